Background: an optimization exercise with open tools, aiming at small area. Do not read the settings as production practice.
Where RTL was checked, it was by simulation tests only, not by an equivalence proof against the original.
Runs are listed by start time; runs that overlapped did not see each other's results, and the first one shown may already differ from the original design.
The series may have gaps, and a smaller design here may also do less where the tests do not look.
For run 3, only the layout was checked, not whether the RTL still works.
Power and IR drop assume default switching activity.

**design.v**
```verilog
`timescale 1ns / 1ps
module uart_tx(clk,clk_x,rst,data_in,send,trans_done,txd);
input clk;
input clk_x;
input rst;
input[7:0] data_in;
input send;
output reg trans_done;
output reg txd;
reg[7:0] data_in_buf;
reg act0,act1;
reg act_down;
parameter
    idle=5'b00000,
    start=5'b00001,
    b0=5'b00011,
    b1=5'b00010,
    b2=5'b00110,
    b3=5'b00111,
    b4=5'b00101,
    b5=5'b00100,
    b6=5'b01100,
    b7=5'b01101,
    check=5'b01111,
    stop=5'b01110;
reg[4:0] present_state;
always@(posedge clk)
begin
    if(rst)
    begin
        act0 <= 1'b0;
        act1 <= 1'b0;
        act_down <= 1'b0;
        present_state <= idle;
        txd <= 1;
        trans_done <= 1'b0;
        data_in_buf <= 8'd0;
    end
    else if (clk_x) begin
     act0<=send;
     act1<=act0;
     act_down<=act0&~act1;
     case(present_state)
        idle: begin
                txd<=1;
                data_in_buf<=data_in;
                if(act_down==1)
                begin
                    present_state <= start;
                end
                else
                    present_state <= idle;
             end
             start: begin
                txd <= 'd0;
                present_state <= b0;
             end
             b0: begin
                txd <= data_in_buf[0];
                present_state<=b1;
             end
             b1: begin
                txd<=data_in_buf[1];
                present_state<=b2;
             end
             b2: begin
                txd<=data_in_buf[2];
                present_state<=b3;
             end
             b3: begin
                txd<=data_in_buf[3];
                present_state<=b4;
             end
             b4: begin
                txd<=data_in_buf[4];
                present_state<=b5;
             end
             b5: begin
                txd<=data_in_buf[5];
                present_state<=b6;
             end
             b6: begin
                txd<=data_in_buf[6];
                present_state<=b7;
             end
             b7: begin
                txd<=data_in_buf[7];
                present_state<=check;
             end
             check: begin
                txd<=data_in_buf[7]^data_in_buf[6]^data_in_buf[5]^data_in_buf[4]^data_in_buf[3]^data_in_buf[2]^data_in_buf[1]^data_in_buf[0];
                present_state<=stop;
             end
             stop: begin
                txd<='d1;
                trans_done <= 1;
                present_state<=idle;
             end
             default: present_state<=present_state;
        endcase
    end
end
endmodule
`timescale 1ns / 1ps
module uart_rx(clk,clk_16x,rst,rxd,data_rec,data_ready,data_error);
input clk;
input clk_16x;
input rst;
input rxd;
output reg data_ready;
output reg data_error;
output[7:0] data_rec;
reg[7:0] data_out,data_out1;
wire rxd_buf = ^data_out;
reg[15:0] clk_16x_cnt;
reg rxd1,rxd2;
reg start_flag;
parameter width=8;
parameter idle=1,one=2,two=3,stop=4;
reg[width-1:0] present_state;
reg[width-1:0] next_state;
assign data_rec=data_out1;
always@ (posedge clk)
begin
    if(rst)
        present_state<=idle;
    else if (clk_16x)
        present_state<=next_state;
end
always @(*)
begin
    next_state=idle;
    if(clk_16x_cnt<='d8)
        next_state=idle;
    if(clk_16x_cnt>'d8 && clk_16x_cnt <= 'd136)
        next_state=one;
    if(clk_16x_cnt>'d136 && clk_16x_cnt <= 'd152)
        next_state=two;
    if(clk_16x_cnt>'d152 && clk_16x_cnt <= 'd168)
        next_state=stop;
    if(clk_16x_cnt > 'd168)
        next_state=idle;
end
always@(posedge clk)
begin
    if(rst)
    begin
        rxd1<=1'd1;
        rxd2<=1'd1;
        data_ready<='d0;
        data_error<=1'd0;
        clk_16x_cnt<='d0;
        start_flag<=0;
        data_out<=8'd0;
        data_out1<=8'd0;
    end
    else if (clk_16x) begin
        case(present_state)
        idle: begin
              rxd1<=rxd;
              rxd2<=rxd1;
              if((~rxd1)&&rxd2)
                    start_flag<='d1;
              else if(start_flag==1)
                clk_16x_cnt<=clk_16x_cnt+'d1;
            end
         one: begin
                clk_16x_cnt<=clk_16x_cnt + 'd1;
                if(clk_16x_cnt=='d24)data_out[0]<=rxd;
                else if(clk_16x_cnt=='d40)data_out[1]<=rxd;
                else if(clk_16x_cnt=='d56)data_out[2]<=rxd;
                else if(clk_16x_cnt=='d72)data_out[3]<=rxd;
                else if(clk_16x_cnt=='d88)data_out[4]<=rxd;
                else if(clk_16x_cnt=='d104)data_out[5]<=rxd;
                else if(clk_16x_cnt=='d120)data_out[6]<=rxd;
                else if(clk_16x_cnt=='d136)data_out[7]<=rxd;
            end
         two: begin
                if(clk_16x_cnt=='d152)
                begin
                    if(rxd_buf==rxd) data_error<=1'd0;
                    else data_error<=1'd1;
                end
                clk_16x_cnt <= clk_16x_cnt+'d1;
            end
         stop: begin
                if(clk_16x_cnt=='d168)
                begin
                    if(1'd1==rxd)
                    begin
                        data_error<=1'd0;
                        data_ready<='d1;
                    end
                    else begin
                        data_error<=1'd1;
                        data_ready<='d0;
                    end
                end
                data_out1<=data_out;
                if(clk_16x_cnt>168)
                begin
                    clk_16x_cnt <= 0;
                    start_flag <= 0;
                end
                else
                    clk_16x_cnt <= clk_16x_cnt + 'd1;
            end
         default: ;
         endcase
    end
end
endmodule
`timescale 1ns / 1ps
module uart_top(
    input clk,
    input rst,
    input[7:0] data_in,
    output[7:0] data_rec,
    input rxd,
    output txd
);
wire clk_ms,clk_20ms,clk_16x,clk_x;
wire data_ready;
wire data_error;
wire send_ready;
reg send;
always @(posedge clk)
    if (rst) send <= 1'b0;
    else if (clk_ms) send <= ~send;
divclk my_divclk(
    .clk(clk),
    .rst(rst),
    .clk_ms(clk_ms),
    .btnclk(clk_20ms),
    .clk_16x(clk_16x),
    .clk_x(clk_x)
);
uart_tx tx(
    .clk(clk),
    .clk_x(clk_x),
    .rst(rst),
    .data_in({1'b1,data_in[6:0]}),
    .send(send),
    .trans_done(send_ready),
    .txd(txd)
    );
uart_rx rx(
    .clk(clk),
    .clk_16x(clk_16x),
    .rst(rst),
    .rxd(rxd),
    .data_rec(data_rec),
    .data_ready(data_ready),
    .data_error(data_error)
);
endmodule
module divclk(clk,rst,clk_ms,btnclk,clk_16x,clk_x);
input clk;
input rst;
output clk_ms,btnclk,clk_16x,clk_x;
reg[31:0] cnt1;
reg[31:0] cnt2;
reg[31:0] cnt3;
reg[31:0] cntclk_cnt;
reg clk_ms_q;
reg btnclk_q;
reg clk_16x_q;
reg clk_x_q;
parameter MS_MAX = 32'd15;
parameter BTN_MAX = 32'd63;
parameter X16_MAX = 32'd0;
parameter X_MAX = 32'd15;
assign clk_ms = (cnt1==MS_MAX) && !clk_ms_q;
assign btnclk = (cntclk_cnt==BTN_MAX) && !btnclk_q;
assign clk_16x = (cnt2==X16_MAX) && !clk_16x_q;
assign clk_x = (cnt3==X_MAX) && !clk_x_q;
always@(posedge clk)
begin
    if (rst) begin
        clk_ms_q<=1'b0;
        cnt1<=0;
    end
    else if(cnt1==MS_MAX)
    begin
        clk_ms_q<=~clk_ms_q;
        cnt1<=0;
    end
    else
        cnt1<=cnt1+1'b1;
end
always@(posedge clk)
begin
    if (rst) begin
        btnclk_q<=1'b0;
        cntclk_cnt<=0;
    end
    else if(cntclk_cnt==BTN_MAX)
    begin
        btnclk_q<=~btnclk_q;
        cntclk_cnt<=0;
    end
    else
        cntclk_cnt<=cntclk_cnt+1'b1;
end
always@(posedge clk)
begin
    if (rst) begin
        clk_16x_q<=1'b0;
        cnt2<=0;
    end
    else if(cnt2==X16_MAX)
    begin
        clk_16x_q<=~clk_16x_q;
        cnt2<='d0;
    end
    else
        cnt2<=cnt2+1'b1;
end
always@(posedge clk)
begin
    if (rst) begin
        clk_x_q<=1'b0;
        cnt3<=0;
    end
    else if(cnt3==X_MAX)
    begin
        clk_x_q<=~clk_x_q;
        cnt3<= 0;
    end
    else
        cnt3<=cnt3+1'b1;
end
endmodule
`timescale 1ns / 1ps
module engine(input [1:0] global_state, input clk, rst, power_on, power_off, manual_power,
              output reg next_power, output reg power_light);
    parameter POFF=1'b0,PON=1'b1;
    reg [1:0] temp_state;
    wire clk_ms,clk_20ms,clk_16x,clk_x;
    divclk my_divclk(
        .clk(clk),
        .rst(rst),
        .clk_ms(clk_ms),
        .btnclk(clk_20ms),
        .clk_16x(clk_16x),
        .clk_x(clk_x)
    );
    reg power1;
    reg [9:0] cnt;
    always @(posedge clk) begin
        if (rst) begin
          temp_state <= 2'b00;
          cnt <= 10'b0;
          power1 <= 1'b0;
        end
        else if (clk_ms) begin
          if (power_on == 1'b1 && power1 == 1'b0) begin
            cnt <= cnt + 10'b1;
            if (cnt == 10'd1000) begin
                cnt <= 10'b0;
                power1 <= 1'b1;
            end
          end
          if (power1 == 1'b1 && power_off == 1'b1) begin
            cnt <= 10'b0;
            power1 <= 1'b0;
          end
          if (global_state == 2'b00 && power_on != 1'b1 && manual_power == POFF) begin
            cnt <= 10'b0;
            power1 <= 1'b0;
          end
          if (temp_state != global_state) begin
            temp_state <= global_state;
            cnt <= 10'b0;
            power1 <= 1'b0;
          end
        end
    end
    always @(*) begin
        next_power = power1;
        power_light = next_power;
    end
endmodule
`timescale 1ns / 1ps
module milecounter(input clk, input rst, input moving, input activate,
output reg [7:0] seg1, output reg [7:0] seg2, output reg [7:0] an);
    reg[18:0] divclk_cnt;
    reg divclk;
    reg[29:0] cntclk_cnt;
    reg cntclk;
    reg[3:0] disp_dat;
    reg[2:0] disp_bit;
    reg[23:0] count;
    reg[3:0] res1;
    reg[3:0] res2;
    reg[3:0] res3;
    reg[3:0] res4;
    reg[3:0] res5;
    reg[3:0] res6;
    reg[3:0] res7;
    reg[23:0] count_n;
    reg[3:0] r1, r2, r3, r4, r5, r6, r7;
    reg[3:0] disp_dat_n;
    reg[2:0] disp_bit_n;
    reg[7:0] an_n;
    reg[7:0] seg_n;
    integer i;
    parameter maxcnt = 19'd7;
    parameter maxcount = 24'd9999999;
    parameter maxclk = 30'd0;
    wire div_en = (divclk_cnt == maxcnt) && !divclk;
    wire cnt_en = (cntclk_cnt == maxclk) && !cntclk;
    always @(posedge clk) begin
        if (rst) begin
            divclk_cnt <= 0;
            divclk <= 1'b0;
            cntclk_cnt <= 0;
            cntclk <= 1'b0;
        end
        else begin
            if (divclk_cnt == maxcnt) begin
                divclk <= ~divclk;
                divclk_cnt <= 0;
            end
            else divclk_cnt <= divclk_cnt + 1'b1;
            if (cntclk_cnt == maxclk) begin
                cntclk <= ~cntclk;
                cntclk_cnt <= 0;
            end
            else cntclk_cnt <= cntclk_cnt + 1'b1;
        end
    end
    always @(*) begin
        disp_bit_n = (disp_bit >= 7) ? 1'b0 : disp_bit + 1'b1;
        case (disp_bit_n)
            3'b000: begin
                disp_dat_n = (activate==1'b0)? 4'hf:res1;
                an_n = 8'b00000001;
            end
            3'b001: begin
                disp_dat_n = (activate==1'b0)? 4'hf:res2;
                an_n = 8'b00000010;
            end
            3'b010: begin
                disp_dat_n = (activate==1'b0)? 4'hf:res3;
                an_n = 8'b00000100;
            end
            3'b011: begin
                disp_dat_n = (activate==1'b0)? 4'hf:res4;
                an_n = 8'b00001000;
            end
            3'b100: begin
                disp_dat_n = (activate==1'b0)? 4'hf:res5;
                an_n = 8'b00010000;
            end
            3'b101: begin
                disp_dat_n = (activate==1'b0)? 4'hf:res6;
                an_n = 8'b00100000;
            end
            3'b110: begin
                disp_dat_n = (activate==1'b0)? 4'hf:res7;
                an_n = 8'b01000000;
            end
            3'b111: begin
                disp_dat_n = 0;
                an_n = 8'b10000000;
            end
            default: begin
                disp_dat_n = 0;
                an_n = 8'b00000000;
            end
        endcase
        case (disp_dat_n)
            4'h0 : seg_n = 8'hfc;
            4'h1 : seg_n = 8'h60;
            4'h2 : seg_n = 8'hda;
            4'h3 : seg_n = 8'hf2;
            4'h4 : seg_n = 8'h66;
            4'h5 : seg_n = 8'hb6;
            4'h6 : seg_n = 8'hbe;
            4'h7 : seg_n = 8'he0;
            4'h8 : seg_n = 8'hfe;
            4'h9 : seg_n = 8'hf6;
            4'ha : seg_n = 8'hee;
            4'hb : seg_n = 8'h3e;
            4'hc : seg_n = 8'h9c;
            4'hd : seg_n = 8'h7a;
            4'he : seg_n = 8'h9e;
            default : seg_n = 8'h8e;
        endcase
    end
    always @(posedge clk) begin
        if (rst) begin
            disp_bit <= 3'd0;
            disp_dat <= 4'd0;
            an <= 8'b00000001;
            seg1 <= 8'd0;
            seg2 <= 8'd0;
        end
        else if (div_en) begin
            disp_bit <= disp_bit_n;
            disp_dat <= disp_dat_n;
            an <= an_n;
            if (an_n > 8'b00001000) seg1 <= seg_n;
            else seg2 <= seg_n;
        end
    end
    always @(*) begin
        if(activate==1'b0)
            count_n = 0;
        else
            count_n = (moving == 1'b1) ? ((count == maxcount) ? 24'd0 : count + 24'd1) : count;
        r1 = 0;
        r2 = 0;
        r3 = 0;
        r4 = 0;
        r5 = 0;
        r6 = 0;
        r7 = 0;
        for (i = 23; i >= 0; i = i - 1) begin
            if (r1 >= 4'd5) r1 = r1 + 4'd3;
            if (r2 >= 4'd5) r2 = r2 + 4'd3;
            if (r3 >= 4'd5) r3 = r3 + 4'd3;
            if (r4 >= 4'd5) r4 = r4 + 4'd3;
            if (r5 >= 4'd5) r5 = r5 + 4'd3;
            if (r6 >= 4'd5) r6 = r6 + 4'd3;
            if (r7 >= 4'd5) r7 = r7 + 4'd3;
            r7 = {r7[2:0], r6[3]};
            r6 = {r6[2:0], r5[3]};
            r5 = {r5[2:0], r4[3]};
            r4 = {r4[2:0], r3[3]};
            r3 = {r3[2:0], r2[3]};
            r2 = {r2[2:0], r1[3]};
            r1 = {r1[2:0], count_n[i]};
        end
    end
    always @(posedge clk) begin
        if (rst) begin
            count <= 24'd0;
            res1 <= 4'd0;
            res2 <= 4'd0;
            res3 <= 4'd0;
            res4 <= 4'd0;
            res5 <= 4'd0;
            res6 <= 4'd0;
            res7 <= 4'd0;
        end
        else if (cnt_en) begin
            count <= count_n;
            res1 <= r1;
            res2 <= r2;
            res3 <= r3;
            res4 <= r4;
            res5 <= r5;
            res6 <= r6;
            res7 <= r7;
        end
    end
endmodule
`timescale 1ns / 1ps
module manual(input clk, input rst, input power, input[1:0] global_state, input[1:0] state, 
input[3:0] moving_state, input clutch,brake,throttle,rgs,left,right,
output reg [1:0] next_state, output reg [3:0] next_moving_state, 
output reg manual_power, output reg turn_left_light, output reg turn_right_light,
output [7:0] seg1, output [7:0] seg2, output [7:0] an);
    parameter POFF=1'b0,PON=1'b1;
    parameter NSTART=2'b00,START=2'b01,MOVING=2'b10;
    parameter NON_MOVING=4'b0000,MOVE_FORWARD=4'b0001,MOVE_BACK=4'b0010,
    TURN_RIGHT=4'b1000,TURN_LEFT=4'b0100;
    reg activate;
    reg moving;
    milecounter mc(.clk(clk), .rst(rst), .moving(moving), .activate(activate),
    .seg1(seg1), .seg2(seg2), .an(an));
    always @(*) begin
      if (power == 1'b1 && global_state == 2'b00) activate = 1'b1;
      else activate = 1'b0;
    end
    always @(*) begin
      if (moving_state == MOVE_FORWARD || moving_state == MOVE_BACK) moving = 1'b1;
      else moving = 1'b0;
    end
    always @(*) begin
    turn_left_light = 1'b0;
    turn_right_light = 1'b0;
    next_state = NSTART;
    next_moving_state = NON_MOVING;
    manual_power = power;
    if (power == PON && global_state == 2'b00) begin
      case(state)
      NSTART:begin
        turn_left_light = 1'b1;
        turn_right_light = 1'b1;
      if (brake) begin 
        next_state = NSTART;
        manual_power = PON; 
      end
      else if(throttle&&~clutch) begin 
        next_state = NSTART;
        manual_power = POFF; 
      end
      else if(throttle&&clutch&&~brake&&~rgs) begin 
        next_state = START;
        manual_power = PON; 
      end
      else begin 
        next_state = state;
        manual_power = power; 
      end
      next_moving_state = NON_MOVING;
      end
      START:begin
      turn_left_light = 1'b0;
      turn_right_light = 1'b0;
      manual_power = PON;
      if (brake) begin 
        next_state = NSTART;
        next_moving_state = NON_MOVING; 
      end
      else if (~clutch&&throttle) begin 
        next_state = MOVING;
        if (rgs) next_moving_state = MOVE_BACK;
        else next_moving_state = MOVE_FORWARD; 
      end
      else if (~throttle) begin
        next_state = state;
        next_moving_state = NON_MOVING;
        manual_power = power;
      end
      else begin 
        next_state = state;
        next_moving_state = moving_state;
        manual_power = power; 
      end
      if (next_state != NSTART && next_moving_state != NON_MOVING && next_moving_state != MOVE_BACK) begin
        if(~left&&~right) begin 
          if (next_state == MOVING) next_moving_state = MOVE_FORWARD;
          turn_left_light = 1'b0;
          turn_right_light = 1'b0;
        end 
        else if (~left&&right) begin
          if (next_state == MOVING) next_moving_state = TURN_RIGHT;
          turn_left_light = 1'b0;
          turn_right_light = 1'b1;
        end
        else if (left&&~right) begin
          if (next_state == MOVING) next_moving_state = TURN_LEFT;
          turn_right_light = 1'b0;
          turn_left_light = 1'b1;
        end
        else begin
          if (next_state == MOVING) next_moving_state = MOVE_FORWARD;
          turn_left_light = 1'b1;
          turn_right_light = 1'b1;
        end
      end
      end
      MOVING:begin
      if (rgs&&~clutch) begin
        manual_power = POFF;
        next_state = NSTART;
        next_moving_state = NON_MOVING;
      end
      else if (brake) begin
        manual_power = PON;
        next_state = NSTART;
        next_moving_state = NON_MOVING;
      end
      else if (~throttle) begin
        manual_power = PON;
        next_state = START;
        next_moving_state = NON_MOVING;
      end
      else if (rgs&&clutch) begin
        manual_power = PON;
        next_state = MOVING;
        next_moving_state = MOVE_BACK;
      end
      else if (~rgs) begin
        manual_power = PON;
        next_state = MOVING;
        next_moving_state = MOVE_FORWARD;
      end
      else begin
        manual_power = PON;
        next_state = state;
        next_moving_state = moving_state;
      end
      if (next_state != NSTART && next_moving_state != NON_MOVING && next_moving_state != MOVE_BACK) begin
        if(~left&&~right) begin 
          if (next_state == MOVING) next_moving_state = MOVE_FORWARD;
          turn_left_light = 1'b0;
          turn_right_light = 1'b0;
        end 
        else if (~left&&right) begin
          if (next_state == MOVING) next_moving_state = TURN_RIGHT;
          turn_left_light = 1'b0;
          turn_right_light = 1'b1;
        end
        else if (left&&~right) begin
          if (next_state == MOVING) next_moving_state = TURN_LEFT;
          turn_right_light = 1'b0;
          turn_left_light = 1'b1;
        end
        else begin
          if (next_state == MOVING) next_moving_state = MOVE_FORWARD;
          turn_left_light = 1'b1;
          turn_right_light = 1'b1;
        end
      end
      end
      endcase
    end
    else begin
      turn_left_light = 1'b0;
      turn_right_light = 1'b0; 
      next_state = NSTART;
      next_moving_state = NON_MOVING;
    end
    end
endmodule
`timescale 1ns / 1ps
module semiauto(input power, input [1:0] global_state, input [3:0] detector, 
input[1:0] state, input[3:0] moving_state, input rst, input sys_clk, 
input left, input right, input straight, input back, 
output reg [1:0] next_state, output reg [3:0] next_moving_state);
  parameter s1=2'b01, s2=2'b00, s3=2'b10, s4=2'b11;
  parameter MOVE_FORWARD=4'b0001, STOP=4'b0000, TURN_LEFT=4'b0100, TURN_RIGHT=4'b1000;
  reg crossroad;
  reg around;
  reg [15:0] turn_cnt;
  reg [10:0] cool_cnt;
  reg [3:0] traffic;
  wire clk_ms,clk_20ms,clk_16x,clk_x;
  divclk myclk(sys_clk,rst,clk_ms,clk_20ms,clk_16x,clk_x);
  always @(posedge sys_clk) begin
    if (rst == 1'b1) begin
      turn_cnt <= 11'b0;
    end
    else if (clk_20ms) begin
      if (state == s3) turn_cnt <= turn_cnt + 11'b1;
      else turn_cnt <= 11'b0;
    end
  end
  always @(posedge sys_clk) begin
    if (rst == 1'b1) begin
      cool_cnt <= 11'b0;
    end
    else if (clk_20ms) begin
      if (state == s4) cool_cnt <= cool_cnt + 11'b1;
      else cool_cnt <= 11'b0;
    end
  end
  always @(posedge sys_clk) begin
    if (rst) crossroad <= 1'b1;
    else if (detector[0] || ~detector[1] || ~detector[2]) crossroad <= 1'b1;
    else crossroad <= 1'b0;
  end
  always @(*) begin
    if (straight) begin
      traffic = MOVE_FORWARD;
      around = 1'b0;
    end
    else if (back) begin
      traffic = TURN_LEFT;
      around = 1'b1;
    end
    else if (left && ~right) begin
      traffic = TURN_LEFT;
      around = 1'b0;
    end 
    else if (~left && right) begin
      traffic = TURN_RIGHT;
      around = 1'b0;
    end 
    else begin
      traffic = STOP;
      around = 1'b0;
    end 
  end
  always @(*) begin
    if (power == 1'b1 && global_state == 2'b10) begin
      case (state)
        s1:begin
          case (crossroad)
            1'b0: begin
              next_state = s1;
              next_moving_state = MOVE_FORWARD;
            end
            1'b1: begin
              next_state = s2;
              next_moving_state = STOP;
            end
            default: begin
              next_state = s1;
              next_moving_state = MOVE_FORWARD;
            end
          endcase
        end 
        s2:begin
          case (traffic)
            STOP: begin
              next_state = s2;
              next_moving_state = STOP;
            end 
            MOVE_FORWARD: begin
              next_state = s4;
              next_moving_state = MOVE_FORWARD;
            end
            TURN_LEFT: begin
              next_state = s3;
              next_moving_state = TURN_LEFT;
            end
            TURN_RIGHT: begin
              next_state = s3;
              next_moving_state = TURN_RIGHT;
            end
            default: begin
              next_state = s2;
              next_moving_state = STOP;
            end
          endcase
        end
        s3:begin
          case (around)
            1'b1: begin
              if (turn_cnt >= 16'd200) begin
                next_state = s4;
                next_moving_state = MOVE_FORWARD;
              end
              else begin
                next_state = s3;
                if (moving_state == TURN_LEFT) next_moving_state = TURN_LEFT;
                else next_moving_state = TURN_RIGHT;
              end
            end
            1'b0: begin
              if (turn_cnt >= 16'd100) begin
                next_state = s4;
                next_moving_state = MOVE_FORWARD;
              end
              else begin
                next_state = s3;
                if (moving_state == TURN_LEFT) next_moving_state = TURN_LEFT;
                else next_moving_state = TURN_RIGHT;
              end
            end
            default: begin
              next_state = s3;
              if (moving_state == TURN_LEFT) next_moving_state = TURN_LEFT;
              else next_moving_state = TURN_RIGHT;
            end
          endcase
        end
        s4:begin
          if (cool_cnt >= 11'd50) begin
            next_state = s1;
            next_moving_state = MOVE_FORWARD;
          end
          else begin
            next_state = s4;
            next_moving_state = MOVE_FORWARD;
          end
        end
      endcase
    end
    else begin
      next_state = s2;
      next_moving_state = STOP;
    end
  end
endmodule
`timescale 1ns / 1ps
module auto(input sys_clk, rst, power,
global_state, input[1:0] state, input[3:0] moving_state, input[3:0] detector,
output pl_beacon_sig, output de_beacon_sig,
output reg[1:0] next_state, output reg[3:0] next_moving_state);
    parameter MOVING=2'b01, WAITING=2'b00, TURNING=2'b10, COOLING=2'b11;
    parameter MOVE_FORWARD=4'b0001, STOP=4'b0000, TURN_LEFT=4'b0100, TURN_RIGHT=4'b1000;
    assign pl_beacon_sig = 1'b0;
    assign de_beacon_sig = 1'b0;
    reg crossroad;
    reg [3:0] nms;
    reg [10:0] turn_cnt;
    reg [10:0] cool_cnt;
    reg [10:0] wait_cnt;
    wire clk_ms,clk_20ms,clk_16x,clk_x;
    divclk myclk(sys_clk,rst,clk_ms,clk_20ms,clk_16x,clk_x);
    always @(*) begin
        if (power == 1'b1 && global_state == 2'b01) begin
            case (state)
                MOVING: begin
                  case (crossroad)
                    1'b0: begin
                      next_state = MOVING;
                      next_moving_state = MOVE_FORWARD;
                    end
                    1'b1: begin
                      next_state = WAITING;
                      next_moving_state = STOP;
                    end
                  endcase
                end
                WAITING: begin
                  if (wait_cnt >= 11'd100) begin
                    case (nms)
                        MOVE_FORWARD: begin
                            next_state = COOLING;
                            next_moving_state = MOVE_FORWARD;
                        end
                        TURN_LEFT: begin
                            next_state = TURNING;
                            next_moving_state = TURN_LEFT;
                        end
                        TURN_RIGHT: begin
                            next_state = TURNING;
                            next_moving_state = TURN_RIGHT;
                        end
                        default: begin
                            next_state = WAITING;
                            next_moving_state = STOP;
                        end
                    endcase
                  end
                  else begin
                    next_state = WAITING;
                    next_moving_state = STOP;
                  end       
                end 
                TURNING: begin
                    if (turn_cnt >= 11'd100) begin
                        next_state = COOLING;
                        next_moving_state = MOVE_FORWARD;
                    end
                    else begin
                        next_state = TURNING;
                        if (moving_state == TURN_LEFT) next_moving_state = TURN_LEFT;
                        else next_moving_state = TURN_RIGHT;
                    end
                end
                COOLING: begin
                    if (cool_cnt >= 11'd50) begin
                        next_state = MOVING;
                        next_moving_state = MOVE_FORWARD;
                    end
                    else begin
                        next_state = COOLING;
                        next_moving_state = MOVE_FORWARD;
                    end
                end
            endcase
        end
        else begin
          next_state = WAITING;
          next_moving_state = STOP;
        end
    end
    always @(posedge sys_clk) begin
         if (rst) nms <= STOP;
         else case (detector)  
            4'b0001: nms <= TURN_LEFT;
            4'b0010: nms <= TURN_LEFT;
            4'b0011: nms <= TURN_LEFT;
            4'b1010: nms <= TURN_LEFT;
            4'b1011: nms <= TURN_LEFT;
            4'b0000: nms <= TURN_RIGHT;
            4'b0100: nms <= TURN_RIGHT;
            4'b0101: nms <= TURN_RIGHT;
            4'b1000: nms <= TURN_RIGHT;
            4'b1001: nms <= TURN_RIGHT;
            4'b1100: nms <= TURN_RIGHT;
            4'b1101: nms <= TURN_RIGHT;
            4'b0110: nms <= MOVE_FORWARD;
            4'b0111: nms <= MOVE_FORWARD;
            4'b1110: nms <= MOVE_FORWARD;
            4'b1111: nms <= MOVE_FORWARD;
         endcase
    end
    always @(posedge sys_clk) begin
        if (rst) crossroad <= 1'b1;
        else if (detector[0] || ~detector[1] || ~detector[2]) crossroad <= 1'b1;
        else crossroad <= 1'b0;
    end
    always @(posedge sys_clk) begin
        if (rst == 1'b1) begin
            wait_cnt <= 11'b0;
        end
        else if (clk_20ms) begin
            if (state == WAITING) wait_cnt <= wait_cnt + 11'b1;
            else wait_cnt <= 11'b0;
        end
    end
    always @(posedge sys_clk) begin
        if (rst == 1'b1) begin
            turn_cnt <= 11'b0;
        end
        else if (clk_20ms) begin
            if (state == TURNING) turn_cnt <= turn_cnt + 11'b1;
            else turn_cnt <= 11'b0;
        end
    end
    always @(posedge sys_clk) begin
        if (rst == 1'b1) begin
            cool_cnt <= 11'b0;
        end
        else if (clk_20ms) begin
            if (state == COOLING) cool_cnt <= cool_cnt + 11'b1;
            else cool_cnt <= 11'b0;
        end
    end
endmodule
`timescale 1ns / 1ps
module SimulatedDevice(
    input[1:0] global_state,
    input sys_clk,
    input rx,
    output tx,
    input turn_left_signal,
    input turn_right_signal,
    input move_forward_signal,
    input move_backward_signal,
    input place_barrier_signal,
    input destroy_barrier_signal,
    input rst,
    input clutch,
    input throttle,
    input brake,
    input power_on,
    input power_off,
    output front_detector,
    output back_detector,
    output left_detector,
    output right_detector,
    output move_backward_light,
    output move_forward_light,
    output turn_left_light,
    output turn_right_light,
    output power_light,
    output reg [2:0] state_light,
    output reg [3:0] moving_light,
    output [7:0] seg1,
    output [7:0] seg2,
    output [7:0] an
    );
    wire power;
    reg [1:0] state;
    reg [3:0] moving_state;
    wire manual_power;
    wire [1:0] next_state1;
    wire [1:0] next_state2;
    wire [1:0] next_state3;
    wire [3:0] next_moving_state1;
    wire [3:0] next_moving_state2;
    wire [3:0] next_moving_state3;
    wire pl_beacon_sig, de_beacon_sig;
    wire next_power;
    engine en(.global_state(global_state), .clk(sys_clk), .rst(rst), .power_on(power_on), .power_off(power_off), 
    .manual_power(manual_power), .next_power(next_power), .power_light(power_light));
    manual ma(.clk(sys_clk), .rst(rst), .power(power), .global_state(global_state), .state(state), .moving_state(moving_state), .clutch(clutch), 
    .brake(brake), .throttle(throttle), .rgs(move_backward_signal), .left(turn_left_signal), 
    .right(turn_right_signal), .next_state(next_state1), .next_moving_state(next_moving_state1),
    .manual_power(manual_power), .turn_left_light(turn_left_light), .turn_right_light(turn_right_light),
    .seg1(seg1), .seg2(seg2), .an(an));
    semiauto sa(.power(power), .global_state(global_state),
    .detector({front_detector, left_detector, right_detector, back_detector}),
    .state(state), .moving_state(moving_state), .rst(rst), .sys_clk(sys_clk), 
    .left(turn_left_signal), .right(turn_right_signal), .straight(move_forward_signal), 
    .back(move_backward_signal), .next_state(next_state2), .next_moving_state(next_moving_state2));
    auto au(.sys_clk(sys_clk), .rst(rst), .power(power), .global_state(global_state), 
    .state(state), .moving_state(moving_state),
    .detector({front_detector, left_detector, right_detector, back_detector}),
    .pl_beacon_sig(pl_beacon_sig), .de_beacon_sig(de_beacon_sig), 
    .next_state(next_state3), .next_moving_state(next_moving_state3));
    assign power = next_power;
    assign move_backward_light = 1'b0;
    assign move_forward_light = 1'b0;
    always @(*) begin
      if (power == 1'b1) begin
        if (global_state == 2'b00) begin
            if (state == 2'b00) state_light = 3'b001;
            else if (state == 2'b01) state_light = 3'b010;
            else state_light = 3'b100;
        end
        else begin
          case (state)
            2'b00: state_light = 3'b001;
            2'b01: state_light = 3'b010;
            2'b10: state_light = 3'b100;
            2'b11: state_light = 3'b111; 
          endcase
        end
        moving_light = moving_state;
      end 
      else begin
        state_light = 3'b000;
        moving_light = moving_state;
      end
    end
    always @(posedge sys_clk) begin
        if (rst == 1'b1) begin
          state <= 2'b00;
          moving_state <= 4'b0000;
        end
        else begin
          case (global_state)
            2'b00:begin
                state <= next_state1;
                moving_state <= next_moving_state1;
            end
            2'b10:begin
                state <= next_state2;
                moving_state <= next_moving_state2;
            end
            2'b01:begin
                state <= next_state3;
                moving_state <= next_moving_state3;
            end
            default: ;
          endcase
        end
    end
    wire [7:0] in = {2'b10, 2'b00, moving_state};
    wire [7:0] rec;
    assign front_detector = rec[0];
    assign left_detector = rec[1];
    assign right_detector = rec[2];
    assign back_detector = rec[3];
    uart_top md(.clk(sys_clk), .rst(rst), .data_in(in), .data_rec(rec), .rxd(rx), .txd(tx));
endmodule
```
**run.sh**
```bash
#!/bin/bash
# synth_recipe.tcl (not shown) runs the flow's synth.tcl, then flattens the netlist and writes it again
# the make line also repeats each setting of config.mk as NAME=value (left out here)
make -C /OpenROAD-flow-scripts/flow DESIGN_CONFIG=/design/flow/config.mk WORK_HOME=/design/flow/orfs CLKGATE_MAP_FILE= SYNTH_SCRIPT=/design/flow/synth_recipe.tcl finish
```
**config.mk**
```make
export PLATFORM = sky130hd
export DESIGN_NAME = SimulatedDevice
export DESIGN_NICKNAME = SimulatedDevice
export VERILOG_FILES = /design/flow/design.v
export SDC_FILE = /design/flow/constraint.sdc
export NUM_CORES = 4
export LEC_CHECK = 0
export CAP_MARGIN = 20
export CORE_MARGIN = 2
export CORE_UTILIZATION = 40
export SLEW_MARGIN = 20
```
**constraint.sdc**
```tcl
create_clock -name core_clock -period 25.0 [get_ports {sys_clk}]
set_input_delay 5.0000 -clock core_clock [delete_from_list [all_inputs] [get_ports {sys_clk}]]
set_output_delay 5.0000 -clock core_clock [all_outputs]
set_load 0.01 [all_outputs]
```
==> metrics.md, run 1 <==
| Metric | Value |
|---|---|
| Number of synthesized flops with an enable pin | `0` |
| Area share of the largest cell type after synthesis | `26.4%` |
| Clk buf depth | `3` |
| Drt drc | `0` |
| Die X | `297 microns` |
| Total Power | `1.51 mW` |
| Via Count | `between 30000 and 40000` |
| #FFs+latches synth | `452` |
| Max Cap Viol | `0` |
| CTS tree | `yes` |
| Setup slack, reg-to-reg | `5170 ps` |
| P_leak | `approximately 14 nW` |
| Cell Area, Synth | `34300 sq um` |
| Final Skew | `23.8 ps` |
| Crit path required time | `25500 ps` |
| Commonest non-fill, non-tap cell in the layout | `nor2_1` |
| Hold WS | `437 ps` |
| GRT Overall Usage | `between 10% and 20%` |
| Worst Max-Slew Pin Slew | `1120 ps` |
| Outcome | `finished clean` |
| NetSw | `0.331 mW` |
| Post-synth ARST share | `0%` |
| RR Endpoint | `ma.mc.res5[3]` |
| Cell family with most CP delay | `compound AO/OA/AOI/OAI gates` |
| Clock Latency Late Sink | `between 500 and 600 ps` |
| Buf+Inv Stages, Crit Path | `13` |
| Ant diodes | `0` |
| Worst-path fanout max | `10` |
| Crit share post-route | `94.1%` |
| Slew margin rel. | `around a quarter` |
| Global-route wire length before repair | `approximately 140000 microns` |
| Placed cell count | `5648` |
| GPL Wtd Cong | `0.884` |
| Row cnt | `107` |
| Warning count from the yosys run | `11` |
| Startpoint types | `input port` |
| Final setup viols | `0` |
| Routed wl met3 | `2870 microns` |
| TritonRoute pass-1 iters | `6` |
| Reg power frac | `between 40% and 50%` |
| Grt total ovfl | `0` |
| HP Class | `flip-flop to flip-flop` |
| Initial drt markers | `around 2100` |
| Switching part of the total | `21.9%` |
| Cells after synthesis | `4554` |
| Fin Setup TNS | `0 ps` |
| Largest net degree at the start of global routing | `77` |
| Crit path depth | `95` |
| Die ar. | `around 90000 sq um` |
| Drt wl/cell | `14.1 microns` |
| Starting Density | `slightly above 40%` |
| Most numerous cell on the critical path | `ha_1` |
| Cell taking the most area after synthesis | `dfxtp_1` |
| Synth Flop Type | `dfxtp_1` |
| Top cells by area, synth | `dfxtp_1 (26%), nor2_1 (7.2%), xor2_1 (5.0%)` |
| I/O Buffers | `50` |
| P_int | `1.18 mW` |
| Area Overhead vs Synth | `10.5%` |
| Fill count | `8591` |
| Vias/cell | `about 5.7` |
| Initial antenna violation count | `0` |
| FMAX | `~43 MHz` |
| Worst Setup SP | `global_state[1]` |
| Arrival time at the worst endpoint | `24030 ps` |
| Setup ws final | `about 1500 ps` |
| Worst-path clk slew | `60 ps` |
| Seq/Total Area, Yosys | `26.4%` |
| Crit end category | `flip-flop` |
| Syn Area/Cell | `7.53 sq um` |
| Ratio of cells with drive above 1 in the final layout | `8.72%` |
| Logic gate share of total power | `2.6%` |
| Antenna-violating nets left | `0` |
| H-tree level count | `2` |
| Post-Route M1 WL | `a little under 40000 microns` |
| Commonest cells after routing, fill and taps aside | `nor2_1 (655), dfxtp_1 (452), nand2_1 (419)` |
| Peak supply drop | `51.2 uV` |
| Worst-case reg-to-reg path depth | `between 90 and 100` |
| Die Y | `297 microns` |
| Tmin final | `23520 ps` |
| Unrepaired setup endpoints after global routing | `no` |
| CTS buffer count | `48` |
| Netlist cell types | `140` |
| DP Worst Slack | `198 ps` |
| Crit path to | `ma.mc.res5[3]` |
| Setup Crit Path Kind | `input port to flip-flop` |
| Hold-fix buffers, CTS | `0` |
| Core Footprint | `approximately 85000 sq um` |
| Clock group share of total power | `between 40 and 50%` |
| Met2 WL | `36900 microns` |
| Final net count | `4683` |
| Final Non-Filler Cells | `5742` |
| Slowest cell on crit path | `or4_1` |
| Via count of the first global-routing pass | `29500` |
| CTS root buf | `clkbuf_16` |
| Reg2reg start | `moving_state[0]` |
| Hpwl dp | `57700 microns` |
| Power Density | `39.8 nW/um^2` |
| Wirelength, routed | `80800 microns` |
| Final max-slew violation count | `0` |
| Final Hold Vio Count | `0` |
| Number of clock sinks | `452` |
| Critical path's largest stage delay | `520 ps` |
| Top routing layer used | `met4` |
| Ports | `57` |
[repair_timing]
action	CTS	global route
resized for setup	0	23
setup buffers	0	5
endpoints found under the setup margin	0	11
[cell usage after synthesis, drive strengths merged, types with 26 or more instances]
library cell / instances
o31ai: 26
dfxtp: 452
or3: 75
buf: 44
o211ai: 75
ha: 108
o21ai: 210
nand4: 91
nand2: 420
o21a: 26
a21o: 35
a31oi: 38
o22ai: 55
and3: 79
clkbuf: 150
or2: 33
inv: 167
a311oi: 26
nor2: 665
nor3: 138
a211oi: 58
and2: 47
nand3: 233
nor4: 80
mux2i: 71
xor2: 197
a21oi: 260
nand2b: 48
xnor2: 143
[cell families (layout without fill, tap and decap cells)]
kind of cell | count (synthesis) | in the layout | synth area share (%)
muxes | 95 | 95 | 3.03
other | 1 | 4 | 0.0109
adders and majority gates | 115 | 115 | 4.15
and+or+nand+nor | 2033 | 2033 | 28.8
buffers and inverters | 365 | 406 | 4.26
AOI/OAI and AO/OA | 1148 | 1148 | 24.1
DFF | 452 | 452 | 26.4
xor gates and xnor gates | 345 | 345 | 9.26
[through the flow]
step	cell area (sq um)	util [%]
6_report	37900	44.6
5_1_grt	37900	44.6
2_1_floorplan	34300	-
3_5_place_dp	36100	42.5
4_1_cts	37800	44.4
3_3_place_gp	36100	42.5
[power groups by stage]
stage	clock [mW]	combinational, mW	sequential [mW]
after detailed placement	0	0.0390	0.745
after floorplan	0	0.0287	0.744
after global routing	0.794	0.0436	0.730
after CTS	0.766	0.0392	0.729
final	0.739	0.0387	0.729
after global placement	0	0.0389	0.745
[layout make-up]
cell class / instances / area [sq um] / share of cell area, %
inverters: 171 / 642 / 1.69
clock buffers: 72 / 1430 / 3.78
repair buffers: 146 / 1220 / 3.21
multi-input cells: 3740 / 23900 / 63.1
well taps: 1144 / 1430 / 3.78
flip-flops and latches: 452 / 9050 / 23.9
clock inverters: 17 / 210 / 0.554
[state kept, by name (all words and copies together) (netlist names), 23 cells and up]
signal               cells
md.my_divclk.cnt1       32
md.my_divclk.cnt2       32
ma.mc.cntclk_cnt        30
en.my_divclk.cnt1       32
au.myclk.cntclk_cnt     32
sa.myclk.cntclk_cnt     32
ma.mc.count             23
md.my_divclk.cnt3       32
[metal layers]
| layer | vias up | GRT usage, % |
|---|---|---|
| li1 | 16700 | - |
| met3 | 97 | 1.86 |
| met2 | 543 | 29.2 |
| met1 | 15100 | 24.1 |
| met4 | 0 | 4.05 |
| met5 | - | 0 |
[how the worst min path moves through the flow]
stage | start | endpoint | slack [ps] | cells past startpoint
4_1_cts | md.my_divclk.cnt3[0] | md.my_divclk.cnt3[0] | 440 | 1
2_1_floorplan | md.my_divclk.cnt1[0] | md.my_divclk.cnt1[0] | 410 | 1
5_1_grt | md.my_divclk.cnt3[0] | md.my_divclk.cnt3[0] | 470 | 1
3_5_place_dp | ma.mc.divclk_cnt[0] | ma.mc.divclk_cnt[0] | 430 | 1
3_3_place_gp | ma.mc.divclk_cnt[0] | ma.mc.divclk_cnt[0] | 430 | 1
6_report | md.my_divclk.cnt1[0] | md.my_divclk.cnt1[0] | 440 | 1
==> inputs of run 2 (changes only) <==
==> design.v (replaced) <==
`timescale 1ns / 1ps
module SimulatedDevice(
    input[1:0] global_state,
    input sys_clk,
    input rx,
    output tx,
    input turn_left_signal,
    input turn_right_signal,
    input move_forward_signal,
    input move_backward_signal,
    input place_barrier_signal,
    input destroy_barrier_signal,
    input rst,
    input clutch,
    input throttle,
    input brake,
    input power_on,
    input power_off,
    output front_detector,
    output back_detector,
    output left_detector,
    output right_detector,
    output move_backward_light,
    output move_forward_light,
    output turn_left_light,
    output turn_right_light,
    output power_light,
    output reg [2:0] state_light,
    output [3:0] moving_light,
    output [7:0] seg1,
    output [7:0] seg2,
    output [7:0] an
    );
    localparam [3:0] NON_MOVING = 4'b0000, MOVE_FORWARD = 4'b0001,
                     MOVE_BACK = 4'b0010, TURN_LEFT = 4'b0100, TURN_RIGHT = 4'b1000;
    reg [6:0] g;
    always @(posedge sys_clk)
        if (rst) g <= 7'd8;
        else g <= g + 7'd1;
    wire even     = ~g[0];                  
    wire tick_ms  = (g[4:0] == 5'd23);      
    wire tick_20  = (g == 7'd71);           
    wire tick_div = (g[3:0] == 4'hf);       
    reg power1;
    reg [1:0] temp_state;
    reg [1:0] state;
    reg [3:0] moving_state;
    wire power = power1;
    assign power_light = power1;
    assign moving_light = moving_state;
    assign move_backward_light = 1'b0;
    assign move_forward_light = 1'b0;
    wire [3:0] rec;
    assign front_detector = rec[0];
    assign left_detector  = rec[1];
    assign right_detector = rec[2];
    assign back_detector  = rec[3];
    reg crossroad, nms_fwd, nms_left;
    always @(posedge sys_clk) begin
        crossroad <= rec[3] | ~rec[2] | ~rec[1];
        nms_fwd   <= rec[1] & rec[2];
        nms_left  <= ~rec[1] & (rec[2] | (rec[3] & ~rec[0]));
    end
    reg [15:0] mc;
    reg [1:0] tag;
    always @(posedge sys_clk) begin
        if (rst) tag <= 2'b01;
        else if (tick_20) begin
            tag <= state;
            mc <= (state == tag) ? mc + 16'd1 : 16'd1;
        end
    end
    wire turn_v  = (tag == 2'b10);
    wire turn16_ge100 = turn_v & (mc >= 16'd100);
    wire turn16_ge200 = turn_v & (mc >= 16'd200);
    wire turn11_ge100 = turn_v & (mc[10:0] >= 11'd100);
    wire cool_ge50    = (tag == 2'b11) & (mc[10:0] >= 11'd50);
    wire wait_ge100   = (tag == 2'b00) & (mc[10:0] >= 11'd100);
    reg [1:0] ns_m;
    reg [3:0] nms_m;
    reg manual_power, tll, trl;
    wire rgs = move_backward_signal;
    wire left = turn_left_signal;
    wire right = turn_right_signal;
    always @(*) begin
        tll = 1'b0;
        trl = 1'b0;
        ns_m = 2'b00;
        nms_m = NON_MOVING;
        manual_power = power;
        case (state)
        2'b00: begin
            tll = 1'b1;
            trl = 1'b1;
            if (~brake & throttle & ~clutch) manual_power = 1'b0;
            if (~brake & throttle & clutch & ~rgs) ns_m = 2'b01;
        end
        2'b01: begin
            if (brake) ;
            else if (~clutch & throttle) begin
                ns_m = 2'b10;
                nms_m = rgs ? MOVE_BACK : MOVE_FORWARD;
            end
            else if (~throttle) ns_m = 2'b01;
            else begin
                ns_m = 2'b01;
                nms_m = moving_state;
            end
            if (ns_m != 2'b00 && nms_m != NON_MOVING && nms_m != MOVE_BACK) begin
                tll = left;
                trl = right;
                if (ns_m == 2'b10)
                    nms_m = (left & ~right) ? TURN_LEFT : (~left & right) ? TURN_RIGHT : MOVE_FORWARD;
            end
        end
        2'b10: begin
            if (rgs & ~clutch) manual_power = 1'b0;
            else if (brake) ;
            else if (~throttle) ns_m = 2'b01;
            else if (rgs) begin
                ns_m = 2'b10;
                nms_m = MOVE_BACK;
            end
            else begin
                ns_m = 2'b10;
                tll = left;
                trl = right;
                nms_m = (left & ~right) ? TURN_LEFT : (~left & right) ? TURN_RIGHT : MOVE_FORWARD;
            end
        end
        default: ;
        endcase
    end
    wire man_act = power & (global_state == 2'b00);
    assign turn_left_light = man_act & tll;
    assign turn_right_light = man_act & trl;
    reg [1:0] ns_s;
    reg [3:0] nms_s;
    wire [3:0] turn_hold = (moving_state == TURN_LEFT) ? TURN_LEFT : TURN_RIGHT;
    always @(*) begin
        ns_s = 2'b00;
        nms_s = NON_MOVING;
        case (state)
        2'b01: if (~crossroad) begin ns_s = 2'b01; nms_s = MOVE_FORWARD; end
        2'b00: begin
            if (move_forward_signal) begin ns_s = 2'b11; nms_s = MOVE_FORWARD; end
            else if (move_backward_signal) begin ns_s = 2'b10; nms_s = TURN_LEFT; end
            else if (left & ~right) begin ns_s = 2'b10; nms_s = TURN_LEFT; end
            else if (~left & right) begin ns_s = 2'b10; nms_s = TURN_RIGHT; end
        end
        2'b10: begin
            if ((~move_forward_signal & move_backward_signal) ? turn16_ge200 : turn16_ge100) begin
                ns_s = 2'b11; nms_s = MOVE_FORWARD;
            end
            else begin
                ns_s = 2'b10; nms_s = turn_hold;
            end
        end
        2'b11: begin
            ns_s = cool_ge50 ? 2'b01 : 2'b11;
            nms_s = MOVE_FORWARD;
        end
        endcase
    end
    reg [1:0] ns_a;
    reg [3:0] nms_a;
    always @(*) begin
        ns_a = 2'b00;
        nms_a = NON_MOVING;
        case (state)
        2'b01: if (~crossroad) begin ns_a = 2'b01; nms_a = MOVE_FORWARD; end
        2'b00: if (wait_ge100) begin
            if (nms_fwd) begin ns_a = 2'b11; nms_a = MOVE_FORWARD; end
            else begin ns_a = 2'b10; nms_a = nms_left ? TURN_LEFT : TURN_RIGHT; end
        end
        2'b10: begin
            if (turn11_ge100) begin ns_a = 2'b11; nms_a = MOVE_FORWARD; end
            else begin ns_a = 2'b10; nms_a = turn_hold; end
        end
        2'b11: begin
            ns_a = cool_ge50 ? 2'b01 : 2'b11;
            nms_a = MOVE_FORWARD;
        end
        endcase
    end
    always @(posedge sys_clk) begin
        if (rst) begin
            state <= 2'b00;
            moving_state <= NON_MOVING;
        end
        else if (global_state != 2'b11) begin
            if (~power) begin
                state <= 2'b00;
                moving_state <= NON_MOVING;
            end
            else case (global_state)
                2'b00: begin state <= ns_m; moving_state <= nms_m; end
                2'b10: begin state <= ns_s; moving_state <= nms_s; end
                default: begin state <= ns_a; moving_state <= nms_a; end
            endcase
        end
    end
    always @(*) begin
        if (power) begin
            case (state)
                2'b00: state_light = 3'b001;
                2'b01: state_light = 3'b010;
                2'b10: state_light = 3'b100;
                default: state_light = (global_state == 2'b00) ? 3'b100 : 3'b111;
            endcase
        end
        else state_light = 3'b000;
    end
    reg [27:0] R;
    reg [27:0] R_inc;
    reg c;
    integer k;
    always @(*) begin
        c = 1'b1;
        for (k = 0; k < 7; k = k + 1) begin
            if (c) begin
                if (R[4*k +: 4] == 4'd9) R_inc[4*k +: 4] = 4'd0;
                else begin
                    R_inc[4*k +: 4] = R[4*k +: 4] + 4'd1;
                    c = 1'b0;
                end
            end
            else R_inc[4*k +: 4] = R[4*k +: 4];
        end
    end
    wire gs_chg = (temp_state != global_state);
    wire manual_poff = ~manual_power;
    wire off_req = power_off | ((global_state == 2'b00) & ~power_on & manual_poff) | gs_chg;
    wire r1000 = R[12];
    wire activate = man_act;
    wire moving = moving_state[0] | moving_state[1];
    always @(posedge sys_clk) begin
        if (rst) begin
            power1 <= 1'b0;
            temp_state <= 2'b00;
            R <= 28'd0;
        end
        else if (tick_ms) begin
            temp_state <= global_state;
            if (power1) begin
                if (off_req) begin
                    power1 <= 1'b0;
                    R <= 28'd0;
                end
            end
            else begin
                if (gs_chg) R <= 28'd0;
                else if (power_on) begin
                    if (r1000) begin
                        R <= 28'd0;
                        power1 <= 1'b1;
                    end
                    else R <= R_inc;
                end
                else if (global_state == 2'b00) R <= 28'd0;
            end
        end
        else if (even & power1) begin
            if (~activate) R <= 28'd0;
            else if (moving) R <= R_inc;
        end
    end
    localparam [3:0] BLANK = 4'ha;
    reg [3:0] S1, S2;
    wire [2:0] dn = g[6:4] + 3'd1;
    reg [3:0] code;
    always @(*) begin
        case (dn)
            3'd0: code = R[3:0];
            3'd1: code = R[7:4];
            3'd2: code = R[11:8];
            3'd3: code = R[15:12];
            3'd4: code = R[19:16];
            3'd5: code = R[23:20];
            3'd6: code = R[27:24];
            default: code = 4'd0;
        endcase
        if (dn != 3'd7 && ~activate) code = 4'hf;
    end
    always @(posedge sys_clk) begin
        if (rst) begin
            S1 <= BLANK;
            S2 <= BLANK;
        end
        else if (tick_div) begin
            if (dn[2]) S1 <= code;
            else S2 <= code;
        end
    end
    function [7:0] segdec(input [3:0] d);
        case (d)
            4'h0 : segdec = 8'hfc;
            4'h1 : segdec = 8'h60;
            4'h2 : segdec = 8'hda;
            4'h3 : segdec = 8'hf2;
            4'h4 : segdec = 8'h66;
            4'h5 : segdec = 8'hb6;
            4'h6 : segdec = 8'hbe;
            4'h7 : segdec = 8'he0;
            4'h8 : segdec = 8'hfe;
            4'h9 : segdec = 8'hf6;
            4'hf : segdec = 8'h8e;
            default : segdec = 8'h00;
        endcase
    endfunction
    assign seg1 = segdec(S1);
    assign seg2 = segdec(S2);
    assign an = 8'b1 << g[6:4];
    reg [3:0] q;
    reg [3:0] tbuf;
    always @(posedge sys_clk) begin
        if (rst) q <= 4'd12;
        else if (tick_ms) begin
            q <= (q == 4'd11) ? 4'd0 : q + 4'd1;
            if (q[3] & q[1] & q[0]) tbuf <= moving_state;
        end
    end
    reg txd;
    always @(*) begin
        case (q)
            4'd1, 4'd6, 4'd7, 4'd8: txd = 1'b0;
            4'd2: txd = tbuf[0];
            4'd3: txd = tbuf[1];
            4'd4: txd = tbuf[2];
            4'd5: txd = tbuf[3];
            4'd10: txd = ~|tbuf;
            default: txd = 1'b1;
        endcase
    end
    assign tx = txd;
    reg [7:0] P;
    reg rxd1, rxd2;
    reg [3:0] dsh, dout1;
    wire p_idle = (P <= 8'd10);
    wire edge_s = ~rxd1 & rxd2;
    always @(posedge sys_clk) begin
        if (rst) begin
            P <= 8'd0;
            rxd1 <= 1'b1;
            rxd2 <= 1'b1;
            dout1 <= 4'd0;
        end
        else if (even) begin
            if (p_idle) begin
                rxd1 <= rx;
                rxd2 <= rxd1;
            end
            if (P == 8'd0) P <= {7'd0, edge_s};
            else if (p_idle) P <= P + {6'd0, ~edge_s & (P == 8'd10), ~edge_s ^ (P == 8'd10)};
            else if (P == 8'd171) P <= 8'd0;
            else P <= P + 8'd1;
            if (P[3:0] == 4'ha && P[7:4] != 4'd0 && P[7:4] <= 4'd4) dsh <= {rx, dsh[3:1]};
            if (P[7:2] == 6'b100111) dout1 <= dsh;
        end
    end
    assign rec = dout1;
endmodule
==> run 2 against run 1 <==
First-iteration DRC count shrank 82%. Via count fell by 81%. Hold slack gained 16 ps. Area after synthesis shrank 79%. Core utilization rose by 3.6 points. Clock-buffer cell count decreased by 51. Critical path depth down 87. Worst setup slack better by 11000 ps. Synthesized cell count is 82% lower. Final area decreased by 78%. Register-to-register slack improved by 16000 ps. Die area down 78%.
==> metrics.md, run 2 <==
| Metric | Value |
|---|---|
| Outcome | `finished clean` |
| Largest net degree at the start of global routing | `64` |
| Crit share post-route | `48.9%` |
| Hpwl dp | `11700 microns` |
| Fin Setup TNS | `0 ps` |
| Startpoint types | `input port` |
| Worst-path cell chain | `clkdlybuf4s50_1 > inv_1 > or4_1 > a31oi_1 > nor2_1 > a21oi_1 > nor3_1 > clkdlybuf4s50_1` |
| Cell Area, Synth | `7150 sq um` |
| Post-synth ARST share | `0%` |
| Final max-slew violation count | `0` |
| Placed cell count | `about 1100` |
| CTS buffer count | `17` |
| Buf+Inv Stages, Crit Path | `3` |
| Max FFs per register | `28` |
| Row cnt | `48` |
| Registers with the most flip-flops | `R x28, mc x16, P x8` |
| Vias/cell | `roughly 5.6` |
| Cell family with most CP delay | `buffers and inverters` |
| Initial antenna violation count | `0` |
| Top reg by flops | `R` |
| Hold WS | `453 ps` |
| Netlist cell types | `85` |
| Tmin final | `~12000 ps` |
| Commonest non-fill, non-tap cell in the layout | `dfxtp_1` |
| Final net count | `927` |
| Post-CTS Resized | `0` |
| Worst-path fanout max | `12` |
| GRT Overall Usage | `a little under a fifth` |
| Grt total ovfl | `0` |
| P_leak | `2.94 nW` |
| Peak supply drop | `52.9 uV` |
| H-tree level count | `4` |
| CTS root buf | `clkbuf_16` |
| Final setup viols | `0` |
| Commonest cells after routing, fill and taps aside | `dfxtp_1 (89), nand2_1 (75), nor2_1 (70)` |
| Hold Path Depth | `0` |
| Warning count from the yosys run | `1` |
| #FFs+latches synth | `113` |
| Cells after synthesis | `837` |
| GPL Wtd Cong | `0.827` |
| Area Overhead vs Synth | `16.9%` |
| FMAX | `81.8 MHz` |
| Most common cell in the synthesized netlist | `dfxtp_1` |
| Slew margin rel. | `just over 40%` |
| Starting Density | `41.2%` |
| Cell taking the most area after synthesis | `dfxtp_1` |
| Crit path required time | `20000 ps` |
| Area share of the largest cell type after synthesis | `24.9%` |
| Drt wl/cell | `15.6 microns` |
| Final Skew | `14.0 ps` |
| Die X | `between 100 and 150 microns` |
| Worst hold path startpoint | `dsh[3]` |
| Hold endpoint | `dsh[2]` |
| HP Class | `flip-flop to flip-flop` |
| Fill count | `1666` |
| Via Count | `6145` |
| Ports | `57` |
| Slowest cell on crit path | `clkdlybuf4s50_1` |
| Worst Max-Slew Pin Slew | `~900 ps` |
| Number of clock sinks | `about 110` |
| Worst-case reg-to-reg path depth | `10` |
| Clk buf depth | `2` |
| Initial drt markers | `about 370` |
| Syn Area/Cell | `8.54 sq um` |
| Power Density | `about 55 nW/um^2` |
| Via count of the first global-routing pass | `5525` |
| Setup bufs post-CTS | `0` |
| Wirelength, routed | `17200 microns` |
| Synth Flop Type | `dfxtp_1` |
| Seq/Total Area, Yosys | `35.0%` |
| Global-route wire length before repair | `28200 microns` |
| Unrepaired setup endpoints after global routing | `no` |
| Critical path's largest stage delay | `720 ps` |
| Hold-fix buffers, CTS | `0` |
| Worst-path clk slew | `roughly 50 ps` |
| Max Cap Viol | `0` |
| Arrival time at the worst endpoint | `7220 ps` |
| TritonRoute pass-1 iters | `5` |
| Ratio of cells with drive above 1 in the final layout | `under 10%` |
| Most numerous cell on the critical path | `clkdlybuf4s50_1` |
| Ant diodes | `0` |
| Setup slack, reg-to-reg | `approximately 21000 ps` |
| DP Worst Slack | `12790 ps` |
| Reg2reg start | `g[4]` |
| Crit end category | `output port` |
| RR Endpoint | `seg1[3]` |
| CTS tree | `yes` |
| Top cells by area, synth | `dfxtp_1 (25%), edfxtp_1 (10%), ha_1 (7.9%)` |
| I/O Buffers | `50` |
| Antenna-violating nets left | `0` |
| Final Non-Filler Cells | `1103` |
| Setup ws final | `12780 ps` |
| Drt drc | `0` |
| Post-synth top cells | `dfxtp_1 (89), nand2_1 (75), nor2_1 (70)` |
| Die Y | `138 microns` |
| Number of synthesized flops with an enable pin | `24` |
| Clock Latency Late Sink | `420 ps` |
| Die ar. | `19000 sq um` |
| Final Hold Vio Count | `0` |
| Setup Crit Path Kind | `input port to output port` |
| Core Footprint | `between 15000 and 20000 sq um` |
[run 2: changes by cell type after synthesis, moves of 119 or more]
cell / previous run / this run
a21oi_1: 251 / 47
clkbuf_1: 149 / 29
dfxtp_1: 452 / 89
nand2_1: 419 / 75
nand3_1: 232 / 31
nor2_1: 657 / 70
o21ai_0: 176 / 45
xnor2_1: 135 / 16
xor2_1: 195 / 9
[run 2: through the flow]
step	total power [mW]	instance area, sq um	util, %
floorplan	0.204	7160	-
global placement	0.209	7730	44.6
detailed placement	0.209	7730	44.6
CTS	0.465	8350	48.1
global route	0.474	8360	48.2
finish	0.461	8360	48.2
[run 2: worst max path at each step]
stage,startpoint,end,slack [ps],depth (start not counted)
finish,clutch,turn_left_light,12780,8
global route,clutch,turn_right_light,12620,8
CTS,clutch,turn_right_light,12790,8
detailed placement,clutch,turn_right_light,12790,8
global placement,clutch,turn_right_light,12780,8
floorplan,clutch,turn_left_light,13800,7
[run 2: power by group]
group	switching, mW	internal, mW	total [mW]
combinational	0.0110	0.00659	0.0176
sequential	0.00106	0.187	0.188
clock	0.0842	0.171	0.255
total	0.0962	0.364	0.461
[run 2: per-layer routing]
layer | GRT usage, % | vias up | part of all wire, %
met3 | 3.94 | 17 | 5.2
met5 | 0 | - | 0
met2 | 28.1 | 163 | 43
met1 | 27.1 | 2876 | 50
met4 | 6.07 | 0 | 1.2
li1 | - | 3089 | -
[run 2: kinds of logic (layout without fill, tap and decap cells)]
family	after synthesis	in the layout	share of synthesized area [%]
AO/OA/AOI/OAI	209	209	20.3
XOR/XNOR	25	25	3.06
adder cells (fa/ha/maj)	46	46	8.16
buffers and inverters	96	134	5.90
flip-flops	113	113	35.0
multiplexers	18	18	2.66
other	1	4	0.0525
AND/OR/NAND/NOR	329	329	24.8
[run 2: area by class of cell]
class,instances,area (sq um),share of cell area [%]
repair buffers,56,541,6.47
flip-flops and latches,113,2500,29.9
inverters,46,173,2.07
clock buffers,21,462,5.52
multi-input cells,631,4240,50.7
well taps,225,282,3.37
clock inverters,11,159,1.90
==> inputs of run 3 (changes only) <==
--- a/design.v
+++ b/design.v
@@ -212,75 +212,70 @@
         else state_light = 3'b000;
     end
     reg [27:0] R;
-    reg [27:0] R_inc;
-    reg c;
-    integer k;
-    always @(*) begin
-        c = 1'b1;
-        for (k = 0; k < 7; k = k + 1) begin
-            if (c) begin
-                if (R[4*k +: 4] == 4'd9) R_inc[4*k +: 4] = 4'd0;
-                else begin
-                    R_inc[4*k +: 4] = R[4*k +: 4] + 4'd1;
-                    c = 1'b0;
-                end
-            end
-            else R_inc[4*k +: 4] = R[4*k +: 4];
-        end
-    end
+    wire [7:0] cy;
+    wire [27:0] R_inc;
+    assign cy[0] = 1'b1;
+    genvar gk;
+    generate for (gk = 0; gk < 7; gk = gk + 1) begin : bcd
+        wire [3:0] d = R[4*gk +: 4];
+        assign R_inc[4*gk]   = ~d[0];
+        assign R_inc[4*gk+1] = (d[1] ^ d[0]) & ~d[3];
+        assign R_inc[4*gk+2] = d[2] ^ (d[1] & d[0]);
+        assign R_inc[4*gk+3] = (d[3] & ~d[0]) | (d[2] & d[1] & d[0]);
+        assign cy[gk+1] = cy[gk] & d[3] & d[0];
+    end endgenerate
     wire gs_chg = (temp_state != global_state);
     wire manual_poff = ~manual_power;
     wire off_req = power_off | ((global_state == 2'b00) & ~power_on & manual_poff) | gs_chg;
     wire r1000 = R[12];
     wire activate = man_act;
     wire moving = moving_state[0] | moving_state[1];
+    reg r_clr, r_inc;
+    always @(*) begin
+        r_clr = 1'b0;
+        r_inc = 1'b0;
+        if (rst) r_clr = 1'b1;
+        else if (tick_ms) begin
+            if (power1) r_clr = off_req;
+            else if (gs_chg | (power_on & r1000) | (~power_on & (global_state == 2'b00))) r_clr = 1'b1;
+            else r_inc = power_on;
+        end
+        else if (even & power1) begin
+            r_clr = ~activate;
+            r_inc = activate & moving;
+        end
+    end
+    integer k;
+    always @(posedge sys_clk)
+        for (k = 0; k < 7; k = k + 1)
+            if (r_clr) R[4*k +: 4] <= 4'd0;
+            else if (r_inc & cy[k]) R[4*k +: 4] <= R_inc[4*k +: 4];
     always @(posedge sys_clk) begin
         if (rst) begin
             power1 <= 1'b0;
             temp_state <= 2'b00;
-            R <= 28'd0;
         end
         else if (tick_ms) begin
             temp_state <= global_state;
-            if (power1) begin
-                if (off_req) begin
-                    power1 <= 1'b0;
-                    R <= 28'd0;
-                end
-            end
-            else begin
-                if (gs_chg) R <= 28'd0;
-                else if (power_on) begin
-                    if (r1000) begin
-                        R <= 28'd0;
-                        power1 <= 1'b1;
-                    end
-                    else R <= R_inc;
-                end
-                else if (global_state == 2'b00) R <= 28'd0;
-            end
-        end
-        else if (even & power1) begin
-            if (~activate) R <= 28'd0;
-            else if (moving) R <= R_inc;
+            if (power1) power1 <= ~off_req;
+            else power1 <= ~gs_chg & power_on & r1000;
         end
     end
     localparam [3:0] BLANK = 4'ha;
     reg [3:0] S1, S2;
-    wire [2:0] dn = g[6:4] + 3'd1;
     reg [3:0] code;
     always @(*) begin
-        case (dn)
-            3'd0: code = R[3:0];
-            3'd1: code = R[7:4];
-            3'd2: code = R[11:8];
-            3'd3: code = R[15:12];
-            3'd4: code = R[19:16];
-            3'd5: code = R[23:20];
-            3'd6: code = R[27:24];
-            default: code = 4'd0;
+        case (g[6:4])
+            3'd7: code = R[3:0];
+            3'd0: code = R[7:4];
+            3'd1: code = R[11:8];
+            3'd2: code = R[15:12];
+            3'd3: code = R[19:16];
+            3'd4: code = R[23:20];
+            default: code = R[27:24];
         endcase
-        if (dn != 3'd7 && ~activate) code = 4'hf;
+        if (~activate) code = 4'hf;
+        if (g[6:4] == 3'd6) code = 4'd0;
     end
     always @(posedge sys_clk) begin
         if (rst) begin
@@ -288,28 +283,14 @@
             S2 <= BLANK;
         end
         else if (tick_div) begin
-            if (dn[2]) S1 <= code;
+            if (g[6:4] == 3'd3 || g[6:4] == 3'd4 || g[6:4] == 3'd5 || g[6:4] == 3'd6) S1 <= code;
             else S2 <= code;
         end
     end
-    function [7:0] segdec(input [3:0] d);
-        case (d)
-            4'h0 : segdec = 8'hfc;
-            4'h1 : segdec = 8'h60;
-            4'h2 : segdec = 8'hda;
-            4'h3 : segdec = 8'hf2;
-            4'h4 : segdec = 8'h66;
-            4'h5 : segdec = 8'hb6;
-            4'h6 : segdec = 8'hbe;
-            4'h7 : segdec = 8'he0;
-            4'h8 : segdec = 8'hfe;
-            4'h9 : segdec = 8'hf6;
-            4'hf : segdec = 8'h8e;
-            default : segdec = 8'h00;
-        endcase
-    endfunction
-    assign seg1 = segdec(S1);
-    assign seg2 = segdec(S2);
+    localparam [127:0] SEGTAB = {8'h8e, 8'h00, 8'h00, 8'h00, 8'h00, 8'h00,
+        8'hf6, 8'hfe, 8'he0, 8'hbe, 8'hb6, 8'h66, 8'hf2, 8'hda, 8'h60, 8'hfc};
+    assign seg1 = SEGTAB[{S1, 3'b000} +: 8];
+    assign seg2 = SEGTAB[{S2, 3'b000} +: 8];
     assign an = 8'b1 << g[6:4];
     reg [3:0] q;
     reg [3:0] tbuf;
@@ -350,10 +331,9 @@
                 rxd1 <= rx;
                 rxd2 <= rxd1;
             end
-            if (P == 8'd0) P <= {7'd0, edge_s};
-            else if (p_idle) P <= P + {6'd0, ~edge_s & (P == 8'd10), ~edge_s ^ (P == 8'd10)};
+            if (P == 8'd10) P <= edge_s ? 8'd11 : 8'd12;
             else if (P == 8'd171) P <= 8'd0;
-            else P <= P + 8'd1;
+            else if (~(p_idle & ((P == 8'd0) ^ edge_s))) P <= P + 8'd1;
             if (P[3:0] == 4'ha && P[7:4] != 4'd0 && P[7:4] <= 4'd4) dsh <= {rx, dsh[3:1]};
             if (P[7:2] == 6'b100111) dout1 <= dsh;
         end
==> flow/run.sh (new file) <==
#!/bin/bash
# Own layout flow: the standard synthesis, then the combinational logic
# re-mapped for area (flip-flops untouched, checked equivalent), then the standard flow's
# standard layout with small port buffers and a small clock tree.
set -uo pipefail
WORK=$(pwd)
PLAT=${FLOW_PLATFORM:-sky130hd}
RES=$WORK/orfs/results/$PLAT/SimulatedDevice/base
LIB=$FLOW_HOME/platforms/$PLAT/lib/sky130_fd_sc_hd__tt_025C_1v80.lib
YOSYS=yosys
[ -x "$FLOW_HOME/../tools/install/yosys/bin/yosys" ] && YOSYS=$FLOW_HOME/../tools/install/yosys/bin/yosys

bash standard.sh synth > $WORK/flow_synth.log 2>&1 || exit 1

# re-map the combinational logic of the standard netlist
cp $RES/1_2_yosys.v $WORK/std_netlist.v
DU=""
for c in $(sed -n '/^export DONT_USE_CELLS/,/^$/p' $FLOW_HOME/platforms/$PLAT/config.mk | grep -o "sky130_fd_sc_hd__[a-z0-9_]*"); do DU="$DU -dont_use $c"; done
SEQ=$(grep -oE "sky130_fd_sc_hd__(e?df|sdf|sedf|dl|conb)[a-z0-9_]*" $WORK/std_netlist.v | sort -u | tr '\n' ' ')
cat > $WORK/remap.ys <<EOF
read_liberty -ignore_miss_func $LIB
blackbox $SEQ
read_verilog $WORK/std_netlist.v
hierarchy -top $FLOW_TOP
flatten
opt_clean
abc -script $WORK/flow/remap.abc -liberty $LIB $DU -D 25000
opt_clean -purge
hilomap -singleton -hicell sky130_fd_sc_hd__conb_1 HI -locell sky130_fd_sc_hd__conb_1 LO
splitnets
opt_clean -purge
stat -liberty $LIB
write_verilog -noattr -noexpr -nohex -nodec -selected $WORK/remap_all.v
EOF
ok=0
if $YOSYS -s $WORK/remap.ys > $WORK/flow_remap.log 2>&1; then
  python3 - $WORK/remap_all.v $WORK/remap_netlist.v $FLOW_TOP <<'P' && ok=1
import sys,re
t=open(sys.argv[1]).read()
m=re.search(r'module '+sys.argv[3]+r'\b.*?endmodule',t,re.S)
open(sys.argv[2],'w').write(m.group(0)+'\n')
P
fi
# check: same flip-flop instances, and equivalent to the standard netlist
if [ $ok = 1 ]; then
  a=$(grep -oE "sky130_fd_sc_hd__(e?df|sdf|sedf)[a-z0-9_]* +[^ ]+" $WORK/std_netlist.v | sort | md5sum)
  b=$(grep -oE "sky130_fd_sc_hd__(e?df|sdf|sedf)[a-z0-9_]* +[^ ]+" $WORK/remap_netlist.v | sort | md5sum)
  [ "$a" = "$b" ] || ok=0
fi
if [ $ok = 1 ]; then
  cat > $WORK/equiv.ys <<EOF
read_liberty -ignore_miss_func $LIB
blackbox $SEQ
read_verilog $WORK/std_netlist.v
hierarchy -top $FLOW_TOP
flatten
rename $FLOW_TOP gold
design -stash gold
read_liberty -ignore_miss_func $LIB
blackbox $SEQ
read_verilog $WORK/remap_netlist.v
hierarchy -top $FLOW_TOP
flatten
rename $FLOW_TOP gate
design -stash gate
design -copy-from gold -as gold gold
design -copy-from gate -as gate gate
equiv_make gold gate equiv
hierarchy -top equiv
equiv_simple
equiv_status -assert
EOF
  $YOSYS -s $WORK/equiv.ys > $WORK/flow_equiv.log 2>&1 || ok=0
fi
if [ $ok = 1 ]; then
  echo "using re-mapped netlist" > $WORK/flow_choice.log
  cp $WORK/remap_netlist.v $RES/1_2_yosys.v
  touch $RES/1_2_yosys.v
else
  echo "using standard netlist" > $WORK/flow_choice.log
fi

bash standard.sh \
  BUFFER_PORTS_ARGS="-buffer_cell sky130_fd_sc_hd__buf_1" \
  CTS_ARGS="-sink_clustering_enable -repair_clock_nets -dont_use_dummy_load -buf_list {sky130_fd_sc_hd__clkbuf_4 sky130_fd_sc_hd__clkbuf_8}" \
  finish > $WORK/flow_layout.log 2>&1
==> flow/remap.abc (new file) <==
strash
dch -f
map -a
strash
balance
rewrite
refactor
balance
rewrite
rewrite -z
balance
refactor -z
rewrite -z
balance
dch -f
map -a
strash
dch -f
map -a
topo
==> standard.sh (new file) <==
#!/bin/bash
# synth_recipe.tcl (not shown) runs the flow's synth.tcl, then flattens the netlist and writes it again
# the make line also repeats each setting of config.mk as NAME=value (left out here)
make -C /OpenROAD-flow-scripts/flow DESIGN_CONFIG=/design/flow/config.mk WORK_HOME=/design/flow/orfs CLKGATE_MAP_FILE= SYNTH_SCRIPT=/design/flow/synth_recipe.tcl "${@:-finish}"
removed: run.sh
==> run 3 against run 2 <==
Still clean on timing, DRC and antenna. Area after synthesis fell by 12%. Combinational power rose by 47%. Sequential power fell by 11%. Critical endpoint is now state_light[0].
==> metrics.md, run 3 <==
| Metric | Value |
|---|---|
| Slowest cell on crit path | `buf_1` |
| Post-CTS Resized | `0` |
| Crit share post-route | `46.3%` |
| Post-synth ARST share | `0%` |
| Area share of the largest cell type after synthesis | `24.0%` |
| Ratio of cells with drive above 1 in the final layout | `4.16%` |
| Commonest cells after routing, fill and taps aside | `dfxtp_1 (75), nand2_1 (74), o21ai_0 (64)` |
| I/O Buffers | `50` |
| Via Count | `5546` |
| Netlist cell types | `between 70 and 80` |
| Post-route cell area | `between 6000 and 7000 sq um` |
| Initial antenna violation count | `0` |
| Cells after synthesis | `between 700 and 800` |
| Critical path's largest stage delay | `680 ps` |
| Peak supply drop | `23.4 uV` |
| Worst-path fanout max | `21` |
| CTS root buf | `clkbuf_8` |
| H-tree level count | `3` |
| Clk buf depth | `2` |
| Max FFs per register | `21` |
| Power Density | `between 40 and 50 nW/um^2` |
| CTS buffer count | `9` |
| Largest net degree at the start of global routing | `49` |
| Setup Crit Path Kind | `input port to output port` |
| Wirelength, routed | `15400 microns` |
| Worst-path cell chain | `buf_1 > nor2_1 > nand2_1 > nand2_1 > nor2_1 > buf_1` |
| FMAX | `between 80 and 90 MHz` |
| Unrepaired setup endpoints after global routing | `no` |
| Row cnt | `45` |
| Max Cap Viol | `0` |
| Drt wl/cell | `15.7 microns` |
| GRT Overall Usage | `18.6%` |
| Final net count | `~800` |
| Crit end category | `output port` |
| Core Footprint | `15300 sq um` |
| Fill count | `1501` |
| Most common cell in the synthesized netlist | `dfxtp_1` |
| Ports | `57` |
| Global-route wire length before repair | `approximately 25000 microns` |
| CTS tree | `yes` |
| Final Non-Filler Cells | `just under 1000` |
| Number of synthesized flops with an enable pin | `24` |
| Top reg by flops | `R` |
| TritonRoute pass-1 iters | `5` |
| Antenna-violating nets left | `0` |
| Hold WS | `452 ps` |
| Die Y | `129 microns` |
| Seq/Total Area, Yosys | `between 30% and 40%` |
| Slew margin rel. | `a little under two fifths` |
| GPL Wtd Cong | `0.927` |
| Tmin final | `11570 ps` |
| Cell taking the most area after synthesis | `dfxtp_1` |
| Worst-path clk slew | `80 ps` |
| P_leak | `2.25 nW` |
| Die X | `about 130 microns` |
| Via count of the first global-routing pass | `5141` |
| Area Overhead vs Synth | `6.40%` |
| Syn Area/Cell | `roughly 8.4 sq um` |
| Vias/cell | `5.66` |
| Drt drc | `0` |
| Commonest non-fill, non-tap cell in the layout | `dfxtp_1` |
| HP Class | `flip-flop to flip-flop` |
| Final Hold Vio Count | `0` |
| Arrival time at the worst endpoint | `~6600 ps` |
| Fin Setup TNS | `0 ps` |
| Registers with the most flip-flops | `R x21, mc x16, P x8` |
| Number of clock sinks | `99` |
| Crit path required time | `20000 ps` |
| Ant diodes | `0` |
| Outcome | `finished clean` |
| Synth Flop Type | `dfxtp_1` |
| Starting Density | `roughly 41%` |
| Setup bufs post-CTS | `0` |
| Initial drt markers | `586` |
| Hpwl dp | `11000 microns` |
| Cell Area, Synth | `6260 sq um` |
| Final max-slew violation count | `0` |
| Warning count from the yosys run | `1` |
| Final Skew | `roughly 24 ps` |
| Grt total ovfl | `0` |
| Area taken by multi-input logic gates | `approximately 3700 sq um` |
| #FFs+latches synth | `99` |
| Startpoint types | `input port` |
| Top cells by area, synth | `dfxtp_1 (24%), edfxtp_1 (12%), ha_1 (7.4%)` |
| Total Power | `0.279 mW` |
| Placed cell count | `971` |
| Clock Latency Late Sink | `390 ps` |
| Die ar. | `16700 sq um` |
| Reg area | `2220 sq um` |
| Final setup viols | `0` |
| Placed instance area | `about 6500 sq um` |
| Hold-fix buffers, CTS | `0` |
| Worst Max-Slew Pin Slew | `930 ps` |
| Post-synth top cells | `dfxtp_1 (75), nand2_1 (74), o21ai_0 (64)` |
run 3: final timing paths:
check                                     start              to  slack (ps)  cells past startpoint
worst min-delay path                     dsh[1]          dsh[0]         450                      0
worst max register to register         state[1]            R[1]       22200                      6
worst max-delay path            global_state[0]  state_light[0]       13430                      6
worst min register to register           dsh[1]          dsh[0]         450                      0
run 3: logic make-up (layout without fill, tap and decap cells):
kind of cell	count (synthesis)	in the layout	synth area share, %
XOR/XNOR	29	29	4.06
other	1	4	0.0599
flip-flops	99	99	35.5
AND/OR/NAND/NOR	296	296	25.3
buffers and inverters	76	95	5.32
adder cells (fa/ha/maj)	37	37	7.40
AO/OA/AOI/OAI	193	193	19.6
multiplexers	16	16	2.76
run 3: cell type report:
class                      instances  share of cell area [%]
timing repair buffer              53                    3.16
multi-input combinational        575                    55.8
tap                              211                    3.97
sequential                        99                    33.4
inverter                          33                    1.86
clock buffer                       9                    1.86
run 3: critical path, delay by kind of cell:
family	cells	cell delay (ps)
buf+inv	2	850
simple gates	4	720
run 3: routing by layer:
metal	part of all wire (%)	track usage, %	vias to the layer above
met5	0	0	-
met4	1.7	7.67	0
met3	4.6	3.18	20
met2	45	28.9	141
met1	49	25.8	2644
li1	-	-	2741
run 3: report_power, final:
group	switching (mW)	internal, mW
Combinational	0.0160	0.00981
Clock	0.0528	0.0324
Sequential	0.00283	0.165
Total	0.0717	0.207
run 3: stage by stage:
step,util [%],setup WS (ps)
after floorplan,-,14070
after global placement,42.8,13490
after detailed placement,42.8,13450
after CTS,43.6,13460
after global routing,43.6,13280
final,43.6,13430
==> inputs of run 4 (changes only) <==
--- a/design.v
+++ b/design.v
@@ -43,8 +43,12 @@
     wire tick_div = (g[3:0] == 4'hf);       
     reg power1;
     reg [1:0] temp_state;
-    reg [1:0] state;
-    reg [3:0] moving_state;
+    localparam [2:0] E_A = 3'd0, E_B = 3'd1, E_C = 3'd3, E_H = 3'd2,
+                     E_D = 3'd4, E_E = 3'd5, E_F = 3'd6, E_G = 3'd7;
+    reg [2:0] e;
+    wire [1:0] state = (e == E_A) ? 2'b00 : (e == E_B || e == E_C) ? 2'b01 :
+                       (e == E_H) ? 2'b11 : 2'b10;
+    wire [3:0] moving_state = {e == E_G, e == E_F, e == E_E, e == E_C || e == E_D || e == E_H};
     wire power = power1;
     assign power_light = power1;
     assign moving_light = moving_state;
@@ -183,23 +187,28 @@
         end
         endcase
     end
-    always @(posedge sys_clk) begin
-        if (rst) begin
-            state <= 2'b00;
-            moving_state <= NON_MOVING;
-        end
-        else if (global_state != 2'b11) begin
-            if (~power) begin
-                state <= 2'b00;
-                moving_state <= NON_MOVING;
-            end
-            else case (global_state)
-                2'b00: begin state <= ns_m; moving_state <= nms_m; end
-                2'b10: begin state <= ns_s; moving_state <= nms_s; end
-                default: begin state <= ns_a; moving_state <= nms_a; end
-            endcase
-        end
+    reg [1:0] ns;
+    reg [3:0] nms;
+    always @(*) begin
+        if (~power) begin ns = 2'b00; nms = NON_MOVING; end
+        else case (global_state)
+            2'b00: begin ns = ns_m; nms = nms_m; end
+            2'b10: begin ns = ns_s; nms = nms_s; end
+            default: begin ns = ns_a; nms = nms_a; end
+        endcase
+    end
+    reg [2:0] e_n;
+    always @(*) begin
+        case (ns)
+            2'b00: e_n = E_A;
+            2'b01: e_n = nms[0] ? E_C : E_B;
+            2'b11: e_n = E_H;
+            default: e_n = nms[1] ? E_E : nms[2] ? E_F : nms[3] ? E_G : E_D;
+        endcase
     end
+    always @(posedge sys_clk)
+        if (rst) e <= E_A;
+        else if (global_state != 2'b11) e <= e_n;
     always @(*) begin
         if (power) begin
             case (state)
@@ -293,23 +302,24 @@
     assign seg2 = SEGTAB[{S2, 3'b000} +: 8];
     assign an = 8'b1 << g[6:4];
     reg [3:0] q;
-    reg [3:0] tbuf;
+    reg [2:0] tbuf;
+    wire [3:0] tms = {tbuf == E_G, tbuf == E_F, tbuf == E_E, tbuf == E_C || tbuf == E_D || tbuf == E_H};
     always @(posedge sys_clk) begin
         if (rst) q <= 4'd12;
         else if (tick_ms) begin
             q <= (q == 4'd11) ? 4'd0 : q + 4'd1;
-            if (q[3] & q[1] & q[0]) tbuf <= moving_state;
+            if (q[3] & q[1] & q[0]) tbuf <= e;
         end
     end
     reg txd;
     always @(*) begin
         case (q)
             4'd1, 4'd6, 4'd7, 4'd8: txd = 1'b0;
-            4'd2: txd = tbuf[0];
-            4'd3: txd = tbuf[1];
-            4'd4: txd = tbuf[2];
-            4'd5: txd = tbuf[3];
-            4'd10: txd = ~|tbuf;
+            4'd2: txd = tms[0];
+            4'd3: txd = tms[1];
+            4'd4: txd = tms[2];
+            4'd5: txd = tms[3];
+            4'd10: txd = (tbuf == E_A || tbuf == E_B);
             default: txd = 1'b1;
         endcase
     end
--- a/flow/run.sh
+++ b/flow/run.sh
@@ -47,28 +47,30 @@
   b=$(grep -oE "sky130_fd_sc_hd__(e?df|sdf|sedf)[a-z0-9_]* +[^ ]+" $WORK/remap_netlist.v | sort | md5sum)
   [ "$a" = "$b" ] || ok=0
 fi
+# combinational equivalence with every flip-flop cut into ports
+if [ $ok = 1 ]; then
+  python3 $WORK/flow/cutff.py $WORK/std_netlist.v $WORK/cut_std.v && \
+  python3 $WORK/flow/cutff.py $WORK/remap_netlist.v $WORK/cut_remap.v || ok=0
+fi
 if [ $ok = 1 ]; then
   cat > $WORK/equiv.ys <<EOF
 read_liberty -ignore_miss_func $LIB
-blackbox $SEQ
-read_verilog $WORK/std_netlist.v
+read_verilog $WORK/cut_std.v
 hierarchy -top $FLOW_TOP
 flatten
 rename $FLOW_TOP gold
 design -stash gold
 read_liberty -ignore_miss_func $LIB
-blackbox $SEQ
-read_verilog $WORK/remap_netlist.v
+read_verilog $WORK/cut_remap.v
 hierarchy -top $FLOW_TOP
 flatten
 rename $FLOW_TOP gate
 design -stash gate
 design -copy-from gold -as gold gold
 design -copy-from gate -as gate gate
-equiv_make gold gate equiv
-hierarchy -top equiv
-equiv_simple
-equiv_status -assert
+miter -equiv -flatten -make_assert gold gate miter
+hierarchy -top miter
+sat -verify -prove-asserts miter
 EOF
   $YOSYS -s $WORK/equiv.ys > $WORK/flow_equiv.log 2>&1 || ok=0
 fi
==> flow/cutff.py (new file) <==
import re,sys
# cutff.py IN.v OUT.v : replace every flip-flop instance by ports (Q -> input, other pins -> outputs)
t=re.sub(r'\(\*.*?\*\)','',open(sys.argv[1]).read())
m=re.search(r'module\s+(\w+)\s*\((.*?)\);',t,re.S)
top=m.group(1)
newports=[];decls=[];assigns=[]
def repl(mm):
    typ,name,body=mm.group(1),mm.group(2),mm.group(3)
    if not re.match(r'sky130_fd_sc_hd__(e?df|sdf|sedf)',typ): return mm.group(0)
    key=re.sub(r'[^A-Za-z0-9_]','_',name)
    for p,n in re.findall(r'\.(\w+)\(([^()]*)\)',body):
        n=n.strip()
        if n.startswith('\\'): n=n+' '
        if p in ('CLK',): continue
        if p in ('Q','Q_N'):
            pn='ffq_%s_%s'%(key,p); newports.append(pn); decls.append('input %s;'%pn)
            assigns.append('assign %s = %s%s;'%(n,'~' if p=='Q_N' else '',pn))
        else:
            pn='ffd_%s_%s'%(key,p); newports.append(pn); decls.append('output %s;'%pn)
            assigns.append('assign %s = %s;'%(pn,n))
    return ''
body=re.sub(r'(sky130_fd_sc_hd__\w+)\s+(\\\S+\s|\S+)\s*\((.*?)\);',repl,t,flags=re.S)
body=body.replace(m.group(0),'module %s(%s, %s);\n%s\n%s'%(top,m.group(2),', '.join(newports),'\n'.join(decls),'\n'.join(assigns)),1)
open(sys.argv[2],'w').write(body)
==> run 4 against run 3 <==
Final area shrank 18%. Core utilization grew 1.8 points. Global-route usage grew 2.0 points. Routed wire length shrank 17%. Non-clock buffer count shrank 1. Sequential cell count shrank 4. First-iteration DRC count shrank 35%. Sequential power shrank 5%. Critical path depth grew 2. Combinational power shrank 38%. Final cell count shrank 7.3%.
==> metrics.md, run 4 <==
| Metric | Value |
|---|---|
| Top routing layer used | `met4` |
| Die ar. | `~13000 sq um` |
| Reg2reg start | `power1` |
| Peak supply drop | `25.6 uV` |
| Die X | `115 microns` |
| CTS tree | `yes` |
| Worst-path clk slew | `around 70 ps` |
| Final max-slew violation count | `0` |
| Wirelength, routed | `12800 microns` |
| Startpoint types | `input port` |
| Final Hold Vio Count | `0` |
| P_leak | `1.76 nW` |
| Ratio of cells with drive above 1 in the final layout | `1.97%` |
| Setup slack, reg-to-reg | `between 20000 and 25000 ps` |
| Die Y | `115 microns` |
| Global-route wire length before repair | `between 20000 and 25000 microns` |
| TritonRoute pass-1 iters | `5` |
| Antenna-violating nets left | `0` |
| Setup bufs post-CTS | `0` |
| CTS root buf | `clkbuf_8` |
| Post-CTS Resized | `0` |
| Post-route cell area | `5450 sq um` |
| Worst-path fanout max | `4` |
| Final setup viols | `0` |
| Area Overhead vs Synth | `10.6%` |
| Hold Path Depth | `2` |
| Grt total ovfl | `0` |
| Clock Latency Late Sink | `380 ps` |
| FMAX | `between 80 and 90 MHz` |
| DP Worst Slack | `13130 ps` |
| Worst hold path startpoint | `dout1[0]` |
| Syn Area/Cell | `7.07 sq um` |
| Largest net degree at the start of global routing | `24` |
| Ant diodes | `0` |
| Warning count from the yosys run | `1` |
| Setup ws final | `13070 ps` |
| Final Skew | `19.4 ps` |
| Number of clock sinks | `95` |
| Worst-case reg-to-reg path depth | `17` |
| Unrepaired setup endpoints after global routing | `no` |
| GRT Overall Usage | `20.6%` |
| Fill count | `around 1300` |
| Hold endpoint | `dout1[0]` |
| Drt drc | `0` |
| Top reg by flops | `R` |
| Starting Density | `41.0%` |
| Met2 WL | `5780 microns` |
| RR Endpoint | `R[25]` |
| Max Cap Viol | `0` |
| Power Density | `46.9 nW/um^2` |
| Via Count | `4916` |
| Arrival time at the worst endpoint | `between 6000 and 7000 ps` |
| Drt wl/cell | `14.1 microns` |
| Area taken by multi-input logic gates | `2350 sq um` |
| Fin Setup TNS | `0 ps` |
| Crit share post-route | `47.7%` |
| Ports | `57` |
| Routed wl met3 | `603 microns` |
| Via count of the first global-routing pass | `approximately 4600` |
| Initial drt markers | `between 300 and 400` |
| GPL Wtd Cong | `0.926` |
| I/O Buffers | `50` |
| Core Footprint | `12000 sq um` |
| Clk buf depth | `2` |
| H-tree level count | `3` |
| Crit path required time | `20000 ps` |
| Tmin final | `11930 ps` |
| Placed instance area | `approximately 5300 sq um` |
| Reg area | `2130 sq um` |
| Hold WS | `451 ps` |
| Vias/cell | `5.41` |
| Setup Crit Path Kind | `input port to output port` |
| HP Class | `flip-flop to flip-flop` |
| Worst Max-Slew Pin Slew | `689 ps` |
| Registers with the most flip-flops | `R x21, mc x16, P x8` |
| Cells after synthesis | `697` |
| Commonest cells after routing, fill and taps aside | `nor2_1 (130), clkinv_1 (121), nand2_1 (81)` |
| Final net count | `779` |
| Commonest non-fill, non-tap cell in the layout | `nor2_1` |
| Row cnt | `40` |
| Initial antenna violation count | `0` |
| Slew margin rel. | `53.6%` |
| Hold-fix buffers, CTS | `0` |
| Crit end category | `output port` |
| Outcome | `finished clean` |
| Max FFs per register | `21` |
| CTS buffer count | `9` |
| Hpwl dp | `approximately 9800 microns` |
| Post-Route M1 WL | `6110 microns` |
| Cell Area, Synth | `between 4000 and 5000 sq um` |
-- run 4: layer usage --
metal	track usage (%)	up-vias
li1	-	2513
met1	27.7	2250
met2	32.9	132
met3	3.27	21
met4	9.16	0
met5	0	-
-- run 4: critical path, cell delays in order --
cell,delay [ps]
buf_1,80
clkinv_1,100
nor4_1,630
clkinv_1,270
o21ai_0,430
nand2_1,100
a21oi_1,150
buf_1,170
-- run 4: report_power, final --
group | internal (mW) | switching [mW]
clock network | 0.0323 | 0.0488
registers | 0.158 | 0.00101
logic | 0.00457 | 0.0115
total | 0.195 | 0.0613
-- run 4: metrics by stage --
| step | utilization (%) | instances | power [mW] |
|---|---|---|---|
| 2_1_floorplan | - | 700 | 0.172 |
| 3_3_place_gp | 44.4 | 899 | 0.178 |
| 3_5_place_dp | 44.4 | 899 | 0.178 |
| 4_1_cts | 45.4 | 908 | 0.258 |
| 5_1_grt | 45.4 | 908 | 0.267 |
| 6_report | 45.4 | 908 | 0.256 |
-- run 4: cell type report --
type                    instances  area share, %
multi-input cells             484           43.2
flip-flops and latches         95           39.1
inverters                     121           8.33
repair buffers                 52           3.72
well taps                     147           3.37
clock buffers                   9           2.27
-- run 4: worst max path at each step --
stage	from	to	slack, ps	depth (start not counted)
final	throttle	turn_left_light	13070	8
after global routing	throttle	turn_right_light	12800	8
after CTS	global_state[1]	turn_right_light	13110	7
after detailed placement	global_state[1]	turn_right_light	13130	7
after global placement	global_state[1]	turn_right_light	13150	7
after floorplan	throttle	turn_left_light	13810	6
==> inputs of run 5 (changes only) <==
==> design.v (replaced) <==
`timescale 1ns / 1ps
module SimulatedDevice(
    input[1:0] global_state,
    input sys_clk,
    input rx,
    output tx,
    input turn_left_signal,
    input turn_right_signal,
    input move_forward_signal,
    input move_backward_signal,
    input place_barrier_signal,
    input destroy_barrier_signal,
    input rst,
    input clutch,
    input throttle,
    input brake,
    input power_on,
    input power_off,
    output front_detector,
    output back_detector,
    output left_detector,
    output right_detector,
    output move_backward_light,
    output move_forward_light,
    output turn_left_light,
    output turn_right_light,
    output power_light,
    output reg [2:0] state_light,
    output [3:0] moving_light,
    output [7:0] seg1,
    output [7:0] seg2,
    output [7:0] an
    );
    localparam [3:0] NON_MOVING = 4'b0000, MOVE_FORWARD = 4'b0001,
                     MOVE_BACK = 4'b0010, TURN_LEFT = 4'b0100, TURN_RIGHT = 4'b1000;
    reg [6:0] g;
    reg [1:0] m3;
    always @(posedge sys_clk)
        if (rst) begin
            g <= 7'd16;
            m3 <= 2'd0;
        end
        else begin
            g <= g + 7'd1;
            if (g == 7'd127) m3 <= m3[1] ? 2'd0 : m3 + 2'd1;
        end
    wire even     = ~g[0];                  
    wire tick_ms  = (g[4:0] == 5'd31);      
    wire tick_20  = (g == 7'd79);           
    wire tick_div = (g[3:0] == 4'h7);       
    reg power1;
    reg [1:0] temp_state;
    localparam [2:0] E_A = 3'd0, E_B = 3'd1, E_C = 3'd3, E_H = 3'd2,
                     E_D = 3'd4, E_E = 3'd5, E_F = 3'd6, E_G = 3'd7;
    reg [2:0] e;
    wire [1:0] state = (e == E_A) ? 2'b00 : (e == E_B || e == E_C) ? 2'b01 :
                       (e == E_H) ? 2'b11 : 2'b10;
    wire [3:0] moving_state = {e == E_G, e == E_F, e == E_E, e == E_C || e == E_D || e == E_H};
    wire power = power1;
    assign power_light = power1;
    assign moving_light = moving_state;
    assign move_backward_light = 1'b0;
    assign move_forward_light = 1'b0;
    wire [3:0] rec;
    assign front_detector = rec[0];
    assign left_detector  = rec[1];
    assign right_detector = rec[2];
    assign back_detector  = rec[3];
    reg crossroad, nms_fwd, nms_left;
    always @(posedge sys_clk) begin
        crossroad <= rec[3] | ~rec[2] | ~rec[1];
        nms_fwd   <= rec[1] & rec[2];
        nms_left  <= ~rec[1] & (rec[2] | (rec[3] & ~rec[0]));
    end
    reg [15:0] mc;
    reg [1:0] tag;
    always @(posedge sys_clk) begin
        if (rst) tag <= 2'b01;
        else if (tick_20) begin
            tag <= state;
            mc <= (state == tag) ? mc + 16'd1 : 16'd1;
        end
    end
    wire turn_v  = (tag == 2'b10);
    wire turn16_ge100 = turn_v & (mc >= 16'd100);
    wire turn16_ge200 = turn_v & (mc >= 16'd200);
    wire turn11_ge100 = turn_v & (mc[10:0] >= 11'd100);
    wire cool_ge50    = (tag == 2'b11) & (mc[10:0] >= 11'd50);
    wire wait_ge100   = (tag == 2'b00) & (mc[10:0] >= 11'd100);
    wire rgs = move_backward_signal;
    wire left = turn_left_signal;
    wire right = turn_right_signal;
    wire lt_only = left & ~right;
    wire rt_only = ~left & right;
    wire [2:0] e_turn = lt_only ? E_F : rt_only ? E_G : E_D;    
    wire [2:0] e_hold = (e == E_F) ? E_F : E_G;                 
    wire s00 = (e == E_A);
    wire s01 = (e == E_B) | (e == E_C);
    wire s10 = (state == 2'b10);
    wire s11 = (e == E_H);
    reg [2:0] e_m, e_s, e_a;
    always @(*) begin
        e_m = E_A;
        if (s00) begin
            if (~brake & throttle & clutch & ~rgs) e_m = E_B;
        end
        else if (s01) begin
            if (brake) e_m = E_A;
            else if (~clutch & throttle) e_m = rgs ? E_E : e_turn;
            else if (~throttle) e_m = E_B;
            else e_m = e;
        end
        else if (s10) begin
            if ((rgs & ~clutch) | brake) e_m = E_A;
            else if (~throttle) e_m = E_B;
            else if (rgs) e_m = E_E;
            else e_m = e_turn;
        end
        e_s = E_A;
        if (s01) e_s = crossroad ? E_A : E_C;
        else if (s00) begin
            if (move_forward_signal) e_s = E_H;
            else if (rgs) e_s = E_F;
            else if (lt_only) e_s = E_F;
            else if (rt_only) e_s = E_G;
        end
        else if (s10) e_s = ((~move_forward_signal & rgs) ? turn16_ge200 : turn16_ge100) ? E_H : e_hold;
        else e_s = cool_ge50 ? E_C : E_H;
        e_a = E_A;
        if (s01) e_a = crossroad ? E_A : E_C;
        else if (s00) begin
            if (wait_ge100) e_a = nms_fwd ? E_H : nms_left ? E_F : E_G;
        end
        else if (s10) e_a = turn11_ge100 ? E_H : e_hold;
        else e_a = cool_ge50 ? E_C : E_H;
    end
    reg [2:0] e_n;
    always @(*) begin
        if (~power) e_n = E_A;
        else case (global_state)
            2'b00: e_n = e_m;
            2'b10: e_n = e_s;
            default: e_n = e_a;
        endcase
    end
    wire man_act = power & (global_state == 2'b00);
    wire lights_on = s00 | (~brake & throttle & ((s01 & ((~clutch & ~rgs) | (clutch & (e == E_C)))) | (s10 & ~rgs)));
    wire lights_lr = ~s00;
    assign turn_left_light = man_act & lights_on & (left | ~lights_lr);
    assign turn_right_light = man_act & lights_on & (right | ~lights_lr);
    wire manual_power = ~((s00 & ~brake & throttle & ~clutch) | (s10 & rgs & ~clutch));    
    always @(posedge sys_clk)
        if (rst) e <= E_A;
        else if (global_state != 2'b11) e <= e_n;
    always @(*) begin
        if (power) begin
            case (state)
                2'b00: state_light = 3'b001;
                2'b01: state_light = 3'b010;
                2'b10: state_light = 3'b100;
                default: state_light = (global_state == 2'b00) ? 3'b100 : 3'b111;
            endcase
        end
        else state_light = 3'b000;
    end
    reg [27:0] R;
    wire [7:0] cy;
    wire [27:0] R_inc;
    assign cy[0] = 1'b1;
    genvar gk;
    generate for (gk = 0; gk < 7; gk = gk + 1) begin : bcd
        wire [3:0] d = R[4*gk +: 4];
        assign R_inc[4*gk]   = ~d[0];
        assign R_inc[4*gk+1] = (d[1] ^ d[0]) & ~d[3];
        assign R_inc[4*gk+2] = d[2] ^ (d[1] & d[0]);
        assign R_inc[4*gk+3] = (d[3] & ~d[0]) | (d[2] & d[1] & d[0]);
        assign cy[gk+1] = cy[gk] & d[3] & d[0];
    end endgenerate
    wire gs_chg = (temp_state != global_state);
    wire manual_poff = ~manual_power;
    wire off_req = power_off | ((global_state == 2'b00) & ~power_on & manual_poff) | gs_chg;
    wire r1000 = R[12];
    wire activate = man_act;
    wire moving = moving_state[0] | moving_state[1];
    reg r_clr, r_inc;
    always @(*) begin
        r_clr = 1'b0;
        r_inc = 1'b0;
        if (rst) r_clr = 1'b1;
        else if (tick_ms) begin
            if (power1) r_clr = off_req;
            else if (gs_chg | (power_on & r1000) | (~power_on & (global_state == 2'b00))) r_clr = 1'b1;
            else r_inc = power_on;
        end
        else if (even & power1) begin
            r_clr = ~activate;
            r_inc = activate & moving;
        end
    end
    integer k;
    always @(posedge sys_clk)
        for (k = 0; k < 7; k = k + 1)
            if (r_clr) R[4*k +: 4] <= 4'd0;
            else if (r_inc & cy[k]) R[4*k +: 4] <= R_inc[4*k +: 4];
    always @(posedge sys_clk) begin
        if (rst) begin
            power1 <= 1'b0;
            temp_state <= 2'b00;
        end
        else if (tick_ms) begin
            temp_state <= global_state;
            if (power1) power1 <= ~off_req;
            else power1 <= ~gs_chg & power_on & r1000;
        end
    end
    localparam [3:0] BLANK = 4'd15;
    localparam [3:0] FCODE = 4'd12;
    reg [3:0] S1, S2;
    reg [3:0] code;
    always @(*) begin
        case (g[6:4])
            3'd0: code = R[3:0];
            3'd1: code = R[7:4];
            3'd2: code = R[11:8];
            3'd3: code = R[15:12];
            3'd4: code = R[19:16];
            3'd5: code = R[23:20];
            default: code = R[27:24];
        endcase
        if (~activate) code = FCODE;
        if (g[6:4] == 3'd7) code = 4'd0;
    end
    always @(posedge sys_clk) begin
        if (rst) begin
            S1 <= BLANK;
            S2 <= BLANK;
        end
        else if (tick_div) begin
            if (g[6]) S1 <= code;
            else S2 <= code;
        end
    end
    localparam [127:0] SEGTAB = {8'h00, 8'h1e, 8'h96, 8'h8e, 8'h52, 8'hda, 8'hf6, 8'hfe, 8'he0, 8'hbe, 8'hb6, 8'h66, 8'hf2, 8'hda, 8'h60, 8'hfc};
    assign seg1 = SEGTAB[{S1, 3'b000} +: 8];
    assign seg2 = SEGTAB[{S2, 3'b000} +: 8];
    genvar ai;
    generate for (ai = 0; ai < 8; ai = ai + 1) begin : anode
        assign an[ai] = (g[6:3] == 2*ai + 1) || (g[6:3] == ((2*ai + 2) % 16));
    end endgenerate
    reg started;
    reg [2:0] tbuf;
    wire [3:0] tms = {tbuf == E_G, tbuf == E_F, tbuf == E_E, tbuf == E_C || tbuf == E_D || tbuf == E_H};
    wire [3:0] h = {m3, g[6:5]};
    always @(posedge sys_clk) begin
        if (rst) started <= 1'b0;
        else if (m3 == 2'd0 && g == 7'd127) begin
            started <= 1'b1;
            tbuf <= e;
        end
    end
    reg txd;
    always @(*) begin
        case (h)
            4'd5, 4'd10, 4'd11, 4'd0: txd = 1'b0;
            4'd6: txd = tms[0];
            4'd7: txd = tms[1];
            4'd8: txd = tms[2];
            4'd9: txd = tms[3];
            4'd2: txd = (tbuf == E_A || tbuf == E_B);
            default: txd = 1'b1;
        endcase
        if (~started) txd = 1'b1;
    end
    assign tx = txd;
    reg [7:0] P;
    reg rxd1, rxd2;
    reg [3:0] dsh, dout1;
    wire p_idle = (P <= 8'd10);
    wire edge_s = ~rxd1 & rxd2;
    always @(posedge sys_clk) begin
        if (rst) begin
            P <= 8'd0;
            rxd1 <= 1'b1;
            rxd2 <= 1'b1;
            dout1 <= 4'd0;
        end
        else if (even) begin
            if (p_idle) begin
                rxd1 <= rx;
                rxd2 <= rxd1;
            end
            if (P == 8'd10) P <= edge_s ? 8'd11 : 8'd12;
            else if (P == 8'd171) P <= 8'd0;
            else if (~(p_idle & ((P == 8'd0) ^ edge_s))) P <= P + 8'd1;
            if (P[3:0] == 4'ha && P[7:4] != 4'd0 && P[7:4] <= 4'd4) dsh <= {rx, dsh[3:1]};
            if (P[7:2] == 6'b100111) dout1 <= dsh;
        end
    end
    assign rec = dout1;
endmodule
==> flow/run.sh (replaced) <==
#!/bin/bash
# Own layout flow: the standard synthesis; then the combinational logic
# re-mapped for area with a few ABC scripts (flip-flops untouched), keeping
# the smallest mapping that is proven equivalent to the standard netlist;
# then the standard layout with small port buffers and a small clock tree.
set -uo pipefail
WORK=$(pwd)
PLAT=${FLOW_PLATFORM:-sky130hd}
RES=$WORK/orfs/results/$PLAT/SimulatedDevice/base
LIB=$FLOW_HOME/platforms/$PLAT/lib/sky130_fd_sc_hd__tt_025C_1v80.lib
YOSYS=yosys
[ -x "$FLOW_HOME/../tools/install/yosys/bin/yosys" ] && YOSYS=$FLOW_HOME/../tools/install/yosys/bin/yosys

bash standard.sh synth > $WORK/flow_synth.log 2>&1 || exit 1
cp $RES/1_2_yosys.v $WORK/std_netlist.v
python3 $WORK/flow/cutff.py $WORK/std_netlist.v $WORK/cut_std.v || exit 1

DU=""
for c in $(sed -n '/^export DONT_USE_CELLS/,/^$/p' $FLOW_HOME/platforms/$PLAT/config.mk | grep -o "sky130_fd_sc_hd__[a-z0-9_]*"); do DU="$DU -dont_use $c"; done
SEQ=$(grep -oE "sky130_fd_sc_hd__(e?df|sdf|sedf|dl|conb)[a-z0-9_]*" $WORK/std_netlist.v | sort -u | tr '\n' ' ')
FFS_STD=$(grep -oE "sky130_fd_sc_hd__(e?df|sdf|sedf)[a-z0-9_]* +[^ ]+" $WORK/std_netlist.v | sort | md5sum)

best=""
best_area=""
for s in a b c d; do
  cat > $WORK/remap_$s.ys <<EOF
read_liberty -ignore_miss_func $LIB
blackbox $SEQ
read_verilog $WORK/std_netlist.v
hierarchy -top $FLOW_TOP
flatten
opt_clean
abc -script $WORK/flow/remap_$s.abc -liberty $LIB $DU -D 25000
opt_clean -purge
hilomap -singleton -hicell sky130_fd_sc_hd__conb_1 HI -locell sky130_fd_sc_hd__conb_1 LO
splitnets
opt_clean -purge
tee -o $WORK/remap_$s.stat stat -liberty $LIB
write_verilog -noattr -noexpr -nohex -nodec -selected $WORK/remap_all_$s.v
EOF
  $YOSYS -s $WORK/remap_$s.ys > $WORK/flow_remap_$s.log 2>&1 || continue
  python3 - $WORK/remap_all_$s.v $WORK/remap_$s.v $FLOW_TOP <<'P' || continue
import sys,re
t=open(sys.argv[1]).read()
m=re.search(r'module '+sys.argv[3]+r'\b.*?endmodule',t,re.S)
open(sys.argv[2],'w').write(m.group(0)+'\n')
P
  # same flip-flop instances as the standard netlist
  [ "$FFS_STD" = "$(grep -oE "sky130_fd_sc_hd__(e?df|sdf|sedf)[a-z0-9_]* +[^ ]+" $WORK/remap_$s.v | sort | md5sum)" ] || continue
  # combinational equivalence, every flip-flop cut into ports
  python3 $WORK/flow/cutff.py $WORK/remap_$s.v $WORK/cut_remap_$s.v || continue
  cat > $WORK/equiv_$s.ys <<EOF
read_liberty -ignore_miss_func $LIB
read_verilog $WORK/cut_std.v
hierarchy -top $FLOW_TOP
flatten
rename $FLOW_TOP gold
design -stash gold
read_liberty -ignore_miss_func $LIB
read_verilog $WORK/cut_remap_$s.v
hierarchy -top $FLOW_TOP
flatten
rename $FLOW_TOP gate
design -stash gate
design -copy-from gold -as gold gold
design -copy-from gate -as gate gate
miter -equiv -flatten -make_assert gold gate miter
hierarchy -top miter
sat -verify -prove-asserts miter
EOF
  $YOSYS -s $WORK/equiv_$s.ys > $WORK/flow_equiv_$s.log 2>&1 || continue
  area=$(grep "Chip area" $WORK/remap_$s.stat | awk '{print $NF}')
  echo "script $s: area $area, equivalent" >> $WORK/flow_choice.log
  if [ -z "$best" ] || python3 -c "import sys; sys.exit(0 if float('$area') < float('$best_area') else 1)"; then
    best=$s; best_area=$area
  fi
done
if [ -n "$best" ]; then
  echo "using re-mapped netlist $best ($best_area)" >> $WORK/flow_choice.log
  cp $WORK/remap_$best.v $RES/1_2_yosys.v
  touch $RES/1_2_yosys.v
else
  echo "using standard netlist" >> $WORK/flow_choice.log
fi

bash standard.sh \
  BUFFER_PORTS_ARGS="-buffer_cell sky130_fd_sc_hd__buf_1" \
  CTS_ARGS="-sink_clustering_enable -repair_clock_nets -dont_use_dummy_load -buf_list {sky130_fd_sc_hd__clkbuf_4 sky130_fd_sc_hd__clkbuf_8}" \
  finish > $WORK/flow_layout.log 2>&1
==> flow/remap_a.abc (new file) <==
strash
dch -f
map -a
strash
balance
rewrite
refactor
balance
rewrite
rewrite -z
balance
refactor -z
rewrite -z
balance
dch -f
map -a
strash
dch -f
map -a
topo
==> flow/remap_b.abc (new file) <==
strash
dch -f
amap
topo
==> flow/remap_c.abc (new file) <==
strash
dch -f
map -a
strash
dch -f
map -a
strash
dch -f
map -a
strash
dch -f
amap
topo
==> flow/remap_d.abc (new file) <==
strash
dc2
dch -f
map -a
strash
dc2
dch -f
map -a
topo
removed: flow/remap.abc
==> run 5 against run 4 <==
Clock power is 3.7% lower. Final cell count is 8.6% lower. Sequential share of layout area is 0.97 points higher. Global-route usage is 2.0 points lower. Still clean on timing, DRC and antenna. Power is 2.4% lower. Sequential cell count is 1 lower. Clock skew is 5.9 ps higher. Critical endpoint is now turn_right_light. Non-clock buffer count is 1 higher. Combinational power is 11% lower. Critical path type unchanged. Sequential power hardly changed. Final area is 3.3% lower.
==> metrics.md, run 5 <==
| Metric | Value |
|---|---|
| Outcome | `finished clean` |
| GPL Wtd Cong | `0.907` |
| Number of clock sinks | `94` |
| Final Hold Vio Count | `0` |
| HP Class | `flip-flop to flip-flop` |
| Final max-slew violation count | `0` |
| CTS buffer count | `9` |
| Grt total ovfl | `0` |
| Max Cap Viol | `0` |
| Top reg by flops | `R` |
| Largest net degree at the start of global routing | `29` |
| Clk buf depth | `2` |
| Die Y | `113 microns` |
| Setup bufs post-CTS | `0` |
| Fill count | `1191` |
| Final setup viols | `0` |
| Worst Max-Slew Pin Slew | `767 ps` |
| Final Skew | `25.2 ps` |
| Commonest non-fill, non-tap cell in the layout | `nor2_1` |
| Registers with the most flip-flops | `R x21, mc x16, P x8` |
| Worst-case reg-to-reg path depth | `17` |
| Initial antenna violation count | `0` |
| Tmin final | `12020 ps` |
| Fin Setup TNS | `0 ps` |
| Antenna-violating nets left | `0` |
| Final Non-Filler Cells | `830` |
| Die X | `113 microns` |
| Peak supply drop | `about 24 uV` |
| P_leak | `1.65 nW` |
| Die ar. | `about 13000 sq um` |
| H-tree level count | `3` |
| Cell Area, Synth | `4750 sq um` |
| Area taken by multi-input logic gates | `2300 sq um` |
| Via Count | `4633` |
| Reg2reg start | `g[0]` |
| Drt wl/cell | `around 14 microns` |
| Setup Crit Path Kind | `input port to output port` |
| Ratio of cells with drive above 1 in the final layout | `1.75%` |
| Power Density | `47.4 nW/um^2` |
| Worst-path fanout max | `6` |
| Crit path to | `turn_right_light` |
| Arrival time at the worst endpoint | `7020 ps` |
| Max FFs per register | `21` |
| Warning count from the yosys run | `1` |
| Ports | `57` |
| Hpwl dp | `8950 microns` |
| Util after Layout | `45.8%` |
| Worst-path clk slew | `70 ps` |
| Final net count | `705` |
| I/O Buffers | `50` |
| Wirelength, routed | `11800 microns` |
| Syn Area/Cell | `7.63 sq um` |
| Crit end category | `output port` |
| Cells after synthesis | `622` |
| Initial drt markers | `306` |
| Crit share post-route | `48.1%` |
| CTS root buf | `clkbuf_8` |
| Setup slack, reg-to-reg | `20280 ps` |
| Area Overhead vs Synth | `11.0%` |
| Worst Setup SP | `global_state[0]` |
| Startpoint types | `input port` |
| Post-CTS Resized | `0` |
| Unrepaired setup endpoints after global routing | `no` |
| Slew margin rel. | `48.1%` |
| Hold-fix buffers, CTS | `0` |
| Via count of the first global-routing pass | `4118` |
| CTS tree | `yes` |
| Ant diodes | `0` |
| Starting Density | `41.2%` |
| Global-route wire length before repair | `19600 microns` |
| Vias/cell | `5.58` |
| Reg area | `2110 sq um` |
| GRT Overall Usage | `18.7%` |
| Drt drc | `0` |
| TritonRoute pass-1 iters | `16` |
| Row cnt | `39` |
| Total Power | `between 0.2 and 0.25 mW` |
| Core Footprint | `11500 sq um` |
| Placed cell count | `between 800 and 900` |
| FMAX | `83.2 MHz` |
| Clock Latency Late Sink | `between 300 and 400 ps` |
| Crit path required time | `20000 ps` |
| Commonest cells after routing, fill and taps aside | `nor2_1 (128), clkinv_1 (92), dfxtp_1 (71)` |
## run 5: how the worst min path moves through the flow
stage	from	end	slack [ps]	depth (start not counted)
floorplan	g[2]	g[2]	430	1
CTS	dsh[2]	dsh[1]	460	0
finish	dsh[1]	dsh[0]	460	0
global placement	dsh[2]	dsh[1]	440	0
global route	dsh[2]	dsh[1]	480	0
detailed placement	dsh[2]	dsh[1]	440	0
## run 5: metal layers
layer | up-vias | track usage [%] | wire (microns)
li1 | 2371 | - | -
met1 | 2134 | 25.8 | 5620
met2 | 114 | 29.1 | 5360
met3 | 14 | 3.54 | 685
met4 | 0 | 7.07 | 158
met5 | - | 0 | 0
## run 5: report_power, final
part           switching, mW  total, mW  internal [mW]
clock                 0.0458     0.0782         0.0324
combinational        0.00981     0.0142        0.00435
sequential           0.00124      0.157          0.156
## run 5: critical path, stage by stage
cell and delay (ps):
buf_1 150, nor2_1 330, clkinv_1 260, nor2_1 340, clkinv_1 290, o22ai_1 340, o21a_1 170, buf_1 150
## run 5: through the flow
step	cell area, sq um	setup WS (ps)	hold WS, ps
after floorplan	4760	13830	425
after global placement	5150	13040	438
after detailed placement	5150	13050	441
after CTS	5270	13040	459
after global routing	5270	12850	477
final	5270	12980	460
## run 5: cell type report
cell class                      instances  area share (%)
Clock buffer                            9            2.35
Inverter                               92            6.55
Multi-Input combinational cell        439            43.6
Sequential cell                        94            40.1
Tap cell                              143            3.40
Timing Repair Buffer                   53            3.99
==> inputs of run 6 (changes only) <==
--- a/flow/run.sh
+++ b/flow/run.sh
@@ -85,5 +85,5 @@
 
 bash standard.sh \
   BUFFER_PORTS_ARGS="-buffer_cell sky130_fd_sc_hd__buf_1" \
-  CTS_ARGS="-sink_clustering_enable -repair_clock_nets -dont_use_dummy_load -buf_list {sky130_fd_sc_hd__clkbuf_4 sky130_fd_sc_hd__clkbuf_8}" \
+  CTS_ARGS="-sink_clustering_enable -repair_clock_nets -dont_use_dummy_load -buf_list {sky130_fd_sc_hd__clkbuf_4 sky130_fd_sc_hd__clkbuf_8} -root_buf sky130_fd_sc_hd__clkbuf_8 -sink_clustering_size 20" \
   finish > $WORK/flow_layout.log 2>&1
--- a/config.mk
+++ b/config.mk
@@ -7,5 +7,5 @@
 export LEC_CHECK = 0
 export CAP_MARGIN = 20
 export CORE_MARGIN = 2
-export CORE_UTILIZATION = 40
+export CORE_UTILIZATION = 60
 export SLEW_MARGIN = 20
==> run 6 against run 5 <==
First-iteration DRC count fell by 13%. Via count rose by 3.1%. Sequential power barely moved. Clock skew fell by 3.0 ps. Critical endpoint unchanged. Routed wire length rose by 0.95%. Die area fell by 32%. Fmax fell by 0.66%. Combinational power barely moved. Clock-buffer cell count did not move. Final area fell by 0.97%. Register-to-register slack got worse by 210 ps. Synthesized cell count did not move. Still clean.
==> metrics.md, run 6 <==
| Metric | Value |
|---|---|
| Outcome | `finished clean` |
| Max FFs per register | `21` |
| Crit path depth | `8` |
| Commonest non-fill, non-tap cell in the layout | `nor2_1` |
| Buf+Inv Stages, Crit Path | `4` |
| H-tree level count | `3` |
| Syn Area/Cell | `7.63 sq um` |
| Post-route cell area | `5220 sq um` |
| Cells after synthesis | `622` |
| Commonest cells after routing, fill and taps aside | `nor2_1 (128), clkinv_1 (92), dfxtp_1 (71)` |
| Final max-slew violation count | `0` |
| Critical path's largest stage delay | `390 ps` |
| Ports | `57` |
| Arrival time at the worst endpoint | `7110 ps` |
| Die X | `92.9 microns` |
| Row cnt | `32` |
| Hpwl dp | `just under 9000 microns` |
| Clk buf depth | `2` |
| Worst-path cell chain | `buf_1 > nor2_1 > clkinv_1 > nor2_1 > clkinv_1 > o22ai_1 > o21a_1 > buf_1` |
| Worst Setup SP | `global_state[0]` |
| Reg2reg start | `g[0]` |
| Cell Area, Synth | `4750 sq um` |
| Final Skew | `22.3 ps` |
| Area Overhead vs Synth | `9.97%` |
| HP Class | `flip-flop to flip-flop` |
| Worst-path fanout max | `6` |
| Wirelength, routed | `around 12000 microns` |
| Area taken by multi-input logic gates | `2300 sq um` |
| Final net count | `705` |
| Ant diodes | `0` |
| Worst-path clk slew | `60 ps` |
| Hold-fix buffers, CTS | `0` |
| Fin Setup TNS | `0 ps` |
| Setup bufs post-CTS | `0` |
| Setup ws final | `12890 ps` |
| Placed instance area | `5090 sq um` |
| Registers with the most flip-flops | `R x21, mc x16, P x8` |
| Worst Max-Slew Pin Slew | `811 ps` |
| Fill count | `~700` |
| Initial antenna violation count | `0` |
| DP Worst Slack | `12990 ps` |
| Number of clock sinks | `94` |
| CTS buffer count | `9` |
| Core Footprint | `7690 sq um` |
| Antenna-violating nets left | `0` |
| Worst-case reg-to-reg path depth | `17` |
| Worst hold path startpoint | `dout1[1]` |
| Global-route wire length before repair | `between 15000 and 20000 microns` |
| Drt wl/cell | `between 15 and 20 microns` |
| Clock Latency Late Sink | `360 ps` |
| Die Y | `92.9 microns` |
| GRT Overall Usage | `28.1%` |
| Largest net degree at the start of global routing | `29` |
| Starting Density | `61.7%` |
| FMAX | `82.6 MHz` |
| Via count of the first global-routing pass | `4320` |
| CTS root buf | `clkbuf_8` |
| TritonRoute pass-1 iters | `5` |
| Tmin final | `between 10000 and 15000 ps` |
| Power Density | `48.2 nW/um^2` |
| Initial drt markers | `266` |
| Slew margin rel. | `between 40% and 50%` |
| Reg area | `2110 sq um` |
| Crit path to | `turn_right_light` |
| Ratio of cells with drive above 1 in the final layout | `about 1.7%` |
| Final setup viols | `0` |
| Drt drc | `0` |
| Peak supply drop | `a little under 40 uV` |
| Via Count | `approximately 4800` |
| I/O Buffers | `50` |
| Grt total ovfl | `0` |
| Final Hold Vio Count | `0` |
| P_leak | `1.65 nW` |
| Crit path required time | `approximately 20000 ps` |
| Startpoint types | `input port` |
| GPL Wtd Cong | `about 0.94` |
| Setup Crit Path Kind | `input port to output port` |
| Warning count from the yosys run | `1` |
| Die ar. | `8640 sq um` |
| Slowest cell on crit path | `nor2_1` |
| Max Cap Viol | `0` |
| Top reg by flops | `R` |
| Post-CTS Resized | `0` |
| Vias/cell | `6.06` |
| Unrepaired setup endpoints after global routing | `no` |
| Cell family with most CP delay | `buffers and inverters` |
| CTS tree | `yes` |
| Crit end category | `output port` |
| Setup slack, reg-to-reg | `around 20000 ps` |
| Hold WS | `around 460 ps` |
| Crit share post-route | `48.4%` |
-- run 6: layout make-up --
type	instances	share of cell area, %
clock buffer	9	2.37
inverter	92	6.62
multi-input combinational	439	44.1
sequential	94	40.5
tap	102	2.45
timing repair buffer	53	4.03
-- run 6: worst min path at each step --
| stage | endpoint | depth (start not counted) |
|---|---|---|
| 2_1_floorplan | g[2] | 1 |
| 3_3_place_gp | nms_left | 1 |
| 3_5_place_dp | dsh[1] | 0 |
| 4_1_cts | nms_left | 1 |
| 5_1_grt | dsh[1] | 0 |
| 6_report | nms_left | 1 |
-- run 6: routing by layer --
layer  wire length [microns]  vias to the layer above  global-route usage, %
met2                    5580                      196                   46.3
met1                    5240                     2175                   37.2
met3                     841                       29                   4.88
met4                     259                        0                   10.2
li1                        -                     2378                      -
met5                       0                        -                      0
-- run 6: through the flow --
stage	instances	utilization, %	total power, mW
floorplan	625	-	0.170
global placement	780	66.3	0.174
detailed placement	780	66.3	0.174
CTS	789	67.9	0.253
global route	789	67.9	0.260
finish	789	67.9	0.252
-- run 6: power by group --
group / leakage, nW / switching (mW) / internal [mW]
Clock: 0.0647 / 0.0478 / 0.0324
Sequential: 0.785 / 0.00124 / 0.156
Combinational: 0.801 / 0.00975 / 0.00435
Total: 1.65 / 0.0588 / 0.193
==> inputs of run 7 (changes only) <==
--- a/flow/run.sh
+++ b/flow/run.sh
@@ -85,5 +85,5 @@
 
 bash standard.sh \
   BUFFER_PORTS_ARGS="-buffer_cell sky130_fd_sc_hd__buf_1" \
-  CTS_ARGS="-sink_clustering_enable -repair_clock_nets -dont_use_dummy_load -buf_list {sky130_fd_sc_hd__clkbuf_4 sky130_fd_sc_hd__clkbuf_8} -root_buf sky130_fd_sc_hd__clkbuf_8 -sink_clustering_size 20" \
+  CTS_ARGS="-sink_clustering_enable -repair_clock_nets -dont_use_dummy_load -buf_list {sky130_fd_sc_hd__clkbuf_16} -sink_clustering_size 100 -sink_clustering_max_diameter 500" \
   finish > $WORK/flow_layout.log 2>&1
==> run 7 against run 6 <==
Still clean. Non-clock buffer count stayed put. Core utilization rose by 1.3 points. Area after synthesis did not move. Hold slack worse by 2.8 ps. Sequential power hardly changed. Die area stayed put. Clock power is 44% higher. Final cell count unchanged.
==> metrics.md, run 7 <==
| Metric | Value |
|---|---|
| I/O Buffers | `50` |
| H-tree level count | `3` |
| GR Util met2 | `a little under half` |
| Wirelength, routed | `~12000 microns` |
| Worst-path cell chain | `buf_1 > nor2_1 > clkinv_1 > nor2_1 > clkinv_1 > o22ai_1 > o21a_1 > buf_1` |
| CTS buffer count | `9` |
| Area Overhead vs Synth | `12.1%` |
| CTS root buf | `clkbuf_16` |
| Clk buf depth | `2` |
| Buf+Inv Stages, Crit Path | `4` |
| Via Count | `4751` |
| Total Power | `0.287 mW` |
| Starting Density | `61.7%` |
| Worst-path clk slew | `around 50 ps` |
| Power Density | `54.0 nW/um^2` |
| Top reg by flops | `R` |
| Outcome | `finished clean` |
| Setup Crit Path Kind | `input port to output port` |
| Largest net degree at the start of global routing | `29` |
| Final Non-Filler Cells | `roughly 790` |
| Worst-path fanout max | `6` |
| Ant diodes | `0` |
| Number of clock sinks | `94` |
| Final setup viols | `0` |
| Setup bufs post-CTS | `0` |
| Row cnt | `32` |
| Final Hold Vio Count | `0` |
| GRT Overall Usage | `28.5%` |
| Vias/cell | `6.02` |
| Slowest cell on crit path | `nor2_1` |
| Die X | `92.9 microns` |
| Hold endpoint | `nms_left` |
| FMAX | `just over 80 MHz` |
| Crit share post-route | `48.4%` |
| Global-route wire length before repair | `19800 microns` |
| Slew margin rel. | `44.0%` |
| P_leak | `1.70 nW` |
| Critical path's largest stage delay | `390 ps` |
| Placed cell count | `780` |
| Cell Area, Synth | `roughly 4700 sq um` |
| Worst Max-Slew Pin Slew | `829 ps` |
| Placed instance area | `5090 sq um` |
| Via count of the first global-routing pass | `4375` |
| Final max-slew violation count | `0` |
| Syn Area/Cell | `7.63 sq um` |
| Die ar. | `between 8000 and 9000 sq um` |
| Final Skew | `between 15 and 20 ps` |
| Max FFs per register | `21` |
| GR Util met3 | `5.21%` |
| Startpoint types | `input port` |
| Ratio of cells with drive above 1 in the final layout | `1.75%` |
| Hpwl dp | `8830 microns` |
| Ports | `57` |
| Arrival time at the worst endpoint | `between 7000 and 8000 ps` |
| Final net count | `705` |
| Antenna-violating nets left | `0` |
| Tmin final | `12100 ps` |
| Core Footprint | `7690 sq um` |
| Clock Latency Late Sink | `330 ps` |
| Warning count from the yosys run | `1` |
| Crit path required time | `around 20000 ps` |
| Setup slack, reg-to-reg | `~20000 ps` |
| Initial antenna violation count | `0` |
| Hold-fix buffers, CTS | `0` |
| HP Class | `flip-flop to flip-flop` |
| TritonRoute pass-1 iters | `4` |
| Post-route cell area | `5320 sq um` |
| Peak supply drop | `35.5 uV` |
| Grt total ovfl | `0` |
| Commonest cells after routing, fill and taps aside | `nor2_1 (128), clkinv_1 (92), dfxtp_1 (71)` |
| Worst hold path startpoint | `dout1[1]` |
| Crit end category | `output port` |
| Post-CTS Resized | `0` |
| Max Cap Viol | `0` |
| Commonest non-fill, non-tap cell in the layout | `nor2_1` |
| Initial drt markers | `278` |
| Die Y | `around 93 microns` |
| Registers with the most flip-flops | `R x21, mc x16, P x8` |
| Hold Path Depth | `1` |
| CTS tree | `yes` |
| Unrepaired setup endpoints after global routing | `no` |
| Cell family with most CP delay | `buffers and inverters` |
| Cells after synthesis | `622` |
| Worst-case reg-to-reg path depth | `17` |
| Top Usage Layer GRT | `met2` |
| GPL Wtd Cong | `0.945` |
| Reg2reg start | `g[0]` |
| Drt drc | `0` |
| Fin Setup TNS | `0 ps` |
| Met1 Usage GRT | `37.5%` |
| Drt wl/cell | `between 15 and 20 microns` |
-- run 7: worst max path at each step --
stage	cells after the start	end	slack, ps	from
finish	8	turn_right_light	12900	global_state[0]
global route	8	turn_right_light	12640	global_state[0]
CTS	8	turn_left_light	12950	global_state[0]
detailed placement	8	turn_left_light	12990	global_state[0]
global placement	8	turn_right_light	12980	global_state[0]
floorplan	6	turn_left_light	13830	global_state[0]
-- run 7: final cells by class --
type | instances | area (sq um)
multi-input combinational | 439 | 2300
timing repair buffer | 53 | 210
tap | 102 | 128
inverter | 92 | 345
fill | 678 | 2370
sequential | 94 | 2110
clock buffer | 9 | 225
-- run 7: power breakdown --
group | internal [mW] | switching, mW
registers | 0.156 | 0.00124
logic | 0.00435 | 0.00972
clock network | 0.0635 | 0.0520
-- run 7: stage by stage --
stage,hold slack [ps],worst slack [ps],utilization (%)
after floorplan,425,13830,-
after global placement,430,12980,66.3
after detailed placement,448,12990,66.3
after CTS,460,12950,69.2
after global routing,466,12640,69.2
final,457,12900,69.2
-- run 7: worst register-to-register path, cell delays in order, from the launching register on --
cell and delay (ps):
dfxtp_1 450, clkinv_1 180, nor2b_1 250, nand2_1 190, nor2_1 210, clkinv_1 120
nor2_1 330, clkinv_1 260, o32a_1 390, nor2_1 200, nand2_1 140, or3_1 390
nor3_1 540, clkinv_1 190, nor3_1 390, clkinv_1 200, o21ai_0 290, o21bai_1 120
-- run 7: layer usage --
layer / wire (microns) / up-vias
met5: 0 / -
met4: 219 / 0
met3: 766 / 26
met2: 5690 / 182
met1: 5340 / 2166
li1: - / 2377
==> inputs of run 8 (changes only) <==
--- a/flow/run.sh
+++ b/flow/run.sh
@@ -85,5 +85,5 @@
 
 bash standard.sh \
   BUFFER_PORTS_ARGS="-buffer_cell sky130_fd_sc_hd__buf_1" \
-  CTS_ARGS="-sink_clustering_enable -repair_clock_nets -dont_use_dummy_load -buf_list {sky130_fd_sc_hd__clkbuf_16} -sink_clustering_size 100 -sink_clustering_max_diameter 500" \
+  CTS_ARGS="-sink_clustering_enable -repair_clock_nets -dont_use_dummy_load -buf_list {sky130_fd_sc_hd__clkbuf_8} -sink_clustering_size 50 -sink_clustering_max_diameter 300" \
   finish > $WORK/flow_layout.log 2>&1
==> run 8 against run 7 <==
Critical path type unchanged. Synthesized cell count unchanged. Non-clock buffer count unchanged. Die area unchanged. Via count increased by 0.57%. Still clean on timing, DRC and antenna. Routed wire length decreased by 0.74%. Fmax about the same. First-iteration DRC count decreased by 4.3%. Combinational power about the same. Clock power decreased by 31%.
==> metrics.md, run 8 <==
| Metric | Value |
|---|---|
| Outcome | `finished clean` |
| Starting Density | `61.7%` |
| Area taken by multi-input logic gates | `2300 sq um` |
| CTS root buf | `clkbuf_8` |
| GPL Wtd Cong | `0.945` |
| FMAX | `82.6 MHz` |
| Worst Max-Slew Pin Slew | `between 800 and 900 ps` |
| CTS tree | `yes` |
| Unrepaired setup endpoints after global routing | `no` |
| Crit end category | `output port` |
| Crit path required time | `20000 ps` |
| Commonest cells after routing, fill and taps aside | `nor2_1 (128), clkinv_1 (92), dfxtp_1 (71)` |
| Drt drc | `0` |
| H-tree level count | `3` |
| Final Skew | `22.3 ps` |
| Fin Setup TNS | `0 ps` |
| Global-route wire length before repair | `19600 microns` |
| Vias/cell | `6.06` |
| Area Overhead vs Synth | `9.97%` |
| Syn Area/Cell | `7.63 sq um` |
| Ratio of cells with drive above 1 in the final layout | `1.75%` |
| Startpoint types | `input port` |
| Antenna-violating nets left | `0` |
| Reg area | `2110 sq um` |
| Tmin final | `between 10000 and 15000 ps` |
| Placed cell count | `780` |
| Placed instance area | `between 5000 and 6000 sq um` |
| Hpwl dp | `8830 microns` |
| Grt total ovfl | `0` |
| Cell Area, Synth | `4750 sq um` |
| TritonRoute pass-1 iters | `5` |
| Via Count | `4778` |
| Util after Layout | `67.9%` |
| I/O Buffers | `50` |
| Slew margin rel. | `a little under half` |
| Registers with the most flip-flops | `R x21, mc x16, P x8` |
| Wirelength, routed | `around 12000 microns` |
| Arrival time at the worst endpoint | `7110 ps` |
| Final Hold Vio Count | `0` |
| Cells after synthesis | `about 620` |
| Crit share post-route | `48.4%` |
| Setup Crit Path Kind | `input port to output port` |
| Initial antenna violation count | `0` |
| Die X | `92.9 microns` |
| Die ar. | `8640 sq um` |
| Peak supply drop | `39.2 uV` |
| Setup bufs post-CTS | `0` |
| Initial drt markers | `266` |
| Hold-fix buffers, CTS | `0` |
| Top reg by flops | `R` |
| Via count of the first global-routing pass | `4320` |
| Worst-path clk slew | `60 ps` |
| Max Cap Viol | `0` |
| Worst hold path startpoint | `dout1[1]` |
| Post-route cell area | `around 5200 sq um` |
| Final Non-Filler Cells | `789` |
| Worst-path fanout max | `6` |
| Fill count | `691` |
| Clock Latency Late Sink | `around 360 ps` |
| Reg2reg start | `g[0]` |
| Power Density | `48.2 nW/um^2` |
| Clk buf depth | `2` |
| Final setup viols | `0` |
| Ant diodes | `0` |
| Largest net degree at the start of global routing | `29` |
| Setup slack, reg-to-reg | `20070 ps` |
| CTS buffer count | `9` |
| Drt wl/cell | `15.1 microns` |
| Number of clock sinks | `94` |
| Post-CTS Resized | `0` |
| Hold Path Depth | `1` |
| Ports | `57` |
| Commonest non-fill, non-tap cell in the layout | `nor2_1` |
| Worst-case reg-to-reg path depth | `17` |
| Final net count | `~710` |
| Warning count from the yosys run | `1` |
| Die Y | `92.9 microns` |
| Max FFs per register | `21` |
| HP Class | `flip-flop to flip-flop` |
| Final max-slew violation count | `0` |
| P_leak | `1.65 nW` |
| Row cnt | `32` |
| GRT Overall Usage | `28.1%` |
| Hold endpoint | `nms_left` |
| Core Footprint | `around 7700 sq um` |
==> run 8: how the worst max path moves through the flow <==
| stage | from | endpoint | cells after the start |
|---|---|---|---|
| global placement | global_state[0] | turn_right_light | 8 |
| CTS | global_state[0] | turn_left_light | 8 |
| floorplan | global_state[0] | turn_left_light | 6 |
| detailed placement | global_state[0] | turn_left_light | 8 |
| global route | global_state[0] | turn_right_light | 8 |
| finish | global_state[0] | turn_right_light | 8 |
==> run 8: worst max-delay path, stage by stage <==
cell      delay, ps
buf_1           140
nor2_1          390
clkinv_1        280
nor2_1          380
clkinv_1        340
o22ai_1         290
o21a_1          140
buf_1           140
==> run 8: cell type report <==
| type | instances | share of cell area, % |
|---|---|---|
| tap | 102 | 2.45 |
| multi-input combinational | 439 | 44.1 |
| inverter | 92 | 6.62 |
| sequential | 94 | 40.5 |
| timing repair buffer | 53 | 4.03 |
| clock buffer | 9 | 2.37 |
==> run 8: per-layer routing <==
| metal | GRT usage, % | up-vias | share of wire [%] |
|---|---|---|---|
| met2 | 46.3 | 196 | 47 |
| met5 | 0 | - | 0 |
| met4 | 10.2 | 0 | 2.2 |
| met3 | 4.88 | 29 | 7.1 |
| li1 | - | 2378 | - |
| met1 | 37.2 | 2175 | 44 |
==> run 8: stage by stage <==
step	worst slack (ps)	power [mW]	hold slack, ps
after floorplan	13830	0.170	425
after global placement	12980	0.174	430
after detailed placement	12990	0.174	448
after CTS	12990	0.253	462
after global routing	12670	0.260	473
final	12890	0.252	460
==> run 8: power breakdown <==
part / internal (mW) / switching (mW) / total [mW]
clock: 0.0324 / 0.0478 / 0.0803
sequential: 0.156 / 0.00124 / 0.157
combinational: 0.00435 / 0.00975 / 0.0141
==> inputs of run 9 (changes only) <==
--- a/design.v
+++ b/design.v
@@ -272,14 +272,14 @@
         if (~started) txd = 1'b1;
     end
     assign tx = txd;
-    reg [7:0] P;
+    reg [7:0] P;     
     reg rxd1, rxd2;
     reg [3:0] dsh, dout1;
-    wire p_idle = (P <= 8'd10);
+    wire p_idle = (P[7:4] == 4'd0);        
     wire edge_s = ~rxd1 & rxd2;
     always @(posedge sys_clk) begin
         if (rst) begin
-            P <= 8'd0;
+            P <= 8'd5;
             rxd1 <= 1'b1;
             rxd2 <= 1'b1;
             dout1 <= 4'd0;
@@ -289,11 +289,11 @@
                 rxd1 <= rx;
                 rxd2 <= rxd1;
             end
-            if (P == 8'd10) P <= edge_s ? 8'd11 : 8'd12;
-            else if (P == 8'd171) P <= 8'd0;
-            else if (~(p_idle & ((P == 8'd0) ^ edge_s))) P <= P + 8'd1;
-            if (P[3:0] == 4'ha && P[7:4] != 4'd0 && P[7:4] <= 4'd4) dsh <= {rx, dsh[3:1]};
-            if (P[7:2] == 6'b100111) dout1 <= dsh;
+            if (P == 8'd15) P <= edge_s ? 8'd16 : 8'd17;
+            else if (P == 8'd176) P <= 8'd5;
+            else if (~(p_idle & ((P == 8'd5) ^ edge_s))) P <= P + 8'd1;
+            if (P[3:0] == 4'hf && P[7:4] != 4'd0 && P[7:4] <= 4'd4) dsh <= {rx, dsh[3:1]};
+            if (P == 8'd161) dout1 <= dsh;
         end
     end
     assign rec = dout1;
--- a/flow/run.sh
+++ b/flow/run.sh
@@ -22,7 +22,8 @@
 
 best=""
 best_area=""
-for s in a b c d; do
+remap_one() {
+  local s=$1
   cat > $WORK/remap_$s.ys <<EOF
 read_liberty -ignore_miss_func $LIB
 blackbox $SEQ
@@ -38,17 +39,17 @@
 tee -o $WORK/remap_$s.stat stat -liberty $LIB
 write_verilog -noattr -noexpr -nohex -nodec -selected $WORK/remap_all_$s.v
 EOF
-  $YOSYS -s $WORK/remap_$s.ys > $WORK/flow_remap_$s.log 2>&1 || continue
-  python3 - $WORK/remap_all_$s.v $WORK/remap_$s.v $FLOW_TOP <<'P' || continue
+  $YOSYS -s $WORK/remap_$s.ys > $WORK/flow_remap_$s.log 2>&1 || return 1
+  python3 - $WORK/remap_all_$s.v $WORK/remap_$s.v $FLOW_TOP <<'P' || return 1
 import sys,re
 t=open(sys.argv[1]).read()
 m=re.search(r'module '+sys.argv[3]+r'\b.*?endmodule',t,re.S)
 open(sys.argv[2],'w').write(m.group(0)+'\n')
 P
   # same flip-flop instances as the standard netlist
-  [ "$FFS_STD" = "$(grep -oE "sky130_fd_sc_hd__(e?df|sdf|sedf)[a-z0-9_]* +[^ ]+" $WORK/remap_$s.v | sort | md5sum)" ] || continue
+  [ "$FFS_STD" = "$(grep -oE "sky130_fd_sc_hd__(e?df|sdf|sedf)[a-z0-9_]* +[^ ]+" $WORK/remap_$s.v | sort | md5sum)" ] || return 1
   # combinational equivalence, every flip-flop cut into ports
-  python3 $WORK/flow/cutff.py $WORK/remap_$s.v $WORK/cut_remap_$s.v || continue
+  python3 $WORK/flow/cutff.py $WORK/remap_$s.v $WORK/cut_remap_$s.v || return 1
   cat > $WORK/equiv_$s.ys <<EOF
 read_liberty -ignore_miss_func $LIB
 read_verilog $WORK/cut_std.v
@@ -68,7 +69,13 @@
 hierarchy -top miter
 sat -verify -prove-asserts miter
 EOF
-  $YOSYS -s $WORK/equiv_$s.ys > $WORK/flow_equiv_$s.log 2>&1 || continue
+  $YOSYS -s $WORK/equiv_$s.ys > $WORK/flow_equiv_$s.log 2>&1 || return 1
+  touch $WORK/remap_$s.ok
+}
+for s in a b c d; do remap_one $s & done
+wait
+for s in a b c d; do
+  [ -f $WORK/remap_$s.ok ] || continue
   area=$(grep "Chip area" $WORK/remap_$s.stat | awk '{print $NF}')
   echo "script $s: area $area, equivalent" >> $WORK/flow_choice.log
   if [ -z "$best" ] || python3 -c "import sys; sys.exit(0 if float('$area') < float('$best_area') else 1)"; then
@@ -85,5 +92,5 @@
 
 bash standard.sh \
   BUFFER_PORTS_ARGS="-buffer_cell sky130_fd_sc_hd__buf_1" \
-  CTS_ARGS="-sink_clustering_enable -repair_clock_nets -dont_use_dummy_load -buf_list {sky130_fd_sc_hd__clkbuf_8} -sink_clustering_size 50 -sink_clustering_max_diameter 300" \
+  CTS_ARGS="-sink_clustering_enable -repair_clock_nets -dont_use_dummy_load -buf_list {sky130_fd_sc_hd__clkbuf_4 sky130_fd_sc_hd__clkbuf_8}" \
   finish > $WORK/flow_layout.log 2>&1
==> flow/remap_a.abc (replaced) <==
strash
dch -f
map -a
strash
dch -f
map -a
strash
dch -f
map -a
strash
dch -f
amap
topo
==> flow/remap_c.abc (replaced) <==
strash
&get -n
&deepsyn -T 60 -S 3
&put
dch -f
map -a
strash
dch -f
map -a
strash
dch -f
map -a
strash
dch -f
amap
topo
==> flow/remap_d.abc (replaced) <==
strash
&get -n
&deepsyn -T 60 -S 11
&put
dch -f
map -a
strash
dch -f
map -a
strash
dch -f
map -a
strash
dch -f
amap
topo
--- a/config.mk
+++ b/config.mk
@@ -7,5 +7,5 @@
 export LEC_CHECK = 0
 export CAP_MARGIN = 20
 export CORE_MARGIN = 2
-export CORE_UTILIZATION = 60
+export CORE_UTILIZATION = 40
 export SLEW_MARGIN = 20
==> run 9 against run 8 <==
Still clean. Worst setup slack got worse by 320 ps. Critical path type unchanged. Clock skew about the same. Sequential cell count unchanged. Highest routed layer unchanged.
==> metrics.md, run 9 <==
| Metric | Value |
|---|---|
| Fin Setup TNS | `0 ps` |
| P_leak | `1.60 nW` |
| Arrival time at the worst endpoint | `7430 ps` |
| Final net count | `approximately 650` |
| Clk buf depth | `2` |
| Hold WS | `456 ps` |
| Final Skew | `around 22 ps` |
| Antenna-violating nets left | `0` |
| FMAX | `approximately 80 MHz` |
| Buf+Inv Stages, Crit Path | `4` |
| Most numerous cell on the critical path | `nor2_1` |
| Worst-path fanout max | `5` |
| Ant diodes | `0` |
| TritonRoute pass-1 iters | `5` |
| Final Non-Filler Cells | `770` |
| Reg power frac | `61.2%` |
| Reg area | `2110 sq um` |
| Row cnt | `38` |
| Clock group share of total power | `30.1%` |
| Area taken by multi-input logic gates | `about 2100 sq um` |
| Crit end category | `output port` |
| Outcome | `finished clean` |
| Top reg by flops | `R` |
| H-tree level count | `3` |
| P_int | `0.199 mW` |
| Hold-fix buffers, CTS | `0` |
| CTS root buf | `clkbuf_8` |
| Power Density | `52.8 nW/um^2` |
| Die ar. | `12100 sq um` |
| Initial drt markers | `about 240` |
| Startpoint types | `input port` |
| Placed cell count | `761` |
| Setup ws final | `12570 ps` |
| Via count of the first global-routing pass | `3837` |
| Number of clock sinks | `94` |
| Registers with the most flip-flops | `R x21, mc x16, P x8` |
| Initial antenna violation count | `0` |
| Setup Crit Path Kind | `input port to output port` |
| Core Footprint | `10900 sq um` |
| Max FFs per register | `21` |
| Setup slack, reg-to-reg | `around 20000 ps` |
| Worst-path clk slew | `90 ps` |
| Max Cap Viol | `0` |
| Setup bufs post-CTS | `0` |
| Commonest non-fill, non-tap cell in the layout | `nor2_1` |
| Cell family with most CP delay | `simple AND/OR/NAND/NOR gates` |
| Die X | `110 microns` |
| GPL Wtd Cong | `0.870` |
| Post-CTS Resized | `0` |
| Ratio of cells with drive above 1 in the final layout | `2.06%` |
| Cells after synthesis | `565` |
| DP Worst Slack | `12620 ps` |
| HP Class | `flip-flop to flip-flop` |
| Area Overhead vs Synth | `11.7%` |
| Unrepaired setup endpoints after global routing | `no` |
| Peak supply drop | `32.6 uV` |
| Ports | `between 50 and 60` |
| CTS tree | `yes` |
| Wirelength, routed | `11000 microns` |
| Worst Max-Slew Pin Slew | `922 ps` |
| Worst-path cell chain | `buf_1 > nor2_1 > clkinv_1 > nor2_1 > clkinv_1 > nor3_1 > a21oi_1 > or2_0 > a21oi_1 > nor2_1 > o32ai_1 > o21a_1 > buf_1` |
| Final max-slew violation count | `0` |
| Clock Latency Late Sink | `360 ps` |
| GRT Overall Usage | `19.2%` |
| Hpwl dp | `between 8000 and 9000 microns` |
| Die Y | `110 microns` |
| Commonest cells after routing, fill and taps aside | `nor2_1 (115), clkinv_1 (85), dfxtp_1 (71)` |
| Vias/cell | `5.51` |
| Final setup viols | `0` |
| Grt total ovfl | `0` |
| Final Hold Vio Count | `0` |
| Via Count | `4246` |
| Drt drc | `0` |
| Critical path's largest stage delay | `340 ps` |
| Slew margin rel. | `37.7%` |
| Global-route wire length before repair | `18200 microns` |
| Switching part of the total | `between 20% and 30%` |
| Crit share post-route | `49.7%` |
| Drt wl/cell | `14.3 microns` |
| Largest net degree at the start of global routing | `23` |
| Warning count from the yosys run | `1` |
| Tmin final | `12430 ps` |
| Starting Density | `41.2%` |
| Cell Area, Synth | `4490 sq um` |
| Syn Area/Cell | `between 7 and 8 sq um` |
| I/O Buffers | `50` |
| Crit path required time | `20000 ps` |
| Logic gate share of total power | `between 8 and 9%` |
| Slowest cell on crit path | `nor2_1` |
| Util after Layout | `between 40% and 50%` |
| Fill count | `1120` |
| CTS buffer count | `9` |
| NetSw | `0.0660 mW` |
## run 9: power groups by stage
stage / Combinational (mW) / Clock [mW] / Sequential [mW]
after floorplan: 0.0166 / 0 / 0.164
after global routing: 0.0266 / 0.0880 / 0.163
after detailed placement: 0.0232 / 0 / 0.165
final: 0.0232 / 0.0797 / 0.162
after global placement: 0.0226 / 0 / 0.165
after CTS: 0.0232 / 0.0821 / 0.162
## run 9: final cells by class
| class | count | share of cell area, % |
|---|---|---|
| Sequential cell | 94 | 42.1 |
| Multi-Input combinational cell | 389 | 41.4 |
| Inverter | 85 | 6.36 |
| Timing Repair Buffer | 53 | 4.19 |
| Tap cell | 140 | 3.49 |
| Clock buffer | 9 | 2.47 |
## run 9: path summary, 6_finish.rpt
| kind | start | endpoint | cells after the start |
|---|---|---|---|
| setup / recovery | global_state[0] | turn_left_light | 13 |
| hold reg to reg | started | started | 2 |
| hold / removal | started | started | 2 |
| setup reg to reg | g[0] | R[25] | 21 |
## run 9: stage by stage
| stage | cell area, sq um | power, mW |
|---|---|---|
| 2_1_floorplan | 4500 | 0.181 |
| 3_3_place_gp | 4890 | 0.188 |
| 3_5_place_dp | 4890 | 0.188 |
| 4_1_cts | 5010 | 0.267 |
| 5_1_grt | 5010 | 0.277 |
| 6_report | 5010 | 0.265 |
## run 9: layer usage
layer / up-vias / global-route usage (%) / part of all wire [%]
met2: 121 / 30.6 / 45
met1: 1973 / 25.9 / 48
li1: 2140 / - / -
met4: 0 / 6.15 / 1.1
met3: 12 / 4.15 / 6.0
met5: - / 0 / 0
## run 9: worst min-delay path, delay by kind of cell, from the launching register on
kind | cells | cell delay [ps]
flip-flops | 1 | 310
buffers and inverters | 1 | 40
AO/OA/AOI/OAI | 1 | 60
==> inputs of run 10 (changes only) <==
--- a/design.v
+++ b/design.v
@@ -272,14 +272,14 @@
         if (~started) txd = 1'b1;
     end
     assign tx = txd;
-    reg [7:0] P;     
+    reg [7:0] P;
     reg rxd1, rxd2;
     reg [3:0] dsh, dout1;
-    wire p_idle = (P[7:4] == 4'd0);        
+    wire p_idle = (P <= 8'd10);
     wire edge_s = ~rxd1 & rxd2;
     always @(posedge sys_clk) begin
         if (rst) begin
-            P <= 8'd5;
+            P <= 8'd0;
             rxd1 <= 1'b1;
             rxd2 <= 1'b1;
             dout1 <= 4'd0;
@@ -289,11 +289,11 @@
                 rxd1 <= rx;
                 rxd2 <= rxd1;
             end
-            if (P == 8'd15) P <= edge_s ? 8'd16 : 8'd17;
-            else if (P == 8'd176) P <= 8'd5;
-            else if (~(p_idle & ((P == 8'd5) ^ edge_s))) P <= P + 8'd1;
-            if (P[3:0] == 4'hf && P[7:4] != 4'd0 && P[7:4] <= 4'd4) dsh <= {rx, dsh[3:1]};
-            if (P == 8'd161) dout1 <= dsh;
+            if (P == 8'd10) P <= edge_s ? 8'd11 : 8'd12;
+            else if (P == 8'd171) P <= 8'd0;
+            else if (~(p_idle & ((P == 8'd0) ^ edge_s))) P <= P + 8'd1;
+            if (P[3:0] == 4'ha && P[7:4] != 4'd0 && P[7:4] <= 4'd4) dsh <= {rx, dsh[3:1]};
+            if (P[7:2] == 6'b100111) dout1 <= dsh;
         end
     end
     assign rec = dout1;
--- a/flow/run.sh
+++ b/flow/run.sh
@@ -22,8 +22,7 @@
 
 best=""
 best_area=""
-remap_one() {
-  local s=$1
+for s in a b c d; do
   cat > $WORK/remap_$s.ys <<EOF
 read_liberty -ignore_miss_func $LIB
 blackbox $SEQ
@@ -39,17 +38,17 @@
 tee -o $WORK/remap_$s.stat stat -liberty $LIB
 write_verilog -noattr -noexpr -nohex -nodec -selected $WORK/remap_all_$s.v
 EOF
-  $YOSYS -s $WORK/remap_$s.ys > $WORK/flow_remap_$s.log 2>&1 || return 1
-  python3 - $WORK/remap_all_$s.v $WORK/remap_$s.v $FLOW_TOP <<'P' || return 1
+  $YOSYS -s $WORK/remap_$s.ys > $WORK/flow_remap_$s.log 2>&1 || continue
+  python3 - $WORK/remap_all_$s.v $WORK/remap_$s.v $FLOW_TOP <<'P' || continue
 import sys,re
 t=open(sys.argv[1]).read()
 m=re.search(r'module '+sys.argv[3]+r'\b.*?endmodule',t,re.S)
 open(sys.argv[2],'w').write(m.group(0)+'\n')
 P
   # same flip-flop instances as the standard netlist
-  [ "$FFS_STD" = "$(grep -oE "sky130_fd_sc_hd__(e?df|sdf|sedf)[a-z0-9_]* +[^ ]+" $WORK/remap_$s.v | sort | md5sum)" ] || return 1
+  [ "$FFS_STD" = "$(grep -oE "sky130_fd_sc_hd__(e?df|sdf|sedf)[a-z0-9_]* +[^ ]+" $WORK/remap_$s.v | sort | md5sum)" ] || continue
   # combinational equivalence, every flip-flop cut into ports
-  python3 $WORK/flow/cutff.py $WORK/remap_$s.v $WORK/cut_remap_$s.v || return 1
+  python3 $WORK/flow/cutff.py $WORK/remap_$s.v $WORK/cut_remap_$s.v || continue
   cat > $WORK/equiv_$s.ys <<EOF
 read_liberty -ignore_miss_func $LIB
 read_verilog $WORK/cut_std.v
@@ -69,13 +68,7 @@
 hierarchy -top miter
 sat -verify -prove-asserts miter
 EOF
-  $YOSYS -s $WORK/equiv_$s.ys > $WORK/flow_equiv_$s.log 2>&1 || return 1
-  touch $WORK/remap_$s.ok
-}
-for s in a b c d; do remap_one $s & done
-wait
-for s in a b c d; do
-  [ -f $WORK/remap_$s.ok ] || continue
+  $YOSYS -s $WORK/equiv_$s.ys > $WORK/flow_equiv_$s.log 2>&1 || continue
   area=$(grep "Chip area" $WORK/remap_$s.stat | awk '{print $NF}')
   echo "script $s: area $area, equivalent" >> $WORK/flow_choice.log
   if [ -z "$best" ] || python3 -c "import sys; sys.exit(0 if float('$area') < float('$best_area') else 1)"; then
@@ -92,5 +85,5 @@
 
 bash standard.sh \
   BUFFER_PORTS_ARGS="-buffer_cell sky130_fd_sc_hd__buf_1" \
-  CTS_ARGS="-sink_clustering_enable -repair_clock_nets -dont_use_dummy_load -buf_list {sky130_fd_sc_hd__clkbuf_4 sky130_fd_sc_hd__clkbuf_8}" \
+  CTS_ARGS="-sink_clustering_enable -repair_clock_nets -dont_use_dummy_load -buf_list {sky130_fd_sc_hd__clkbuf_8} -sink_buffer_max_cap_derate 1.0 -sink_clustering_size 50 -sink_clustering_max_diameter 300" \
   finish > $WORK/flow_layout.log 2>&1
==> flow/remap_a.abc (replaced) <==
strash
dch -f
map -a
strash
balance
rewrite
refactor
balance
rewrite
rewrite -z
balance
refactor -z
rewrite -z
balance
dch -f
map -a
strash
dch -f
map -a
topo
==> flow/remap_c.abc (replaced) <==
strash
dch -f
map -a
strash
dch -f
map -a
strash
dch -f
map -a
strash
dch -f
amap
topo
==> flow/remap_d.abc (replaced) <==
strash
dc2
dch -f
map -a
strash
dc2
dch -f
map -a
topo
==> run 10 against run 9 <==
Clock-buffer cell count unchanged. Critical path depth decreased by 5. Via count increased by 9.1%. Die area increased by 5.5%. Synthesized cell count increased by 10%. Largest power group unchanged. Highest routed layer unchanged.
==> metrics.md, run 10 <==
| Metric | Value |
|---|---|
| Area Overhead vs Synth | `11.0%` |
| Commonest non-fill, non-tap cell in the layout | `nor2_1` |
| Top reg by flops | `R` |
| Setup slack, reg-to-reg | `20280 ps` |
| Starting Density | `between 40% and 50%` |
| Placed instance area | `5150 sq um` |
| Initial antenna violation count | `0` |
| Crit path to | `turn_right_light` |
| Ant diodes | `0` |
| Commonest cells after routing, fill and taps aside | `nor2_1 (128), clkinv_1 (92), dfxtp_1 (71)` |
| Setup bufs post-CTS | `0` |
| Final Non-Filler Cells | `between 800 and 900` |
| Antenna-violating nets left | `0` |
| Die Y | `113 microns` |
| Crit share post-route | `48.1%` |
| Hold Path Depth | `0` |
| Outcome | `finished clean` |
| Final net count | `roughly 700` |
| Die X | `113 microns` |
| Tmin final | `approximately 12000 ps` |
| CTS buffer count | `9` |
| Largest net degree at the start of global routing | `29` |
| Post-CTS Resized | `0` |
| P_leak | `1.65 nW` |
| GRT Overall Usage | `18.7%` |
| Hold-fix buffers, CTS | `0` |
| Reg2reg start | `g[0]` |
| TritonRoute pass-1 iters | `16` |
| Worst hold path startpoint | `dsh[1]` |
| Drt wl/cell | `around 14 microns` |
| Hold WS | `460 ps` |
| Max Cap Viol | `0` |
| H-tree level count | `3` |
| Registers with the most flip-flops | `R x21, mc x16, P x8` |
| CTS tree | `yes` |
| Vias/cell | `5.58` |
| Syn Area/Cell | `7.63 sq um` |
| Final Hold Vio Count | `0` |
| Die ar. | `between 10000 and 15000 sq um` |
| Cells after synthesis | `622` |
| Warning count from the yosys run | `1` |
| CTS root buf | `clkbuf_8` |
| DP Worst Slack | `13050 ps` |
| Setup Crit Path Kind | `input port to output port` |
| Global-route wire length before repair | `~20000 microns` |
| Unrepaired setup endpoints after global routing | `no` |
| GPL Wtd Cong | `slightly above 0.9` |
| Core Footprint | `~12000 sq um` |
| Worst-path clk slew | `70 ps` |
| Crit path required time | `20000 ps` |
| Slew margin rel. | `48.1%` |
| Via Count | `roughly 4600` |
| Final setup viols | `0` |
| Via count of the first global-routing pass | `roughly 4100` |
| Clock Latency Late Sink | `350 ps` |
| Setup ws final | `12980 ps` |
| Peak supply drop | `23.8 uV` |
| Critical path's largest stage delay | `roughly 340 ps` |
| Ports | `57` |
| I/O Buffers | `50` |
| Worst Setup SP | `global_state[0]` |
| Row cnt | `39` |
| Crit end category | `output port` |
| Max FFs per register | `21` |
| Wirelength, routed | `between 10000 and 15000 microns` |
| Initial drt markers | `306` |
| Placed cell count | `821` |
| Final max-slew violation count | `0` |
| Startpoint types | `input port` |
| Worst Max-Slew Pin Slew | `767 ps` |
| Worst-case reg-to-reg path depth | `17` |
| Post-route cell area | `5270 sq um` |
| Slowest cell on crit path | `nor2_1` |
| Number of clock sinks | `94` |
| Arrival time at the worst endpoint | `between 7000 and 8000 ps` |
| Final Skew | `approximately 25 ps` |
| Hpwl dp | `8950 microns` |
| Cell Area, Synth | `4750 sq um` |
| Drt drc | `0` |
| Ratio of cells with drive above 1 in the final layout | `1.75%` |
| Fill count | `~1200` |
| Clk buf depth | `2` |
| Grt total ovfl | `0` |
| Worst-path cell chain | `buf_1 > nor2_1 > clkinv_1 > nor2_1 > clkinv_1 > o22ai_1 > o21a_1 > buf_1` |
| Power Density | `between 40 and 50 nW/um^2` |
| HP Class | `flip-flop to flip-flop` |
| Fin Setup TNS | `0 ps` |
| FMAX | `about 83 MHz` |
| Worst-path fanout max | `6` |
## run 10: worst max-delay path: cells and delay by family
| kind | cells | cell delay (ps) |
|---|---|---|
| AO/OA/AOI/OAI | 2 | 510 |
| buffers and inverters | 4 | 850 |
| AND/OR/NAND/NOR | 2 | 670 |
## run 10: layout make-up
type	instances	area (sq um)	area share, %
well taps	143	179	3.40
clock buffers	9	124	2.35
repair buffers	53	210	3.99
inverters	92	345	6.55
flip-flops and latches	94	2110	40.1
multi-input cells	439	2300	43.6
## run 10: worst min path at each step
stage,end,slack [ps]
floorplan,g[2],430
global placement,dsh[1],440
detailed placement,dsh[1],440
CTS,dsh[1],460
global route,dsh[1],480
finish,dsh[0],460
## run 10: layer usage
metal / global-route usage [%] / wire (microns) / vias up
met5: 0 / 0 / -
met4: 7.07 / 158 / 0
met3: 3.54 / 685 / 14
met2: 29.1 / 5360 / 114
met1: 25.8 / 5620 / 2134
li1: - / - / 2371
## run 10: through the flow
stage	power, mW	util [%]
finish	0.250	45.8
global route	0.261	45.8
CTS	0.253	45.8
detailed placement	0.175	44.7
global placement	0.174	44.7
floorplan	0.170	-
## run 10: power breakdown
group          leakage (nW)  switching (mW)  internal [mW]
Clock                0.0647          0.0458         0.0324
Combinational         0.801         0.00981        0.00435
Sequential            0.785         0.00124          0.156
Total                  1.65          0.0569          0.193
==> inputs of run 11 (changes only) <==
--- a/design.v
+++ b/design.v
@@ -51,7 +51,7 @@
     reg power1;
     reg [1:0] temp_state;
     localparam [2:0] E_A = 3'd0, E_B = 3'd1, E_C = 3'd3, E_H = 3'd2,
-                     E_D = 3'd4, E_E = 3'd5, E_F = 3'd6, E_G = 3'd7;
+                     E_D = 3'd4, E_E = 3'd6, E_F = 3'd5, E_G = 3'd7;
     reg [2:0] e;
     wire [1:0] state = (e == E_A) ? 2'b00 : (e == E_B || e == E_C) ? 2'b01 :
                        (e == E_H) ? 2'b11 : 2'b10;
@@ -216,19 +216,18 @@
     localparam [3:0] BLANK = 4'd15;
     localparam [3:0] FCODE = 4'd12;
     reg [3:0] S1, S2;
-    reg [3:0] code;
-    always @(*) begin
-        case (g[6:4])
-            3'd0: code = R[3:0];
-            3'd1: code = R[7:4];
-            3'd2: code = R[11:8];
-            3'd3: code = R[15:12];
-            3'd4: code = R[19:16];
-            3'd5: code = R[23:20];
-            default: code = R[27:24];
+    reg [3:0] code1, code2;
+    always @(*) begin
+        case (g[5:4])
+            2'd0: begin code2 = R[3:0];   code1 = R[19:16]; end
+            2'd1: begin code2 = R[7:4];   code1 = R[23:20]; end
+            2'd2: begin code2 = R[11:8];  code1 = R[27:24]; end
+            default: begin code2 = R[15:12]; code1 = 4'd0; end
         endcase
-        if (~activate) code = FCODE;
-        if (g[6:4] == 3'd7) code = 4'd0;
+        if (~activate) begin
+            code2 = FCODE;
+            if (g[5:4] != 2'd3) code1 = FCODE;
+        end
     end
     always @(posedge sys_clk) begin
         if (rst) begin
@@ -236,8 +235,8 @@
             S2 <= BLANK;
         end
         else if (tick_div) begin
-            if (g[6]) S1 <= code;
-            else S2 <= code;
+            if (g[6]) S1 <= code1;
+            else S2 <= code2;
         end
     end
     localparam [127:0] SEGTAB = {8'h00, 8'h1e, 8'h96, 8'h8e, 8'h52, 8'hda, 8'hf6, 8'hfe, 8'he0, 8'hbe, 8'hb6, 8'h66, 8'hf2, 8'hda, 8'h60, 8'hfc};
@@ -272,14 +271,14 @@
         if (~started) txd = 1'b1;
     end
     assign tx = txd;
-    reg [7:0] P;
+    reg [7:0] P;     
     reg rxd1, rxd2;
     reg [3:0] dsh, dout1;
-    wire p_idle = (P <= 8'd10);
+    wire p_idle = (P[7:4] == 4'd0);        
     wire edge_s = ~rxd1 & rxd2;
     always @(posedge sys_clk) begin
         if (rst) begin
-            P <= 8'd0;
+            P <= 8'd5;
             rxd1 <= 1'b1;
             rxd2 <= 1'b1;
             dout1 <= 4'd0;
@@ -289,11 +288,11 @@
                 rxd1 <= rx;
                 rxd2 <= rxd1;
             end
-            if (P == 8'd10) P <= edge_s ? 8'd11 : 8'd12;
-            else if (P == 8'd171) P <= 8'd0;
-            else if (~(p_idle & ((P == 8'd0) ^ edge_s))) P <= P + 8'd1;
-            if (P[3:0] == 4'ha && P[7:4] != 4'd0 && P[7:4] <= 4'd4) dsh <= {rx, dsh[3:1]};
-            if (P[7:2] == 6'b100111) dout1 <= dsh;
+            if (P == 8'd15) P <= edge_s ? 8'd16 : 8'd17;
+            else if (P == 8'd176) P <= 8'd5;
+            else if (~(p_idle & ((P == 8'd5) ^ edge_s))) P <= P + 8'd1;
+            if (P[3:0] == 4'hf && P[7:4] != 4'd0 && P[7:4] <= 4'd4) dsh <= {rx, dsh[3:1]};
+            if (P == 8'd161) dout1 <= dsh;
         end
     end
     assign rec = dout1;
==> flow/run.sh: back to that of run 9 <==
==> flow/remap_a.abc (replaced) <==
strash
dch -f
map -a
strash
dch -f
map -a
strash
dch -f
map -a
strash
dch -f
amap
topo
==> flow/remap_c.abc (replaced) <==
strash
&get -n
&deepsyn -T 60 -S 3
&put
dch -f
map -a
strash
dch -f
map -a
strash
dch -f
map -a
strash
dch -f
amap
topo
==> flow/remap_d.abc (replaced) <==
strash
&get -n
&deepsyn -T 60 -S 11
&put
dch -f
map -a
strash
dch -f
map -a
strash
dch -f
map -a
strash
dch -f
amap
topo
==> run 11 against run 10 <==
Global-route usage up 0.059 points. Die area down 4.8%. Worst setup slack got worse by 290 ps. Sequential power grew 3%. Final area is 4.5% lower. Critical endpoint is now turn_left_light. First-iteration DRC count is 38% lower. Critical path depth up 1. Final cell count fell by 7.0%. Fmax decreased by 2.4%. Still clean on timing, DRC and antenna. Combinational power rose by 84%.
==> metrics.md, run 11 <==
| Metric | Value |
|---|---|
| Outcome | `finished clean` |
| Crit path required time | `20000 ps` |
| Ant diodes | `0` |
| Area Overhead vs Synth | `11.5%` |
| Crit path to | `turn_left_light` |
| Max FFs per register | `21` |
| GPL Wtd Cong | `0.883` |
| Reg2reg start | `g[0]` |
| Slew margin rel. | `53.2%` |
| Final net count | `650` |
| TritonRoute pass-1 iters | `4` |
| Die ar. | `12100 sq um` |
| Setup Crit Path Kind | `input port to output port` |
| Initial antenna violation count | `0` |
| Worst-path clk slew | `90 ps` |
| P_leak | `~1.6 nW` |
| I/O Buffers | `50` |
| Peak supply drop | `35.2 uV` |
| Arrival time at the worst endpoint | `7320 ps` |
| Util after Layout | `a little under half` |
| Setup slack, reg-to-reg | `20590 ps` |
| Die X | `110 microns` |
| Final setup viols | `0` |
| Row cnt | `38` |
| Final Hold Vio Count | `0` |
| RR Endpoint | `R[26]` |
| Ratio of cells with drive above 1 in the final layout | `1.90%` |
| Unrepaired setup endpoints after global routing | `no` |
| Vias/cell | `about 5.4` |
| Cell Area, Synth | `roughly 4500 sq um` |
| Wirelength, routed | `10800 microns` |
| Fill count | `1126` |
| Drt wl/cell | `approximately 14 microns` |
| Worst-path fanout max | `7` |
| Grt total ovfl | `0` |
| Cells after synthesis | `567` |
| Starting Density | `approximately two fifths` |
| Final Skew | `20.8 ps` |
| Post-CTS Resized | `0` |
| Power Density | `53.1 nW/um^2` |
| Registers with the most flip-flops | `R x21, mc x16, P x8` |
| Antenna-violating nets left | `0` |
| Crit share post-route | `49.3%` |
| Worst Max-Slew Pin Slew | `696 ps` |
| CTS root buf | `clkbuf_8` |
| CTS buffer count | `9` |
| HP Class | `flip-flop to flip-flop` |
| Top reg by flops | `R` |
| Commonest non-fill, non-tap cell in the layout | `nor2_1` |
| Fin Setup TNS | `0 ps` |
| Max Cap Viol | `0` |
| Worst-case reg-to-reg path depth | `18` |
| Syn Area/Cell | `7.96 sq um` |
| Die Y | `roughly 110 microns` |
| Area taken by multi-input logic gates | `approximately 2100 sq um` |
| CTS tree | `yes` |
| GRT Overall Usage | `18.7%` |
| Warning count from the yosys run | `1` |
| Clock Latency Late Sink | `370 ps` |
| Largest net degree at the start of global routing | `24` |
| Via count of the first global-routing pass | `3736` |
| Commonest cells after routing, fill and taps aside | `nor2_1 (124), clkinv_1 (83), dfxtp_1 (71)` |
| H-tree level count | `3` |
| Hold-fix buffers, CTS | `0` |
| Final max-slew violation count | `0` |
| Tmin final | `12320 ps` |
| Crit end category | `output port` |
| Ports | `57` |
| Number of clock sinks | `94` |
| Clk buf depth | `2` |
| Drt drc | `0` |
| Startpoint types | `input port` |
| Global-route wire length before repair | `17500 microns` |
| FMAX | `81.2 MHz` |
| Reg area | `2110 sq um` |
| Hpwl dp | `roughly 8000 microns` |
| Initial drt markers | `about 190` |
| Core Footprint | `10900 sq um` |
| Via Count | `~4200` |
| Setup bufs post-CTS | `0` |
| Worst Setup SP | `global_state[1]` |
==> run 11: how the worst min path moves through the flow <==
stage,endpoint,cells after the start,from
finish,g[2],1,g[2]
global route,g[2],1,g[2]
CTS,g[2],1,g[2]
detailed placement,dsh[0],0,dsh[1]
global placement,g[2],1,g[2]
floorplan,g[2],1,g[2]
==> run 11: per-layer routing <==
layer	share of wire, %	global-route usage (%)
met2	45	30.5
met3	4.0	3.29
met4	2.0	7.86
met1	49	24.5
met5	0	0
==> run 11: worst max-delay path, stage by stage <==
cell and delay (ps):
buf_1 100, nor2_1 440, clkinv_1 300, nor2_1 420, clkinv_1 320, nor3_1 320, a22oi_1 120, o22ai_1 130
buf_1 170
==> run 11: where the power goes <==
| part | total, mW | internal (mW) | switching, mW |
|---|---|---|---|
| clock network | 0.0797 | 0.0323 | 0.0474 |
| logic | 0.0261 | 0.00876 | 0.0173 |
| registers | 0.161 | 0.158 | 0.00307 |
| total | 0.267 | 0.199 | 0.0678 |
==> run 11: area by class of cell <==
class                   count  share of cell area, %
multi-input cells         393                   41.7
flip-flops and latches     94                   42.0
well taps                 140                   3.48
repair buffers             53                   4.18
inverters                  83                   6.19
clock buffers               9                   2.46
==> run 11: metrics by stage <==
stage / hold WS, ps / power, mW / instance area (sq um) / cells / setup WS [ps]
global placement: 436 / 0.190 / 4910 / 763 / 12700
CTS: 457 / 0.270 / 5030 / 772 / 12660
floorplan: 426 / 0.183 / 4520 / 570 / 13540
detailed placement: 442 / 0.191 / 4910 / 763 / 12660
global route: 474 / 0.282 / 5030 / 772 / 12310
finish: 452 / 0.267 / 5030 / 772 / 12680
==> inputs of run 12 (changes only) <==
--- a/design.v
+++ b/design.v
@@ -66,21 +66,25 @@
     assign left_detector  = rec[1];
     assign right_detector = rec[2];
     assign back_detector  = rec[3];
-    reg crossroad, nms_fwd, nms_left;
-    always @(posedge sys_clk) begin
-        crossroad <= rec[3] | ~rec[2] | ~rec[1];
-        nms_fwd   <= rec[1] & rec[2];
-        nms_left  <= ~rec[1] & (rec[2] | (rec[3] & ~rec[0]));
-    end
+    wire [3:0] D;
+    wire crossroad = D[3] | ~D[2] | ~D[1];
+    wire nms_fwd   = D[1] & D[2];
+    wire nms_left  = ~D[1] & (D[2] | (D[3] & ~D[0]));
     reg [15:0] mc;
     reg [1:0] tag;
     always @(posedge sys_clk) begin
         if (rst) tag <= 2'b01;
-        else if (tick_20) begin
-            tag <= state;
-            mc <= (state == tag) ? mc + 16'd1 : 16'd1;
-        end
+        else if (tick_20) tag <= state;
     end
+    wire mc_new = tick_20 & (state != tag);
+    wire [15:0] mc_t;
+    assign mc_t[0] = tick_20 & (state == tag);
+    genvar mi;
+    generate for (mi = 1; mi < 16; mi = mi + 1) begin : mct
+        assign mc_t[mi] = mc_t[mi-1] & mc[mi-1];
+    end endgenerate
+    always @(posedge sys_clk)
+        mc <= mc_new ? 16'd1 : (mc ^ mc_t);
     wire turn_v  = (tag == 2'b10);
     wire turn16_ge100 = turn_v & (mc >= 16'd100);
     wire turn16_ge200 = turn_v & (mc >= 16'd200);
@@ -170,10 +174,10 @@
     genvar gk;
     generate for (gk = 0; gk < 7; gk = gk + 1) begin : bcd
         wire [3:0] d = R[4*gk +: 4];
-        assign R_inc[4*gk]   = ~d[0];
-        assign R_inc[4*gk+1] = (d[1] ^ d[0]) & ~d[3];
-        assign R_inc[4*gk+2] = d[2] ^ (d[1] & d[0]);
-        assign R_inc[4*gk+3] = (d[3] & ~d[0]) | (d[2] & d[1] & d[0]);
+        assign R_inc[4*gk]   = cy[gk];
+        assign R_inc[4*gk+1] = cy[gk] & d[0] & ~d[3];
+        assign R_inc[4*gk+2] = cy[gk] & d[1] & d[0];
+        assign R_inc[4*gk+3] = cy[gk] & d[0] & (d[3] | (d[2] & d[1]));
         assign cy[gk+1] = cy[gk] & d[3] & d[0];
     end endgenerate
     wire gs_chg = (temp_state != global_state);
@@ -197,11 +201,8 @@
             r_inc = activate & moving;
         end
     end
-    integer k;
     always @(posedge sys_clk)
-        for (k = 0; k < 7; k = k + 1)
-            if (r_clr) R[4*k +: 4] <= 4'd0;
-            else if (r_inc & cy[k]) R[4*k +: 4] <= R_inc[4*k +: 4];
+        R <= r_clr ? 28'd0 : (R ^ ({28{r_inc}} & R_inc));
     always @(posedge sys_clk) begin
         if (rst) begin
             power1 <= 1'b0;
@@ -273,27 +274,33 @@
     assign tx = txd;
     reg [7:0] P;     
     reg rxd1, rxd2;
-    reg [3:0] dsh, dout1;
+    reg [3:0] dsh, dprev;
     wire p_idle = (P[7:4] == 4'd0);        
     wire edge_s = ~rxd1 & rxd2;
     always @(posedge sys_clk) begin
-        if (rst) begin
-            P <= 8'd5;
-            rxd1 <= 1'b1;
-            rxd2 <= 1'b1;
-            dout1 <= 4'd0;
-        end
+        if (rst) rxd1 <= 1'b1;
         else if (even) begin
             if (p_idle) begin
                 rxd1 <= rx;
                 rxd2 <= rxd1;
             end
-            if (P == 8'd15) P <= edge_s ? 8'd16 : 8'd17;
-            else if (P == 8'd176) P <= 8'd5;
-            else if (~(p_idle & ((P == 8'd5) ^ edge_s))) P <= P + 8'd1;
             if (P[3:0] == 4'hf && P[7:4] != 4'd0 && P[7:4] <= 4'd4) dsh <= {rx, dsh[3:1]};
-            if (P == 8'd161) dout1 <= dsh;
         end
     end
-    assign rec = dout1;
+    wire p_jump = rst | (even & ((P == 8'd15) | (P == 8'd176)));
+    wire [7:0] p_to = rst ? 8'd5 : (P == 8'd15) ? (edge_s ? 8'd16 : 8'd17) : 8'd5;
+    wire [7:0] p_t;
+    assign p_t[0] = even & ~(p_idle & ((P == 8'd5) ^ edge_s));
+    genvar pi;
+    generate for (pi = 1; pi < 8; pi = pi + 1) begin : pt
+        assign p_t[pi] = p_t[pi-1] & P[pi-1];
+    end endgenerate
+    always @(posedge sys_clk)
+        P <= p_jump ? p_to : (P ^ p_t);
+    wire d_new = (P == 8'd162) & ~even;
+    always @(posedge sys_clk)
+        if (rst) dprev <= 4'd0;
+        else if (d_new) dprev <= dsh;
+    assign rec = d_new ? dsh : dprev;
+    assign D = dprev;
 endmodule
--- a/flow/run.sh
+++ b/flow/run.sh
@@ -72,9 +72,11 @@
   $YOSYS -s $WORK/equiv_$s.ys > $WORK/flow_equiv_$s.log 2>&1 || return 1
   touch $WORK/remap_$s.ok
 }
-for s in a b c d; do remap_one $s & done
+for s in s1 s2 s3 s5; do remap_one $s & done
 wait
-for s in a b c d; do
+for s in s7 s11 s13 s17; do remap_one $s & done
+wait
+for s in s1 s2 s3 s5 s7 s11 s13 s17; do
   [ -f $WORK/remap_$s.ok ] || continue
   area=$(grep "Chip area" $WORK/remap_$s.stat | awk '{print $NF}')
   echo "script $s: area $area, equivalent" >> $WORK/flow_choice.log
==> flow/remap_s1.abc (new file) <==
strash
&get -n
&deepsyn -T 60 -S 1
&put
dch -f
map -a
strash
dch -f
map -a
strash
dch -f
map -a
strash
dch -f
amap
topo
==> flow/remap_s11.abc (new file) <==
strash
&get -n
&deepsyn -T 60 -S 11
&put
dch -f
map -a
strash
dch -f
map -a
strash
dch -f
map -a
strash
dch -f
amap
topo
==> flow/remap_s13.abc (new file) <==
strash
&get -n
&deepsyn -T 60 -S 13
&put
dch -f
map -a
strash
dch -f
map -a
strash
dch -f
map -a
strash
dch -f
amap
topo
==> flow/remap_s17.abc (new file) <==
strash
&get -n
&deepsyn -T 60 -S 17
&put
dch -f
map -a
strash
dch -f
map -a
strash
dch -f
map -a
strash
dch -f
amap
topo
==> flow/remap_s2.abc (new file) <==
strash
&get -n
&deepsyn -T 60 -S 2
&put
dch -f
map -a
strash
dch -f
map -a
strash
dch -f
map -a
strash
dch -f
amap
topo
==> flow/remap_s3.abc (new file) <==
strash
&get -n
&deepsyn -T 60 -S 3
&put
dch -f
map -a
strash
dch -f
map -a
strash
dch -f
map -a
strash
dch -f
amap
topo
==> flow/remap_s5.abc (new file) <==
strash
&get -n
&deepsyn -T 60 -S 5
&put
dch -f
map -a
strash
dch -f
map -a
strash
dch -f
map -a
strash
dch -f
amap
topo
==> flow/remap_s7.abc (new file) <==
strash
&get -n
&deepsyn -T 60 -S 7
&put
dch -f
map -a
strash
dch -f
map -a
strash
dch -f
map -a
strash
dch -f
amap
topo
removed: flow/remap_a.abc
removed: flow/remap_b.abc
removed: flow/remap_c.abc
removed: flow/remap_d.abc
==> run 12 against run 11 <==
First-iteration DRC count grew 62%. Critical path depth fell by 2. Clock power down 3%. Routed wire length increased by 1.0%. Final area is 4.7% lower. Largest cell class is now multi-input gates. Sequential share of layout area is 2.3 points lower. Critical endpoint unchanged.
==> metrics.md, run 12 <==
| Metric | Value |
|---|---|
| Outcome | `finished clean` |
| Vias/cell | `about 5.4` |
| P_leak | `1.63 nW` |
| Area Overhead vs Synth | `11.7%` |
| Ports | `57` |
| TritonRoute pass-1 iters | `4` |
| Arrival time at the worst endpoint | `6600 ps` |
| Slew margin rel. | `between 30% and 40%` |
| Clk buf depth | `2` |
| Reg2reg start | `g[0]` |
| Warning count from the yosys run | `1` |
| Crit path required time | `approximately 20000 ps` |
| Ant diodes | `0` |
| Final Skew | `30.6 ps` |
| Total Power | `roughly 0.25 mW` |
| Commonest non-fill, non-tap cell in the layout | `nor2_1` |
| Final setup viols | `0` |
| Util after Layout | `a little under half` |
| Hold-fix buffers, CTS | `0` |
| Drt wl/cell | `14.2 microns` |
| Placed cell count | `754` |
| Number of clock sinks | `91` |
| Initial drt markers | `between 300 and 400` |
| Via Count | `slightly above 4000` |
| CTS tree | `yes` |
| Final net count | `645` |
| HP Class | `flip-flop to flip-flop` |
| Die ar. | `11600 sq um` |
| Wirelength, routed | `10900 microns` |
| I/O Buffers | `50` |
| Final Non-Filler Cells | `763` |
| Hpwl dp | `8270 microns` |
| Max Cap Viol | `0` |
| Post-route cell area | `4790 sq um` |
| Placed instance area | `4670 sq um` |
| Via count of the first global-routing pass | `around 3900` |
| Commonest cells after routing, fill and taps aside | `nor2_1 (110), dfxtp_1 (83), clkinv_1 (73)` |
| Die X | `108 microns` |
| Top reg by flops | `R` |
| Unrepaired setup endpoints after global routing | `no` |
| CTS root buf | `clkbuf_8` |
| Worst hold path startpoint | `dsh[1]` |
| Starting Density | `41.4%` |
| H-tree level count | `3` |
| Core Footprint | `approximately 10000 sq um` |
| Final max-slew violation count | `0` |
| CTS buffer count | `9` |
| Registers with the most flip-flops | `R x28, mc x16, P x8` |
| Worst-path fanout max | `3` |
| GPL Wtd Cong | `between 0.9 and 1` |
| Antenna-violating nets left | `0` |
| Fin Setup TNS | `0 ps` |
| Cells after synthesis | `564` |
| Startpoint types | `input port` |
| Initial antenna violation count | `0` |
| Post-CTS Resized | `0` |
| Max FFs per register | `28` |
| Fill count | `1083` |
| Ratio of cells with drive above 1 in the final layout | `1.75%` |
| Worst Setup SP | `clutch` |
| Cell Area, Synth | `4290 sq um` |
| Final Hold Vio Count | `0` |
| Worst-path clk slew | `90 ps` |
| Crit share post-route | `around 46%` |
| Crit end category | `output port` |
| Tmin final | `11600 ps` |
| Die Y | `108 microns` |
| Row cnt | `37` |
| Setup Crit Path Kind | `input port to output port` |
| Global-route wire length before repair | `18400 microns` |
| FMAX | `86.2 MHz` |
| Peak supply drop | `roughly 31 uV` |
| Setup bufs post-CTS | `0` |
| Power Density | `52.3 nW/um^2` |
| GRT Overall Usage | `about a fifth` |
| Syn Area/Cell | `7.61 sq um` |
| Worst Max-Slew Pin Slew | `slightly above 900 ps` |
| Clock Latency Late Sink | `about 360 ps` |
| Largest net degree at the start of global routing | `27` |
| Grt total ovfl | `0` |
| Drt drc | `0` |
==> run 12: cell types whose count changed in the layout (fill, tap and decap cells not counted), moves of 4 or more <==
| cell | before | now |
|---|---|---|
| clkinv_1 | 83 | 73 |
| nor3_1 | 31 | 38 |
| o221ai_1 | 8 | 3 |
| nor2b_1 | 3 | 7 |
| nand3_1 | 7 | 12 |
| a31oi_1 | 4 | 13 |
| edfxtp_1 | 23 | 8 |
| nor2_1 | 124 | 110 |
| dfxtp_1 | 71 | 83 |
| o21ai_0 | 26 | 33 |
| and3_1 | 3 | 10 |
==> run 12: path summary, 6_finish.rpt <==
check	to	slack, ps	depth (start not counted)
worst max-delay path	turn_left_light	13400	7
worst min-delay path	dsh[0]	430	0
worst max register to register	mc[15]	21220	19
worst min register to register	dsh[0]	430	0
==> run 12: area by class of cell <==
cell class	instances	area, sq um	area share, %
multi-input cells	403	2130	44.4
flip-flops and latches	91	1900	39.7
well taps	136	170	3.55
inverters	73	274	5.72
repair buffers	51	195	4.07
clock buffers	9	124	2.58
==> run 12: where the power goes <==
part           leakage, nW  total, mW  switching, mW  internal, mW
clock network       0.0647     0.0777         0.0454        0.0323
logic                0.819     0.0208         0.0139       0.00692
registers            0.746      0.152        0.00283         0.149
total                 1.63      0.251         0.0621         0.189
==> run 12: worst max-delay path, cell delays in order <==
cell and delay [ps]:
buf_1 150, clkinv_1 120, nor4_1 510, nand3_1 140, a31oi_1 340, o21a_1 180
buf_1 150
==> run 12: layer usage <==
layer | wire length (microns) | vias up | track usage, %
met5 | 0 | - | 0
met4 | 169 | 0 | 6.14
met3 | 529 | 14 | 4.54
met2 | 4630 | 102 | 30.0
met1 | 5540 | 1889 | 28.0
li1 | - | 2151 | -
==> run 12: stage by stage <==
stage          worst slack [ps]  hold slack, ps
5_1_grt                   13250             449
3_3_place_gp              13420             437
2_1_floorplan             13980             424
6_report                  13400             434
3_5_place_dp              13440             442
4_1_cts                   13440             437
==> inputs of run 13 (changes only) <==
--- a/design.v
+++ b/design.v
@@ -35,15 +35,16 @@
                      MOVE_BACK = 4'b0010, TURN_LEFT = 4'b0100, TURN_RIGHT = 4'b1000;
     reg [6:0] g;
     reg [1:0] m3;
-    always @(posedge sys_clk)
-        if (rst) begin
-            g <= 7'd16;
-            m3 <= 2'd0;
-        end
-        else begin
-            g <= g + 7'd1;
-            if (g == 7'd127) m3 <= m3[1] ? 2'd0 : m3 + 2'd1;
-        end
+    wire [7:0] g_t;        
+    assign g_t[0] = 1'b1;
+    genvar gi;
+    generate for (gi = 1; gi < 8; gi = gi + 1) begin : gt
+        assign g_t[gi] = g_t[gi-1] & g[gi-1];
+    end endgenerate
+    always @(posedge sys_clk) begin
+        g <= rst ? 7'd16 : (g ^ g_t[6:0]);
+        m3 <= rst ? 2'd3 : g_t[7] ? {~m3[1] & m3[0], ~(m3[1] ^ m3[0])} : m3;
+    end
     wire even     = ~g[0];                  
     wire tick_ms  = (g[4:0] == 5'd31);      
     wire tick_20  = (g == 7'd79);           
@@ -247,17 +248,11 @@
     generate for (ai = 0; ai < 8; ai = ai + 1) begin : anode
         assign an[ai] = (g[6:3] == 2*ai + 1) || (g[6:3] == ((2*ai + 2) % 16));
     end endgenerate
-    reg started;
     reg [2:0] tbuf;
     wire [3:0] tms = {tbuf == E_G, tbuf == E_F, tbuf == E_E, tbuf == E_C || tbuf == E_D || tbuf == E_H};
     wire [3:0] h = {m3, g[6:5]};
-    always @(posedge sys_clk) begin
-        if (rst) started <= 1'b0;
-        else if (m3 == 2'd0 && g == 7'd127) begin
-            started <= 1'b1;
-            tbuf <= e;
-        end
-    end
+    always @(posedge sys_clk)
+        if (~(m3[1] ^ m3[0]) && g == 7'd127) tbuf <= e;
     reg txd;
     always @(*) begin
         case (h)
@@ -269,7 +264,6 @@
             4'd2: txd = (tbuf == E_A || tbuf == E_B);
             default: txd = 1'b1;
         endcase
-        if (~started) txd = 1'b1;
     end
     assign tx = txd;
     reg [7:0] P;     
--- a/flow/run.sh
+++ b/flow/run.sh
@@ -72,11 +72,13 @@
   $YOSYS -s $WORK/equiv_$s.ys > $WORK/flow_equiv_$s.log 2>&1 || return 1
   touch $WORK/remap_$s.ok
 }
-for s in s1 s2 s3 s5; do remap_one $s & done
+for s in w1 w2 w3 w5; do remap_one $s & done
 wait
-for s in s7 s11 s13 s17; do remap_one $s & done
+for s in w7 w11 y1 y2; do remap_one $s & done
 wait
-for s in s1 s2 s3 s5 s7 s11 s13 s17; do
+for s in y3 y5 y7 y11; do remap_one $s & done
+wait
+for s in w1 w2 w3 w5 w7 w11 y1 y2 y3 y5 y7 y11; do
   [ -f $WORK/remap_$s.ok ] || continue
   area=$(grep "Chip area" $WORK/remap_$s.stat | awk '{print $NF}')
   echo "script $s: area $area, equivalent" >> $WORK/flow_choice.log
==> flow/remap_w1.abc (new file) <==
strash
&get -n
&deepsyn -T 60 -S 1
&put
dch -f
map -a
strash
dch -f
map -a
strash
dch -f
map -a
strash
dch -f
amap
topo
==> flow/remap_w11.abc (new file) <==
strash
&get -n
&deepsyn -T 60 -S 11
&put
dch -f
map -a
strash
dch -f
map -a
strash
dch -f
map -a
strash
dch -f
amap
topo
==> flow/remap_w2.abc (new file) <==
strash
&get -n
&deepsyn -T 60 -S 2
&put
dch -f
map -a
strash
dch -f
map -a
strash
dch -f
map -a
strash
dch -f
amap
topo
==> flow/remap_w3.abc (new file) <==
strash
&get -n
&deepsyn -T 60 -S 3
&put
dch -f
map -a
strash
dch -f
map -a
strash
dch -f
map -a
strash
dch -f
amap
topo
==> flow/remap_w5.abc (new file) <==
strash
&get -n
&deepsyn -T 60 -S 5
&put
dch -f
map -a
strash
dch -f
map -a
strash
dch -f
map -a
strash
dch -f
amap
topo
==> flow/remap_w7.abc (new file) <==
strash
&get -n
&deepsyn -T 60 -S 7
&put
dch -f
map -a
strash
dch -f
map -a
strash
dch -f
map -a
strash
dch -f
amap
topo
==> flow/remap_y1.abc (new file) <==
strash
&get -n
&deepsyn -T 60 -S 1
&put
dch -f
amap
topo
==> flow/remap_y11.abc (new file) <==
strash
&get -n
&deepsyn -T 60 -S 11
&put
dch -f
amap
topo
==> flow/remap_y2.abc (new file) <==
strash
&get -n
&deepsyn -T 60 -S 2
&put
dch -f
amap
topo
==> flow/remap_y3.abc (new file) <==
strash
&get -n
&deepsyn -T 60 -S 3
&put
dch -f
amap
topo
==> flow/remap_y5.abc (new file) <==
strash
&get -n
&deepsyn -T 60 -S 5
&put
dch -f
amap
topo
==> flow/remap_y7.abc (new file) <==
strash
&get -n
&deepsyn -T 60 -S 7
&put
dch -f
amap
topo
removed: flow/remap_s1.abc
removed: flow/remap_s11.abc
removed: flow/remap_s13.abc
removed: flow/remap_s17.abc
removed: flow/remap_s2.abc
removed: flow/remap_s3.abc
removed: flow/remap_s5.abc
removed: flow/remap_s7.abc
==> run 13 against run 12 <==
Still clean. Clock power fell by 0.8%. Hold slack gained 32 ps. Combinational power shrank about 20%. Critical path depth increased by 2. Power down 2.5%. Worst setup slack got worse by 290 ps. Die area fell by 0.84%. Core utilization is 0.11 points lower. Clock-buffer cell count stayed put. Critical path type unchanged. Critical endpoint unchanged. Largest cell class unchanged. Largest power group unchanged. Highest routed layer unchanged.
==> metrics.md, run 13 <==
| Metric | Value |
|---|---|
| Total Power | `approximately 0.24 mW` |
| I/O Buffers | `50` |
| Final max-slew violation count | `0` |
| Clock Latency Late Sink | `370 ps` |
| Global-route wire length before repair | `17900 microns` |
| Setup slack, reg-to-reg | `20420 ps` |
| Via Count | `4182` |
| Fin Setup TNS | `0 ps` |
| Clk buf depth | `2` |
| Crit share post-route | `47.5%` |
| Initial drt markers | `217` |
| Ports | `57` |
| Registers with the most flip-flops | `R x28, mc x16, P x8` |
| Outcome | `finished clean` |
| Wirelength, routed | `around 11000 microns` |
| Crit end category | `output port` |
| TritonRoute pass-1 iters | `4` |
| Max FFs per register | `28` |
| Power Density | `51.3 nW/um^2` |
| Final Skew | `around 22 ps` |
| Ant diodes | `0` |
| Unrepaired setup endpoints after global routing | `no` |
| Crit path required time | `20000 ps` |
| Post-CTS Resized | `0` |
| Tmin final | `11890 ps` |
| Antenna-violating nets left | `0` |
| Row cnt | `37` |
| Worst hold path startpoint | `dsh[2]` |
| Setup Crit Path Kind | `input port to output port` |
| Reg2reg start | `g[0]` |
| Final setup viols | `0` |
| Commonest non-fill, non-tap cell in the layout | `nor2_1` |
| Largest net degree at the start of global routing | `25` |
| Placed cell count | `756` |
| Top reg by flops | `R` |
| Core Footprint | `10300 sq um` |
| CTS buffer count | `9` |
| Drt drc | `0` |
| Vias/cell | `between 5 and 6` |
| Slew margin rel. | `52.6%` |
| Final Non-Filler Cells | `roughly 770` |
| Critical path's largest stage delay | `350 ps` |
| Worst-case reg-to-reg path depth | `21` |
| Number of clock sinks | `90` |
| Drt wl/cell | `14.2 microns` |
| Warning count from the yosys run | `1` |
| Syn Area/Cell | `7.53 sq um` |
| H-tree level count | `3` |
| Max Cap Viol | `0` |
| Die X | `around 110 microns` |
| Startpoint types | `input port` |
| Ratio of cells with drive above 1 in the final layout | `1.75%` |
| HP Class | `flip-flop to flip-flop` |
| Grt total ovfl | `0` |
| Peak supply drop | `32.6 uV` |
| Hold endpoint | `dsh[1]` |
| Worst-path fanout max | `9` |
| Cells after synthesis | `565` |
| Slowest cell on crit path | `nor3_1` |
| GRT Overall Usage | `19.6%` |
| CTS root buf | `clkbuf_8` |
| Fill count | `1079` |
| Via count of the first global-routing pass | `3908` |
| Final net count | `647` |
| CTS tree | `yes` |
| Worst-path clk slew | `80 ps` |
| Arrival time at the worst endpoint | `slightly below 7000 ps` |
| Area Overhead vs Synth | `11.9%` |
| Starting Density | `41.2%` |
| Die Y | `107 microns` |
| P_leak | `1.58 nW` |
| Hold WS | `466 ps` |
| Hpwl dp | `roughly 8300 microns` |
| GPL Wtd Cong | `0.926` |
| Initial antenna violation count | `0` |
| FMAX | `approximately 84 MHz` |
| Commonest cells after routing, fill and taps aside | `nor2_1 (108), dfxtp_1 (82), clkinv_1 (74)` |
| Cell Area, Synth | `between 4000 and 5000 sq um` |
| Setup bufs post-CTS | `0` |
| Final Hold Vio Count | `0` |
| Hold Path Depth | `0` |
| Worst-path cell chain | `buf_1 > nor2_1 > clkinv_1 > nor2_1 > nand2_1 > nor3_1 > a31oi_1 > o21ai_0 > buf_1` |
| Hold-fix buffers, CTS | `0` |
| RR Endpoint | `R[27]` |
| Die ar. | `11500 sq um` |
| Worst Max-Slew Pin Slew | `704 ps` |
==> run 13: power breakdown <==
part           total [mW]  switching (mW)  internal [mW]
Combinational      0.0166          0.0107        0.00586
Sequential          0.151         0.00270          0.148
Clock              0.0771          0.0449         0.0322
==> run 13: routing by layer <==
layer,track usage [%],part of all wire (%)
met3,4.26,5.0
met4,8.91,2.3
met2,31.6,46
met5,0,0
met1,24.9,47
==> run 13: critical path, delay by kind of cell <==
family,cells,cell delay (ps)
simple gates,4,910
buf+inv,3,610
compound gates,2,360
==> run 13: layout make-up <==
cell class	count	area, sq um	area share [%]
multi-input cells	404	2110	44.2
flip-flops and latches	90	1880	39.5
inverters	74	278	5.83
repair buffers	52	203	4.26
well taps	136	170	3.57
clock buffers	9	124	2.60
==> run 13: worst max-delay path by stage <==
stage,startpoint,endpoint,cells after the start
2_1_floorplan,global_state[1],turn_left_light,7
3_3_place_gp,global_state[1],turn_left_light,9
3_5_place_dp,global_state[1],turn_left_light,9
4_1_cts,global_state[1],turn_left_light,9
5_1_grt,global_state[1],turn_left_light,9
6_report,global_state[1],turn_left_light,9
==> run 13: metrics by stage <==
step | worst slack, ps | util (%) | area, sq um
after floorplan | 13890 | - | 4270
after global placement | 13240 | 44.9 | 4640
after detailed placement | 13190 | 44.9 | 4640
after CTS | 13190 | 46.1 | 4760
after global routing | 13020 | 46.1 | 4760
final | 13110 | 46.1 | 4760
==> inputs of run 14 (changes only) <==
--- a/flow/run.sh
+++ b/flow/run.sh
@@ -72,13 +72,17 @@
   $YOSYS -s $WORK/equiv_$s.ys > $WORK/flow_equiv_$s.log 2>&1 || return 1
   touch $WORK/remap_$s.ok
 }
-for s in w1 w2 w3 w5; do remap_one $s & done
-wait
-for s in w7 w11 y1 y2; do remap_one $s & done
-wait
-for s in y3 y5 y7 y11; do remap_one $s & done
-wait
-for s in w1 w2 w3 w5 w7 w11 y1 y2 y3 y5 y7 y11; do
+ALL="w1 w2 w3 w5 w7 w11 w13 w17 y1 y2 y3 y5 y7 y11 y13 y17 n1 n2 n3 n5 n7 n11 n13 n17"
+set -- $ALL
+while [ $# -gt 0 ]; do
+  for i in 1 2 3 4; do
+    [ $# -gt 0 ] || break
+    remap_one $1 &
+    shift
+  done
+  wait
+done
+for s in $ALL; do
   [ -f $WORK/remap_$s.ok ] || continue
   area=$(grep "Chip area" $WORK/remap_$s.stat | awk '{print $NF}')
   echo "script $s: area $area, equivalent" >> $WORK/flow_choice.log
==> flow/remap_n1.abc (new file) <==
strash
&get -n
&deepsyn -T 60 -S 1
&dch
&nf -R 1000 -p -F 8 -A 4
&put
topo
==> flow/remap_n11.abc (new file) <==
strash
&get -n
&deepsyn -T 60 -S 11
&dch
&nf -R 1000 -p -F 8 -A 4
&put
topo
==> flow/remap_n13.abc (new file) <==
strash
&get -n
&deepsyn -T 60 -S 13
&dch
&nf -R 1000 -p -F 8 -A 4
&put
topo
==> flow/remap_n17.abc (new file) <==
strash
&get -n
&deepsyn -T 60 -S 17
&dch
&nf -R 1000 -p -F 8 -A 4
&put
topo
==> flow/remap_n2.abc (new file) <==
strash
&get -n
&deepsyn -T 60 -S 2
&dch
&nf -R 1000 -p -F 8 -A 4
&put
topo
==> flow/remap_n3.abc (new file) <==
strash
&get -n
&deepsyn -T 60 -S 3
&dch
&nf -R 1000 -p -F 8 -A 4
&put
topo
==> flow/remap_n5.abc (new file) <==
strash
&get -n
&deepsyn -T 60 -S 5
&dch
&nf -R 1000 -p -F 8 -A 4
&put
topo
==> flow/remap_n7.abc (new file) <==
strash
&get -n
&deepsyn -T 60 -S 7
&dch
&nf -R 1000 -p -F 8 -A 4
&put
topo
==> flow/remap_w13.abc (new file) <==
strash
&get -n
&deepsyn -T 60 -S 13
&put
dch -f
map -a
strash
dch -f
map -a
strash
dch -f
map -a
strash
dch -f
amap
topo
==> flow/remap_w17.abc (new file) <==
strash
&get -n
&deepsyn -T 60 -S 17
&put
dch -f
map -a
strash
dch -f
map -a
strash
dch -f
map -a
strash
dch -f
amap
topo
==> flow/remap_y13.abc (new file) <==
strash
&get -n
&deepsyn -T 60 -S 13
&put
dch -f
amap
topo
==> flow/remap_y17.abc (new file) <==
strash
&get -n
&deepsyn -T 60 -S 17
&put
dch -f
amap
topo
==> run 14 against run 13 <==
Still clean. Critical path depth did not move. Routed wire length did not move. Via count did not move. Sequential share of layout area did not move. Critical path type unchanged. Critical endpoint unchanged. Largest power group unchanged.
==> metrics.md, run 14 <==
| Metric | Value |
|---|---|
| Outcome | `finished clean` |
| Worst Max-Slew Pin Slew | `just over 700 ps` |
| Warning count from the yosys run | `1` |
| Fin Setup TNS | `0 ps` |
| Largest net degree at the start of global routing | `25` |
| Worst-case reg-to-reg path depth | `21` |
| Hold-fix buffers, CTS | `0` |
| Row cnt | `37` |
| Initial antenna violation count | `0` |
| Final Hold Vio Count | `0` |
| Drt drc | `0` |
| Util after Layout | `46.1%` |
| CTS root buf | `clkbuf_8` |
| Setup Crit Path Kind | `input port to output port` |
| Reg2reg start | `g[0]` |
| Startpoint types | `input port` |
| RR Endpoint | `R[27]` |
| Hpwl dp | `8260 microns` |
| Cell family with most CP delay | `simple AND/OR/NAND/NOR gates` |
| Setup slack, reg-to-reg | `20420 ps` |
| Vias/cell | `5.47` |
| Critical path's largest stage delay | `about 350 ps` |
| Antenna-violating nets left | `0` |
| Buf+Inv Stages, Crit Path | `3` |
| GPL Wtd Cong | `0.926` |
| Crit share post-route | `between 40 and 50%` |
| Final net count | `647` |
| TritonRoute pass-1 iters | `4` |
| Max FFs per register | `28` |
| Area taken by multi-input logic gates | `around 2100 sq um` |
| Worst-path cell chain | `buf_1 > nor2_1 > clkinv_1 > nor2_1 > nand2_1 > nor3_1 > a31oi_1 > o21ai_0 > buf_1` |
| Grt total ovfl | `0` |
| Registers with the most flip-flops | `R x28, mc x16, P x8` |
| Slew margin rel. | `~53%` |
| Unrepaired setup endpoints after global routing | `no` |
| CTS buffer count | `9` |
| Die ar. | `11500 sq um` |
| Tmin final | `11890 ps` |
| Ports | `57` |
| Arrival time at the worst endpoint | `6890 ps` |
| FMAX | `84.1 MHz` |
| Commonest non-fill, non-tap cell in the layout | `nor2_1` |
| Hold endpoint | `dsh[1]` |
| Crit end category | `output port` |
| Reg area | `approximately 1900 sq um` |
| Top reg by flops | `R` |
| Clock Latency Late Sink | `between 300 and 400 ps` |
| HP Class | `flip-flop to flip-flop` |
| Hold Path Depth | `0` |
| Via Count | `4182` |
| Ant diodes | `0` |
| Cells after synthesis | `565` |
| Power Density | `between 50 and 60 nW/um^2` |
| Ratio of cells with drive above 1 in the final layout | `1.75%` |
| Initial drt markers | `roughly 220` |
| Wirelength, routed | `10800 microns` |
| Max Cap Viol | `0` |
| Starting Density | `41.2%` |
| Worst-path clk slew | `~80 ps` |
| Die Y | `about 110 microns` |
| Final Skew | `approximately 22 ps` |
| Drt wl/cell | `14.2 microns` |
| Syn Area/Cell | `7.53 sq um` |
| Core Footprint | `10300 sq um` |
| Post-CTS Resized | `0` |
| Cell Area, Synth | `4250 sq um` |
| Fill count | `approximately 1100` |
| Number of clock sinks | `90` |
| H-tree level count | `3` |
| Final setup viols | `0` |
| GRT Overall Usage | `between 10% and 20%` |
| Area Overhead vs Synth | `11.9%` |
| P_leak | `about 1.6 nW` |
| Worst hold path startpoint | `dsh[2]` |
| I/O Buffers | `50` |
| Global-route wire length before repair | `approximately 18000 microns` |
| Worst-path fanout max | `9` |
| Die X | `107 microns` |
| Clk buf depth | `2` |
| Final max-slew violation count | `0` |
| CTS tree | `yes` |
| Setup bufs post-CTS | `0` |
| Slowest cell on crit path | `nor3_1` |
| Commonest cells after routing, fill and taps aside | `nor2_1 (108), dfxtp_1 (82), clkinv_1 (74)` |
| Via count of the first global-routing pass | `3908` |
| Peak supply drop | `32.6 uV` |
| Crit path required time | `roughly 20000 ps` |
[run 14: worst register-to-register path: stages (launching register included)]
cell and delay, ps:
dfxtp_1 480, and2_0 270, nand2_1 170, nor2_1 230
nand2_1 230, nor3_1 320, a21o_1 190, nand2_1 110
nor2_1 230, nand2_1 120, nor2_1 200, nand2_1 140
nor2_1 260, nand2_1 110, nor2_1 270, and3_1 330
and3_1 240, nand2_1 100, clkinv_1 80, and3_1 170
nor2_1 40, a211oi_1 190
[run 14: layer usage]
metal	share of wire [%]	track usage [%]	vias to the layer above
li1	-	-	2143
met4	2.3	8.91	0
met5	0	0	-
met3	5.0	4.26	18
met2	46	31.6	99
met1	47	24.9	1922
[run 14: worst max-delay path by stage]
stage,from,to,slack [ps],cells after the start
floorplan,global_state[1],turn_left_light,13890,7
global placement,global_state[1],turn_left_light,13240,9
detailed placement,global_state[1],turn_left_light,13190,9
CTS,global_state[1],turn_left_light,13190,9
global route,global_state[1],turn_left_light,13020,9
finish,global_state[1],turn_left_light,13110,9
[run 14: power breakdown]
part	leakage [nW]	switching (mW)	total, mW	internal (mW)
clock	0.0647	0.0449	0.0771	0.0322
combinational	0.784	0.0107	0.0166	0.00586
sequential	0.730	0.00270	0.151	0.148
total	1.58	0.0583	0.244	0.186
[run 14: final cells by class]
type | count | share of cell area, %
inverter | 74 | 5.83
timing repair buffer | 52 | 4.26
clock buffer | 9 | 2.60
multi-input combinational | 404 | 44.2
tap | 136 | 3.57
sequential | 90 | 39.5
[run 14: per-stage QoR]
step	total power, mW	hold slack [ps]	area, sq um	worst slack [ps]	std cells
floorplan	0.165	425	4270	13890	568
global placement	0.170	439	4640	13240	756
detailed placement	0.170	451	4640	13190	756
CTS	0.247	471	4760	13190	765
global route	0.256	479	4760	13020	765
finish	0.244	466	4760	13110	765
==> inputs of run 15 (changes only) <==
--- a/flow/run.sh
+++ b/flow/run.sh
@@ -72,17 +72,13 @@
   $YOSYS -s $WORK/equiv_$s.ys > $WORK/flow_equiv_$s.log 2>&1 || return 1
   touch $WORK/remap_$s.ok
 }
-ALL="w1 w2 w3 w5 w7 w11 w13 w17 y1 y2 y3 y5 y7 y11 y13 y17 n1 n2 n3 n5 n7 n11 n13 n17"
-set -- $ALL
-while [ $# -gt 0 ]; do
-  for i in 1 2 3 4; do
-    [ $# -gt 0 ] || break
-    remap_one $1 &
-    shift
-  done
-  wait
-done
-for s in $ALL; do
+for s in w1 w2 w3 w5; do remap_one $s & done
+wait
+for s in w7 w11 y1 y2; do remap_one $s & done
+wait
+for s in y3 y5 y7 y11; do remap_one $s & done
+wait
+for s in w1 w2 w3 w5 w7 w11 y1 y2 y3 y5 y7 y11; do
   [ -f $WORK/remap_$s.ok ] || continue
   area=$(grep "Chip area" $WORK/remap_$s.stat | awk '{print $NF}')
   echo "script $s: area $area, equivalent" >> $WORK/flow_choice.log
--- a/config.mk
+++ b/config.mk
@@ -8,4 +8,5 @@
 export CAP_MARGIN = 20
 export CORE_MARGIN = 2
 export CORE_UTILIZATION = 40
+export GPL_TIMING_DRIVEN = 0
 export SLEW_MARGIN = 20
removed: flow/remap_n1.abc
removed: flow/remap_n11.abc
removed: flow/remap_n13.abc
removed: flow/remap_n17.abc
removed: flow/remap_n2.abc
removed: flow/remap_n3.abc
removed: flow/remap_n5.abc
removed: flow/remap_n7.abc
removed: flow/remap_w13.abc
removed: flow/remap_w17.abc
removed: flow/remap_y13.abc
removed: flow/remap_y17.abc
==> run 15 against run 14 <==
Still clean. Critical path depth fell by 2. Clock-buffer cell count stayed put. Worst setup slack lost 52 ps. Sequential power about the same. Power increased by 0.26%. Die area unchanged. Via count decreased by 0.86%. Critical path type unchanged. Largest power group unchanged.
==> metrics.md, run 15 <==
| Metric | Value |
|---|---|
| Switching part of the total | `approximately a quarter` |
| Ports | `57` |
| Crit path required time | `20000 ps` |
| Drt wl/cell | `14.0 microns` |
| Final max-slew violation count | `0` |
| Setup slack, reg-to-reg | `20430 ps` |
| Commonest cells after routing, fill and taps aside | `nor2_1 (108), dfxtp_1 (82), clkinv_1 (74)` |
| Wirelength, routed | `10700 microns` |
| Setup bufs post-CTS | `0` |
| CTS tree | `yes` |
| Crit end category | `output port` |
| Logic gate share of total power | `6.7%` |
| Worst-case reg-to-reg path depth | `21` |
| TritonRoute pass-1 iters | `5` |
| Slew margin rel. | `between 30% and 40%` |
| Initial drt markers | `329` |
| Syn Area/Cell | `7.53 sq um` |
| Ratio of cells with drive above 1 in the final layout | `1.75%` |
| Setup Crit Path Kind | `input port to output port` |
| Power Density | `51.4 nW/um^2` |
| GRT Overall Usage | `19.6%` |
| Antenna-violating nets left | `0` |
| Die ar. | `11500 sq um` |
| Total Power | `0.245 mW` |
| Final Non-Filler Cells | `764` |
| Worst-path fanout max | `9` |
| Final Hold Vio Count | `0` |
| Hold WS | `459 ps` |
| Via Count | `4146` |
| Hold-fix buffers, CTS | `0` |
| Hold endpoint | `dsh[1]` |
| H-tree level count | `3` |
| GPL Wtd Cong | `0.907` |
| Final Skew | `between 20 and 30 ps` |
| Grt total ovfl | `0` |
| Drt drc | `0` |
| CTS root buf | `clkbuf_8` |
| Post-CTS Resized | `0` |
| Cell Area, Synth | `4250 sq um` |
| I/O Buffers | `50` |
| Final setup viols | `0` |
| Core Footprint | `10300 sq um` |
| P_leak | `approximately 1.6 nW` |
| Worst-path clk slew | `80 ps` |
| Final net count | `about 650` |
| FMAX | `83.8 MHz` |
| Worst hold path startpoint | `dsh[2]` |
| Crit share post-route | `47.8%` |
| Area Overhead vs Synth | `12.0%` |
| Ant diodes | `0` |
| Arrival time at the worst endpoint | `6940 ps` |
| Die Y | `approximately 110 microns` |
| Max FFs per register | `28` |
| Worst Max-Slew Pin Slew | `~1000 ps` |
| Number of clock sinks | `90` |
| Top reg by flops | `R` |
| Vias/cell | `~5.4` |
| CTS buffer count | `9` |
| Global-route wire length before repair | `roughly 18000 microns` |
| Largest net degree at the start of global routing | `25` |
| Starting Density | `about two fifths` |
| NetSw | `about 0.06 mW` |
| Clock Latency Late Sink | `about 380 ps` |
| Reg area | `roughly 1900 sq um` |
| Clock group share of total power | `31.8%` |
| Unrepaired setup endpoints after global routing | `no` |
| Placed cell count | `755` |
| Cells after synthesis | `565` |
| Die X | `107 microns` |
| Tmin final | `11940 ps` |
| Registers with the most flip-flops | `R x28, mc x16, P x8` |
| Fill count | `around 1100` |
| Reg2reg start | `g[0]` |
| Peak supply drop | `approximately 45 uV` |
| Max Cap Viol | `0` |
| Commonest non-fill, non-tap cell in the layout | `nor2_1` |
| RR Endpoint | `R[27]` |
| HP Class | `flip-flop to flip-flop` |
| P_int | `0.186 mW` |
| Row cnt | `37` |
| Fin Setup TNS | `0 ps` |
| Hold Path Depth | `0` |
| Via count of the first global-routing pass | `3831` |
| Area taken by multi-input logic gates | `2110 sq um` |
| Warning count from the yosys run | `1` |
| Initial antenna violation count | `0` |
| Hpwl dp | `8120 microns` |
| Reg power frac | `61.5%` |
| Clk buf depth | `2` |
| Outcome | `finished clean` |
| Startpoint types | `input port` |
run 15: layout make-up:
| cell class | count | share of cell area (%) |
|---|---|---|
| timing repair buffer | 51 | 4.18 |
| clock buffer | 9 | 2.60 |
| sequential | 90 | 39.5 |
| inverter | 74 | 5.83 |
| tap | 136 | 3.57 |
| multi-input combinational | 404 | 44.3 |
run 15: layer usage:
metal	track usage, %	vias up	part of all wire [%]
met3	6.26	11	5.7
met5	0	-	0
met1	24.7	1880	47
met4	6.59	0	1.6
met2	31.7	110	46
li1	-	2145	-
run 15: how the worst max path moves through the flow:
stage               slack, ps       startpoint                to
floorplan               13890  global_state[1]   turn_left_light
global placement        13120  global_state[1]   turn_left_light
detailed placement      13130  global_state[1]  turn_right_light
CTS                     13110  global_state[1]  turn_right_light
global route            12870  global_state[1]  turn_right_light
finish                  13060  global_state[1]  turn_right_light
run 15: through the flow:
stage          instance area [sq um]  worst slack (ps)  utilization (%)
6_report                        4760             13060             46.2
4_1_cts                         4760             13110             46.2
2_1_floorplan                   4270             13890                -
5_1_grt                         4760             12870             46.2
3_5_place_dp                    4640             13130             45.0
3_3_place_gp                    4620             13120             44.8
run 15: worst max-delay path, cell delays in order:
cell	delay [ps]
buf_1	140
nor2_1	280
clkinv_1	310
nor2_1	530
a31oi_1	240
o21ai_0	260
buf_1	180
run 15: power by group through the flow:
stage	sequential (mW)	clock (mW)	combinational, mW
after global placement	0.154	0	0.0159
after detailed placement	0.154	0	0.0165
after CTS	0.151	0.0814	0.0165
after floorplan	0.153	0	0.0118
final	0.151	0.0778	0.0165
after global routing	0.151	0.0876	0.0192
==> inputs of run 16 (changes only) <==
--- a/design.v
+++ b/design.v
@@ -191,16 +191,13 @@
     always @(*) begin
         r_clr = 1'b0;
         r_inc = 1'b0;
-        if (rst) r_clr = 1'b1;
+        if (rst | (power1 & ~activate)) r_clr = 1'b1;
         else if (tick_ms) begin
             if (power1) r_clr = off_req;
             else if (gs_chg | (power_on & r1000) | (~power_on & (global_state == 2'b00))) r_clr = 1'b1;
             else r_inc = power_on;
         end
-        else if (even & power1) begin
-            r_clr = ~activate;
-            r_inc = activate & moving;
-        end
+        else if (even & power1) r_inc = moving;
     end
     always @(posedge sys_clk)
         R <= r_clr ? 28'd0 : (R ^ ({28{r_inc}} & R_inc));
--- a/flow/run.sh
+++ b/flow/run.sh
@@ -72,13 +72,17 @@
   $YOSYS -s $WORK/equiv_$s.ys > $WORK/flow_equiv_$s.log 2>&1 || return 1
   touch $WORK/remap_$s.ok
 }
-for s in w1 w2 w3 w5; do remap_one $s & done
-wait
-for s in w7 w11 y1 y2; do remap_one $s & done
-wait
-for s in y3 y5 y7 y11; do remap_one $s & done
-wait
-for s in w1 w2 w3 w5 w7 w11 y1 y2 y3 y5 y7 y11; do
+ALL="w1 w2 w3 w5 w7 w11 w13 w17 y1 y2 y3 y5 y7 y11 y13 y17 n1 n2 n3 n5 n7 n11 n13 n17"
+set -- $ALL
+while [ $# -gt 0 ]; do
+  for i in 1 2 3 4; do
+    [ $# -gt 0 ] || break
+    remap_one $1 &
+    shift
+  done
+  wait
+done
+for s in $ALL; do
   [ -f $WORK/remap_$s.ok ] || continue
   area=$(grep "Chip area" $WORK/remap_$s.stat | awk '{print $NF}')
   echo "script $s: area $area, equivalent" >> $WORK/flow_choice.log
==> flow/remap_n1.abc (new file) <==
strash
&get -n
&deepsyn -T 60 -S 1
&dch
&nf -R 1000 -p -F 8 -A 4
&put
topo
==> flow/remap_n11.abc (new file) <==
strash
&get -n
&deepsyn -T 60 -S 11
&dch
&nf -R 1000 -p -F 8 -A 4
&put
topo
==> flow/remap_n13.abc (new file) <==
strash
&get -n
&deepsyn -T 60 -S 13
&dch
&nf -R 1000 -p -F 8 -A 4
&put
topo
==> flow/remap_n17.abc (new file) <==
strash
&get -n
&deepsyn -T 60 -S 17
&dch
&nf -R 1000 -p -F 8 -A 4
&put
topo
==> flow/remap_n2.abc (new file) <==
strash
&get -n
&deepsyn -T 60 -S 2
&dch
&nf -R 1000 -p -F 8 -A 4
&put
topo
==> flow/remap_n3.abc (new file) <==
strash
&get -n
&deepsyn -T 60 -S 3
&dch
&nf -R 1000 -p -F 8 -A 4
&put
topo
==> flow/remap_n5.abc (new file) <==
strash
&get -n
&deepsyn -T 60 -S 5
&dch
&nf -R 1000 -p -F 8 -A 4
&put
topo
==> flow/remap_n7.abc (new file) <==
strash
&get -n
&deepsyn -T 60 -S 7
&dch
&nf -R 1000 -p -F 8 -A 4
&put
topo
==> flow/remap_w13.abc (new file) <==
strash
&get -n
&deepsyn -T 60 -S 13
&put
dch -f
map -a
strash
dch -f
map -a
strash
dch -f
map -a
strash
dch -f
amap
topo
==> flow/remap_w17.abc (new file) <==
strash
&get -n
&deepsyn -T 60 -S 17
&put
dch -f
map -a
strash
dch -f
map -a
strash
dch -f
map -a
strash
dch -f
amap
topo
==> flow/remap_y13.abc (new file) <==
strash
&get -n
&deepsyn -T 60 -S 13
&put
dch -f
amap
topo
==> flow/remap_y17.abc (new file) <==
strash
&get -n
&deepsyn -T 60 -S 17
&put
dch -f
amap
topo
--- a/config.mk
+++ b/config.mk
@@ -8,5 +8,4 @@
 export CAP_MARGIN = 20
 export CORE_MARGIN = 2
 export CORE_UTILIZATION = 40
-export GPL_TIMING_DRIVEN = 0
 export SLEW_MARGIN = 20
==> run 16 against run 15 <==
Final area fell by 0.34%. Area after synthesis fell by 0.32%. Clock power fell by 0.6%. Combinational power fell by 2%. First-iteration DRC count rose by 18%. Core utilization fell by 0.16 points. Routed wire length fell by 6.1%. Worst setup slack improved by 210 ps. Largest cell class unchanged. Highest routed layer unchanged.
==> metrics.md, run 16 <==
| Metric | Value |
|---|---|
| Die ar. | `11400 sq um` |
| Arrival time at the worst endpoint | `roughly 6700 ps` |
| Peak supply drop | `28.7 uV` |
| Fin Setup TNS | `0 ps` |
| Via Count | `4039` |
| Tmin final | `11730 ps` |
| RR Endpoint | `R[27]` |
| Cell Area, Synth | `~4200 sq um` |
| Global-route wire length before repair | `16700 microns` |
| FMAX | `85.2 MHz` |
| HP Class | `flip-flop to flip-flop` |
| Final Skew | `29.7 ps` |
| Cells after synthesis | `519` |
| Top Usage Layer GRT | `met2` |
| CTS root buf | `clkbuf_8` |
| Max Cap Viol | `0` |
| Worst-path clk slew | `90 ps` |
| Largest net degree at the start of global routing | `39` |
| Drt wl/cell | `roughly 14 microns` |
| Initial drt markers | `388` |
| Post-route cell area | `4750 sq um` |
| P_leak | `1.71 nW` |
| Critical path's largest stage delay | `430 ps` |
| Ports | `57` |
| Met1 Usage GRT | `24.0%` |
| Power Density | `a little over 50 nW/um^2` |
| Hold endpoint | `dsh[0]` |
| Hold-fix buffers, CTS | `0` |
| GR Util met3 | `2.86%` |
| Top reg by flops | `R` |
| Worst-case reg-to-reg path depth | `14` |
| Slowest cell on crit path | `or2_0` |
| Clk buf depth | `2` |
| Final net count | `between 600 and 700` |
| Crit end category | `output port` |
| Crit path required time | `20000 ps` |
| Total Power | `0.244 mW` |
| I/O Buffers | `50` |
| Final Hold Vio Count | `0` |
| Crit path depth | `6` |
| Outcome | `finished clean` |
| Antenna-violating nets left | `0` |
| CTS buffer count | `9` |
| Commonest non-fill, non-tap cell in the layout | `dfxtp_1` |
| Number of clock sinks | `90` |
| Worst-path cell chain | `buf_1 > or2_0 > nor2_1 > a21boi_0 > o21a_1 > buf_1` |
| Commonest cells after routing, fill and taps aside | `dfxtp_1 (82), a21oi_1 (70), nor2_1 (61)` |
| GPL Wtd Cong | `a little over 0.9` |
| Row cnt | `37` |
| Ratio of cells with drive above 1 in the final layout | `1.89%` |
| Setup Crit Path Kind | `input port to output port` |
| Startpoint types | `input port` |
| Post-CTS Resized | `0` |
| Grt total ovfl | `0` |
| Die X | `107 microns` |
| Core Footprint | `10300 sq um` |
| Final max-slew violation count | `0` |
| Placed instance area | `4620 sq um` |
| Ant diodes | `0` |
| GR Util met2 | `29.4%` |
| Registers with the most flip-flops | `R x28, mc x16, P x8` |
| Worst-path fanout max | `11` |
| Slew margin rel. | `36.8%` |
| Setup slack, reg-to-reg | `20830 ps` |
| GRT Overall Usage | `17.8%` |
| Crit share post-route | `a little under half` |
| Unrepaired setup endpoints after global routing | `no` |
| Buf+Inv Stages, Crit Path | `2` |
| Area Overhead vs Synth | `12.0%` |
| Hold Path Depth | `0` |
| Syn Area/Cell | `8.17 sq um` |
| Reg2reg start | `g[0]` |
| Setup bufs post-CTS | `0` |
| Warning count from the yosys run | `1` |
| Via count of the first global-routing pass | `between 3000 and 4000` |
| Starting Density | `41.1%` |
| Wirelength, routed | `10100 microns` |
| Initial antenna violation count | `0` |
| Most numerous cell on the critical path | `buf_1` |
| CTS tree | `yes` |
| Worst hold path startpoint | `dsh[1]` |
| Clock Latency Late Sink | `350 ps` |
| Vias/cell | `5.62` |
| Final setup viols | `0` |
| TritonRoute pass-1 iters | `6` |
| Die Y | `about 110 microns` |
| H-tree level count | `3` |
| Hpwl dp | `approximately 7400 microns` |
| Worst Max-Slew Pin Slew | `948 ps` |
| Drt drc | `0` |
| Max FFs per register | `28` |
| Cell family with most CP delay | `simple AND/OR/NAND/NOR gates` |
run 16: worst max-delay path by stage:
stage | start | end | slack (ps)
after floorplan | global_state[1] | turn_left_light | 14060
after global placement | global_state[0] | turn_left_light | 13310
after detailed placement | global_state[0] | turn_right_light | 13310
after CTS | global_state[0] | turn_right_light | 13310
after global routing | global_state[0] | turn_right_light | 13110
final | global_state[0] | turn_right_light | 13270
run 16: stage by stage:
stage / hold WS (ps) / setup slack (ps) / std cells / utilization, %
final: 453 / 13270 / 719 / 46.0
after global routing: 474 / 13110 / 719 / 46.0
after CTS: 455 / 13310 / 719 / 46.0
after detailed placement: 451 / 13310 / 710 / 44.8
after global placement: 439 / 13310 / 710 / 44.8
after floorplan: 422 / 14060 / 522 / -
run 16: final cells by class:
type / count / area, sq um
Sequential cell: 90 / 1880
Inverter: 11 / 41.3
Tap cell: 136 / 170
Clock buffer: 9 / 124
Fill cell: 1051 / 5580
Multi-Input combinational cell: 421 / 2330
Timing Repair Buffer: 52 / 203
run 16: power breakdown:
group	total, mW	internal (mW)	switching (mW)	leakage [nW]
Combinational	0.0161	0.00628	0.00986	0.902
Clock	0.0773	0.0324	0.0450	0.0647
Sequential	0.151	0.148	0.00301	0.738
run 16: worst reg2reg max path: cells and delay by family, from the launching register on:
family | cells | cell delay (ps)
flip-flops | 1 | 530
AO/OA/AOI/OAI | 2 | 300
AND/OR/NAND/NOR | 12 | 3270
run 16: layer usage:
metal | up-vias | part of all wire [%]
met2 | 95 | 46
met3 | 14 | 3.9
li1 | 2057 | -
met1 | 1873 | 48
met4 | 0 | 1.4
met5 | - | 0
==> inputs of run 17 (changes only) <==
--- a/design.v
+++ b/design.v
@@ -278,7 +278,8 @@
             if (P[3:0] == 4'hf && P[7:4] != 4'd0 && P[7:4] <= 4'd4) dsh <= {rx, dsh[3:1]};
         end
     end
-    wire p_jump = rst | (even & ((P == 8'd15) | (P == 8'd176)));
+    wire p_end = P[7] & P[5] & P[4];       
+    wire p_jump = rst | (even & ((P == 8'd15) | p_end));
     wire [7:0] p_to = rst ? 8'd5 : (P == 8'd15) ? (edge_s ? 8'd16 : 8'd17) : 8'd5;
     wire [7:0] p_t;
     assign p_t[0] = even & ~(p_idle & ((P == 8'd5) ^ edge_s));
@@ -288,7 +289,7 @@
     end endgenerate
     always @(posedge sys_clk)
         P <= p_jump ? p_to : (P ^ p_t);
-    wire d_new = (P == 8'd162) & ~even;
+    wire d_new = P[7] & P[5] & ~P[4] & (P[3:0] == 4'd2) & ~even;    
     always @(posedge sys_clk)
         if (rst) dprev <= 4'd0;
         else if (d_new) dprev <= dsh;
==> run 17 against run 16 <==
Largest cell class unchanged. Power increased by 0.11%. Routed wire length rose by 6.4%. Largest power group unchanged. First-iteration DRC count is 44% lower. Register-to-register slack worse by 960 ps. Die area about the same. Critical endpoint is now turn_left_light. Clock skew down 2.0 ps. Critical path depth is 3 higher. Final area is essentially flat. Sequential power about the same. Still clean.
==> metrics.md, run 17 <==
| Metric | Value |
|---|---|
| CTS tree | `yes` |
| Warning count from the yosys run | `1` |
| Worst Max-Slew Pin Slew | `957 ps` |
| Antenna-violating nets left | `0` |
| Core Footprint | `10300 sq um` |
| Drt drc | `0` |
| CTS root buf | `clkbuf_8` |
| Number of clock sinks | `90` |
| Area Overhead vs Synth | `12.0%` |
| Grt total ovfl | `0` |
| Fin Setup TNS | `0 ps` |
| Hpwl dp | `8160 microns` |
| Startpoint types | `input port` |
| Setup Crit Path Kind | `input port to output port` |
| Routed wl met3 | `464 microns` |
| Outcome | `finished clean` |
| Tmin final | `11720 ps` |
| Final Non-Filler Cells | `between 700 and 800` |
| I/O Buffers | `50` |
| Setup ws final | `13280 ps` |
| Registers with the most flip-flops | `R x28, mc x16, P x8` |
| Cells after synthesis | `567` |
| Clock Latency Late Sink | `370 ps` |
| Syn Area/Cell | `7.49 sq um` |
| Initial antenna violation count | `0` |
| Cell Area, Synth | `4240 sq um` |
| Unrepaired setup endpoints after global routing | `no` |
| H-tree level count | `3` |
| DP Worst Slack | `13280 ps` |
| Final Skew | `about 28 ps` |
| Cell family with most CP delay | `compound AO/OA/AOI/OAI gates` |
| Wirelength, routed | `10700 microns` |
| Die Y | `between 100 and 150 microns` |
| Met2 WL | `4800 microns` |
| Post-Route M1 WL | `approximately 5200 microns` |
| Vias/cell | `5.52` |
| P_leak | `1.55 nW` |
| Worst Setup SP | `global_state[1]` |
| Arrival time at the worst endpoint | `6720 ps` |
| GPL Wtd Cong | `0.919` |
| Largest net degree at the start of global routing | `24` |
| FMAX | `85.3 MHz` |
| Top routing layer used | `met4` |
| Slowest cell on crit path | `a311oi_1` |
| GRT Overall Usage | `19.7%` |
| Commonest non-fill, non-tap cell in the layout | `nor2_1` |
| Row cnt | `37` |
| Global-route wire length before repair | `roughly 18000 microns` |
| CTS buffer count | `9` |
| Post-CTS Resized | `0` |
| Crit share post-route | `46.9%` |
| TritonRoute pass-1 iters | `5` |
| Worst-path cell chain | `buf_1 > clkinv_1 > nand2_1 > a311oi_1 > o21ai_0 > nor2_1 > a32oi_1 > o21ai_0 > buf_1` |
| Final setup viols | `0` |
| Ratio of cells with drive above 1 in the final layout | `roughly 1.7%` |
| Via Count | `between 4000 and 5000` |
| Ant diodes | `0` |
| Starting Density | `41.1%` |
| Reg2reg start | `g[0]` |
| Final net count | `649` |
| Worst-path clk slew | `60 ps` |
| Worst-path fanout max | `10` |
| Final Hold Vio Count | `0` |
| Drt wl/cell | `14.0 microns` |
| Initial drt markers | `about 220` |
| Critical path's largest stage delay | `~360 ps` |
| Setup bufs post-CTS | `0` |
| Via count of the first global-routing pass | `3932` |
| Peak supply drop | `about 25 uV` |
| Power Density | `51.4 nW/um^2` |
| Die X | `107 microns` |
| Clk buf depth | `2` |
| Slew margin rel. | `between 30% and 40%` |
| Max FFs per register | `28` |
| HP Class | `flip-flop to flip-flop` |
| Max Cap Viol | `0` |
| Buf+Inv Stages, Crit Path | `3` |
| Die ar. | `11500 sq um` |
| Crit end category | `output port` |
| Final max-slew violation count | `0` |
| Crit path required time | `around 20000 ps` |
| Worst hold path startpoint | `g[2]` |
| Hold-fix buffers, CTS | `0` |
| Total Power | `0.244 mW` |
| Placed cell count | `758` |
| Commonest cells after routing, fill and taps aside | `nor2_1 (112), dfxtp_1 (82), clkinv_1 (78)` |
| Top reg by flops | `R` |
| Ports | `57` |
-- run 17: cell count changes in the layout (fill, tap and decap cells not counted), sizes merged, moves of 13 or more --
cell,delta
clkinv,+67
nor2b,-14
and3,-24
a211oi,+18
nor2,+51
a21oi,-43
nand2,+13
-- run 17: layout make-up --
type / instances / area [sq um]
Clock buffer: 9 / 124
Fill cell: 1049 / 5570
Inverter: 78 / 293
Multi-Input combinational cell: 402 / 2080
Sequential cell: 90 / 1880
Tap cell: 136 / 170
Timing Repair Buffer: 52 / 203
-- run 17: worst paths after layout --
path | to | slack [ps] | cells after the start
worst max-delay path | turn_left_light | 13280 | 9
worst max register to register | R[27] | 19870 | 25
worst min-delay path | g[2] | 450 | 1
worst min register to register | g[2] | 450 | 1
-- run 17: where the power goes --
part	leakage, nW	total (mW)	internal, mW	switching [mW]
logic	0.755	0.0177	0.00607	0.0116
registers	0.730	0.150	0.148	0.00197
clock network	0.0647	0.0772	0.0323	0.0449
-- run 17: layer usage --
layer | up-vias | global-route usage [%]
li1 | 2143 | -
met1 | 1967 | 26.2
met2 | 109 | 31.5
met3 | 18 | 2.92
met4 | 0 | 9.09
met5 | - | 0
-- run 17: worst register-to-register path: cells and delay by family, from the launching register on --
family,cells,cell delay [ps]
buffers and inverters,3,420
DFF,1,410
AOI/OAI and AO/OA,2,340
and+or+nand+nor,20,3860
-- run 17: stage by stage --
stage	utilization [%]	hold slack [ps]	cell area, sq um
final	46.0	452	4750
after floorplan	-	423	4260
after global placement	44.8	437	4630
after CTS	46.0	456	4750
after detailed placement	44.8	445	4630
after global routing	46.0	482	4750

==> static timing again, ports no longer ideal <==
In the flow no input, the clock included, has a driving cell. The finished layouts below were timed again as built, in two steps. Step 1 (the two cells are an assumption about what drives the block):
set clk [get_ports {sys_clk}]
set_driving_cell -lib_cell sky130_fd_sc_hd__clkbuf_16 $clk
set_driving_cell -lib_cell sky130_fd_sc_hd__buf_2 [delete_from_list [all_inputs] $clk]
Step 2 times the ports against the registers' clock, not the clock port: input delays grow and output delays shrink by t, the midpoint of the rising clock arrivals with the driver on. a / b / c = ideal / step 1 / step 2; a / b = the first two.
run | t (ns) | setup WS [ns] | clock arrival spread, ns
run 1 | 0.639 | 1.476 / 1.516 / 0.877 | 0.023 / 0.024
run 2 | 0.458 | 12.775 / 12.749 / 12.749 | 0.015 / 0.014
run 3 | 0.417 | 13.433 / 13.384 / 13.384 | 0.024 / 0.025
run 4 | 0.407 | 13.074 / 13.046 / 13.046 | 0.020 / 0.020
run 5 | 0.370 | 12.975 / 12.956 / 12.956 | 0.026 / 0.026
run 6 | 0.383 | 12.895 / 12.863 / 12.863 | 0.022 / 0.022
run 7 | 0.366 | 12.904 / 12.873 / 12.873 | 0.016 / 0.015
run 8 | 0.383 | 12.895 / 12.863 / 12.863 | 0.022 / 0.022
run 9 | 0.386 | 12.574 / 12.553 / 12.553 | 0.023 / 0.022
run 10 | 0.370 | 12.975 / 12.956 / 12.956 | 0.026 / 0.026
run 11 | 0.395 | 12.680 / 12.656 / 12.656 | 0.020 / 0.020
run 12 | 0.384 | 13.403 / 13.379 / 13.379 | 0.031 / 0.031
run 13 | 0.393 | 13.113 / 13.093 / 13.093 | 0.023 / 0.024
run 14 | 0.393 | 13.113 / 13.093 / 13.093 | 0.023 / 0.024
run 15 | 0.400 | 13.061 / 13.041 / 13.041 | 0.028 / 0.028
run 16 | 0.374 | 13.269 / 13.247 / 13.247 | 0.030 / 0.029
run 17 | 0.385 | 13.276 / 13.246 / 13.246 | 0.028 / 0.028
After both steps setup and hold are still met in every run listed. For run 1, which loses most, drivers alone change the setup slack by +0.040 ns; drivers and shift together by -0.599 ns.
